Source: an optimization exercise on an open RTL-to-GDS flow. Production flows keep margins and buffers that such runs may drop. Function was checked by simulation only, so behaviour that the tests miss may differ from the original. The runs stand in the order in which they began. Some may have run side by side, so a run need not build on the results above it, and the first need not be the original design. Not every run is shown, and edits may drop behaviour that the tests do not exercise. Power and IR drop assume default switching activity.

$ cat flow/run.sh
#!/bin/bash
# synth_recipe.tcl (not shown) runs the flow's synth.tcl, then flattens the netlist and writes it again
# the make line also repeats each setting of config.mk as NAME=value (left out here)
make -C /OpenROAD-flow-scripts/flow DESIGN_CONFIG=/design/flow/config.mk WORK_HOME=/design/flow/orfs CLKGATE_MAP_FILE= SYNTH_SCRIPT=/design/flow/synth_recipe.tcl finish
$ cat flow/constraint.sdc
create_clock -name core_clock -period 6.2 [get_ports {CLK}]
set_input_delay 1.2400 -clock core_clock [delete_from_list [all_inputs] [get_ports {CLK}]]
set_output_delay 1.2400 -clock core_clock [all_outputs]
set_load 0.01 [all_outputs]
$ cat flow/config.mk
export PLATFORM = sky130hd
export DESIGN_NAME = JAM
export DESIGN_NICKNAME = JAM
export VERILOG_FILES = /design/flow/design.v
export SDC_FILE = /design/flow/constraint.sdc
export NUM_CORES = 4
export LEC_CHECK = 0
export CAP_MARGIN = 20
export CORE_MARGIN = 2
export CORE_UTILIZATION = 40
export SLEW_MARGIN = 20
$ cat flow/design.v
module JAM (
input CLK,
input RST,
output reg [2:0] W,
output reg [2:0] J,
input [6:0] Cost,
output [3:0] MatchCount,
output [9:0] MinCost,
output Valid );
parameter INIT  = 4'b0000;
parameter COMP  = 4'b0001;
parameter CHAN  = 4'b0010;
parameter FIND  = 4'b0011;
parameter EXCH  = 4'b0100;
parameter REV   = 4'b0101;
parameter GIVE  = 4'b0110;
parameter COUNT = 4'b0111;
parameter VALID = 4'b1000;
reg [3:0] curr_state;
reg [3:0] next_state;
parameter [0:3*128-1] mapTbl = {3'd7, 3'd6, 3'd5, 3'd6, 3'd4, 3'd6, 3'd5, 3'd6, 3'd3, 3'd6, 3'd5, 3'd6, 3'd4, 3'd6, 3'd5, 3'd6,
                            	3'd2, 3'd6, 3'd5, 3'd6, 3'd4, 3'd6, 3'd5, 3'd6, 3'd3, 3'd6, 3'd5, 3'd6, 3'd4, 3'd6, 3'd5, 3'd6,
                            	3'd1, 3'd6, 3'd5, 3'd6, 3'd4, 3'd6, 3'd5, 3'd6, 3'd3, 3'd6, 3'd5, 3'd6, 3'd4, 3'd6, 3'd5, 3'd6,
                	            3'd2, 3'd6, 3'd5, 3'd6, 3'd4, 3'd6, 3'd5, 3'd6, 3'd3, 3'd6, 3'd5, 3'd6, 3'd4, 3'd6, 3'd5, 3'd6,
                		  	    3'd0, 3'd6, 3'd5, 3'd6, 3'd4, 3'd6, 3'd5, 3'd6, 3'd3, 3'd6, 3'd5, 3'd6, 3'd4, 3'd6, 3'd5, 3'd6,
                			    3'd2, 3'd6, 3'd5, 3'd6, 3'd4, 3'd6, 3'd5, 3'd6, 3'd3, 3'd6, 3'd5, 3'd6, 3'd4, 3'd6, 3'd5, 3'd6,
                			    3'd1, 3'd6, 3'd5, 3'd6, 3'd4, 3'd6, 3'd5, 3'd6, 3'd3, 3'd6, 3'd5, 3'd6, 3'd4, 3'd6, 3'd5, 3'd6,
                				3'd2, 3'd6, 3'd5, 3'd6, 3'd4, 3'd6, 3'd5, 3'd6, 3'd3, 3'd6, 3'd5, 3'd6, 3'd4, 3'd6, 3'd5, 3'd6};
reg [0:6] compare;
reg [3:0] permutation [0:7];
reg [3:0] permutation_rot [0:7];
reg [3:0] permutation_ex [0:7];
reg [1:0] FIND_count;
wire [2:0] rot;
wire done;
reg [3:0] matchcount;
reg [9:0] mincost;
always@(posedge CLK) begin
	if(RST) curr_state <= INIT;
	else    curr_state <= next_state; 
end 
always@(*)begin
	case (curr_state)
	INIT  : next_state = COMP;
	COMP  : next_state = CHAN;  
	CHAN  : next_state = FIND;  
	FIND  : if(FIND_count==2) next_state = EXCH;  
	        else next_state = FIND;
	EXCH  : next_state = REV;  
	REV   : next_state = GIVE;  
	GIVE  : next_state = COUNT;
	COUNT : if(done) next_state = VALID;
			else next_state = COMP;
	VALID : next_state =  INIT;
	default : next_state = INIT;
	endcase
end
reg [3:0] count;
reg [9:0] cost;
reg start;
always@(posedge CLK) begin
	if(RST) start <= 0;
	else if(~RST) start <= 1;
	else start <= start;
end 
always@(posedge CLK) begin
	if(RST) begin
		W <= 0;
		J <= 0;
		count <= 1;
	end
	else begin
		W <= count >= 8 ? 0 : count;
		J <= permutation[count >= 8 ? 0 : count];
		if(count == 10) begin
			count <= 2;
			W <= 1;
			J <= permutation[1];
		end
		else begin
			count <= count + 1;
		end
	end
end
always@(posedge CLK) begin
	if(curr_state==INIT) begin
		mincost <= 10'd1023;
		matchcount <= 0;
		cost <= 0;
	end
	else if(start)begin
		cost <= cost + Cost;
		if(count == 10) begin
			if(cost < mincost)begin
				mincost <= cost;
				matchcount <= 1;
			end
			else if(cost == mincost)begin
				matchcount <= matchcount + 1;
			end
			cost <= 0;
		end
	end
end
assign MatchCount = matchcount;
assign MinCost = mincost;
always@(posedge CLK)begin
	if(curr_state == COMP) begin
		compare[6] <= permutation[6] < permutation[7];
		compare[5] <= permutation[5] < permutation[6];
		compare[4] <= permutation[4] < permutation[5];
		compare[3] <= permutation[3] < permutation[4];
		compare[2] <= permutation[2] < permutation[3];
		compare[1] <= permutation[1] < permutation[2];
		compare[0] <= permutation[0] < permutation[1];
	end
end
assign rot = mapTbl[compare*3+:3];
always @(posedge CLK) begin
	if(curr_state == CHAN) begin
  		permutation_rot[0] <= 0<=rot || (0>rot && permutation[0]<permutation[rot]) ? 8 : permutation[0];
  		permutation_rot[1] <= 1<=rot || (1>rot && permutation[1]<permutation[rot]) ? 8 : permutation[1];
  		permutation_rot[2] <= 2<=rot || (2>rot && permutation[2]<permutation[rot]) ? 8 : permutation[2];
  		permutation_rot[3] <= 3<=rot || (3>rot && permutation[3]<permutation[rot]) ? 8 : permutation[3];
  		permutation_rot[4] <= 4<=rot || (4>rot && permutation[4]<permutation[rot]) ? 8 : permutation[4];
  		permutation_rot[5] <= 5<=rot || (5>rot && permutation[5]<permutation[rot]) ? 8 : permutation[5];
  		permutation_rot[6] <= 6<=rot || (6>rot && permutation[6]<permutation[rot]) ? 8 : permutation[6];
  		permutation_rot[7] <= 7<=rot || (7>rot && permutation[7]<permutation[rot]) ? 8 : permutation[7];
  	end
end
reg [2:0] minIdx1;
reg [2:0] minIdx2;
reg [2:0] minIdx3;
reg [2:0] minIdx4;
reg [2:0] minIdx11;
reg [2:0] minIdx22;
reg [2:0] minIdx;
always@(posedge CLK)begin
	if(curr_state==INIT) begin
		FIND_count <= 0;
	end
	if(curr_state==FIND && FIND_count==0)begin
		minIdx4 <= permutation_rot[7] > permutation_rot[6] ? 6 : 7;
		minIdx3 <= permutation_rot[5] > permutation_rot[4] ? 4 : 5;
		minIdx2 <= permutation_rot[3] > permutation_rot[2] ? 2 : 3;
		minIdx1 <= permutation_rot[1] > permutation_rot[0] ? 0 : 1;
		FIND_count <= 1;
	end
	else if(curr_state==FIND && FIND_count==1)begin
		minIdx22 <= permutation_rot[minIdx4] > permutation_rot[minIdx3] ? minIdx3 : minIdx4;
		minIdx11 <= permutation_rot[minIdx2] > permutation_rot[minIdx1] ? minIdx1 : minIdx2;
		FIND_count <= 2;
	end
	else if(curr_state==FIND && FIND_count==2)begin
		minIdx <= permutation_rot[minIdx22] > permutation_rot[minIdx11] ? minIdx11 : minIdx22;
		FIND_count <= 0;
	end
	else begin
		FIND_count <= 0;
	end
end
always@(posedge CLK) begin
	if(curr_state==COMP) begin
		permutation_ex[0] <= permutation[0];
		permutation_ex[1] <= permutation[1];
		permutation_ex[2] <= permutation[2];
		permutation_ex[3] <= permutation[3];
		permutation_ex[4] <= permutation[4];
		permutation_ex[5] <= permutation[5];
		permutation_ex[6] <= permutation[6];
		permutation_ex[7] <= permutation[7];
	end
	else if(curr_state==EXCH) begin
		permutation_ex[rot] <= permutation[minIdx];
		permutation_ex[minIdx] <= permutation[rot];
	end
	else if(curr_state == REV)begin
		if(0>rot)
			permutation_ex[0] <= permutation_ex[7-(0-rot-1)];
		if(1>rot)
			permutation_ex[1] <= permutation_ex[7-(1-rot-1)];
		if(2>rot)
			permutation_ex[2] <= permutation_ex[7-(2-rot-1)];
		if(3>rot)
			permutation_ex[3] <= permutation_ex[7-(3-rot-1)];
		if(4>rot)
			permutation_ex[4] <= permutation_ex[7-(4-rot-1)];
		if(5>rot)
			permutation_ex[5] <= permutation_ex[7-(5-rot-1)];
		if(6>rot)
			permutation_ex[6] <= permutation_ex[7-(6-rot-1)];
		if(7>rot)
			permutation_ex[7] <= permutation_ex[7-(7-rot-1)];
	end
end
always@(posedge CLK)begin
	if(curr_state == INIT) begin
		permutation[0] <= 0;
		permutation[1] <= 1;
		permutation[2] <= 2;
		permutation[3] <= 3;
		permutation[4] <= 4;
		permutation[5] <= 5;
		permutation[6] <= 6;
		permutation[7] <= 7;
	end
	else if(curr_state == GIVE) begin
		permutation[0] <= permutation_ex[0];
		permutation[1] <= permutation_ex[1];
		permutation[2] <= permutation_ex[2];
		permutation[3] <= permutation_ex[3];
		permutation[4] <= permutation_ex[4];
		permutation[5] <= permutation_ex[5];
		permutation[6] <= permutation_ex[6];
		permutation[7] <= permutation_ex[7];
	end
end
assign done = compare==0;
assign Valid = (curr_state == VALID);
endmodule
==> results of run 1 <==
[cells in the mapped netlist (37+ instances only)]
master	count	share of area, %
ha_1	122	11
nand2_1	184	4.9
edfxtp_1	82	18
inv_1	99	2.7
nand3_1	43	1.5
nor2_1	106	2.8
o21ai_0	76	2.7
a21oi_1	136	4.9
dfxtp_1	73	10
mux2i_1	57	4.1
clkbuf_1	61	1.6
nand2b_1	37	1.7
[path summary, 6_finish.rpt]
kind	startpoint	endpoint	slack (ns)	cells after the start
setup / recovery	compare[4]	permutation_rot[5][2]	0.15	25
hold / removal	FIND_count[0]	FIND_count[1]	0.48	1
setup reg to reg	compare[4]	permutation_rot[5][2]	0.15	25
hold reg to reg	FIND_count[0]	FIND_count[1]	0.48	1
[logic make-up (layout without fill, tap and decap cells)]
group | count (synthesis) | in the layout | synth area share, %
and+or+nand+nor | 536 | 536 | 18.6
buffers and inverters | 196 | 277 | 5.71
DFF | 155 | 155 | 28.0
muxes | 88 | 88 | 7.93
AOI/OAI and AO/OA | 531 | 531 | 26.6
xor gates and xnor gates | 24 | 24 | 1.77
adders and majority gates | 125 | 125 | 11.3
[worst max-delay path, stage by stage (launching register included)]
cell and delay [ns]:
edfxtp_1 0.35, buf_4 0.12, inv_1 0.04, ha_1 0.27, inv_1 0.04, ha_1 0.32, buf_12 0.17, xor2_4 0.22
a2111oi_4 0.38, a21o_1 0.29, o22ai_1 0.15, o41ai_1 0.46, o311ai_2 0.22, o211ai_1 0.23, nand3_4 0.15, inv_2 0.09
ha_2 0.21, a22oi_1 0.09, o21ai_0 0.30, a311o_1 0.20, a311oi_2 0.05, or2_4 0.32, ha_1 0.19, or4_1 0.50
o31a_1 0.28, and2_1 0.17
[placed cells by master, fill, tap and decap left out, types with 12 or more instances in the layout]
cell	Yosys	routed
inv_1	99	98
a21o_1	30	29
nand2_1	184	183
nand4_1	17	17
and2_1	16	16
o211ai_1	35	35
nand3_1	43	43
a211oi_1	27	25
nor2_1	106	103
nor4_1	14	12
mux2_2	12	12
o22ai_1	20	18
a22oi_1	16	16
clkbuf_16	0	17
nand2b_1	37	36
clkdlybuf4s50_1	0	29
mux4_2	17	17
a31oi_1	14	13
nor2b_1	20	20
nor3_1	28	25
a21oi_1	136	136
mux2i_1	57	57
buf_4	3	107
dfxtp_1	73	73
o21ai_0	76	71
or3_1	18	18
ha_1	122	115
edfxtp_1	82	82
o21a_1	17	17
[per-stage QoR]
step	worst slack, ns	power [uW]
after CTS	0.00122	2820
after detailed placement	0.0163	1790
after global routing	-0.0895	2940
after floorplan	0.000340	1600
after global placement	0.0598	1780
final	0.149	2820
[sequential cells by signal, summed over array words and instances, names as in the netlist, 2 cells and up]
| name | flops |
|---|---|
| count | 4 |
| mincost | 10 |
| FIND_count | 2 |
| curr_state | 4 |
| permutation_rot | 32 |
| minIdx22 | 2 |
| permutation_ex | 32 |
| minIdx11 | 2 |
| compare | 7 |
| permutation | 32 |
| cost | 10 |
| J | 3 |
| W | 3 |
| matchcount | 4 |
| minIdx | 3 |
[where the power goes]
part,internal [uW],switching [uW],leakage (uW)
Combinational,253,339,0.00513
Sequential,1140,66.1,0.00131
Clock,540,490,0.000281
Total,1930,895,0.00672
[metal layers]
metal  GRT usage [%]  routed length [um]  vias to the layer above
li1                -                   -                     6382
met1            39.0               22400                     6603
met2            43.9               23000                      700
met3            5.25                4590                      150
met4            12.2                2250                        0
met5               0                   0                        -
[layout make-up]
| type | instances | area, um^2 | area share [%] |
|---|---|---|---|
| clock buffer | 19 | 443 | 2.73 |
| clock inverter | 13 | 120 | 0.742 |
| inverter | 103 | 390 | 2.41 |
| multi-input combinational | 1304 | 9570 | 59.1 |
| sequential | 155 | 3920 | 24.2 |
| tap | 455 | 569 | 3.51 |
| timing repair buffer | 142 | 1180 | 7.28 |
[timing repair]
item,4_1_cts,5_1_grt
gates resized for setup,1,46
endpoints found under the setup margin,2,32
setup buffers,0,11
pin swaps,0,14
==> results.py, run 1 <==
metrics = {
    "run_status": {
        "outcome": "timing/DRC/antenna clean",
    },
    "grt": {
        "first_global_vias": 13100,
        "grt_pass1_wl_mm": 79.1,
        "grt_start_max_net_pins": 39,
        "gr-total-overflow": 0,
        "antenna_found_initial": 0,
        "grt_use_total_pct": 28.5,
    },
    "layout": {
        "final_cells": 2191,
        "fin_nets": 1857,
        "fin_util_pct": 46.9,
        "stdcell_area_um2": 16200,
        "fill_cells": 3404,
        "diodes": 0,
        "drive_gt1_share_pct": 14.9,
        "area_growth_pct": 15.6,
    },
    "setup_path": {
        "startpoint_type": "flip-flop",
        "path_max_fanout": 14,
        "worstPathArrival_ns": 6.24,
        "path_class": "reg2reg",
        "end_kind": "flip-flop",
        "required_ns": 6.39,
    },
    "logic_synthesis": {
        "synth_edf_count": 82,
        "synth.yosys.seq_area_share_pct": 28.0,
        "ys_seq_elements": 155,
        "syn-cell-area_um2": 14000,
        "synth_area_per_cell_um2": 8.47,
        "synth_ff_type": "edfxtp_1",
        "postSynthCellCount": 1655,
        "async_flop_share_pct": 0,
        "ys_types": 101,
        "synth_nets": 1789,
        "yosysWarnings": 3,
    },
    "clocking": {
        "path_clk_slew_ns": 0.07,
        "cts_made_buffers": 17,
        "cts.hold.buffers_added": 0,
        "cts_sinks": 155,
        "cts_root_buffer": "clkbuf_16",
        "tritoncts": "yes",
        "cts_max_level": 4,
        "worstSkewPairLatency_ns": 0.45,
        "clockBufferDepth": 2,
    },
    "floorplanning": {
        "io_pins": 30,
        "coreArea_um2": 34500,
        "rows": 68,
        "die_h_um": 191,
        "start_util_pct": 40.6,
        "fp.dieW_um": 191,
        "die_area_um2": 36600,
    },
    "drt": {
        "vias": 13800,
        "wl_per_cell_um": 23.8,
        "drtAntennaViolNets": 0,
        "drcViolationCount": 0,
        "firstDrtPassIters": 6,
        "wl_mm": 52.2,
        "drt_iter0_markers": 1409,
        "via_per_inst": 6.31,
    },
    "min_path": {
        "worstHoldPathType": "reg2reg",
    },
    "timing": {
        "slew_headroom_pct": 27.0,
        "setup_tns_ns": 0,
        "fin_crit_sh_pct": 97.6,
        "fin_skew_ns": 0.0131,
        "slew_viol_final": 0,
        "worst_slew_pin_slew_ns": 1.09,
        "hold_viol_final": 0,
        "fmax_mhz": 165,
        "setup_viol": 0,
        "hold_ws_ns": 0.485,
        "fin_crit_ns": 6.05,
    },
    "placed_design": {
        "placed_area_um2": 15400,
        "place.gp.congestion": 1.00,
        "io_buffers": 29,
        "dp.cells": 2148,
        "place_hpwl_mm": 38.6,
    },
    "flow_run": {
        "drv_cap": 0,
    },
    "pwr": {
        "ir_drop_mv": 0.189,
        "total_leakage_power_uw": 0.00672,
        "p_per_area_nw_per_um2": 174,
    },
}
==> run 2, diff against run 1 <==
==> flow/design.v (replaced) <==
module JAM (
input CLK,
input RST,
output [2:0] W,
output [2:0] J,
input [6:0] Cost,
output [3:0] MatchCount,
output [9:0] MinCost,
output Valid );
reg  [7:0] c;
always @(posedge CLK) begin
	if (RST)            c <= 8'd0;
	else if (~c[7] | ~c[3]) c <= c + 8'd1;  
end
assign W = c[5:3];
assign J = c[2:0];
wire loading = ~c[7] & ~c[6];
reg [6:0] t0_0, t0_1, t0_2, t0_3, t0_4, t0_5, t0_6, t0_7;
reg [6:0] t1_0, t1_1, t1_2, t1_3, t1_4, t1_5, t1_6, t1_7;
reg [6:0] t2_0, t2_1, t2_2, t2_3, t2_4, t2_5, t2_6, t2_7;
reg [6:0] t3_0, t3_1, t3_2, t3_3, t3_4, t3_5, t3_6, t3_7;
reg [6:0] t4_0, t4_1, t4_2, t4_3, t4_4, t4_5, t4_6, t4_7;
reg [6:0] t5_0, t5_1, t5_2, t5_3, t5_4, t5_5, t5_6, t5_7;
reg [6:0] t6_0, t6_1, t6_2, t6_3, t6_4, t6_5, t6_6, t6_7;
reg [6:0] t7_0, t7_1, t7_2, t7_3, t7_4, t7_5, t7_6, t7_7;
always @(posedge CLK) begin
	t0_0 <= t0_1;
	t0_1 <= t0_2;
	t0_2 <= t0_3;
	t0_3 <= t0_4;
	t0_4 <= t0_5;
	t0_5 <= t0_6;
	t0_6 <= t0_7;
	t0_7 <= (loading && c[5:3] == 3'd0) ? Cost : t0_0;
	t1_0 <= t1_1;
	t1_1 <= t1_2;
	t1_2 <= t1_3;
	t1_3 <= t1_4;
	t1_4 <= t1_5;
	t1_5 <= t1_6;
	t1_6 <= t1_7;
	t1_7 <= (loading && c[5:3] == 3'd1) ? Cost : t1_0;
	t2_0 <= t2_1;
	t2_1 <= t2_2;
	t2_2 <= t2_3;
	t2_3 <= t2_4;
	t2_4 <= t2_5;
	t2_5 <= t2_6;
	t2_6 <= t2_7;
	t2_7 <= (loading && c[5:3] == 3'd2) ? Cost : t2_0;
	t3_0 <= t3_1;
	t3_1 <= t3_2;
	t3_2 <= t3_3;
	t3_3 <= t3_4;
	t3_4 <= t3_5;
	t3_5 <= t3_6;
	t3_6 <= t3_7;
	t3_7 <= (loading && c[5:3] == 3'd3) ? Cost : t3_0;
	t4_0 <= t4_1;
	t4_1 <= t4_2;
	t4_2 <= t4_3;
	t4_3 <= t4_4;
	t4_4 <= t4_5;
	t4_5 <= t4_6;
	t4_6 <= t4_7;
	t4_7 <= (loading && c[5:3] == 3'd4) ? Cost : t4_0;
	t5_0 <= t5_1;
	t5_1 <= t5_2;
	t5_2 <= t5_3;
	t5_3 <= t5_4;
	t5_4 <= t5_5;
	t5_5 <= t5_6;
	t5_6 <= t5_7;
	t5_7 <= (loading && c[5:3] == 3'd5) ? Cost : t5_0;
	t6_0 <= t6_1;
	t6_1 <= t6_2;
	t6_2 <= t6_3;
	t6_3 <= t6_4;
	t6_4 <= t6_5;
	t6_5 <= t6_6;
	t6_6 <= t6_7;
	t6_7 <= (loading && c[5:3] == 3'd6) ? Cost : t6_0;
	t7_0 <= t7_1;
	t7_1 <= t7_2;
	t7_2 <= t7_3;
	t7_3 <= t7_4;
	t7_4 <= t7_5;
	t7_5 <= t7_6;
	t7_6 <= t7_7;
	t7_7 <= (loading && c[5:3] == 3'd7) ? Cost : t7_0;
end
wire [3:0] o = c[7] ? {3'b100, c[2]} : {1'b0, c[5:3]};
wire [9:0] oh = 10'd1 << o;
wire q0_0 = oh[0] | oh[1] | oh[2] | oh[3] | oh[4] | oh[5] | oh[6];
wire q0_4 = oh[7] | oh[8] | oh[9];
wire q1_0 = oh[7] | oh[8] | oh[9];
wire q1_1 = oh[0] | oh[1] | oh[2] | oh[3] | oh[4] | oh[5] | oh[6];
wire q2_4 = oh[1] | oh[4];
wire q2_5 = oh[2] | oh[5] | oh[7];
wire q2_6 = oh[3] | oh[6] | oh[9];
wire q2_7 = oh[0] | oh[8];
wire q3_2 = oh[0] | oh[1] | oh[2] | oh[3] | oh[7] | oh[9];
wire q3_3 = oh[4] | oh[5] | oh[6] | oh[8];
wire q4_2 = oh[4] | oh[5] | oh[6] | oh[8];
wire q4_3 = oh[0] | oh[1] | oh[2] | oh[3] | oh[7] | oh[9];
wire q5_1 = oh[7] | oh[8] | oh[9];
wire q5_4 = oh[0] | oh[2] | oh[3] | oh[5] | oh[6];
wire q5_7 = oh[1] | oh[4];
wire q6_5 = oh[3] | oh[6] | oh[9];
wire q6_6 = oh[0] | oh[1] | oh[2] | oh[4] | oh[5] | oh[7] | oh[8];
wire q7_5 = oh[0] | oh[1] | oh[4] | oh[8];
wire q7_7 = oh[2] | oh[3] | oh[5] | oh[6] | oh[7] | oh[9];
wire [6:0] m00 = ({7{q0_0}} & t0_0) | ({7{q0_4}} & t0_4);
wire [6:0] m01 = ({7{q1_0}} & t0_0) | ({7{q1_1}} & t0_1);
wire [6:0] m02 = ({7{q2_4}} & t0_4) | ({7{q2_5}} & t0_5) | ({7{q2_6}} & t0_6) | ({7{q2_7}} & t0_7);
wire [6:0] m03 = ({7{q3_2}} & t0_2) | ({7{q3_3}} & t0_3);
wire [6:0] m10 = ({7{q0_0}} & t1_0) | ({7{q0_4}} & t1_4);
wire [6:0] m11 = ({7{q1_0}} & t1_0) | ({7{q1_1}} & t1_1);
wire [6:0] m12 = ({7{q2_4}} & t1_4) | ({7{q2_5}} & t1_5) | ({7{q2_6}} & t1_6) | ({7{q2_7}} & t1_7);
wire [6:0] m13 = ({7{q3_2}} & t1_2) | ({7{q3_3}} & t1_3);
wire [6:0] m20 = ({7{q0_0}} & t2_0) | ({7{q0_4}} & t2_4);
wire [6:0] m21 = ({7{q1_0}} & t2_0) | ({7{q1_1}} & t2_1);
wire [6:0] m22 = ({7{q2_4}} & t2_4) | ({7{q2_5}} & t2_5) | ({7{q2_6}} & t2_6) | ({7{q2_7}} & t2_7);
wire [6:0] m23 = ({7{q3_2}} & t2_2) | ({7{q3_3}} & t2_3);
wire [6:0] m30 = ({7{q0_0}} & t3_0) | ({7{q0_4}} & t3_4);
wire [6:0] m31 = ({7{q1_0}} & t3_0) | ({7{q1_1}} & t3_1);
wire [6:0] m32 = ({7{q2_4}} & t3_4) | ({7{q2_5}} & t3_5) | ({7{q2_6}} & t3_6) | ({7{q2_7}} & t3_7);
wire [6:0] m33 = ({7{q3_2}} & t3_2) | ({7{q3_3}} & t3_3);
wire [6:0] m40 = ({7{q4_2}} & t4_2) | ({7{q4_3}} & t4_3);
wire [6:0] m41 = ({7{q5_1}} & t4_1) | ({7{q5_4}} & t4_4) | ({7{q5_7}} & t4_7);
wire [6:0] m42 = ({7{q6_5}} & t4_5) | ({7{q6_6}} & t4_6);
wire [6:0] m43 = ({7{q7_5}} & t4_5) | ({7{q7_7}} & t4_7);
wire [6:0] m50 = ({7{q4_2}} & t5_2) | ({7{q4_3}} & t5_3);
wire [6:0] m51 = ({7{q5_1}} & t5_1) | ({7{q5_4}} & t5_4) | ({7{q5_7}} & t5_7);
wire [6:0] m52 = ({7{q6_5}} & t5_5) | ({7{q6_6}} & t5_6);
wire [6:0] m53 = ({7{q7_5}} & t5_5) | ({7{q7_7}} & t5_7);
wire [6:0] m60 = ({7{q4_2}} & t6_2) | ({7{q4_3}} & t6_3);
wire [6:0] m61 = ({7{q5_1}} & t6_1) | ({7{q5_4}} & t6_4) | ({7{q5_7}} & t6_7);
wire [6:0] m62 = ({7{q6_5}} & t6_5) | ({7{q6_6}} & t6_6);
wire [6:0] m63 = ({7{q7_5}} & t6_5) | ({7{q7_7}} & t6_7);
wire [6:0] m70 = ({7{q4_2}} & t7_2) | ({7{q4_3}} & t7_3);
wire [6:0] m71 = ({7{q5_1}} & t7_1) | ({7{q5_4}} & t7_4) | ({7{q5_7}} & t7_7);
wire [6:0] m72 = ({7{q6_5}} & t7_5) | ({7{q6_6}} & t7_6);
wire [6:0] m73 = ({7{q7_5}} & t7_5) | ({7{q7_7}} & t7_7);
function [12:0] mc9;           
	input [12:0] x, y;
	begin
		if (x[12:4] < y[12:4])      mc9 = x;
		else if (y[12:4] < x[12:4]) mc9 = y;
		else                        mc9 = {x[12:4], x[3:0] + y[3:0]};
	end
endfunction
function [8:0] blk2;
	input [6:0] ua, ub, va, vb;
	reg [7:0] p, q;
	begin
		p = ua + vb;
		q = ub + va;
		blk2 = {(p < q) ? p : q, p == q};
	end
endfunction
function [12:0] term;
	input [8:0] x, y;
	reg [1:0] e;
	begin
		e = x[0] + y[0];
		term = {{1'b0, x[8:1]} + {1'b0, y[8:1]}, 1'b0, e == 2'd2, e == 2'd1, e == 2'd0};
	end
endfunction
wire [6:0] a00 = m00, a01 = m01, a02 = m02, a03 = m03;
wire [6:0] a10 = m10, a11 = m11, a12 = m12, a13 = m13;
wire [6:0] a20 = m20, a21 = m21, a22 = m22, a23 = m23;
wire [6:0] a30 = m30, a31 = m31, a32 = m32, a33 = m33;
wire [6:0] b00 = m40, b01 = m41, b02 = m42, b03 = m43;
wire [6:0] b10 = m50, b11 = m51, b12 = m52, b13 = m53;
wire [6:0] b20 = m60, b21 = m61, b22 = m62, b23 = m63;
wire [6:0] b30 = m70, b31 = m71, b32 = m72, b33 = m73;
wire [12:0] ta0 = term(blk2(a00,a01,a10,a11), blk2(a22,a23,a32,a33));
wire [12:0] ta1 = term(blk2(a00,a02,a10,a12), blk2(a21,a23,a31,a33));
wire [12:0] ta2 = term(blk2(a00,a03,a10,a13), blk2(a21,a22,a31,a32));
wire [12:0] ta3 = term(blk2(a01,a02,a11,a12), blk2(a20,a23,a30,a33));
wire [12:0] ta4 = term(blk2(a01,a03,a11,a13), blk2(a20,a22,a30,a32));
wire [12:0] ta5 = term(blk2(a02,a03,a12,a13), blk2(a20,a21,a30,a31));
wire [12:0] tb0 = term(blk2(b00,b01,b10,b11), blk2(b22,b23,b32,b33));
wire [12:0] tb1 = term(blk2(b00,b02,b10,b12), blk2(b21,b23,b31,b33));
wire [12:0] tb2 = term(blk2(b00,b03,b10,b13), blk2(b21,b22,b31,b32));
wire [12:0] tb3 = term(blk2(b01,b02,b11,b12), blk2(b20,b23,b30,b33));
wire [12:0] tb4 = term(blk2(b01,b03,b11,b13), blk2(b20,b22,b30,b32));
wire [12:0] tb5 = term(blk2(b02,b03,b12,b13), blk2(b20,b21,b30,b31));
reg [12:0] pa0, pa1, pa2, pb0, pb1, pb2;
reg v1, v2;
always @(posedge CLK) begin
	pa0 <= mc9(ta0, ta1); pa1 <= mc9(ta2, ta3); pa2 <= mc9(ta4, ta5);
	pb0 <= mc9(tb0, tb1); pb1 <= mc9(tb2, tb3); pb2 <= mc9(tb4, tb5);
	v1  <= c >= 8'd64 && c <= 8'd133;
end
wire [12:0] fa = mc9(mc9(pa0, pa1), pa2);
wire [12:0] fb = mc9(mc9(pb0, pb1), pb2);
wire [3:0]  pc = fa[3:0] * fb[3:0];
reg  [13:0] tr;    
always @(posedge CLK) begin
	tr <= {{1'b0, fa[12:4]} + {1'b0, fb[12:4]}, pc};
	v2 <= v1;
end
reg [9:0] mincost;
reg [3:0] matchcount;
always @(posedge CLK) begin
	if (RST) begin
		mincost    <= 10'd1023;
		matchcount <= 4'd0;
	end else if (v2) begin
		if (tr[13:4] < mincost) begin
			mincost    <= tr[13:4];
			matchcount <= tr[3:0];
		end else if (tr[13:4] == mincost) begin
			matchcount <= matchcount + tr[3:0];
		end
	end
end
assign MinCost    = mincost;
assign MatchCount = matchcount;
assign Valid      = c == 8'd136;
endmodule
==> results.py, run 2 <==
metrics = {
    "run_status": {
        "outcome": "finished with violations",
        "check-failures": "negative setup slack",
    },
    "clocking": {
        "cts_max_level": 2,
        "clockBufferDepth": 3,
        "tritoncts": "yes",
        "worstSkewPairLatency_ns": 0.71,
        "cts.hold.buffers_added": 0,
        "cts_root_buffer": "clkbuf_16",
        "cts_made_buffers": 61,
        "path_clk_slew_ns": 0.07,
        "cts_sinks": 564,
    },
    "layout": {
        "layout_commonest_cell": "buf_4",
        "drive_gt1_share_pct": 39.5,
        "area_growth_pct": 42.9,
        "layout_common_cells": "buf_4, ha_1, dfxtp_1",
        "largest_reg_flops": 14,
        "final_cells": 7474,
        "diodes": 0,
        "top_register": "tr",
        "fin_nets": 6902,
    },
    "logic_synthesis": {
        "synth_area_per_cell_um2": 9.31,
        "yosysTopAreaCell": "dfxtp_1",
        "ys_seq_elements": 564,
        "synth.yosys.seq_area_share_pct": 26.4,
        "syn-cell-area_um2": 42800,
        "synth_most_common_cell": "ha_1",
        "async_flop_share_pct": 0,
        "synth_edf_count": 0,
        "yosysWarnings": 1,
        "synthTopCellsByArea": "dfxtp_1, ha_1, mux2_2, xnor2_1, a21oi_1",
        "ys_types": 71,
        "postSynthCellCount": 4590,
        "synth_top_area_share_pct": 26.4,
        "synth_nets": 5462,
        "ys_top_cells_by_count": "ha_1, dfxtp_1, inv_1, a21oi_1, nand2_1",
        "synth_ff_type": "dfxtp_1",
    },
    "setup_path": {
        "worstPathArrival_ns": 7.62,
        "startpoint_type": "flip-flop",
        "required_ns": 6.74,
        "timing.rr.start": "c[7]",
        "r2r-end": "pb0[10]",
        "ff2ff_path_depth": 35,
        "path_class": "reg2reg",
        "path_max_fanout": 13,
        "slowest_delay_ns": 0.59,
        "crit_top_cell": "o21a_1",
        "end_kind": "flip-flop",
        "ff2ff_setup_slack_ns": -0.88,
        "critPathSlowestCell": "fa_2",
    },
    "grt": {
        "grt_use_met3_pct": 2.52,
        "grt_pass1_wl_mm": 217,
        "gr-total-overflow": 0,
        "grt_start_max_net_pins": 26,
        "grt_busiest_layer": "met2",
        "antenna_found_initial": 0,
        "first_global_vias": 39000,
        "met1_usage_pct": 31.6,
        "grt_use_total_pct": 25.8,
        "grt_use_met2_pct": 44.6,
    },
    "timing": {
        "worst_slew_pin_slew_ns": 1.01,
        "setup_tns_ns": -59.16,
        "slew_viol_final": 0,
        "hold_ws_ns": 0.304,
        "fin_crit_sh_pct": 114,
        "fmax_mhz": 141,
        "rsz0062_at_grt": "yes",
        "fin_crit_ns": 7.08,
        "hold_viol_final": 0,
        "fin_skew_ns": 0.0620,
        "setup_viol": 78,
        "slew_headroom_pct": 32.7,
        "setup_slack_ns": -0.879,
    },
    "drt": {
        "wl_mm": 143,
        "drcViolationCount": 0,
        "firstDrtPassIters": 9,
        "via_per_inst": 5.11,
        "vias": 38200,
        "drt_iter0_markers": 2014,
        "wl_per_cell_um": 19.1,
        "drtAntennaViolNets": 0,
    },
    "min_path": {
        "min_to": "t5_0[0]",
        "min_from": "t5_1[0]",
        "worstHoldPathType": "reg2reg",
        "whs_path_depth": 0,
    },
    "pwr": {
        "power_frac_clock_pct": 23.7,
        "p_per_area_nw_per_um2": 274,
        "switchingPower_uw": 6200,
        "pwr-share-comb_pct": 51.6,
        "p_seq_share_pct": 24.7,
        "swShare_pct": 37.0,
        "power_uw": 16700,
        "power.internal_uw": 10500,
        "ir_drop_mv": 0.385,
        "total_leakage_power_uw": 0.0317,
    },
    "placed_design": {
        "dp.cells": 7148,
        "place.gp.congestion": 0.955,
        "place_ws_ns": -1.21,
        "place_hpwl_mm": 114,
        "io_buffers": 29,
    },
    "floorplanning": {
        "start_util_pct": 40.4,
        "coreArea_um2": 106000,
        "die_h_um": 331,
        "rows": 119,
        "io_pins": 30,
        "fp.dieW_um": 331,
        "die_area_um2": 110000,
    },
    "flow_run": {
        "drv_cap": 0,
    },
}
[run 2: cell count changes in the layout (fill, tap and decap cells not counted), sizes merged, moves of 54 or more]
cell	previous run	this run
ha	122	793
nand2	185	304
inv	110	520
dfxtp	73	564
buf	112	1446
clkbuf	20	74
mux2	14	264
a21oi	137	472
fa	3	70
edfxtp	82	0
xnor2	16	291
a21o	30	172
o21bai	4	194
[run 2: timing repair]
item                       CTS  global route
cloned                       9             0
resized for setup          414           195
setup buffers              147            60
setup endpoints to repair   78            78
pin swaps                  199           228
[run 2: through the flow]
stage / cell area, um^2 / util [%]
floorplan: 43500 / -
global placement: 54400 / 51.5
detailed placement: 54400 / 51.5
CTS: 59600 / 56.4
global route: 61100 / 57.8
finish: 61100 / 57.8
[run 2: routing by layer]
metal / up-vias / share of wire [%]
met2: 756 / 47
met5: - / 0
met1: 18100 / 43
met3: 296 / 4.0
li1: 19000 / -
met4: 0 / 6.1
[run 2: final cells by class]
type                    count  area (um^2)
inverters                 515         1940
well taps                1391         1740
flip-flops and latches    564        11300
clock inverters            42          552
repair buffers           1477        11900
fillers                  9076        44600
clock buffers              74         1660
multi-input cells        3411        32100
[run 2: power groups by stage]
stage / Clock (uW) / Combinational (uW) / Sequential (uW)
2_1_floorplan: 0 / 5090 / 4130
3_3_place_gp: 0 / 7430 / 4210
3_5_place_dp: 0 / 7580 / 4220
4_1_cts: 4010 / 8210 / 4140
5_1_grt: 4160 / 9530 / 4160
6_report: 3960 / 8630 / 4140
[run 2: worst max-delay path by stage]
stage,startpoint,to,slack (ns),cells after the start
6_report,c[7],pb0[10],-0.88,35
3_3_place_gp,c[3],pb0[10],-1.40,35
4_1_cts,c[3],pb1[0],-0.74,35
2_1_floorplan,c[3],pa1[10],-0.56,37
5_1_grt,c[3],pb0[2],-1.15,34
3_5_place_dp,c[3],pa2[2],-1.21,32
[run 2: cell families after synthesis]
family	after synthesis	synth area share (%)
AOI/OAI and AO/OA	1140	17.2
adders and majority gates	869	26.6
and+or+nand+nor	676	7.42
buffers and inverters	617	5.53
DFF	564	26.4
muxes	372	9.52
xor gates and xnor gates	352	7.25
[run 2: critical path, delay by kind of cell, from the launching register on]
kind,cells,cell delay (ns)
buffers and inverters,8,1.07
and+or+nand+nor,1,0.12
DFF,1,0.37
adders and majority gates,6,1.90
xor gates and xnor gates,1,0.18
AOI/OAI and AO/OA,19,3.23
==> run 3, diff against run 2 <==
==> flow/design.v (replaced) <==
module JAM (
input CLK,
input RST,
output [2:0] W,
output [2:0] J,
input [6:0] Cost,
output [3:0] MatchCount,
output [9:0] MinCost,
output Valid );
reg  [7:0] c;
always @(posedge CLK) begin
	if (RST)                 c <= 8'd0;
	else if (c != 8'd138)    c <= c + 8'd1;
end
assign W = c[5:3];
assign J = c[2:0];
assign Valid = c == 8'd138;
wire loading = ~c[7] & ~c[6];
reg [6:0] t0_0, t0_1, t0_2, t0_3, t0_4, t0_5, t0_6, t0_7;
reg [6:0] t1_0, t1_1, t1_2, t1_3, t1_4, t1_5, t1_6, t1_7;
reg [6:0] t2_0, t2_1, t2_2, t2_3, t2_4, t2_5, t2_6, t2_7;
reg [6:0] t3_0, t3_1, t3_2, t3_3, t3_4, t3_5, t3_6, t3_7;
reg [6:0] t4_0, t4_1, t4_2, t4_3, t4_4, t4_5, t4_6, t4_7;
reg [6:0] t5_0, t5_1, t5_2, t5_3, t5_4, t5_5, t5_6, t5_7;
reg [6:0] t6_0, t6_1, t6_2, t6_3, t6_4, t6_5, t6_6, t6_7;
reg [6:0] t7_0, t7_1, t7_2, t7_3, t7_4, t7_5, t7_6, t7_7;
always @(posedge CLK) begin
	t0_0 <= t0_1;
	t0_1 <= t0_2;
	t0_2 <= t0_3;
	t0_3 <= t0_4;
	t0_4 <= t0_5;
	t0_5 <= t0_6;
	t0_6 <= t0_7;
	t0_7 <= (loading && c[5:3] == 3'd0) ? Cost : t0_0;
	t1_0 <= t1_1;
	t1_1 <= t1_2;
	t1_2 <= t1_3;
	t1_3 <= t1_4;
	t1_4 <= t1_5;
	t1_5 <= t1_6;
	t1_6 <= t1_7;
	t1_7 <= (loading && c[5:3] == 3'd1) ? Cost : t1_0;
	t2_0 <= t2_1;
	t2_1 <= t2_2;
	t2_2 <= t2_3;
	t2_3 <= t2_4;
	t2_4 <= t2_5;
	t2_5 <= t2_6;
	t2_6 <= t2_7;
	t2_7 <= (loading && c[5:3] == 3'd2) ? Cost : t2_0;
	t3_0 <= t3_1;
	t3_1 <= t3_2;
	t3_2 <= t3_3;
	t3_3 <= t3_4;
	t3_4 <= t3_5;
	t3_5 <= t3_6;
	t3_6 <= t3_7;
	t3_7 <= (loading && c[5:3] == 3'd3) ? Cost : t3_0;
	t4_0 <= t4_1;
	t4_1 <= t4_2;
	t4_2 <= t4_3;
	t4_3 <= t4_4;
	t4_4 <= t4_5;
	t4_5 <= t4_6;
	t4_6 <= t4_7;
	t4_7 <= (loading && c[5:3] == 3'd4) ? Cost : t4_0;
	t5_0 <= t5_1;
	t5_1 <= t5_2;
	t5_2 <= t5_3;
	t5_3 <= t5_4;
	t5_4 <= t5_5;
	t5_5 <= t5_6;
	t5_6 <= t5_7;
	t5_7 <= (loading && c[5:3] == 3'd5) ? Cost : t5_0;
	t6_0 <= t6_1;
	t6_1 <= t6_2;
	t6_2 <= t6_3;
	t6_3 <= t6_4;
	t6_4 <= t6_5;
	t6_5 <= t6_6;
	t6_6 <= t6_7;
	t6_7 <= (loading && c[5:3] == 3'd6) ? Cost : t6_0;
	t7_0 <= t7_1;
	t7_1 <= t7_2;
	t7_2 <= t7_3;
	t7_3 <= t7_4;
	t7_4 <= t7_5;
	t7_5 <= t7_6;
	t7_6 <= t7_7;
	t7_7 <= (loading && c[5:3] == 3'd7) ? Cost : t7_0;
end
wire [7:0] cn = c + 8'd1;
wire [3:0] on = cn[7] ? {3'b100, cn[2]} : {1'b0, cn[5:3]};
wire [9:0] ohn = 10'd1 << on;
reg  q0_0;
always @(posedge CLK) q0_0 <= ohn[0] | ohn[1] | ohn[2] | ohn[3] | ohn[4] | ohn[5] | ohn[6];
reg  q0_4;
always @(posedge CLK) q0_4 <= ohn[7] | ohn[8] | ohn[9];
reg  q1_0;
always @(posedge CLK) q1_0 <= ohn[7] | ohn[8] | ohn[9];
reg  q1_1;
always @(posedge CLK) q1_1 <= ohn[0] | ohn[1] | ohn[2] | ohn[3] | ohn[4] | ohn[5] | ohn[6];
reg  q2_4;
always @(posedge CLK) q2_4 <= ohn[1] | ohn[4];
reg  q2_5;
always @(posedge CLK) q2_5 <= ohn[2] | ohn[5] | ohn[7];
reg  q2_6;
always @(posedge CLK) q2_6 <= ohn[3] | ohn[6] | ohn[9];
reg  q2_7;
always @(posedge CLK) q2_7 <= ohn[0] | ohn[8];
reg  q3_2;
always @(posedge CLK) q3_2 <= ohn[0] | ohn[1] | ohn[2] | ohn[3] | ohn[7] | ohn[9];
reg  q3_3;
always @(posedge CLK) q3_3 <= ohn[4] | ohn[5] | ohn[6] | ohn[8];
reg  q4_2;
always @(posedge CLK) q4_2 <= ohn[4] | ohn[5] | ohn[6] | ohn[8];
reg  q4_3;
always @(posedge CLK) q4_3 <= ohn[0] | ohn[1] | ohn[2] | ohn[3] | ohn[7] | ohn[9];
reg  q5_1;
always @(posedge CLK) q5_1 <= ohn[7] | ohn[8] | ohn[9];
reg  q5_4;
always @(posedge CLK) q5_4 <= ohn[0] | ohn[2] | ohn[3] | ohn[5] | ohn[6];
reg  q5_7;
always @(posedge CLK) q5_7 <= ohn[1] | ohn[4];
reg  q6_5;
always @(posedge CLK) q6_5 <= ohn[3] | ohn[6] | ohn[9];
reg  q6_6;
always @(posedge CLK) q6_6 <= ohn[0] | ohn[1] | ohn[2] | ohn[4] | ohn[5] | ohn[7] | ohn[8];
reg  q7_5;
always @(posedge CLK) q7_5 <= ohn[0] | ohn[1] | ohn[4] | ohn[8];
reg  q7_7;
always @(posedge CLK) q7_7 <= ohn[2] | ohn[3] | ohn[5] | ohn[6] | ohn[7] | ohn[9];
wire [6:0] m00 = ({7{q0_0}} & t0_0) | ({7{q0_4}} & t0_4);
wire [6:0] m01 = ({7{q1_0}} & t0_0) | ({7{q1_1}} & t0_1);
wire [6:0] m02 = ({7{q2_4}} & t0_4) | ({7{q2_5}} & t0_5) | ({7{q2_6}} & t0_6) | ({7{q2_7}} & t0_7);
wire [6:0] m03 = ({7{q3_2}} & t0_2) | ({7{q3_3}} & t0_3);
wire [6:0] m10 = ({7{q0_0}} & t1_0) | ({7{q0_4}} & t1_4);
wire [6:0] m11 = ({7{q1_0}} & t1_0) | ({7{q1_1}} & t1_1);
wire [6:0] m12 = ({7{q2_4}} & t1_4) | ({7{q2_5}} & t1_5) | ({7{q2_6}} & t1_6) | ({7{q2_7}} & t1_7);
wire [6:0] m13 = ({7{q3_2}} & t1_2) | ({7{q3_3}} & t1_3);
wire [6:0] m20 = ({7{q0_0}} & t2_0) | ({7{q0_4}} & t2_4);
wire [6:0] m21 = ({7{q1_0}} & t2_0) | ({7{q1_1}} & t2_1);
wire [6:0] m22 = ({7{q2_4}} & t2_4) | ({7{q2_5}} & t2_5) | ({7{q2_6}} & t2_6) | ({7{q2_7}} & t2_7);
wire [6:0] m23 = ({7{q3_2}} & t2_2) | ({7{q3_3}} & t2_3);
wire [6:0] m30 = ({7{q0_0}} & t3_0) | ({7{q0_4}} & t3_4);
wire [6:0] m31 = ({7{q1_0}} & t3_0) | ({7{q1_1}} & t3_1);
wire [6:0] m32 = ({7{q2_4}} & t3_4) | ({7{q2_5}} & t3_5) | ({7{q2_6}} & t3_6) | ({7{q2_7}} & t3_7);
wire [6:0] m33 = ({7{q3_2}} & t3_2) | ({7{q3_3}} & t3_3);
wire [6:0] m40 = ({7{q4_2}} & t4_2) | ({7{q4_3}} & t4_3);
wire [6:0] m41 = ({7{q5_1}} & t4_1) | ({7{q5_4}} & t4_4) | ({7{q5_7}} & t4_7);
wire [6:0] m42 = ({7{q6_5}} & t4_5) | ({7{q6_6}} & t4_6);
wire [6:0] m43 = ({7{q7_5}} & t4_5) | ({7{q7_7}} & t4_7);
wire [6:0] m50 = ({7{q4_2}} & t5_2) | ({7{q4_3}} & t5_3);
wire [6:0] m51 = ({7{q5_1}} & t5_1) | ({7{q5_4}} & t5_4) | ({7{q5_7}} & t5_7);
wire [6:0] m52 = ({7{q6_5}} & t5_5) | ({7{q6_6}} & t5_6);
wire [6:0] m53 = ({7{q7_5}} & t5_5) | ({7{q7_7}} & t5_7);
wire [6:0] m60 = ({7{q4_2}} & t6_2) | ({7{q4_3}} & t6_3);
wire [6:0] m61 = ({7{q5_1}} & t6_1) | ({7{q5_4}} & t6_4) | ({7{q5_7}} & t6_7);
wire [6:0] m62 = ({7{q6_5}} & t6_5) | ({7{q6_6}} & t6_6);
wire [6:0] m63 = ({7{q7_5}} & t6_5) | ({7{q7_7}} & t6_7);
wire [6:0] m70 = ({7{q4_2}} & t7_2) | ({7{q4_3}} & t7_3);
wire [6:0] m71 = ({7{q5_1}} & t7_1) | ({7{q5_4}} & t7_4) | ({7{q5_7}} & t7_7);
wire [6:0] m72 = ({7{q6_5}} & t7_5) | ({7{q6_6}} & t7_6);
wire [6:0] m73 = ({7{q7_5}} & t7_5) | ({7{q7_7}} & t7_7);
function [7:0] add7;   
	input [6:0] a, b;
	add7 = a + b;
endfunction
function [9:0] add9;   
	input [8:0] a, b;
	add9 = a + b;
endfunction
function lt10;   
	input [9:0] a, b;
	integer i;
	reg l;
	begin
		l = 1'b0;
		for (i = 0; i < 10; i = i + 1)
			l = (~a[i] & b[i]) | (~(a[i] ^ b[i]) & l);
		lt10 = l;
	end
endfunction
function [12:0] mc9;           
	input [12:0] x, y;
	begin
		if (x[12:4] == y[12:4])                          mc9 = {x[12:4], x[3:0] + y[3:0]};
		else if (lt10({1'b0, x[12:4]}, {1'b0, y[12:4]})) mc9 = x;
		else                                             mc9 = y;
	end
endfunction
function [8:0] blk2;
	input [6:0] ua, ub, va, vb;
	reg [7:0] p, q;
	begin
		p = add7(ua, vb);
		q = add7(ub, va);
		blk2 = {lt10({2'b0, p}, {2'b0, q}) ? p : q, p == q};
	end
endfunction
function [12:0] term;
	input [8:0] x, y;
	reg [1:0] e;
	begin
		e = x[0] + y[0];
		term = {add9({1'b0, x[8:1]}, {1'b0, y[8:1]}), 1'b0, e == 2'd2, e == 2'd1, e == 2'd0};
	end
endfunction
reg  [8:0] xa01;
always @(posedge CLK) xa01 <= blk2(m00, m01, m10, m11);
reg  [8:0] ya01;
always @(posedge CLK) ya01 <= blk2(m20, m21, m30, m31);
reg  [8:0] xa02;
always @(posedge CLK) xa02 <= blk2(m00, m02, m10, m12);
reg  [8:0] ya02;
always @(posedge CLK) ya02 <= blk2(m20, m22, m30, m32);
reg  [8:0] xa03;
always @(posedge CLK) xa03 <= blk2(m00, m03, m10, m13);
reg  [8:0] ya03;
always @(posedge CLK) ya03 <= blk2(m20, m23, m30, m33);
reg  [8:0] xa12;
always @(posedge CLK) xa12 <= blk2(m01, m02, m11, m12);
reg  [8:0] ya12;
always @(posedge CLK) ya12 <= blk2(m21, m22, m31, m32);
reg  [8:0] xa13;
always @(posedge CLK) xa13 <= blk2(m01, m03, m11, m13);
reg  [8:0] ya13;
always @(posedge CLK) ya13 <= blk2(m21, m23, m31, m33);
reg  [8:0] xa23;
always @(posedge CLK) xa23 <= blk2(m02, m03, m12, m13);
reg  [8:0] ya23;
always @(posedge CLK) ya23 <= blk2(m22, m23, m32, m33);
reg  [8:0] xb01;
always @(posedge CLK) xb01 <= blk2(m40, m41, m50, m51);
reg  [8:0] yb01;
always @(posedge CLK) yb01 <= blk2(m60, m61, m70, m71);
reg  [8:0] xb02;
always @(posedge CLK) xb02 <= blk2(m40, m42, m50, m52);
reg  [8:0] yb02;
always @(posedge CLK) yb02 <= blk2(m60, m62, m70, m72);
reg  [8:0] xb03;
always @(posedge CLK) xb03 <= blk2(m40, m43, m50, m53);
reg  [8:0] yb03;
always @(posedge CLK) yb03 <= blk2(m60, m63, m70, m73);
reg  [8:0] xb12;
always @(posedge CLK) xb12 <= blk2(m41, m42, m51, m52);
reg  [8:0] yb12;
always @(posedge CLK) yb12 <= blk2(m61, m62, m71, m72);
reg  [8:0] xb13;
always @(posedge CLK) xb13 <= blk2(m41, m43, m51, m53);
reg  [8:0] yb13;
always @(posedge CLK) yb13 <= blk2(m61, m63, m71, m73);
reg  [8:0] xb23;
always @(posedge CLK) xb23 <= blk2(m42, m43, m52, m53);
reg  [8:0] yb23;
always @(posedge CLK) yb23 <= blk2(m62, m63, m72, m73);
wire [12:0] ta0 = term(xa01, ya23);
wire [12:0] ta1 = term(xa02, ya13);
wire [12:0] ta2 = term(xa03, ya12);
wire [12:0] ta3 = term(xa12, ya03);
wire [12:0] ta4 = term(xa13, ya02);
wire [12:0] ta5 = term(xa23, ya01);
wire [12:0] tb0 = term(xb01, yb23);
wire [12:0] tb1 = term(xb02, yb13);
wire [12:0] tb2 = term(xb03, yb12);
wire [12:0] tb3 = term(xb12, yb03);
wire [12:0] tb4 = term(xb13, yb02);
wire [12:0] tb5 = term(xb23, yb01);
reg  [12:0] pa0;
always @(posedge CLK) pa0 <= mc9(ta0, ta1);
reg  [12:0] pa1;
always @(posedge CLK) pa1 <= mc9(ta2, ta3);
reg  [12:0] pa2;
always @(posedge CLK) pa2 <= mc9(ta4, ta5);
reg  [12:0] fa;
always @(posedge CLK) fa <= mc9(mc9(pa0, pa1), pa2);
reg  [12:0] pb0;
always @(posedge CLK) pb0 <= mc9(tb0, tb1);
reg  [12:0] pb1;
always @(posedge CLK) pb1 <= mc9(tb2, tb3);
reg  [12:0] pb2;
always @(posedge CLK) pb2 <= mc9(tb4, tb5);
reg  [12:0] fb;
always @(posedge CLK) fb <= mc9(mc9(pb0, pb1), pb2);
wire [3:0] pc = fa[3:0] * fb[3:0];
reg  [13:0] tr;
always @(posedge CLK) tr <= {add9(fa[12:4], fb[12:4]), pc};
wire trv = c >= 8'd68 && c <= 8'd137;
reg [9:0] mincost;
reg [3:0] matchcount;
always @(posedge CLK) begin
	if (RST) begin
		mincost    <= 10'd1023;
		matchcount <= 4'd0;
	end else if (trv) begin
		if (lt10(tr[13:4], mincost)) begin
			mincost    <= tr[13:4];
			matchcount <= tr[3:0];
		end else if (tr[13:4] == mincost) begin
			matchcount <= matchcount + tr[3:0];
		end
	end
end
assign MinCost    = mincost;
assign MatchCount = matchcount;
endmodule
==> results.py, run 3 <==
metrics = {
    "drt": {
        "drcViolationCount": 0,
        "vias": 34400,
        "drtAntennaViolNets": 0,
        "wl_per_cell_um": 20.4,
        "via_per_inst": 5.33,
        "drt_iter0_markers": 2543,
        "wl_mm": 132,
        "firstDrtPassIters": 7,
    },
    "layout": {
        "largest_reg_flops": 14,
        "stdcell_area_um2": 53100,
        "area_growth_pct": 11.1,
        "fill_cells": 11100,
        "fin_util_pct": 44.9,
        "layout_common_cells": "ha_1, dfxtp_1, inv_1",
        "fin_nets": 5755,
        "top_register": "tr",
        "layout_commonest_cell": "ha_1",
        "drive_gt1_share_pct": 7.86,
    },
    "logic_synthesis": {
        "synth_ff_type": "dfxtp_1",
        "synth_compound_area_share_pct": 17.6,
        "synth_nets": 5694,
        "async_flop_share_pct": 0,
        "muxShareOfSynthArea_pct": 5.92,
        "yosysTopAreaCell": "dfxtp_1",
        "synth_top_area_share_pct": 34.2,
        "synth-xor-area-share_pct": 6.35,
        "synth_edf_count": 0,
        "yosysWarnings": 1,
        "syn-cell-area_um2": 47800,
        "synth_most_common_cell": "ha_1",
        "postSynthCellCount": 4780,
        "ys_seq_elements": 816,
        "synthAdderAreaFrac_pct": 24.8,
        "synth_top_family_by_area": "adder cells",
        "ys_top_cells_by_count": "ha_1, dfxtp_1, inv_1, a21oi_1, xnor2_1",
        "synthTopCellsByArea": "dfxtp_1, ha_1, a21oi_1, xnor2_1, inv_1",
        "synth.yosys.seq_area_share_pct": 34.2,
        "ys_types": 69,
        "yosys.area_share.simple_pct": 6.56,
        "synth_area_per_cell_um2": 9.99,
    },
    "clocking": {
        "cts_made_buffers": 88,
        "cts_root_buffer": "clkbuf_16",
        "cts.hold.buffers_added": 0,
        "cts_sinks": 816,
        "path_clk_slew_ns": 0.07,
        "clockBufferDepth": 3,
        "ctsResizeCount": 0,
        "cts_max_level": 3,
        "worstSkewPairLatency_ns": 0.69,
        "tritoncts": "yes",
        "cts_setup_buffers": 0,
    },
    "floorplanning": {
        "rows": 126,
        "coreArea_um2": 118000,
        "start_util_pct": 40.4,
        "die_h_um": 350,
        "die_area_um2": 122000,
        "io_pins": 30,
        "fp.dieW_um": 350,
    },
    "timing": {
        "slew_headroom_pct": 19.8,
        "worst_slew_pin_slew_ns": 1.19,
        "hold_ws_ns": 0.319,
        "rsz0062_at_grt": "no",
        "slew_viol_final": 0,
        "setup_tns_ns": 0,
        "hold_viol_final": 0,
        "fmax_mhz": 209,
        "setup_slack_ns": 1.42,
        "setup_viol": 0,
        "fin_skew_ns": 0.0486,
        "fin_crit_ns": 4.78,
        "fin_crit_sh_pct": 77.1,
    },
    "pwr": {
        "p_per_area_nw_per_um2": 314,
        "ir_drop_mv": 0.223,
        "p_seq_share_pct": 36.6,
        "switchingPower_uw": 5420,
        "power.internal_uw": 11200,
        "total_leakage_power_uw": 0.0263,
        "pwr-share-comb_pct": 29.5,
        "swShare_pct": 32.6,
        "power_frac_clock_pct": 33.9,
    },
    "setup_path": {
        "cp_top_family": "compound AO/OA/AOI/OAI gates",
        "crit_top_cell": "a21oi_1",
        "path_max_fanout": 25,
        "path_cells": "buf_4 -> a222oi_1 -> inv_1 -> ha_1 -> a21o_1 -> a21oi_1 -> o21bai_1 -> a21oi_1 -> o21bai_1 -> a21oi_1 -> ha_1 -> a21oi_1 -> nand2_1 -> mux2_2",
        "required_ns": 6.76,
        "critPathSlowestCell": "a222oi_1",
        "worstPathArrival_ns": 5.34,
        "slowest_delay_ns": 0.79,
        "startpoint_type": "flip-flop",
        "path_class": "reg2reg",
        "end_kind": "flip-flop",
        "worst-path-buf-inv": 2,
    },
    "grt": {
        "grt_use_total_pct": 21.5,
        "first_global_vias": 33300,
        "grt_start_max_net_pins": 65,
        "antenna_found_initial": 14,
        "grt_pass1_wl_mm": 200,
        "gr-total-overflow": 0,
    },
    "min_path": {
        "worstHoldPathType": "reg2reg",
    },
    "placed_design": {
        "placed_area_um2": 49900,
        "place_ws_ns": 1.49,
        "io_buffers": 29,
        "place_hpwl_mm": 107,
        "place.gp.congestion": 0.936,
    },
    "flow_run": {
        "drv_cap": 0,
    },
    "run_status": {
        "outcome": "timing/DRC/antenna clean",
    },
}
==> run 3: changes by cell type in the layout (fill, tap and decap cells not counted), sizes merged, moves of 47 or more <==
cell   change
mux2     -158
buf     -1418
a22oi     +57
dfxtp    +252
nand2    -143
xnor2     -71
o21a      -47
a22o     +169
mux2i     +55
xor2      +65
nor2      +59
==> run 3: final cells by class <==
type,instances,area [um^2],share of cell area [%]
well taps,1536,1920,3.62
clock inverters,47,704,1.33
inverters,483,1810,3.42
diodes,5,12.5,0.0236
repair buffers,57,517,0.974
clock buffers,115,2480,4.68
flip-flops and latches,816,16300,30.8
multi-input cells,3395,29300,55.1
==> run 3: cells by family after synthesis <==
group / Yosys count
DFF: 816
buffers and inverters: 569
AOI/OAI and AO/OA: 1241
adders and majority gates: 905
xor gates and xnor gates: 346
muxes: 269
and+or+nand+nor: 634
==> run 3: worst register-to-register path, stage by stage (launching register included) <==
cell	delay [ns]
dfxtp_2	0.51
buf_4	0.31
a222oi_1	0.80
inv_1	0.29
ha_1	0.36
a21o_1	0.18
a21oi_1	0.21
o21bai_1	0.10
a21oi_1	0.25
o21bai_1	0.09
a21oi_1	0.24
ha_1	0.30
a21oi_1	0.42
nand2_1	0.27
mux2_2	0.33
==> run 3: per-stage QoR <==
stage / instances / total power [uW]
final: 6454 / 16700
after global routing: 6449 / 17700
after CTS: 6449 / 16800
after detailed placement: 6287 / 11100
after global placement: 6286 / 11000
after floorplan: 4780 / 9860
==> run 3: path summary, 6_finish.rpt <==
path / start / endpoint / slack (ns) / cells past startpoint
worst max-delay path: q5_7 / yb13[1] / 1.42 / 14
worst min-delay path: t3_3[1] / t3_2[1] / 0.32 / 0
worst max register to register: q5_7 / yb13[1] / 1.42 / 14
worst min register to register: t3_3[1] / t3_2[1] / 0.32 / 0
==> run 3: power groups by stage <==
stage / Combinational [uW] / Clock [uW] / Sequential [uW]
6_report: 4910 / 5640 / 6100
5_1_grt: 5540 / 5980 / 6150
4_1_cts: 4930 / 5760 / 6120
3_5_place_dp: 4880 / 0 / 6230
3_3_place_gp: 4820 / 0 / 6220
2_1_floorplan: 3820 / 0 / 6040
==> run 3: per-layer routing <==
layer | global-route usage (%) | wire [um] | up-vias
met2 | 33.1 | 56200 | 854
met4 | 5.81 | 3130 | 4
met5 | 0 | 24 | -
met1 | 31.3 | 64600 | 16200
met3 | 2.98 | 7940 | 185
li1 | - | - | 17100
==> run 4, diff against run 3 <==
--- a/flow/design.v
+++ b/flow/design.v
@@ -173,14 +173,7 @@
 endfunction
 function lt10;   
 	input [9:0] a, b;
-	integer i;
-	reg l;
-	begin
-		l = 1'b0;
-		for (i = 0; i < 10; i = i + 1)
-			l = (~a[i] & b[i]) | (~(a[i] ^ b[i]) & l);
-		lt10 = l;
-	end
+	lt10 = a < b;
 endfunction
 function [12:0] mc9;           
 	input [12:0] x, y;
==> results.py, run 4 <==
metrics = {
    "min_path": {
        "min_from": "t7_4[0]",
        "whs_path_depth": 0,
        "worstHoldPathType": "reg2reg",
        "min_to": "t7_3[0]",
    },
    "timing": {
        "setup_slack_ns": 1.23,
        "worst_slew_pin_slew_ns": 1.01,
        "hold_ws_ns": 0.311,
        "slew_headroom_pct": 32.3,
        "setup_tns_ns": 0,
        "fin_skew_ns": 0.0772,
        "fin_crit_sh_pct": 80.2,
        "fin_crit_ns": 4.97,
        "slew_viol_final": 0,
        "rsz0062_at_grt": "no",
        "fmax_mhz": 201,
        "hold_viol_final": 0,
        "setup_viol": 0,
    },
    "floorplanning": {
        "rows": 126,
        "fp.dieW_um": 348,
        "coreArea_um2": 118000,
        "start_util_pct": 40.2,
        "die_h_um": 348,
        "io_pins": 30,
        "die_area_um2": 121000,
    },
    "pwr": {
        "total_leakage_power_uw": 0.0260,
        "p_per_area_nw_per_um2": 342,
        "ir_drop_mv": 0.262,
    },
    "setup_path": {
        "ff2ff_path_depth": 17,
        "path_class": "reg2reg",
        "r2r-end": "xb01[5]",
        "crit_start": "q2_4",
        "startpoint_type": "flip-flop",
        "ff2ff_setup_slack_ns": 1.23,
        "end_kind": "flip-flop",
        "required_ns": 6.74,
        "path_max_fanout": 33,
        "worstPathArrival_ns": 5.51,
        "timing.rr.start": "q2_4",
    },
    "layout": {
        "drive_gt1_share_pct": 6.96,
        "fill_cells": 11200,
        "multiInputGateArea_um2": 28600,
        "area_growth_pct": 11.2,
        "layout_common_cells": "dfxtp_1, ha_1, inv_1",
        "seqCellArea_um2": 16300,
        "top_register": "tr",
        "largest_reg_flops": 14,
        "layout_commonest_cell": "dfxtp_1",
        "fin_nets": 5771,
    },
    "clocking": {
        "cts_setup_buffers": 0,
        "worstSkewPairLatency_ns": 0.70,
        "cts_made_buffers": 88,
        "path_clk_slew_ns": 0.06,
        "cts_root_buffer": "clkbuf_16",
        "tritoncts": "yes",
        "cts_max_level": 3,
        "cts.hold.buffers_added": 0,
        "ctsResizeCount": 0,
        "cts_sinks": 816,
        "clockBufferDepth": 3,
    },
    "run_status": {
        "outcome": "timing/DRC/antenna clean",
    },
    "logic_synthesis": {
        "synth.yosys.seq_area_share_pct": 34.6,
        "synth_nets": 5719,
        "synthTopCellsByArea": "dfxtp_1, ha_1, a21oi_1, inv_1, xnor2_1",
        "yosysTopAreaCell": "dfxtp_1",
        "postSynthCellCount": 4839,
        "yosysWarnings": 1,
        "async_flop_share_pct": 0,
        "ys_seq_elements": 816,
        "synth_edf_count": 0,
        "synth_ff_type": "dfxtp_1",
        "synth_area_per_cell_um2": 9.77,
        "ys_top_cells_by_count": "dfxtp_1, ha_1, inv_1, a21oi_1, nor2_1",
        "synth_top_area_share_pct": 34.6,
        "ys_types": 69,
        "synth_most_common_cell": "dfxtp_1",
        "syn-cell-area_um2": 47300,
    },
    "grt": {
        "first_global_vias": 34200,
        "gr-total-overflow": 0,
        "grt_use_total_pct": 22.2,
        "grt_start_max_net_pins": 64,
        "antenna_found_initial": 6,
        "grt_pass1_wl_mm": 205,
    },
    "placed_design": {
        "place_ws_ns": 1.27,
        "place_hpwl_mm": 110,
        "io_buffers": 29,
        "place.gp.congestion": 0.958,
    },
    "drt": {
        "drcViolationCount": 0,
        "drt_iter0_markers": 2431,
        "firstDrtPassIters": 6,
        "drtAntennaViolNets": 0,
        "wl_mm": 135,
        "via_per_inst": 5.33,
        "vias": 34600,
        "wl_per_cell_um": 20.7,
    },
    "flow_run": {
        "drv_cap": 0,
    },
}
==> run 4: cell count changes in the layout (fill, tap and decap cells not counted), moves of 18 or more <==
cell      change
buf_4        +19
o21ai_0      +99
nor2_1       +47
o21bai_1     -97
ha_1         -34
a31o_2       -39
xnor2_1      -27
nor3b_1      -18
a21oi_1      +22
nor3_1       -39
nand4_1      +18
o21a_1       +43
nand2_1      +51
mux2i_1      -28
==> run 4: per-layer routing <==
layer  global-route usage [%]  vias to the layer above  wire length (um)
met3                     2.93                      163              7890
li1                         -                    17200                 -
met1                     30.5                    16400             63200
met2                     36.2                      827             60300
met4                     6.22                        0              3310
met5                        0                        -                 0
==> run 4: cells by family (layout without fill, tap and decap cells) <==
logic type,after synthesis,in the layout,share of synthesized area (%)
mux,257,257,5.77
simple gates,662,662,6.46
xor+xnor,335,335,6.21
buf+inv,600,720,4.87
other cells,0,1,0
compound gates,1298,1298,17.9
flops,816,816,34.6
fa+ha+maj,871,871,24.2
==> run 4: area by class of cell <==
cell class,count,share of cell area [%]
antenna,1,0.00476
inverter,486,3.47
timing repair buffer,76,1.24
multi-input combinational,3423,54.5
tap,1536,3.66
sequential,816,31.1
clock inverter,46,1.40
clock buffer,112,4.63
==> run 4: per-stage QoR <==
step	instances	util (%)	total power [uW]	area (um^2)
detailed placement	6336	42.0	12500	49400
global route	6495	44.7	19200	52500
finish	6496	44.7	18000	52600
global placement	6336	42.0	12400	49400
CTS	6494	44.7	18100	52500
floorplan	4839	-	10900	47300
==> run 4: how the worst max path moves through the flow <==
stage          endpoint  slack (ns)  cells after the start
4_1_cts         yb13[5]        1.18                     16
6_report        xb01[5]        1.23                     17
2_1_floorplan   xb12[3]        2.33                     18
3_3_place_gp    yb12[5]        1.32                     16
5_1_grt         xb01[5]        0.89                     17
3_5_place_dp    yb13[5]        1.27                     16
==> run 4: worst max-delay path, stage by stage, from the launching register on <==
cell	delay, ns
dfxtp_2	0.56
buf_4	0.37
a222oi_1	0.72
inv_1	0.34
ha_1	0.38
a21o_1	0.19
a21oi_1	0.23
o21ai_0	0.12
a21oi_1	0.22
xor2_1	0.24
inv_1	0.07
ha_1	0.31
a21o_1	0.19
a21o_1	0.18
a21oi_1	0.12
o21ai_0	0.09
buf_4	0.18
mux2_2	0.27
==> run 4: power breakdown <==
group          total (uW)  internal, uW  switching (uW)
logic                6070          2590            3490
registers            6280          5860             419
clock network        5610          3320            2290
total               18000         11800            6200
==> run 5, diff against run 4 <==
--- a/flow/design.v
+++ b/flow/design.v
@@ -93,76 +93,76 @@
 wire [7:0] cn = c + 8'd1;
 wire [3:0] on = cn[7] ? {3'b100, cn[2]} : {1'b0, cn[5:3]};
 wire [9:0] ohn = 10'd1 << on;
-reg  q0_0;
-always @(posedge CLK) q0_0 <= ohn[0] | ohn[1] | ohn[2] | ohn[3] | ohn[4] | ohn[5] | ohn[6];
-reg  q0_4;
-always @(posedge CLK) q0_4 <= ohn[7] | ohn[8] | ohn[9];
-reg  q1_0;
-always @(posedge CLK) q1_0 <= ohn[7] | ohn[8] | ohn[9];
-reg  q1_1;
-always @(posedge CLK) q1_1 <= ohn[0] | ohn[1] | ohn[2] | ohn[3] | ohn[4] | ohn[5] | ohn[6];
-reg  q2_4;
-always @(posedge CLK) q2_4 <= ohn[1] | ohn[4];
-reg  q2_5;
-always @(posedge CLK) q2_5 <= ohn[2] | ohn[5] | ohn[7];
-reg  q2_6;
-always @(posedge CLK) q2_6 <= ohn[3] | ohn[6] | ohn[9];
-reg  q2_7;
-always @(posedge CLK) q2_7 <= ohn[0] | ohn[8];
-reg  q3_2;
-always @(posedge CLK) q3_2 <= ohn[0] | ohn[1] | ohn[2] | ohn[3] | ohn[7] | ohn[9];
-reg  q3_3;
-always @(posedge CLK) q3_3 <= ohn[4] | ohn[5] | ohn[6] | ohn[8];
-reg  q4_2;
-always @(posedge CLK) q4_2 <= ohn[4] | ohn[5] | ohn[6] | ohn[8];
-reg  q4_3;
-always @(posedge CLK) q4_3 <= ohn[0] | ohn[1] | ohn[2] | ohn[3] | ohn[7] | ohn[9];
-reg  q5_1;
-always @(posedge CLK) q5_1 <= ohn[7] | ohn[8] | ohn[9];
-reg  q5_4;
-always @(posedge CLK) q5_4 <= ohn[0] | ohn[2] | ohn[3] | ohn[5] | ohn[6];
-reg  q5_7;
-always @(posedge CLK) q5_7 <= ohn[1] | ohn[4];
-reg  q6_5;
-always @(posedge CLK) q6_5 <= ohn[3] | ohn[6] | ohn[9];
-reg  q6_6;
-always @(posedge CLK) q6_6 <= ohn[0] | ohn[1] | ohn[2] | ohn[4] | ohn[5] | ohn[7] | ohn[8];
-reg  q7_5;
-always @(posedge CLK) q7_5 <= ohn[0] | ohn[1] | ohn[4] | ohn[8];
-reg  q7_7;
-always @(posedge CLK) q7_7 <= ohn[2] | ohn[3] | ohn[5] | ohn[6] | ohn[7] | ohn[9];
-wire [6:0] m00 = ({7{q0_0}} & t0_0) | ({7{q0_4}} & t0_4);
-wire [6:0] m01 = ({7{q1_0}} & t0_0) | ({7{q1_1}} & t0_1);
-wire [6:0] m02 = ({7{q2_4}} & t0_4) | ({7{q2_5}} & t0_5) | ({7{q2_6}} & t0_6) | ({7{q2_7}} & t0_7);
-wire [6:0] m03 = ({7{q3_2}} & t0_2) | ({7{q3_3}} & t0_3);
-wire [6:0] m10 = ({7{q0_0}} & t1_0) | ({7{q0_4}} & t1_4);
-wire [6:0] m11 = ({7{q1_0}} & t1_0) | ({7{q1_1}} & t1_1);
-wire [6:0] m12 = ({7{q2_4}} & t1_4) | ({7{q2_5}} & t1_5) | ({7{q2_6}} & t1_6) | ({7{q2_7}} & t1_7);
-wire [6:0] m13 = ({7{q3_2}} & t1_2) | ({7{q3_3}} & t1_3);
-wire [6:0] m20 = ({7{q0_0}} & t2_0) | ({7{q0_4}} & t2_4);
-wire [6:0] m21 = ({7{q1_0}} & t2_0) | ({7{q1_1}} & t2_1);
-wire [6:0] m22 = ({7{q2_4}} & t2_4) | ({7{q2_5}} & t2_5) | ({7{q2_6}} & t2_6) | ({7{q2_7}} & t2_7);
-wire [6:0] m23 = ({7{q3_2}} & t2_2) | ({7{q3_3}} & t2_3);
-wire [6:0] m30 = ({7{q0_0}} & t3_0) | ({7{q0_4}} & t3_4);
-wire [6:0] m31 = ({7{q1_0}} & t3_0) | ({7{q1_1}} & t3_1);
-wire [6:0] m32 = ({7{q2_4}} & t3_4) | ({7{q2_5}} & t3_5) | ({7{q2_6}} & t3_6) | ({7{q2_7}} & t3_7);
-wire [6:0] m33 = ({7{q3_2}} & t3_2) | ({7{q3_3}} & t3_3);
-wire [6:0] m40 = ({7{q4_2}} & t4_2) | ({7{q4_3}} & t4_3);
-wire [6:0] m41 = ({7{q5_1}} & t4_1) | ({7{q5_4}} & t4_4) | ({7{q5_7}} & t4_7);
-wire [6:0] m42 = ({7{q6_5}} & t4_5) | ({7{q6_6}} & t4_6);
-wire [6:0] m43 = ({7{q7_5}} & t4_5) | ({7{q7_7}} & t4_7);
-wire [6:0] m50 = ({7{q4_2}} & t5_2) | ({7{q4_3}} & t5_3);
-wire [6:0] m51 = ({7{q5_1}} & t5_1) | ({7{q5_4}} & t5_4) | ({7{q5_7}} & t5_7);
-wire [6:0] m52 = ({7{q6_5}} & t5_5) | ({7{q6_6}} & t5_6);
-wire [6:0] m53 = ({7{q7_5}} & t5_5) | ({7{q7_7}} & t5_7);
-wire [6:0] m60 = ({7{q4_2}} & t6_2) | ({7{q4_3}} & t6_3);
-wire [6:0] m61 = ({7{q5_1}} & t6_1) | ({7{q5_4}} & t6_4) | ({7{q5_7}} & t6_7);
-wire [6:0] m62 = ({7{q6_5}} & t6_5) | ({7{q6_6}} & t6_6);
-wire [6:0] m63 = ({7{q7_5}} & t6_5) | ({7{q7_7}} & t6_7);
-wire [6:0] m70 = ({7{q4_2}} & t7_2) | ({7{q4_3}} & t7_3);
-wire [6:0] m71 = ({7{q5_1}} & t7_1) | ({7{q5_4}} & t7_4) | ({7{q5_7}} & t7_7);
-wire [6:0] m72 = ({7{q6_5}} & t7_5) | ({7{q6_6}} & t7_6);
-wire [6:0] m73 = ({7{q7_5}} & t7_5) | ({7{q7_7}} & t7_7);
+reg  q0_0_0;
+always @(posedge CLK) q0_0_0 <= ohn[0] | ohn[1] | ohn[2] | ohn[3] | ohn[4] | ohn[5] | ohn[6];
+reg  q0_4_0;
+always @(posedge CLK) q0_4_0 <= ohn[7] | ohn[8] | ohn[9];
+reg  q1_0_0;
+always @(posedge CLK) q1_0_0 <= ohn[7] | ohn[8] | ohn[9];
+reg  q1_1_0;
+always @(posedge CLK) q1_1_0 <= ohn[0] | ohn[1] | ohn[2] | ohn[3] | ohn[4] | ohn[5] | ohn[6];
+reg  q2_4_0;
+always @(posedge CLK) q2_4_0 <= ohn[1] | ohn[4];
+reg  q2_5_0;
+always @(posedge CLK) q2_5_0 <= ohn[2] | ohn[5] | ohn[7];
+reg  q2_6_0;
+always @(posedge CLK) q2_6_0 <= ohn[3] | ohn[6] | ohn[9];
+reg  q2_7_0;
+always @(posedge CLK) q2_7_0 <= ohn[0] | ohn[8];
+reg  q3_2_0;
+always @(posedge CLK) q3_2_0 <= ohn[0] | ohn[1] | ohn[2] | ohn[3] | ohn[7] | ohn[9];
+reg  q3_3_0;
+always @(posedge CLK) q3_3_0 <= ohn[4] | ohn[5] | ohn[6] | ohn[8];
+reg  q4_2_0;
+always @(posedge CLK) q4_2_0 <= ohn[4] | ohn[5] | ohn[6] | ohn[8];
+reg  q4_3_0;
+always @(posedge CLK) q4_3_0 <= ohn[0] | ohn[1] | ohn[2] | ohn[3] | ohn[7] | ohn[9];
+reg  q5_1_0;
+always @(posedge CLK) q5_1_0 <= ohn[7] | ohn[8] | ohn[9];
+reg  q5_4_0;
+always @(posedge CLK) q5_4_0 <= ohn[0] | ohn[2] | ohn[3] | ohn[5] | ohn[6];
+reg  q5_7_0;
+always @(posedge CLK) q5_7_0 <= ohn[1] | ohn[4];
+reg  q6_5_0;
+always @(posedge CLK) q6_5_0 <= ohn[3] | ohn[6] | ohn[9];
+reg  q6_6_0;
+always @(posedge CLK) q6_6_0 <= ohn[0] | ohn[1] | ohn[2] | ohn[4] | ohn[5] | ohn[7] | ohn[8];
+reg  q7_5_0;
+always @(posedge CLK) q7_5_0 <= ohn[0] | ohn[1] | ohn[4] | ohn[8];
+reg  q7_7_0;
+always @(posedge CLK) q7_7_0 <= ohn[2] | ohn[3] | ohn[5] | ohn[6] | ohn[7] | ohn[9];
+wire [6:0] m00 = ({7{q0_0_0}} & t0_0) | ({7{q0_4_0}} & t0_4);
+wire [6:0] m01 = ({7{q1_0_0}} & t0_0) | ({7{q1_1_0}} & t0_1);
+wire [6:0] m02 = ({7{q2_4_0}} & t0_4) | ({7{q2_5_0}} & t0_5) | ({7{q2_6_0}} & t0_6) | ({7{q2_7_0}} & t0_7);
+wire [6:0] m03 = ({7{q3_2_0}} & t0_2) | ({7{q3_3_0}} & t0_3);
+wire [6:0] m10 = ({7{q0_0_0}} & t1_0) | ({7{q0_4_0}} & t1_4);
+wire [6:0] m11 = ({7{q1_0_0}} & t1_0) | ({7{q1_1_0}} & t1_1);
+wire [6:0] m12 = ({7{q2_4_0}} & t1_4) | ({7{q2_5_0}} & t1_5) | ({7{q2_6_0}} & t1_6) | ({7{q2_7_0}} & t1_7);
+wire [6:0] m13 = ({7{q3_2_0}} & t1_2) | ({7{q3_3_0}} & t1_3);
+wire [6:0] m20 = ({7{q0_0_0}} & t2_0) | ({7{q0_4_0}} & t2_4);
+wire [6:0] m21 = ({7{q1_0_0}} & t2_0) | ({7{q1_1_0}} & t2_1);
+wire [6:0] m22 = ({7{q2_4_0}} & t2_4) | ({7{q2_5_0}} & t2_5) | ({7{q2_6_0}} & t2_6) | ({7{q2_7_0}} & t2_7);
+wire [6:0] m23 = ({7{q3_2_0}} & t2_2) | ({7{q3_3_0}} & t2_3);
+wire [6:0] m30 = ({7{q0_0_0}} & t3_0) | ({7{q0_4_0}} & t3_4);
+wire [6:0] m31 = ({7{q1_0_0}} & t3_0) | ({7{q1_1_0}} & t3_1);
+wire [6:0] m32 = ({7{q2_4_0}} & t3_4) | ({7{q2_5_0}} & t3_5) | ({7{q2_6_0}} & t3_6) | ({7{q2_7_0}} & t3_7);
+wire [6:0] m33 = ({7{q3_2_0}} & t3_2) | ({7{q3_3_0}} & t3_3);
+wire [6:0] m40 = ({7{q4_2_0}} & t4_2) | ({7{q4_3_0}} & t4_3);
+wire [6:0] m41 = ({7{q5_1_0}} & t4_1) | ({7{q5_4_0}} & t4_4) | ({7{q5_7_0}} & t4_7);
+wire [6:0] m42 = ({7{q6_5_0}} & t4_5) | ({7{q6_6_0}} & t4_6);
+wire [6:0] m43 = ({7{q7_5_0}} & t4_5) | ({7{q7_7_0}} & t4_7);
+wire [6:0] m50 = ({7{q4_2_0}} & t5_2) | ({7{q4_3_0}} & t5_3);
+wire [6:0] m51 = ({7{q5_1_0}} & t5_1) | ({7{q5_4_0}} & t5_4) | ({7{q5_7_0}} & t5_7);
+wire [6:0] m52 = ({7{q6_5_0}} & t5_5) | ({7{q6_6_0}} & t5_6);
+wire [6:0] m53 = ({7{q7_5_0}} & t5_5) | ({7{q7_7_0}} & t5_7);
+wire [6:0] m60 = ({7{q4_2_0}} & t6_2) | ({7{q4_3_0}} & t6_3);
+wire [6:0] m61 = ({7{q5_1_0}} & t6_1) | ({7{q5_4_0}} & t6_4) | ({7{q5_7_0}} & t6_7);
+wire [6:0] m62 = ({7{q6_5_0}} & t6_5) | ({7{q6_6_0}} & t6_6);
+wire [6:0] m63 = ({7{q7_5_0}} & t6_5) | ({7{q7_7_0}} & t6_7);
+wire [6:0] m70 = ({7{q4_2_0}} & t7_2) | ({7{q4_3_0}} & t7_3);
+wire [6:0] m71 = ({7{q5_1_0}} & t7_1) | ({7{q5_4_0}} & t7_4) | ({7{q5_7_0}} & t7_7);
+wire [6:0] m72 = ({7{q6_5_0}} & t7_5) | ({7{q6_6_0}} & t7_6);
+wire [6:0] m73 = ({7{q7_5_0}} & t7_5) | ({7{q7_7_0}} & t7_7);
 function [7:0] add7;   
 	input [6:0] a, b;
 	add7 = a + b;
@@ -173,7 +173,14 @@
 endfunction
 function lt10;   
 	input [9:0] a, b;
-	lt10 = a < b;
+	integer i;
+	reg l;
+	begin
+		l = 1'b0;
+		for (i = 0; i < 10; i = i + 1)
+			l = (~a[i] & b[i]) | (~(a[i] ^ b[i]) & l);
+		lt10 = l;
+	end
 endfunction
 function [12:0] mc9;           
 	input [12:0] x, y;
--- a/flow/config.mk
+++ b/flow/config.mk
@@ -5,7 +5,9 @@
 export SDC_FILE = /design/flow/constraint.sdc
 export NUM_CORES = 4
 export LEC_CHECK = 0
+export ABC_CLOCK_PERIOD_IN_PS = 4000
 export CAP_MARGIN = 20
 export CORE_MARGIN = 2
 export CORE_UTILIZATION = 40
+export SETUP_SLACK_MARGIN = 2.0
 export SLEW_MARGIN = 20
==> results.py, run 5 <==
metrics = {
    "drt": {
        "wl_mm": 134,
        "firstDrtPassIters": 6,
        "vias": 34600,
        "wl_per_cell_um": 20.7,
        "drcViolationCount": 0,
        "via_per_inst": 5.33,
        "drtAntennaViolNets": 0,
        "drt_iter0_markers": 2505,
    },
    "clocking": {
        "cts_sinks": 816,
        "cts_max_level": 3,
        "worstSkewPairLatency_ns": 0.69,
        "path_clk_slew_ns": 0.07,
        "clockBufferDepth": 3,
        "cts_made_buffers": 88,
        "tritoncts": "yes",
        "cts_root_buffer": "clkbuf_16",
        "cts.hold.buffers_added": 0,
    },
    "setup_path": {
        "worstPathArrival_ns": 4.60,
        "path_class": "reg2reg",
        "end_kind": "flip-flop",
        "ff2ff_setup_slack_ns": 2.11,
        "path_max_fanout": 13,
        "startpoint_type": "flip-flop",
        "timing.rr.start": "q4_2_0",
        "r2r-end": "xb03[3]",
        "required_ns": 6.71,
        "slowest_delay_ns": 0.59,
        "path_cells": "clkbuf_8 -> a22o_1 -> ha_1 -> fa_1 -> a21oi_1 -> nor2_1 -> nor2_1 -> o21bai_1 -> a21oi_1 -> xor2_1 -> inv_1 -> ha_1 -> nand2_1 -> o21ai_2 -> mux2i_1",
        "ff2ff_path_depth": 15,
        "critPathSlowestCell": "mux2i_1",
    },
    "min_path": {
        "min_to": "t3_0[4]",
        "min_from": "t3_1[4]",
        "worstHoldPathType": "reg2reg",
        "whs_path_depth": 0,
    },
    "placed_design": {
        "place_hpwl_mm": 107,
        "place.gp.congestion": 0.936,
        "io_buffers": 29,
        "placed_area_um2": 49900,
    },
    "timing": {
        "fmax_mhz": 244,
        "setup_tns_ns": 0,
        "worst_slew_pin_slew_ns": 1.16,
        "slew_viol_final": 0,
        "rsz0062_at_grt": "yes",
        "slew_headroom_pct": 21.8,
        "setup_viol": 0,
        "fin_crit_ns": 4.09,
        "hold_viol_final": 0,
        "fin_skew_ns": 0.0468,
        "fin_crit_sh_pct": 66.0,
    },
    "layout": {
        "area_growth_pct": 12.5,
        "stdcell_area_um2": 53700,
        "drive_gt1_share_pct": 9.91,
        "fin_nets": 5786,
        "largest_reg_flops": 14,
        "layout_commonest_cell": "ha_1",
        "layout_common_cells": "ha_1, dfxtp_1, inv_1",
        "top_register": "tr",
    },
    "grt": {
        "grt_use_total_pct": 21.6,
        "gr-total-overflow": 0,
        "first_global_vias": 33400,
        "grt_pass1_wl_mm": 201,
        "antenna_found_initial": 14,
        "grt_start_max_net_pins": 65,
    },
    "floorplanning": {
        "rows": 126,
        "coreArea_um2": 118000,
        "io_pins": 30,
        "die_area_um2": 122000,
        "start_util_pct": 40.4,
        "fp.dieW_um": 350,
        "die_h_um": 350,
    },
    "pwr": {
        "ir_drop_mv": 0.225,
        "total_leakage_power_uw": 0.0265,
        "p_per_area_nw_per_um2": 314,
    },
    "logic_synthesis": {
        "synth.yosys.seq_area_share_pct": 34.2,
        "yosysWarnings": 1,
        "synth_top_area_share_pct": 34.2,
        "synth_edf_count": 0,
        "synthTopCellsByArea": "dfxtp_1, ha_1, a21oi_1, xnor2_1, inv_1",
        "ys_seq_elements": 816,
        "postSynthCellCount": 4780,
        "syn-cell-area_um2": 47800,
        "yosysTopAreaCell": "dfxtp_1",
        "async_flop_share_pct": 0,
        "ys_top_cells_by_count": "ha_1, dfxtp_1, inv_1, a21oi_1, xnor2_1",
        "synth_nets": 5694,
        "ys_types": 69,
        "synth_most_common_cell": "ha_1",
        "synth_ff_type": "dfxtp_1",
        "synth_area_per_cell_um2": 9.99,
    },
    "flow_run": {
        "drv_cap": 0,
    },
    "run_status": {
        "outcome": "timing/DRC/antenna clean",
    },
}
## run 5: cell types whose count changed in the layout (fill, tap and decap cells not counted), sizes merged, moves of 17 or more
cell / previous run / this run
o21ai: 223 / 126
a31o: 0 / 39
nor3b: 11 / 29
o21a: 50 / 7
nand4: 65 / 47
a21o: 167 / 150
nor2: 220 / 180
ha: 799 / 833
mux2i: 135 / 163
o21bai: 82 / 179
nor3: 15 / 54
xnor2: 193 / 220
nand2: 211 / 161
## run 5: timing repair
action	4_1_cts	5_1_grt
setup buffers	7	23
gates cloned	0	1
pin swaps	5	11
gates resized for setup	33	74
setup endpoints to repair	123	143
## run 5: critical path: cells and delay by family, from the launching register on
kind / cells / cell delay (ns)
compound gates: 5 / 1.16
fa+ha+maj: 3 / 0.98
mux: 1 / 0.59
flops: 1 / 0.42
buf+inv: 2 / 0.28
simple gates: 3 / 0.28
xor+xnor: 1 / 0.20
## run 5: worst max path at each step
stage / from / cells after the start / slack [ns] / endpoint
final: q4_2_0 / 15 / 2.11 / xb03[3]
after detailed placement: q5_7_0 / 14 / 1.49 / yb13[1]
after CTS: q5_7_0 / 16 / 1.97 / yb13[1]
after global routing: q6_5_0 / 16 / 1.97 / ya23[4]
after floorplan: q5_7_0 / 16 / 2.44 / xb01[1]
after global placement: q5_7_0 / 16 / 1.53 / yb01[1]
## run 5: cell families (layout without fill, tap and decap cells)
logic type	Yosys count	after routing	share of synthesized area (%)
xor+xnor	346	346	6.35
simple gates	634	634	6.56
other cells	0	2	0
flops	816	816	34.2
mux	269	269	5.92
fa+ha+maj	905	905	24.8
buf+inv	569	733	4.54
compound gates	1241	1241	17.6
## run 5: stage by stage
step	total power, uW	cells	setup WS [ns]	utilization [%]	hold WS [ns]
6_report	16900	6482	2.11	45.4	0.322
3_5_place_dp	11100	6287	1.49	42.2	0.337
3_3_place_gp	11000	6286	1.53	42.2	0.332
4_1_cts	16800	6456	1.97	45.0	0.322
5_1_grt	17900	6480	1.97	45.4	0.331
2_1_floorplan	9860	4780	2.44	-	0.330
## run 5: where the power goes
| part | internal, uW | total [uW] | switching [uW] |
|---|---|---|---|
| registers | 5760 | 6100 | 339 |
| clock network | 3340 | 5650 | 2300 |
| logic | 2260 | 5120 | 2860 |
## run 5: cell type report
class | instances | area (um^2)
repair buffers | 88 | 847
inverters | 483 | 1810
fillers | 11100 | 64500
multi-input cells | 3395 | 29600
clock inverters | 47 | 704
flip-flops and latches | 816 | 16400
well taps | 1536 | 1920
diodes | 2 | 5.00
clock buffers | 115 | 2480
## run 5: routing by layer
metal / vias to the layer above / routed length [um] / track usage, %
met3: 188 / 7130 / 3.02
met5: - / 24 / 0
li1: 17200 / - / -
met4: 4 / 3200 / 5.79
met2: 811 / 57400 / 33.3
met1: 16400 / 66200 / 31.4
==> run 6, diff against run 5 <==
--- a/flow/design.v
+++ b/flow/design.v
@@ -10,11 +10,11 @@
 reg  [7:0] c;
 always @(posedge CLK) begin
 	if (RST)                 c <= 8'd0;
-	else if (c != 8'd138)    c <= c + 8'd1;
+	else if (c != 8'd137)    c <= c + 8'd1;
 end
 assign W = c[5:3];
 assign J = c[2:0];
-assign Valid = c == 8'd138;
+assign Valid = c == 8'd137;
 wire loading = ~c[7] & ~c[6];
 reg [6:0] t0_0, t0_1, t0_2, t0_3, t0_4, t0_5, t0_6, t0_7;
 reg [6:0] t1_0, t1_1, t1_2, t1_3, t1_4, t1_5, t1_6, t1_7;
@@ -95,42 +95,80 @@
 wire [9:0] ohn = 10'd1 << on;
 reg  q0_0_0;
 always @(posedge CLK) q0_0_0 <= ohn[0] | ohn[1] | ohn[2] | ohn[3] | ohn[4] | ohn[5] | ohn[6];
+reg  q0_0_1;
+always @(posedge CLK) q0_0_1 <= ohn[0] | ohn[1] | ohn[2] | ohn[3] | ohn[4] | ohn[5] | ohn[6];
 reg  q0_4_0;
 always @(posedge CLK) q0_4_0 <= ohn[7] | ohn[8] | ohn[9];
+reg  q0_4_1;
+always @(posedge CLK) q0_4_1 <= ohn[7] | ohn[8] | ohn[9];
 reg  q1_0_0;
 always @(posedge CLK) q1_0_0 <= ohn[7] | ohn[8] | ohn[9];
+reg  q1_0_1;
+always @(posedge CLK) q1_0_1 <= ohn[7] | ohn[8] | ohn[9];
 reg  q1_1_0;
 always @(posedge CLK) q1_1_0 <= ohn[0] | ohn[1] | ohn[2] | ohn[3] | ohn[4] | ohn[5] | ohn[6];
+reg  q1_1_1;
+always @(posedge CLK) q1_1_1 <= ohn[0] | ohn[1] | ohn[2] | ohn[3] | ohn[4] | ohn[5] | ohn[6];
 reg  q2_4_0;
 always @(posedge CLK) q2_4_0 <= ohn[1] | ohn[4];
+reg  q2_4_1;
+always @(posedge CLK) q2_4_1 <= ohn[1] | ohn[4];
 reg  q2_5_0;
 always @(posedge CLK) q2_5_0 <= ohn[2] | ohn[5] | ohn[7];
+reg  q2_5_1;
+always @(posedge CLK) q2_5_1 <= ohn[2] | ohn[5] | ohn[7];
 reg  q2_6_0;
 always @(posedge CLK) q2_6_0 <= ohn[3] | ohn[6] | ohn[9];
+reg  q2_6_1;
+always @(posedge CLK) q2_6_1 <= ohn[3] | ohn[6] | ohn[9];
 reg  q2_7_0;
 always @(posedge CLK) q2_7_0 <= ohn[0] | ohn[8];
+reg  q2_7_1;
+always @(posedge CLK) q2_7_1 <= ohn[0] | ohn[8];
 reg  q3_2_0;
 always @(posedge CLK) q3_2_0 <= ohn[0] | ohn[1] | ohn[2] | ohn[3] | ohn[7] | ohn[9];
+reg  q3_2_1;
+always @(posedge CLK) q3_2_1 <= ohn[0] | ohn[1] | ohn[2] | ohn[3] | ohn[7] | ohn[9];
 reg  q3_3_0;
 always @(posedge CLK) q3_3_0 <= ohn[4] | ohn[5] | ohn[6] | ohn[8];
+reg  q3_3_1;
+always @(posedge CLK) q3_3_1 <= ohn[4] | ohn[5] | ohn[6] | ohn[8];
 reg  q4_2_0;
 always @(posedge CLK) q4_2_0 <= ohn[4] | ohn[5] | ohn[6] | ohn[8];
+reg  q4_2_1;
+always @(posedge CLK) q4_2_1 <= ohn[4] | ohn[5] | ohn[6] | ohn[8];
 reg  q4_3_0;
 always @(posedge CLK) q4_3_0 <= ohn[0] | ohn[1] | ohn[2] | ohn[3] | ohn[7] | ohn[9];
+reg  q4_3_1;
+always @(posedge CLK) q4_3_1 <= ohn[0] | ohn[1] | ohn[2] | ohn[3] | ohn[7] | ohn[9];
 reg  q5_1_0;
 always @(posedge CLK) q5_1_0 <= ohn[7] | ohn[8] | ohn[9];
+reg  q5_1_1;
+always @(posedge CLK) q5_1_1 <= ohn[7] | ohn[8] | ohn[9];
 reg  q5_4_0;
 always @(posedge CLK) q5_4_0 <= ohn[0] | ohn[2] | ohn[3] | ohn[5] | ohn[6];
+reg  q5_4_1;
+always @(posedge CLK) q5_4_1 <= ohn[0] | ohn[2] | ohn[3] | ohn[5] | ohn[6];
 reg  q5_7_0;
 always @(posedge CLK) q5_7_0 <= ohn[1] | ohn[4];
+reg  q5_7_1;
+always @(posedge CLK) q5_7_1 <= ohn[1] | ohn[4];
 reg  q6_5_0;
 always @(posedge CLK) q6_5_0 <= ohn[3] | ohn[6] | ohn[9];
+reg  q6_5_1;
+always @(posedge CLK) q6_5_1 <= ohn[3] | ohn[6] | ohn[9];
 reg  q6_6_0;
 always @(posedge CLK) q6_6_0 <= ohn[0] | ohn[1] | ohn[2] | ohn[4] | ohn[5] | ohn[7] | ohn[8];
+reg  q6_6_1;
+always @(posedge CLK) q6_6_1 <= ohn[0] | ohn[1] | ohn[2] | ohn[4] | ohn[5] | ohn[7] | ohn[8];
 reg  q7_5_0;
 always @(posedge CLK) q7_5_0 <= ohn[0] | ohn[1] | ohn[4] | ohn[8];
+reg  q7_5_1;
+always @(posedge CLK) q7_5_1 <= ohn[0] | ohn[1] | ohn[4] | ohn[8];
 reg  q7_7_0;
 always @(posedge CLK) q7_7_0 <= ohn[2] | ohn[3] | ohn[5] | ohn[6] | ohn[7] | ohn[9];
+reg  q7_7_1;
+always @(posedge CLK) q7_7_1 <= ohn[2] | ohn[3] | ohn[5] | ohn[6] | ohn[7] | ohn[9];
 wire [6:0] m00 = ({7{q0_0_0}} & t0_0) | ({7{q0_4_0}} & t0_4);
 wire [6:0] m01 = ({7{q1_0_0}} & t0_0) | ({7{q1_1_0}} & t0_1);
 wire [6:0] m02 = ({7{q2_4_0}} & t0_4) | ({7{q2_5_0}} & t0_5) | ({7{q2_6_0}} & t0_6) | ({7{q2_7_0}} & t0_7);
@@ -139,14 +177,14 @@
 wire [6:0] m11 = ({7{q1_0_0}} & t1_0) | ({7{q1_1_0}} & t1_1);
 wire [6:0] m12 = ({7{q2_4_0}} & t1_4) | ({7{q2_5_0}} & t1_5) | ({7{q2_6_0}} & t1_6) | ({7{q2_7_0}} & t1_7);
 wire [6:0] m13 = ({7{q3_2_0}} & t1_2) | ({7{q3_3_0}} & t1_3);
-wire [6:0] m20 = ({7{q0_0_0}} & t2_0) | ({7{q0_4_0}} & t2_4);
-wire [6:0] m21 = ({7{q1_0_0}} & t2_0) | ({7{q1_1_0}} & t2_1);
-wire [6:0] m22 = ({7{q2_4_0}} & t2_4) | ({7{q2_5_0}} & t2_5) | ({7{q2_6_0}} & t2_6) | ({7{q2_7_0}} & t2_7);
-wire [6:0] m23 = ({7{q3_2_0}} & t2_2) | ({7{q3_3_0}} & t2_3);
-wire [6:0] m30 = ({7{q0_0_0}} & t3_0) | ({7{q0_4_0}} & t3_4);
-wire [6:0] m31 = ({7{q1_0_0}} & t3_0) | ({7{q1_1_0}} & t3_1);
-wire [6:0] m32 = ({7{q2_4_0}} & t3_4) | ({7{q2_5_0}} & t3_5) | ({7{q2_6_0}} & t3_6) | ({7{q2_7_0}} & t3_7);
-wire [6:0] m33 = ({7{q3_2_0}} & t3_2) | ({7{q3_3_0}} & t3_3);
+wire [6:0] m20 = ({7{q0_0_1}} & t2_0) | ({7{q0_4_1}} & t2_4);
+wire [6:0] m21 = ({7{q1_0_1}} & t2_0) | ({7{q1_1_1}} & t2_1);
+wire [6:0] m22 = ({7{q2_4_1}} & t2_4) | ({7{q2_5_1}} & t2_5) | ({7{q2_6_1}} & t2_6) | ({7{q2_7_1}} & t2_7);
+wire [6:0] m23 = ({7{q3_2_1}} & t2_2) | ({7{q3_3_1}} & t2_3);
+wire [6:0] m30 = ({7{q0_0_1}} & t3_0) | ({7{q0_4_1}} & t3_4);
+wire [6:0] m31 = ({7{q1_0_1}} & t3_0) | ({7{q1_1_1}} & t3_1);
+wire [6:0] m32 = ({7{q2_4_1}} & t3_4) | ({7{q2_5_1}} & t3_5) | ({7{q2_6_1}} & t3_6) | ({7{q2_7_1}} & t3_7);
+wire [6:0] m33 = ({7{q3_2_1}} & t3_2) | ({7{q3_3_1}} & t3_3);
 wire [6:0] m40 = ({7{q4_2_0}} & t4_2) | ({7{q4_3_0}} & t4_3);
 wire [6:0] m41 = ({7{q5_1_0}} & t4_1) | ({7{q5_4_0}} & t4_4) | ({7{q5_7_0}} & t4_7);
 wire [6:0] m42 = ({7{q6_5_0}} & t4_5) | ({7{q6_6_0}} & t4_6);
@@ -155,14 +193,14 @@
 wire [6:0] m51 = ({7{q5_1_0}} & t5_1) | ({7{q5_4_0}} & t5_4) | ({7{q5_7_0}} & t5_7);
 wire [6:0] m52 = ({7{q6_5_0}} & t5_5) | ({7{q6_6_0}} & t5_6);
 wire [6:0] m53 = ({7{q7_5_0}} & t5_5) | ({7{q7_7_0}} & t5_7);
-wire [6:0] m60 = ({7{q4_2_0}} & t6_2) | ({7{q4_3_0}} & t6_3);
-wire [6:0] m61 = ({7{q5_1_0}} & t6_1) | ({7{q5_4_0}} & t6_4) | ({7{q5_7_0}} & t6_7);
-wire [6:0] m62 = ({7{q6_5_0}} & t6_5) | ({7{q6_6_0}} & t6_6);
-wire [6:0] m63 = ({7{q7_5_0}} & t6_5) | ({7{q7_7_0}} & t6_7);
-wire [6:0] m70 = ({7{q4_2_0}} & t7_2) | ({7{q4_3_0}} & t7_3);
-wire [6:0] m71 = ({7{q5_1_0}} & t7_1) | ({7{q5_4_0}} & t7_4) | ({7{q5_7_0}} & t7_7);
-wire [6:0] m72 = ({7{q6_5_0}} & t7_5) | ({7{q6_6_0}} & t7_6);
-wire [6:0] m73 = ({7{q7_5_0}} & t7_5) | ({7{q7_7_0}} & t7_7);
+wire [6:0] m60 = ({7{q4_2_1}} & t6_2) | ({7{q4_3_1}} & t6_3);
+wire [6:0] m61 = ({7{q5_1_1}} & t6_1) | ({7{q5_4_1}} & t6_4) | ({7{q5_7_1}} & t6_7);
+wire [6:0] m62 = ({7{q6_5_1}} & t6_5) | ({7{q6_6_1}} & t6_6);
+wire [6:0] m63 = ({7{q7_5_1}} & t6_5) | ({7{q7_7_1}} & t6_7);
+wire [6:0] m70 = ({7{q4_2_1}} & t7_2) | ({7{q4_3_1}} & t7_3);
+wire [6:0] m71 = ({7{q5_1_1}} & t7_1) | ({7{q5_4_1}} & t7_4) | ({7{q5_7_1}} & t7_7);
+wire [6:0] m72 = ({7{q6_5_1}} & t7_5) | ({7{q6_6_1}} & t7_6);
+wire [6:0] m73 = ({7{q7_5_1}} & t7_5) | ({7{q7_7_1}} & t7_7);
 function [7:0] add7;   
 	input [6:0] a, b;
 	add7 = a + b;
@@ -284,9 +322,8 @@
 reg  [12:0] fb;
 always @(posedge CLK) fb <= mc9(mc9(pb0, pb1), pb2);
 wire [3:0] pc = fa[3:0] * fb[3:0];
-reg  [13:0] tr;
-always @(posedge CLK) tr <= {add9(fa[12:4], fb[12:4]), pc};
-wire trv = c >= 8'd68 && c <= 8'd137;
+wire [13:0] tr = {add9(fa[12:4], fb[12:4]), pc};
+wire trv = c >= 8'd67 && c <= 8'd136;
 reg [9:0] mincost;
 reg [3:0] matchcount;
 always @(posedge CLK) begin
==> results.py, run 6 <==
metrics = {
    "placed_design": {
        "dp.cells": 6218,
        "io_buffers": 29,
        "place_hpwl_mm": 107,
        "place.gp.congestion": 0.925,
    },
    "logic_synthesis": {
        "ys_types": 74,
        "postSynthCellCount": 4711,
        "yosysWarnings": 1,
        "synth_most_common_cell": "ha_1",
        "synth_ff_type": "dfxtp_1",
        "synthTopCellsByArea": "dfxtp_1, ha_1, a21oi_1, xnor2_1, inv_1",
        "ys_top_cells_by_count": "ha_1, dfxtp_1, inv_1, a21oi_1, xnor2_1",
        "synth_top_area_share_pct": 33.9,
        "async_flop_share_pct": 0,
        "syn-cell-area_um2": 47300,
        "synth_area_per_cell_um2": 10.0,
        "ys_seq_elements": 802,
        "synth.yosys.seq_area_share_pct": 33.9,
        "synth_nets": 5623,
        "yosysTopAreaCell": "dfxtp_1",
        "synth_edf_count": 0,
    },
    "setup_path": {
        "ff2ff_setup_slack_ns": 2.09,
        "path_cells": "buf_4 -> a222oi_1 -> buf_4 -> inv_1 -> ha_1 -> a21o_1 -> a21oi_1 -> o21bai_1 -> a21oi_1 -> xor2_1 -> inv_1 -> ha_1 -> nand2_1 -> o21ai_0 -> nand3_1 -> nand2_2 -> mux2_2",
        "timing.rr.start": "q5_4_1",
        "ff2ff_path_depth": 17,
        "path_class": "reg2reg",
        "required_ns": 6.73,
        "end_kind": "flip-flop",
        "worstPathArrival_ns": 4.64,
        "r2r-end": "yb13[1]",
        "critPathSlowestCell": "mux2_2",
        "path_max_fanout": 27,
        "startpoint_type": "flip-flop",
        "slowest_delay_ns": 0.35,
    },
    "clocking": {
        "cts_made_buffers": 88,
        "tritoncts": "yes",
        "cts_max_level": 3,
        "worstSkewPairLatency_ns": 0.68,
        "clockBufferDepth": 3,
        "cts_root_buffer": "clkbuf_16",
        "path_clk_slew_ns": 0.06,
        "cts.hold.buffers_added": 0,
        "cts_sinks": 802,
    },
    "floorplanning": {
        "die_h_um": 348,
        "fp.dieW_um": 348,
        "start_util_pct": 40.2,
        "io_pins": 30,
        "rows": 126,
        "die_area_um2": 121000,
        "coreArea_um2": 118000,
    },
    "timing": {
        "fin_crit_sh_pct": 66.2,
        "worst_slew_pin_slew_ns": 0.934,
        "hold_viol_final": 0,
        "slew_headroom_pct": 37.6,
        "setup_viol": 0,
        "fmax_mhz": 244,
        "slew_viol_final": 0,
        "fin_skew_ns": 0.0444,
        "setup_tns_ns": 0,
        "fin_crit_ns": 4.11,
        "rsz0062_at_grt": "yes",
    },
    "drt": {
        "wl_mm": 131,
        "wl_per_cell_um": 20.4,
        "drtAntennaViolNets": 0,
        "drcViolationCount": 0,
        "vias": 34100,
        "via_per_inst": 5.31,
        "drt_iter0_markers": 2228,
        "firstDrtPassIters": 7,
    },
    "pwr": {
        "total_leakage_power_uw": 0.0264,
        "p_per_area_nw_per_um2": 310,
        "power_uw": 16500,
        "ir_drop_mv": 0.274,
    },
    "grt": {
        "grt_start_max_net_pins": 67,
        "antenna_found_initial": 8,
        "grt_use_total_pct": 21.4,
        "gr-total-overflow": 0,
        "first_global_vias": 33400,
        "grt_pass1_wl_mm": 198,
    },
    "min_path": {
        "worstHoldPathType": "reg2reg",
        "whs_path_depth": 0,
        "min_from": "t7_2[1]",
        "min_to": "t7_1[1]",
    },
    "layout": {
        "final_cells": 6415,
        "fin_nets": 5717,
        "drive_gt1_share_pct": 9.68,
        "fill_cells": 10900,
        "layout_common_cells": "ha_1, dfxtp_1, inv_1",
        "fin_util_pct": 45.2,
        "layout_commonest_cell": "ha_1",
        "area_growth_pct": 12.3,
    },
    "run_status": {
        "outcome": "timing/DRC/antenna clean",
    },
    "flow_run": {
        "drv_cap": 0,
    },
}
run 6: cell types whose count changed after synthesis, moves of 8 or more:
cell / change
o21ai_0: -22
nor3_1: -17
dfxtp_1: -14
o211ai_1: +14
nor3b_1: -12
nor2_1: -11
a21oi_1: -10
clkbuf_1: +10
mux2i_1: +10
o21bai_1: -10
buf_1: -9
mux2_2: +9
a31o_2: -8
or2_2: -8
run 6: area by class of cell:
class / instances / area, um^2 / area share (%)
Antenna cell: 1 / 2.50 / 0.00470
Clock buffer: 119 / 2510 / 4.72
Clock inverter: 44 / 572 / 1.07
Inverter: 484 / 1820 / 3.42
Multi-Input combinational cell: 3340 / 29400 / 55.4
Sequential cell: 802 / 16100 / 30.3
Tap cell: 1536 / 1920 / 3.61
Timing Repair Buffer: 89 / 831 / 1.56
run 6: what timing repair did:
item	CTS	global route
hold endpoints to repair	0	0
resized for setup	32	69
setup endpoints to repair	177	174
buffers inserted	7	26
pin swaps	4	11
run 6: worst max-delay path by stage:
stage                       from      end  slack, ns  cells past startpoint
after CTS                 q7_5_1  yb13[1]       2.01                     15
final                     q5_4_1  yb13[1]       2.09                     17
after global routing      q5_4_1  yb13[1]       1.83                     17
after floorplan           q5_7_1  yb01[1]       2.45                     16
after global placement    q5_7_1  yb13[1]       1.64                     13
after detailed placement  q5_1_1  xa03[1]       1.52                     14
run 6: report_power, final:
part | total [uW] | switching, uW | internal (uW)
logic | 5150 | 2870 | 2280
clock network | 5440 | 2280 | 3150
registers | 5920 | 306 | 5610
total | 16500 | 5460 | 11000
run 6: critical path: cells and delay by family (launching register included):
kind | cells | cell delay [ns]
adder cells (fa/ha/maj) | 2 | 0.65
flip-flops | 1 | 0.31
multiplexers | 1 | 0.35
AND/OR/NAND/NOR | 3 | 0.52
AO/OA/AOI/OAI | 6 | 1.21
buffers and inverters | 4 | 0.64
XOR/XNOR | 1 | 0.25
run 6: cells by family after synthesis:
kind of cell             synth area share, %
AND/OR/NAND/NOR                         5.94
flip-flops                              33.9
XOR/XNOR                                6.45
buffers and inverters                   4.61
adder cells (fa/ha/maj)                 25.0
AO/OA/AOI/OAI                           17.5
multiplexers                            6.55
run 6: metrics by stage:
stage               hold WS, ns  instance area, um^2  setup slack, ns
floorplan                 0.330                47300             2.45
global placement          0.332                49400             1.64
detailed placement        0.336                49400             1.52
CTS                       0.333                52700             2.01
global route              0.343                53200             1.83
finish                    0.339                53200             2.09
run 6: routing by layer:
metal  global-route usage (%)  routed length (um)
met5                        0                  13
met4                     6.32                3500
met3                     2.52                6610
met2                     33.3               56400
met1                     31.0               64500
==> run 7, diff against run 6 <==
==> flow/design.v (replaced) <==
module JAM (
input CLK,
input RST,
output [2:0] W,
output [2:0] J,
input [6:0] Cost,
output [3:0] MatchCount,
output [9:0] MinCost,
output Valid );
reg  [7:0] c;
always @(posedge CLK) begin
	if (RST)                 c <= 8'd0;
	else if (c != 8'd138)    c <= c + 8'd1;
end
assign W = c[5:3];
assign J = c[2:0];
assign Valid = c == 8'd138;
wire loading = ~c[7] & ~c[6];
reg  [3:0] k;       
reg  [7:0] mu;      
wire [3:0] kn = (k == 4'd9) ? 4'd0 : k + 4'd1;
always @(posedge CLK) begin
	if (RST) begin
		k  <= 4'd0;
		mu <= 8'd0;
	end else begin
		k  <= kn;
		mu <= {8{~loading & ~kn[0] & (kn != 4'd4)}};
	end
end
reg [6:0] t0_0, t0_1, t0_2, t0_3, t0_4, t0_5, t0_6, t0_7;
reg [6:0] t1_0, t1_1, t1_2, t1_3, t1_4, t1_5, t1_6, t1_7;
reg [6:0] t2_0, t2_1, t2_2, t2_3, t2_4, t2_5, t2_6, t2_7;
reg [6:0] t3_0, t3_1, t3_2, t3_3, t3_4, t3_5, t3_6, t3_7;
reg [6:0] t4_0, t4_1, t4_2, t4_3, t4_4, t4_5, t4_6, t4_7;
reg [6:0] t5_0, t5_1, t5_2, t5_3, t5_4, t5_5, t5_6, t5_7;
reg [6:0] t6_0, t6_1, t6_2, t6_3, t6_4, t6_5, t6_6, t6_7;
reg [6:0] t7_0, t7_1, t7_2, t7_3, t7_4, t7_5, t7_6, t7_7;
always @(posedge CLK) begin
	t0_0 <= t0_1;
	t0_1 <= mu[0] ? t0_7 : t0_2;
	t0_2 <= mu[0] ? t0_2 : t0_3;
	t0_3 <= mu[0] ? t0_3 : t0_4;
	t0_4 <= t0_5;
	t0_5 <= t0_6;
	t0_6 <= mu[0] ? t0_4 : t0_7;
	t0_7 <= (loading && c[5:3] == 3'd0) ? Cost : t0_0;
	t1_0 <= t1_1;
	t1_1 <= mu[1] ? t1_7 : t1_2;
	t1_2 <= mu[1] ? t1_2 : t1_3;
	t1_3 <= mu[1] ? t1_3 : t1_4;
	t1_4 <= t1_5;
	t1_5 <= t1_6;
	t1_6 <= mu[1] ? t1_4 : t1_7;
	t1_7 <= (loading && c[5:3] == 3'd1) ? Cost : t1_0;
	t2_0 <= t2_1;
	t2_1 <= mu[2] ? t2_7 : t2_2;
	t2_2 <= mu[2] ? t2_2 : t2_3;
	t2_3 <= mu[2] ? t2_3 : t2_4;
	t2_4 <= t2_5;
	t2_5 <= t2_6;
	t2_6 <= mu[2] ? t2_4 : t2_7;
	t2_7 <= (loading && c[5:3] == 3'd2) ? Cost : t2_0;
	t3_0 <= t3_1;
	t3_1 <= mu[3] ? t3_7 : t3_2;
	t3_2 <= mu[3] ? t3_2 : t3_3;
	t3_3 <= mu[3] ? t3_3 : t3_4;
	t3_4 <= t3_5;
	t3_5 <= t3_6;
	t3_6 <= mu[3] ? t3_4 : t3_7;
	t3_7 <= (loading && c[5:3] == 3'd3) ? Cost : t3_0;
	t4_0 <= t4_1;
	t4_1 <= mu[4] ? t4_7 : t4_2;
	t4_2 <= mu[4] ? t4_2 : t4_3;
	t4_3 <= mu[4] ? t4_3 : t4_4;
	t4_4 <= t4_5;
	t4_5 <= t4_6;
	t4_6 <= mu[4] ? t4_4 : t4_7;
	t4_7 <= (loading && c[5:3] == 3'd4) ? Cost : t4_0;
	t5_0 <= t5_1;
	t5_1 <= mu[5] ? t5_7 : t5_2;
	t5_2 <= mu[5] ? t5_2 : t5_3;
	t5_3 <= mu[5] ? t5_3 : t5_4;
	t5_4 <= t5_5;
	t5_5 <= t5_6;
	t5_6 <= mu[5] ? t5_4 : t5_7;
	t5_7 <= (loading && c[5:3] == 3'd5) ? Cost : t5_0;
	t6_0 <= t6_1;
	t6_1 <= mu[6] ? t6_7 : t6_2;
	t6_2 <= mu[6] ? t6_2 : t6_3;
	t6_3 <= mu[6] ? t6_3 : t6_4;
	t6_4 <= t6_5;
	t6_5 <= t6_6;
	t6_6 <= mu[6] ? t6_4 : t6_7;
	t6_7 <= (loading && c[5:3] == 3'd6) ? Cost : t6_0;
	t7_0 <= t7_1;
	t7_1 <= mu[7] ? t7_7 : t7_2;
	t7_2 <= mu[7] ? t7_2 : t7_3;
	t7_3 <= mu[7] ? t7_3 : t7_4;
	t7_4 <= t7_5;
	t7_5 <= t7_6;
	t7_6 <= mu[7] ? t7_4 : t7_7;
	t7_7 <= (loading && c[5:3] == 3'd7) ? Cost : t7_0;
end
wire [6:0] m00 = t0_0, m01 = t0_1, m02 = t0_2, m03 = t0_4;
wire [6:0] m10 = t1_0, m11 = t1_1, m12 = t1_2, m13 = t1_4;
wire [6:0] m20 = t2_0, m21 = t2_1, m22 = t2_2, m23 = t2_4;
wire [6:0] m30 = t3_0, m31 = t3_1, m32 = t3_2, m33 = t3_4;
wire [6:0] m40 = t4_3, m41 = t4_5, m42 = t4_6, m43 = t4_7;
wire [6:0] m50 = t5_3, m51 = t5_5, m52 = t5_6, m53 = t5_7;
wire [6:0] m60 = t6_3, m61 = t6_5, m62 = t6_6, m63 = t6_7;
wire [6:0] m70 = t7_3, m71 = t7_5, m72 = t7_6, m73 = t7_7;
function [7:0] add7;   
	input [6:0] a, b;
	add7 = a + b;
endfunction
function [9:0] add9;   
	input [8:0] a, b;
	add9 = a + b;
endfunction
function lt10;   
	input [9:0] a, b;
	lt10 = a < b;
endfunction
function [12:0] mc9;           
	input [12:0] x, y;
	begin
		if (x[12:4] == y[12:4])                          mc9 = {x[12:4], x[3:0] + y[3:0]};
		else if (lt10({1'b0, x[12:4]}, {1'b0, y[12:4]})) mc9 = x;
		else                                             mc9 = y;
	end
endfunction
function [8:0] blk2;
	input [6:0] ua, ub, va, vb;
	reg [7:0] p, q;
	begin
		p = add7(ua, vb);
		q = add7(ub, va);
		blk2 = {lt10({2'b0, p}, {2'b0, q}) ? p : q, p == q};
	end
endfunction
function [12:0] term;
	input [8:0] x, y;
	reg [1:0] e;
	begin
		e = x[0] + y[0];
		term = {add9({1'b0, x[8:1]}, {1'b0, y[8:1]}), 1'b0, e == 2'd2, e == 2'd1, e == 2'd0};
	end
endfunction
reg  [8:0] xa01;
always @(posedge CLK) xa01 <= blk2(m00, m01, m10, m11);
reg  [8:0] ya01;
always @(posedge CLK) ya01 <= blk2(m20, m21, m30, m31);
reg  [8:0] xa02;
always @(posedge CLK) xa02 <= blk2(m00, m02, m10, m12);
reg  [8:0] ya02;
always @(posedge CLK) ya02 <= blk2(m20, m22, m30, m32);
reg  [8:0] xa03;
always @(posedge CLK) xa03 <= blk2(m00, m03, m10, m13);
reg  [8:0] ya03;
always @(posedge CLK) ya03 <= blk2(m20, m23, m30, m33);
reg  [8:0] xa12;
always @(posedge CLK) xa12 <= blk2(m01, m02, m11, m12);
reg  [8:0] ya12;
always @(posedge CLK) ya12 <= blk2(m21, m22, m31, m32);
reg  [8:0] xa13;
always @(posedge CLK) xa13 <= blk2(m01, m03, m11, m13);
reg  [8:0] ya13;
always @(posedge CLK) ya13 <= blk2(m21, m23, m31, m33);
reg  [8:0] xa23;
always @(posedge CLK) xa23 <= blk2(m02, m03, m12, m13);
reg  [8:0] ya23;
always @(posedge CLK) ya23 <= blk2(m22, m23, m32, m33);
reg  [8:0] xb01;
always @(posedge CLK) xb01 <= blk2(m40, m41, m50, m51);
reg  [8:0] yb01;
always @(posedge CLK) yb01 <= blk2(m60, m61, m70, m71);
reg  [8:0] xb02;
always @(posedge CLK) xb02 <= blk2(m40, m42, m50, m52);
reg  [8:0] yb02;
always @(posedge CLK) yb02 <= blk2(m60, m62, m70, m72);
reg  [8:0] xb03;
always @(posedge CLK) xb03 <= blk2(m40, m43, m50, m53);
reg  [8:0] yb03;
always @(posedge CLK) yb03 <= blk2(m60, m63, m70, m73);
reg  [8:0] xb12;
always @(posedge CLK) xb12 <= blk2(m41, m42, m51, m52);
reg  [8:0] yb12;
always @(posedge CLK) yb12 <= blk2(m61, m62, m71, m72);
reg  [8:0] xb13;
always @(posedge CLK) xb13 <= blk2(m41, m43, m51, m53);
reg  [8:0] yb13;
always @(posedge CLK) yb13 <= blk2(m61, m63, m71, m73);
reg  [8:0] xb23;
always @(posedge CLK) xb23 <= blk2(m42, m43, m52, m53);
reg  [8:0] yb23;
always @(posedge CLK) yb23 <= blk2(m62, m63, m72, m73);
wire [12:0] ta0 = term(xa01, ya23);
wire [12:0] ta1 = term(xa02, ya13);
wire [12:0] ta2 = term(xa03, ya12);
wire [12:0] ta3 = term(xa12, ya03);
wire [12:0] ta4 = term(xa13, ya02);
wire [12:0] ta5 = term(xa23, ya01);
wire [12:0] tb0 = term(xb01, yb23);
wire [12:0] tb1 = term(xb02, yb13);
wire [12:0] tb2 = term(xb03, yb12);
wire [12:0] tb3 = term(xb12, yb03);
wire [12:0] tb4 = term(xb13, yb02);
wire [12:0] tb5 = term(xb23, yb01);
reg  [12:0] pa0;
always @(posedge CLK) pa0 <= mc9(ta0, ta1);
reg  [12:0] pa1;
always @(posedge CLK) pa1 <= mc9(ta2, ta3);
reg  [12:0] pa2;
always @(posedge CLK) pa2 <= mc9(ta4, ta5);
reg  [12:0] fa;
always @(posedge CLK) fa <= mc9(mc9(pa0, pa1), pa2);
reg  [12:0] pb0;
always @(posedge CLK) pb0 <= mc9(tb0, tb1);
reg  [12:0] pb1;
always @(posedge CLK) pb1 <= mc9(tb2, tb3);
reg  [12:0] pb2;
always @(posedge CLK) pb2 <= mc9(tb4, tb5);
reg  [12:0] fb;
always @(posedge CLK) fb <= mc9(mc9(pb0, pb1), pb2);
wire [3:0] pc = fa[3:0] * fb[3:0];
reg  [13:0] tr;
always @(posedge CLK) tr <= {add9(fa[12:4], fb[12:4]), pc};
wire trv = c >= 8'd68 && c <= 8'd137;
reg [9:0] mincost;
reg [3:0] matchcount;
always @(posedge CLK) begin
	if (RST) begin
		mincost    <= 10'd1023;
		matchcount <= 4'd0;
	end else if (trv) begin
		if (lt10(tr[13:4], mincost)) begin
			mincost    <= tr[13:4];
			matchcount <= tr[3:0];
		end else if (tr[13:4] == mincost) begin
			matchcount <= matchcount + tr[3:0];
		end
	end
end
assign MinCost    = mincost;
assign MatchCount = matchcount;
endmodule
==> flow/config.mk (replaced) <==
export PLATFORM = sky130hd
export DESIGN_NAME = JAM
export DESIGN_NICKNAME = JAM
export VERILOG_FILES = /design/flow/design.v
export SDC_FILE = /design/flow/constraint.sdc
export NUM_CORES = 4
export LEC_CHECK = 0
export ABC_CLOCK_PERIOD_IN_PS = 3500
export CAP_MARGIN = 20
export CORE_MARGIN = 2
export CORE_UTILIZATION = 40
export SETUP_SLACK_MARGIN = 2.6
export SLEW_MARGIN = 20
==> results.py, run 7 <==
metrics = {
    "drt": {
        "drt_iter0_markers": 1694,
        "drtAntennaViolNets": 0,
        "wl_per_cell_um": 20.0,
        "via_per_inst": 5.12,
        "firstDrtPassIters": 6,
        "wl_mm": 126,
        "drcViolationCount": 0,
        "vias": 32200,
    },
    "logic_synthesis": {
        "synth_nets": 5376,
        "postSynthCellCount": 4496,
        "synth-xor-area-share_pct": 6.45,
        "syn-cell-area_um2": 46700,
        "synthAdderAreaFrac_pct": 24.5,
        "synth_area_per_cell_um2": 10.4,
        "ys_seq_elements": 809,
        "synth_top_family_by_area": "adder cells",
        "yosys.area_share.simple_pct": 5.85,
        "ys_top_cells_by_count": "ha_1, dfxtp_1, a21oi_1, inv_1, mux2_2",
        "muxShareOfSynthArea_pct": 8.97,
        "synth_ff_type": "dfxtp_1",
        "synthTopCellsByArea": "dfxtp_1, ha_1, edfxtp_1, mux2_2, a21oi_1",
        "synth_compound_area_share_pct": 13.2,
        "ys_types": 63,
        "synth_edf_count": 112,
        "yosysTopAreaCell": "dfxtp_1",
        "async_flop_share_pct": 0,
        "yosysWarnings": 1,
        "synth_top_area_share_pct": 29.9,
        "synth.yosys.seq_area_share_pct": 37.1,
        "synth_most_common_cell": "ha_1",
    },
    "setup_path": {
        "worstPathArrival_ns": 4.07,
        "end_kind": "flip-flop",
        "timing.rr.start": "pa1[8]",
        "path_max_fanout": 7,
        "path_class": "reg2reg",
        "ff2ff_setup_slack_ns": 2.68,
        "startpoint_type": "flip-flop",
        "required_ns": 6.75,
        "ff2ff_path_depth": 15,
        "r2r-end": "fa[12]",
        "crit_start": "pa1[8]",
    },
    "flow_run": {
        "drv_cap": 0,
    },
    "min_path": {
        "min_from": "t6_1[3]",
        "worstHoldPathType": "reg2reg",
        "min_to": "t6_0[3]",
        "whs_path_depth": 0,
    },
    "pwr": {
        "power_uw": 24700,
        "total_leakage_power_uw": 0.0259,
        "p_per_area_nw_per_um2": 457,
        "ir_drop_mv": 0.284,
    },
    "floorplanning": {
        "io_pins": 30,
        "die_area_um2": 120000,
        "fp.dieW_um": 346,
        "die_h_um": 346,
        "coreArea_um2": 116000,
        "start_util_pct": 40.3,
        "rows": 125,
    },
    "grt": {
        "grt_start_max_net_pins": 71,
        "grt_pass1_wl_mm": 189,
        "grt_use_total_pct": 20.6,
        "antenna_found_initial": 4,
        "first_global_vias": 31900,
        "gr-total-overflow": 0,
    },
    "timing": {
        "fmax_mhz": 284,
        "hold_viol_final": 0,
        "setup_viol": 0,
        "slew_headroom_pct": 27.7,
        "slew_viol_final": 0,
        "worst_slew_pin_slew_ns": 1.09,
        "fin_crit_sh_pct": 56.8,
        "rsz0062_at_grt": "yes",
        "fin_skew_ns": 0.0289,
        "setup_tns_ns": 0,
        "fin_crit_ns": 3.52,
    },
    "placed_design": {
        "place.gp.congestion": 0.889,
        "place_hpwl_mm": 98.7,
        "dp.cells": 6014,
        "io_buffers": 29,
    },
    "layout": {
        "largest_reg_flops": 14,
        "final_cells": 6302,
        "layout_common_cells": "ha_1, dfxtp_1, inv_1",
        "top_register": "tr",
        "fin_nets": 5581,
        "drive_gt1_share_pct": 15.6,
        "layout_commonest_cell": "ha_1",
        "area_growth_pct": 15.8,
    },
    "clocking": {
        "cts_root_buffer": "clkbuf_16",
        "cts_max_level": 3,
        "path_clk_slew_ns": 0.06,
        "worstSkewPairLatency_ns": 0.68,
        "cts_made_buffers": 89,
        "cts_sinks": 809,
        "cts.hold.buffers_added": 0,
        "tritoncts": "yes",
        "clockBufferDepth": 3,
    },
    "run_status": {
        "outcome": "timing/DRC/antenna clean",
    },
}
## run 7: metal layers
metal / wire, um / up-vias / global-route usage (%) / part of all wire, %
met2: 60000 / 509 / 35.3 / 48
met3: 3760 / 211 / 2.32 / 3.0
met5: 0 / - / 0 / 0
li1: - / 16200 / - / -
met4: 4960 / 0 / 7.64 / 3.9
met1: 57100 / 15300 / 26.5 / 45
## run 7: cell type report
type                    instances  area (um^2)
multi-input cells            3209        28500
clock inverters                54          787
clock buffers                 113         2530
inverters                     416         1560
flip-flops and latches        809        17400
well taps                    1524         1910
fillers                     10700        62000
repair buffers                176         1450
diodes                          1         2.50
## run 7: kinds of logic (layout without fill, tap and decap cells)
logic type / after synthesis / after routing
other cells: 0 / 1
fa+ha+maj: 871 / 871
buf+inv: 478 / 759
xor+xnor: 344 / 344
simple gates: 580 / 580
flops: 809 / 809
compound gates: 1025 / 1025
mux: 389 / 389
## run 7: critical path, cell delays in order, from the launching register on
cell and delay (ns):
dfxtp_1 0.32, inv_1 0.04, ha_1 0.33, nand3_4 0.11, a211oi_4 0.28, nor3_4 0.09, buf_4 0.15, buf_4 0.13
nand2_1 0.06, o21ai_0 0.16, ha_2 0.25, or4_4 0.54, a221oi_4 0.24, o2bb2ai_4 0.21, buf_4 0.17, mux2_4 0.31
## run 7: repair_timing
| action | CTS | global route |
|---|---|---|
| hold endpoints to repair | 0 | 0 |
| pin swaps | 27 | 68 |
| endpoints found under the setup margin | 191 | 219 |
| buffers inserted | 39 | 80 |
| cloned | 0 | 1 |
| gates resized for setup | 93 | 170 |
## run 7: power by group
group	internal, uW	switching [uW]	total [uW]
sequential	6310	762	7080
combinational	5490	6210	11700
clock	3590	2340	5930
## run 7: how the worst max path moves through the flow
stage / end / slack, ns / cells after the start
2_1_floorplan: fb[10] / 2.68 / 15
3_3_place_gp: fa[5] / 2.03 / 13
3_5_place_dp: fa[3] / 2.00 / 13
4_1_cts: fa[3] / 2.56 / 15
5_1_grt: xb23[5] / 2.53 / 13
6_report: fa[12] / 2.68 / 15
## run 7: stage by stage
step | util, % | hold WS (ns) | worst slack (ns) | area, um^2
4_1_cts | 45.5 | 0.323 | 2.56 | 52800
5_1_grt | 46.6 | 0.328 | 2.53 | 54100
3_3_place_gp | 42.1 | 0.310 | 2.03 | 48800
3_5_place_dp | 42.1 | 0.312 | 2.00 | 48800
2_1_floorplan | - | 0.310 | 2.68 | 46700
6_report | 46.6 | 0.319 | 2.68 | 54100
==> run 8, diff against run 7 <==
--- a/flow/design.v
+++ b/flow/design.v
@@ -213,19 +213,26 @@
 always @(posedge CLK) pa1 <= mc9(ta2, ta3);
 reg  [12:0] pa2;
 always @(posedge CLK) pa2 <= mc9(ta4, ta5);
+reg  [12:0] ra0;
+always @(posedge CLK) ra0 <= mc9(pa0, pa1);
+reg  [12:0] ra1;
+always @(posedge CLK) ra1 <= pa2;
 reg  [12:0] fa;
-always @(posedge CLK) fa <= mc9(mc9(pa0, pa1), pa2);
+always @(posedge CLK) fa <= mc9(ra0, ra1);
 reg  [12:0] pb0;
 always @(posedge CLK) pb0 <= mc9(tb0, tb1);
 reg  [12:0] pb1;
 always @(posedge CLK) pb1 <= mc9(tb2, tb3);
 reg  [12:0] pb2;
 always @(posedge CLK) pb2 <= mc9(tb4, tb5);
+reg  [12:0] rb0;
+always @(posedge CLK) rb0 <= mc9(pb0, pb1);
+reg  [12:0] rb1;
+always @(posedge CLK) rb1 <= pb2;
 reg  [12:0] fb;
-always @(posedge CLK) fb <= mc9(mc9(pb0, pb1), pb2);
+always @(posedge CLK) fb <= mc9(rb0, rb1);
 wire [3:0] pc = fa[3:0] * fb[3:0];
-reg  [13:0] tr;
-always @(posedge CLK) tr <= {add9(fa[12:4], fb[12:4]), pc};
+wire [13:0] tr = {add9(fa[12:4], fb[12:4]), pc};
 wire trv = c >= 8'd68 && c <= 8'd137;
 reg [9:0] mincost;
 reg [3:0] matchcount;
==> results.py, run 8 <==
metrics = {
    "run_status": {
        "outcome": "timing/DRC/antenna clean",
    },
    "logic_synthesis": {
        "ys_top_cells_by_count": "ha_1, dfxtp_1, inv_1, a21oi_1, nand2_1",
        "synth_area_per_cell_um2": 10.3,
        "muxShareOfSynthArea_pct": 8.83,
        "ys_types": 67,
        "synthAdderAreaFrac_pct": 23.8,
        "synth_top_area_share_pct": 30.6,
        "postSynthCellCount": 4681,
        "synth_most_common_cell": "ha_1",
        "synth_ff_type": "dfxtp_1",
        "synth-xor-area-share_pct": 5.81,
        "syn-cell-area_um2": 48100,
        "synth_compound_area_share_pct": 12.5,
        "ys_seq_elements": 847,
        "yosysTopAreaCell": "dfxtp_1",
        "yosys.area_share.simple_pct": 6.76,
        "yosysWarnings": 1,
        "synth_nets": 5561,
        "synth_edf_count": 112,
        "synthTopCellsByArea": "dfxtp_1, ha_1, edfxtp_1, mux2_2, a21oi_1",
        "synth_top_family_by_area": "adder cells",
        "async_flop_share_pct": 0,
        "synth.yosys.seq_area_share_pct": 37.6,
    },
    "pwr": {
        "p_seq_share_pct": 29.0,
        "total_leakage_power_uw": 0.0257,
        "p_per_area_nw_per_um2": 496,
        "power_frac_clock_pct": 20.2,
        "switchingPower_uw": 10700,
        "pwr-share-comb_pct": 50.9,
        "swShare_pct": 39.7,
        "ir_drop_mv": 0.652,
        "power.internal_uw": 16300,
    },
    "clocking": {
        "worstSkewPairLatency_ns": 0.68,
        "clockBufferDepth": 3,
        "cts.hold.buffers_added": 0,
        "path_clk_slew_ns": 0.06,
        "cts_made_buffers": 91,
        "cts_max_level": 3,
        "tritoncts": "yes",
        "cts_root_buffer": "clkbuf_16",
        "cts_sinks": 847,
    },
    "grt": {
        "first_global_vias": 32600,
        "grt_use_total_pct": 20.4,
        "grt_pass1_wl_mm": 190,
        "gr-total-overflow": 0,
        "antenna_found_initial": 8,
        "grt_start_max_net_pins": 91,
    },
    "timing": {
        "fin_crit_ns": 3.58,
        "fin_skew_ns": 0.0252,
        "fin_crit_sh_pct": 57.8,
        "rsz0062_at_grt": "yes",
        "hold_viol_final": 0,
        "slew_viol_final": 0,
        "worst_slew_pin_slew_ns": 1.16,
        "setup_tns_ns": 0,
        "hold_ws_ns": 0.315,
        "slew_headroom_pct": 22.8,
        "setup_viol": 0,
        "fmax_mhz": 279,
    },
    "setup_path": {
        "timing.rr.start": "t7_3[1]",
        "crit_start": "t7_3[1]",
        "crit_top_cell": "a21oi_1",
        "path_cells": "buf_4 -> fa_1 -> a21o_1 -> a21oi_1 -> o21bai_1 -> a21oi_1 -> xor2_1 -> ha_1 -> a21o_1 -> a21oi_1 -> o21ai_4 -> o21ai_1",
        "end_kind": "flip-flop",
        "worst-path-buf-inv": 1,
        "critPathSlowestCell": "edfxtp_1",
        "path_class": "reg2reg",
        "startpoint_type": "flip-flop",
        "cp_top_family": "compound AO/OA/AOI/OAI gates",
        "worstPathArrival_ns": 4.09,
        "path_max_fanout": 12,
        "required_ns": 6.71,
        "slowest_delay_ns": 0.52,
    },
    "drt": {
        "firstDrtPassIters": 5,
        "drtAntennaViolNets": 0,
        "wl_per_cell_um": 19.5,
        "drcViolationCount": 0,
        "wl_mm": 127,
        "drt_iter0_markers": 1656,
        "vias": 33000,
        "via_per_inst": 5.07,
    },
    "floorplanning": {
        "coreArea_um2": 119000,
        "rows": 127,
        "die_h_um": 351,
        "fp.dieW_um": 351,
        "die_area_um2": 123000,
        "start_util_pct": 40.2,
        "io_pins": 30,
    },
    "placed_design": {
        "place.gp.congestion": 0.943,
        "placed_area_um2": 50200,
        "dp.cells": 6270,
        "io_buffers": 29,
        "place_hpwl_mm": 101,
    },
    "layout": {
        "stdcell_area_um2": 54400,
        "final_cells": 6515,
        "layout_commonest_cell": "ha_1",
        "area_growth_pct": 13.2,
        "drive_gt1_share_pct": 11.7,
        "fin_nets": 5701,
        "layout_common_cells": "ha_1, dfxtp_1, inv_1",
        "fin_util_pct": 45.5,
    },
    "flow_run": {
        "drv_cap": 0,
    },
    "min_path": {
        "worstHoldPathType": "reg2reg",
        "min_from": "t1_5[3]",
    },
}
-- run 8: cell count changes in the layout (fill, tap and decap cells not counted), sizes merged, moves of 23 or more --
cell,previous run,this run
nor2b,36,78
o21ai,168,250
a21oi,469,404
nand2,157,201
o21bai,108,49
inv,424,534
dfxtp,697,735
buf,148,66
nor2,220,197
-- run 8: what timing repair did --
item / CTS / global route
gates cloned: 0 / 8
gates resized for setup: 48 / 121
buffers inserted: 2 / 60
pin swaps: 4 / 46
setup endpoints to repair: 138 / 218
-- run 8: final timing paths --
check / to / slack (ns) / cells after the start
max reg2reg: yb01[1] / 2.62 / 12
min reg2reg: t1_4[3] / 0.32 / 0
min: t1_4[3] / 0.32 / 0
max: yb01[1] / 2.62 / 12
-- run 8: layout make-up --
| type | count | area, um^2 |
|---|---|---|
| inverter | 523 | 1970 |
| antenna | 6 | 15.0 |
| clock inverter | 50 | 469 |
| clock buffer | 119 | 2550 |
| timing repair buffer | 95 | 826 |
| tap | 1612 | 2020 |
| sequential | 847 | 18100 |
| fill | 11300 | 65100 |
| multi-input combinational | 3263 | 28500 |
-- run 8: metal layers --
metal	track usage (%)	share of wire [%]
met4	8.36	4.5
met3	2.30	3.5
met2	34.9	47
met5	0	0
met1	26.1	45
-- run 8: through the flow --
step / worst slack, ns / power (uW)
after floorplan: 2.84 / 17100
after global placement: 2.11 / 20100
after detailed placement: 2.05 / 20200
after CTS: 2.47 / 25900
after global routing: 2.55 / 29000
final: 2.62 / 27000
-- run 8: logic make-up (layout without fill, tap and decap cells) --
group                      Yosys count  count (layout)
xor gates and xnor gates           319             319
muxes                              386             386
and+or+nand+nor                    673             673
AOI/OAI and AO/OA                 1006            1014
other                                0               6
adders and majority gates          871             871
DFF                                847             847
buffers and inverters              579             787
-- run 8: power groups by stage --
stage	Sequential, uW	Combinational (uW)	Clock [uW]
after global routing	7880	15300	5800
after floorplan	7300	9790	0
after CTS	7820	12500	5580
after global placement	7930	12200	0
final	7810	13700	5440
after detailed placement	7930	12300	0
==> run 9, diff against run 8 <==
--- a/flow/design.v
+++ b/flow/design.v
@@ -10,22 +10,22 @@
 reg  [7:0] c;
 always @(posedge CLK) begin
 	if (RST)                 c <= 8'd0;
-	else if (c != 8'd138)    c <= c + 8'd1;
+	else if (c != 8'd135)    c <= c + 8'd1;
 end
 assign W = c[5:3];
 assign J = c[2:0];
-assign Valid = c == 8'd138;
+assign Valid = c == 8'd135;
 wire loading = ~c[7] & ~c[6];
 reg  [3:0] k;       
 reg  [7:0] mu;      
 wire [3:0] kn = (k == 4'd9) ? 4'd0 : k + 4'd1;
 always @(posedge CLK) begin
 	if (RST) begin
-		k  <= 4'd0;
+		k  <= 4'd2;
 		mu <= 8'd0;
 	end else begin
 		k  <= kn;
-		mu <= {8{~loading & ~kn[0] & (kn != 4'd4)}};
+		mu <= {8{(c >= 8'd60) & ~kn[0] & (kn != 4'd4)}};
 	end
 end
 reg [6:0] t0_0, t0_1, t0_2, t0_3, t0_4, t0_5, t0_6, t0_7;
@@ -213,27 +213,20 @@
 always @(posedge CLK) pa1 <= mc9(ta2, ta3);
 reg  [12:0] pa2;
 always @(posedge CLK) pa2 <= mc9(ta4, ta5);
-reg  [12:0] ra0;
-always @(posedge CLK) ra0 <= mc9(pa0, pa1);
-reg  [12:0] ra1;
-always @(posedge CLK) ra1 <= pa2;
 reg  [12:0] fa;
-always @(posedge CLK) fa <= mc9(ra0, ra1);
+always @(posedge CLK) fa <= mc9(mc9(pa0, pa1), pa2);
 reg  [12:0] pb0;
 always @(posedge CLK) pb0 <= mc9(tb0, tb1);
 reg  [12:0] pb1;
 always @(posedge CLK) pb1 <= mc9(tb2, tb3);
 reg  [12:0] pb2;
 always @(posedge CLK) pb2 <= mc9(tb4, tb5);
-reg  [12:0] rb0;
-always @(posedge CLK) rb0 <= mc9(pb0, pb1);
-reg  [12:0] rb1;
-always @(posedge CLK) rb1 <= pb2;
 reg  [12:0] fb;
-always @(posedge CLK) fb <= mc9(rb0, rb1);
+always @(posedge CLK) fb <= mc9(mc9(pb0, pb1), pb2);
 wire [3:0] pc = fa[3:0] * fb[3:0];
-wire [13:0] tr = {add9(fa[12:4], fb[12:4]), pc};
-wire trv = c >= 8'd68 && c <= 8'd137;
+reg  [13:0] tr;
+always @(posedge CLK) tr <= {add9(fa[12:4], fb[12:4]), pc};
+wire trv = c >= 8'd65 && c <= 8'd134;
 reg [9:0] mincost;
 reg [3:0] matchcount;
 always @(posedge CLK) begin
--- a/flow/config.mk
+++ b/flow/config.mk
@@ -9,5 +9,5 @@
 export CAP_MARGIN = 20
 export CORE_MARGIN = 2
 export CORE_UTILIZATION = 40
-export SETUP_SLACK_MARGIN = 2.6
+export SETUP_SLACK_MARGIN = 2.8
 export SLEW_MARGIN = 20
==> results.py, run 9 <==
metrics = {
    "placed_design": {
        "placed_area_um2": 48900,
        "place_hpwl_mm": 99.9,
        "place.gp.congestion": 0.936,
        "io_buffers": 29,
    },
    "clocking": {
        "tritoncts": "yes",
        "worstSkewPairLatency_ns": 0.66,
        "clockBufferDepth": 3,
        "cts.hold.buffers_added": 0,
        "path_clk_slew_ns": 0.06,
        "cts_made_buffers": 87,
        "cts_root_buffer": "clkbuf_16",
        "cts_max_level": 3,
        "cts_sinks": 809,
    },
    "timing": {
        "hold_viol_final": 0,
        "fin_skew_ns": 0.0317,
        "fin_crit_ns": 3.60,
        "fin_crit_sh_pct": 58.1,
        "rsz0062_at_grt": "yes",
        "setup_viol": 0,
        "worst_slew_pin_slew_ns": 1.05,
        "slew_headroom_pct": 30.0,
        "setup_tns_ns": 0,
        "hold_ws_ns": 0.316,
        "fmax_mhz": 277,
        "slew_viol_final": 0,
    },
    "floorplanning": {
        "coreArea_um2": 116000,
        "die_area_um2": 120000,
        "start_util_pct": 40.2,
        "fp.dieW_um": 346,
        "io_pins": 30,
        "rows": 125,
        "die_h_um": 346,
    },
    "setup_path": {
        "required_ns": 6.76,
        "path_cells": "inv_2 -> ha_4 -> nand3b_1 -> a211oi_4 -> nor3_4 -> nor2_4 -> buf_12 -> mux2_4 -> ha_4 -> or4_4 -> a221oi_4 -> o2bb2ai_4 -> buf_6 -> nor3_2 -> or3_4 -> nor2_2",
        "startpoint_type": "flip-flop",
        "end_kind": "flip-flop",
        "slowest_delay_ns": 0.51,
        "worstPathArrival_ns": 4.17,
        "path_max_fanout": 6,
        "path_class": "reg2reg",
        "crit_top_cell": "ha_4",
        "cp_top_family": "simple AND/OR/NAND/NOR gates",
        "critPathSlowestCell": "or4_4",
        "worst-path-buf-inv": 3,
    },
    "layout": {
        "area_growth_pct": 22.1,
        "layout_commonest_cell": "ha_1",
        "top_register": "tr",
        "stdcell_area_um2": 57000,
        "layout_common_cells": "ha_1, dfxtp_1, inv_1",
        "largest_reg_flops": 14,
        "drive_gt1_share_pct": 25.1,
        "fin_nets": 5752,
        "fin_util_pct": 49.1,
    },
    "logic_synthesis": {
        "synth_nets": 5390,
        "synth_ff_type": "dfxtp_1",
        "yosysWarnings": 1,
        "synth_top_area_share_pct": 29.9,
        "async_flop_share_pct": 0,
        "syn-cell-area_um2": 46700,
        "synth.yosys.seq_area_share_pct": 37.1,
        "postSynthCellCount": 4512,
        "ys_types": 67,
        "yosysTopAreaCell": "dfxtp_1",
        "synth_area_per_cell_um2": 10.4,
        "synth_most_common_cell": "ha_1",
        "ys_seq_elements": 809,
        "synthTopCellsByArea": "dfxtp_1, ha_1, edfxtp_1, mux2_2, a21oi_1",
        "synth_edf_count": 112,
        "ys_top_cells_by_count": "ha_1, dfxtp_1, a21oi_1, inv_1, mux2_2",
    },
    "pwr": {
        "ir_drop_mv": 0.477,
        "pwr-share-comb_pct": 57.4,
        "p_seq_share_pct": 24.9,
        "swShare_pct": 39.4,
        "p_per_area_nw_per_um2": 521,
        "power_frac_clock_pct": 17.7,
        "power.internal_uw": 18000,
        "switchingPower_uw": 11700,
        "total_leakage_power_uw": 0.0267,
        "power_uw": 29700,
    },
    "flow_run": {
        "drv_cap": 0,
    },
    "grt": {
        "first_global_vias": 32800,
        "grt_pass1_wl_mm": 195,
        "grt_start_max_net_pins": 58,
        "gr-total-overflow": 0,
        "grt_use_total_pct": 21.1,
        "antenna_found_initial": 3,
    },
    "run_status": {
        "outcome": "timing/DRC/antenna clean",
    },
    "drt": {
        "drcViolationCount": 0,
        "drt_iter0_markers": 1753,
        "wl_mm": 131,
        "wl_per_cell_um": 20.2,
        "vias": 33500,
        "via_per_inst": 5.17,
        "drtAntennaViolNets": 0,
        "firstDrtPassIters": 5,
    },
    "min_path": {
        "worstHoldPathType": "reg2reg",
    },
}
[run 9: cell count changes after synthesis, sizes merged, moves of 38 or more]
cell    previous run  this run
inv              522       417
o21ai            243       190
dfxtp            735       697
nor2b             78        39
a21oi            404       461
o21bai            49       106
[run 9: cell families (layout without fill, tap and decap cells)]
family | count (synthesis) | after routing | synth area share [%]
other cells | 0 | 3 | 0
fa+ha+maj | 869 | 869 | 24.4
simple gates | 594 | 595 | 5.94
flops | 809 | 809 | 37.1
xor+xnor | 342 | 342 | 6.41
compound gates | 1026 | 1026 | 13.2
buf+inv | 482 | 917 | 3.95
mux | 390 | 390 | 8.99
[run 9: worst reg2reg max path, cell delays in order, from the launching register on]
cell,delay (ns)
dfxtp_2,0.34
inv_2,0.05
ha_4,0.27
nand3b_1,0.12
a211oi_4,0.30
nor3_4,0.10
nor2_4,0.15
buf_12,0.13
mux2_4,0.32
ha_4,0.16
or4_4,0.51
a221oi_4,0.26
o2bb2ai_4,0.19
buf_6,0.13
nor3_2,0.03
or3_4,0.37
nor2_2,0.09
[run 9: final timing paths]
path / depth (start not counted) / slack (ns) / endpoint / startpoint
max: 16 / 2.60 / fa[3] / pa1[6]
max reg2reg: 16 / 2.60 / fa[3] / pa1[6]
min: 0 / 0.32 / t0_5[5] / t0_6[5]
min reg2reg: 0 / 0.32 / t0_5[5] / t0_6[5]
[run 9: timing repair]
action / CTS / global route
cloned: 3 / 2
resized for setup: 326 / 459
endpoints found under the setup margin: 289 / 280
buffers inserted: 122 / 152
pin swaps: 105 / 297
[run 9: per-stage QoR]
stage,std cells,worst slack (ns)
floorplan,4512,2.74
global placement,6030,1.97
detailed placement,6030,2.01
CTS,6318,2.68
global route,6472,2.48
finish,6475,2.60
[run 9: power groups by stage]
stage	combinational (uW)	clock [uW]	sequential, uW
global route	18600	5570	7450
detailed placement	11900	0	7450
CTS	14400	5370	7350
global placement	11800	0	7460
floorplan	9260	0	6910
finish	17100	5250	7390
[run 9: metal layers]
metal  track usage, %  vias to the layer above  wire [um]
li1                 -                    16600          -
met1             27.4                    16100      59300
met2             36.6                      549      63000
met3             2.35                      194       4180
met4             6.75                        2       4390
met5                0                        -         13
[run 9: area by class of cell]
type,count,area (um^2)
multi-input cells,3222,30300
clock buffers,115,2450
diodes,3,7.51
flip-flops and latches,809,17500
fillers,10500,59000
well taps,1524,1910
repair buffers,337,2890
clock inverters,48,424
inverters,417,1570
==> run 10, diff against run 9 <==
--- a/flow/design.v
+++ b/flow/design.v
@@ -10,11 +10,11 @@
 reg  [7:0] c;
 always @(posedge CLK) begin
 	if (RST)                 c <= 8'd0;
-	else if (c != 8'd135)    c <= c + 8'd1;
+	else if (c != 8'd136)    c <= c + 8'd1;
 end
 assign W = c[5:3];
 assign J = c[2:0];
-assign Valid = c == 8'd135;
+assign Valid = c == 8'd136;
 wire loading = ~c[7] & ~c[6];
 reg  [3:0] k;       
 reg  [7:0] mu;      
@@ -213,20 +213,28 @@
 always @(posedge CLK) pa1 <= mc9(ta2, ta3);
 reg  [12:0] pa2;
 always @(posedge CLK) pa2 <= mc9(ta4, ta5);
+reg  [12:0] ra0;
+always @(posedge CLK) ra0 <= mc9(pa0, pa1);
+reg  [12:0] ra1;
+always @(posedge CLK) ra1 <= pa2;
 reg  [12:0] fa;
-always @(posedge CLK) fa <= mc9(mc9(pa0, pa1), pa2);
+always @(posedge CLK) fa <= mc9(ra0, ra1);
 reg  [12:0] pb0;
 always @(posedge CLK) pb0 <= mc9(tb0, tb1);
 reg  [12:0] pb1;
 always @(posedge CLK) pb1 <= mc9(tb2, tb3);
 reg  [12:0] pb2;
 always @(posedge CLK) pb2 <= mc9(tb4, tb5);
+reg  [12:0] rb0;
+always @(posedge CLK) rb0 <= mc9(pb0, pb1);
+reg  [12:0] rb1;
+always @(posedge CLK) rb1 <= pb2;
 reg  [12:0] fb;
-always @(posedge CLK) fb <= mc9(mc9(pb0, pb1), pb2);
+always @(posedge CLK) fb <= mc9(rb0, rb1);
 wire [3:0] pc = fa[3:0] * fb[3:0];
 reg  [13:0] tr;
 always @(posedge CLK) tr <= {add9(fa[12:4], fb[12:4]), pc};
-wire trv = c >= 8'd65 && c <= 8'd134;
+wire trv = c >= 8'd66 && c <= 8'd135;
 reg [9:0] mincost;
 reg [3:0] matchcount;
 always @(posedge CLK) begin
==> flow/config.mk (replaced) <==
export PLATFORM = sky130hd
export DESIGN_NAME = JAM
export DESIGN_NICKNAME = JAM
export VERILOG_FILES = /design/flow/design.v
export SDC_FILE = /design/flow/constraint.sdc
export NUM_CORES = 4
export LEC_CHECK = 0
export ABC_CLOCK_PERIOD_IN_PS = 3200
export CAP_MARGIN = 20
export CORE_MARGIN = 2
export CORE_UTILIZATION = 40
export SETUP_SLACK_MARGIN = 3.0
export SLEW_MARGIN = 20
==> results.py, run 10 <==
metrics = {
    "clocking": {
        "cts_sinks": 861,
        "cts_root_buffer": "clkbuf_16",
        "tritoncts": "yes",
        "clockBufferDepth": 3,
        "path_clk_slew_ns": 0.06,
        "cts_made_buffers": 94,
        "worstSkewPairLatency_ns": 0.68,
        "cts_max_level": 3,
    },
    "placed_design": {
        "placed_area_um2": 52100,
        "io_buffers": 29,
        "place.gp.congestion": 0.927,
        "place_hpwl_mm": 107,
        "place_ws_ns": 2.37,
    },
    "min_path": {
        "min_to": "t3_4[3]",
        "whs_path_depth": 0,
        "worstHoldPathType": "reg2reg",
        "min_from": "t3_5[3]",
    },
    "pwr": {
        "p_per_area_nw_per_um2": 498,
        "ir_drop_mv": 1.19,
        "total_leakage_power_uw": 0.0282,
    },
    "setup_path": {
        "critPathSlowestCell": "edfxtp_1",
        "timing.rr.start": "t1_2[0]",
        "crit_start": "t1_2[0]",
        "slowest_delay_ns": 0.44,
        "path_max_fanout": 6,
        "ff2ff_setup_slack_ns": 2.81,
        "worstPathArrival_ns": 3.93,
        "required_ns": 6.74,
        "end_kind": "flip-flop",
        "startpoint_type": "flip-flop",
        "path_class": "reg2reg",
        "path_cells": "buf_6 -> ha_4 -> inv_4 -> fa_2 -> nor2b_2 -> o21ai_2 -> a21boi_2 -> mux2_4 -> nor2_4 -> inv_2 -> ha_4 -> a21o_1 -> a21oi_2 -> o21ai_4 -> buf_12 -> mux2_4",
        "ff2ff_path_depth": 16,
        "r2r-end": "xa02[1]",
    },
    "logic_synthesis": {
        "ys_seq_elements": 861,
        "synth_ff_type": "dfxtp_1",
        "synth_top_area_share_pct": 30.1,
        "synth_nets": 5816,
        "synth_area_per_cell_um2": 10.1,
        "synth_most_common_cell": "ha_1",
        "yosysWarnings": 1,
        "synthTopCellsByArea": "dfxtp_1, ha_1, edfxtp_1, mux2_2, inv_1",
        "yosysTopAreaCell": "dfxtp_1",
        "synth.yosys.seq_area_share_pct": 36.8,
        "async_flop_share_pct": 0,
        "ys_types": 67,
        "ys_top_cells_by_count": "ha_1, dfxtp_1, inv_1, nor2_1, mux2_2",
        "synth_edf_count": 112,
        "postSynthCellCount": 4939,
        "syn-cell-area_um2": 49900,
    },
    "grt": {
        "gr-total-overflow": 0,
        "grt_use_total_pct": 21.5,
        "first_global_vias": 35800,
        "antenna_found_initial": 10,
        "grt_start_max_net_pins": 61,
        "grt_pass1_wl_mm": 211,
    },
    "layout": {
        "area_growth_pct": 22.9,
        "stdcell_area_um2": 61300,
        "fin_nets": 6233,
        "fin_util_pct": 49.6,
        "layout_common_cells": "ha_1, dfxtp_1, inv_1",
        "top_register": "tr",
        "drive_gt1_share_pct": 25.0,
        "largest_reg_flops": 14,
        "fill_cells": 11200,
        "layout_commonest_cell": "ha_1",
    },
    "floorplanning": {
        "start_util_pct": 40.3,
        "die_h_um": 357,
        "fp.dieW_um": 357,
        "die_area_um2": 128000,
        "coreArea_um2": 124000,
        "io_pins": 30,
        "rows": 129,
    },
    "drt": {
        "wl_per_cell_um": 20.1,
        "drcViolationCount": 0,
        "vias": 37100,
        "drt_iter0_markers": 2196,
        "drtAntennaViolNets": 0,
        "wl_mm": 142,
        "via_per_inst": 5.24,
        "firstDrtPassIters": 5,
    },
    "timing": {
        "setup_slack_ns": 2.81,
        "fmax_mhz": 295,
        "setup_viol": 0,
        "setup_tns_ns": 0,
        "fin_skew_ns": 0.0356,
        "slew_viol_final": 0,
        "slew_headroom_pct": 18.4,
        "fin_crit_ns": 3.39,
        "worst_slew_pin_slew_ns": 1.22,
        "rsz0062_at_grt": "yes",
        "fin_crit_sh_pct": 54.7,
        "hold_viol_final": 0,
    },
    "flow_run": {
        "drv_cap": 0,
    },
    "run_status": {
        "outcome": "timing/DRC/antenna clean",
    },
}
run 10: worst max path at each step:
stage | to | depth (start not counted)
final | xa02[1] | 16
after floorplan | pb1[4] | 12
after detailed placement | pb2[4] | 12
after CTS | pa2[12] | 17
after global routing | xa02[5] | 16
after global placement | pa2[12] | 15
run 10: cell families (layout without fill, tap and decap cells):
kind of cell               after synthesis  after routing  synth area share, %
and+or+nand+nor                        977            977                 9.47
AOI/OAI and AO/OA                      921            921                 12.0
adders and majority gates              868            868                 22.9
DFF                                    861            861                 36.8
buffers and inverters                  597           1092                 4.61
muxes                                  425            425                 9.17
xor gates and xnor gates               290            290                 5.09
other                                    0              1                    0
run 10: through the flow:
| step | hold WS (ns) | cells | power, uW |
|---|---|---|---|
| 2_1_floorplan | 0.310 | 4939 | 16900 |
| 3_3_place_gp | 0.310 | 6564 | 19900 |
| 3_5_place_dp | 0.312 | 6564 | 20100 |
| 4_1_cts | 0.316 | 6911 | 28100 |
| 5_1_grt | 0.324 | 7071 | 32600 |
| 6_report | 0.310 | 7072 | 30500 |
run 10: routing by layer:
metal | track usage [%] | share of wire (%) | vias to the layer above
li1 | - | - | 18300
met1 | 27.8 | 44 | 17800
met5 | 0 | 0 | -
met2 | 37.1 | 48 | 794
met4 | 6.63 | 3.4 | 0
met3 | 2.81 | 4.1 | 247
run 10: power breakdown:
group	switching, uW	leakage, uW	internal, uW
Sequential	920	0.00743	6940
Clock	2400	0.00156	3380
Combinational	8560	0.0192	8340
Total	11900	0.0282	18700
run 10: critical path, delay by kind of cell (launching register included):
kind | cells | cell delay [ns]
flip-flops | 1 | 0.44
multiplexers | 2 | 0.62
adder cells (fa/ha/maj) | 3 | 0.76
AO/OA/AOI/OAI | 5 | 0.74
buffers and inverters | 4 | 0.39
AND/OR/NAND/NOR | 2 | 0.29
run 10: timing repair:
action / 4_1_cts / 5_1_grt
hold endpoints to repair: 0 / 0
hold buffers: 0 / 0
endpoints found under the setup margin: 263 / 273
gates resized for setup: 373 / 511
setup buffers: 173 / 160
cloned: 0 / 0
pin swaps: 156 / 293
run 10: cell type report:
class	instances	area, um^2	share of cell area, %
multi-input cells	3481	32200	52.5
well taps	1637	2050	3.34
diodes	1	2.50	0.00408
clock inverters	52	561	0.914
clock buffers	122	2660	4.34
inverters	546	2060	3.36
flip-flops and latches	861	18500	30.3
repair buffers	372	3250	5.30
==> run 11, diff against run 10 <==
--- a/flow/design.v
+++ b/flow/design.v
@@ -10,11 +10,11 @@
 reg  [7:0] c;
 always @(posedge CLK) begin
 	if (RST)                 c <= 8'd0;
-	else if (c != 8'd136)    c <= c + 8'd1;
+	else if (c != 8'd135)    c <= c + 8'd1;
 end
 assign W = c[5:3];
 assign J = c[2:0];
-assign Valid = c == 8'd136;
+assign Valid = c == 8'd135;
 wire loading = ~c[7] & ~c[6];
 reg  [3:0] k;       
 reg  [7:0] mu;      
@@ -213,28 +213,20 @@
 always @(posedge CLK) pa1 <= mc9(ta2, ta3);
 reg  [12:0] pa2;
 always @(posedge CLK) pa2 <= mc9(ta4, ta5);
-reg  [12:0] ra0;
-always @(posedge CLK) ra0 <= mc9(pa0, pa1);
-reg  [12:0] ra1;
-always @(posedge CLK) ra1 <= pa2;
 reg  [12:0] fa;
-always @(posedge CLK) fa <= mc9(ra0, ra1);
+always @(posedge CLK) fa <= mc9(mc9(pa0, pa1), pa2);
 reg  [12:0] pb0;
 always @(posedge CLK) pb0 <= mc9(tb0, tb1);
 reg  [12:0] pb1;
 always @(posedge CLK) pb1 <= mc9(tb2, tb3);
 reg  [12:0] pb2;
 always @(posedge CLK) pb2 <= mc9(tb4, tb5);
-reg  [12:0] rb0;
-always @(posedge CLK) rb0 <= mc9(pb0, pb1);
-reg  [12:0] rb1;
-always @(posedge CLK) rb1 <= pb2;
 reg  [12:0] fb;
-always @(posedge CLK) fb <= mc9(rb0, rb1);
+always @(posedge CLK) fb <= mc9(mc9(pb0, pb1), pb2);
 wire [3:0] pc = fa[3:0] * fb[3:0];
 reg  [13:0] tr;
 always @(posedge CLK) tr <= {add9(fa[12:4], fb[12:4]), pc};
-wire trv = c >= 8'd66 && c <= 8'd135;
+wire trv = c >= 8'd65 && c <= 8'd134;
 reg [9:0] mincost;
 reg [3:0] matchcount;
 always @(posedge CLK) begin
==> flow/config.mk (replaced) <==
export PLATFORM = sky130hd
export DESIGN_NAME = JAM
export DESIGN_NICKNAME = JAM
export VERILOG_FILES = /design/flow/design.v
export SDC_FILE = /design/flow/constraint.sdc
export NUM_CORES = 4
export LEC_CHECK = 0
export ABC_CLOCK_PERIOD_IN_PS = 3500
export CAP_MARGIN = 20
export CORE_MARGIN = 2
export CORE_UTILIZATION = 40
export SETUP_SLACK_MARGIN = 2.6
export SLEW_MARGIN = 20
==> results.py, run 11 <==
metrics = {
    "layout": {
        "layout_commonest_cell": "ha_1",
        "layout_common_cells": "ha_1, dfxtp_1, inv_1",
        "stdcell_area_um2": 54000,
        "largest_reg_flops": 14,
        "area_growth_pct": 15.6,
        "drive_gt1_share_pct": 16.7,
        "fin_nets": 5602,
        "top_register": "tr",
        "diodes": 0,
    },
    "timing": {
        "worst_slew_pin_slew_ns": 1.01,
        "rsz0062_at_grt": "yes",
        "fin_crit_ns": 3.57,
        "fin_skew_ns": 0.0391,
        "slew_viol_final": 0,
        "setup_tns_ns": 0,
        "slew_headroom_pct": 32.8,
        "hold_viol_final": 0,
        "hold_ws_ns": 0.314,
        "fin_crit_sh_pct": 57.5,
        "setup_viol": 0,
        "fmax_mhz": 280,
    },
    "setup_path": {
        "path_class": "reg2reg",
        "startpoint_type": "flip-flop",
        "slowest_delay_ns": 0.48,
        "r2r-end": "xb02[2]",
        "path_cells": "buf_4 -> ha_1 -> fa_2 -> a21o_1 -> a21oi_4 -> o21bai_1 -> a21oi_1 -> xor2_1 -> inv_1 -> ha_1 -> a21o_1 -> a21oi_2 -> o21ai_2 -> buf_4 -> mux2_2",
        "worstPathArrival_ns": 4.10,
        "path_max_fanout": 8,
        "required_ns": 6.74,
        "ff2ff_path_depth": 15,
        "timing.rr.start": "t4_3[0]",
        "critPathSlowestCell": "edfxtp_1",
        "crit_end": "xb02[2]",
        "crit_start": "t4_3[0]",
        "end_kind": "flip-flop",
        "ff2ff_setup_slack_ns": 2.63,
    },
    "placed_design": {
        "placed_area_um2": 48800,
        "place_hpwl_mm": 99.6,
        "io_buffers": 29,
        "place.gp.congestion": 0.926,
    },
    "pwr": {
        "p_per_area_nw_per_um2": 506,
        "power_uw": 27300,
        "ir_drop_mv": 0.360,
        "total_leakage_power_uw": 0.0257,
    },
    "drt": {
        "vias": 32400,
        "drcViolationCount": 0,
        "wl_per_cell_um": 20.0,
        "drtAntennaViolNets": 0,
        "drt_iter0_markers": 1780,
        "wl_mm": 126,
        "firstDrtPassIters": 7,
        "via_per_inst": 5.13,
    },
    "logic_synthesis": {
        "synth_ff_type": "dfxtp_1",
        "yosysWarnings": 1,
        "synth_nets": 5390,
        "syn-cell-area_um2": 46700,
        "ys_top_cells_by_count": "ha_1, dfxtp_1, a21oi_1, inv_1, mux2_2",
        "ys_types": 67,
        "ys_seq_elements": 809,
        "synth_top_area_share_pct": 29.9,
        "yosysTopAreaCell": "dfxtp_1",
        "postSynthCellCount": 4512,
        "synthTopCellsByArea": "dfxtp_1, ha_1, edfxtp_1, mux2_2, a21oi_1",
        "synth_most_common_cell": "ha_1",
        "synth.yosys.seq_area_share_pct": 37.1,
        "synth_edf_count": 112,
        "synth_area_per_cell_um2": 10.4,
        "async_flop_share_pct": 0,
    },
    "clocking": {
        "tritoncts": "yes",
        "clockBufferDepth": 3,
        "cts_root_buffer": "clkbuf_16",
        "cts_made_buffers": 85,
        "cts_sinks": 809,
        "cts_max_level": 3,
        "path_clk_slew_ns": 0.06,
        "worstSkewPairLatency_ns": 0.66,
    },
    "floorplanning": {
        "io_pins": 30,
        "die_area_um2": 120000,
        "coreArea_um2": 116000,
        "rows": 125,
        "fp.dieW_um": 346,
        "start_util_pct": 40.2,
        "die_h_um": 346,
    },
    "grt": {
        "gr-total-overflow": 0,
        "grt_pass1_wl_mm": 191,
        "antenna_found_initial": 4,
        "grt_use_total_pct": 20.7,
        "grt_start_max_net_pins": 62,
        "first_global_vias": 32200,
    },
    "run_status": {
        "outcome": "timing/DRC/antenna clean",
    },
    "flow_run": {
        "drv_cap": 0,
    },
    "min_path": {
        "worstHoldPathType": "reg2reg",
    },
}
==> run 11: cell families (layout without fill, tap and decap cells) <==
family	count (synthesis)	after routing	share of synthesized area, %
multiplexers	390	390	8.99
AO/OA/AOI/OAI	1026	1026	13.2
adder cells (fa/ha/maj)	869	869	24.4
AND/OR/NAND/NOR	594	596	5.94
flip-flops	809	809	37.1
XOR/XNOR	342	342	6.41
buffers and inverters	482	761	3.95
==> run 11: power breakdown <==
group          internal [uW]  leakage [uW]  switching, uW
registers               6460       0.00697            860
clock network           2980       0.00138           2190
logic                   6940        0.0174           7870
total                  16400        0.0257          10900
==> run 11: layout make-up <==
type / instances / area, um^2
timing repair buffer: 188 / 1560
sequential: 809 / 17400
inverter: 417 / 1570
clock inverter: 34 / 313
multi-input combinational: 3223 / 28800
clock buffer: 122 / 2500
tap: 1524 / 1910
fill: 10900 / 62100
==> run 11: worst max-delay path, delay by kind of cell, from the launching register on <==
family | cells | cell delay (ns)
mux | 1 | 0.27
flops | 1 | 0.48
compound gates | 7 | 1.06
buf+inv | 3 | 0.46
xor+xnor | 1 | 0.27
fa+ha+maj | 3 | 0.92
==> run 11: worst min-delay path by stage <==
stage                 start      end  slack (ns)  cells past startpoint
floorplan           t0_5[0]  t0_4[0]        0.31                      0
global placement    t5_1[3]  t5_0[3]        0.31                      0
detailed placement  t3_6[0]  t3_5[0]        0.31                      0
CTS                 t7_1[6]  t7_0[6]        0.32                      0
global route        t7_1[6]  t7_0[6]        0.32                      0
finish              t7_1[6]  t7_0[6]        0.31                      0
==> run 11: timing repair <==
item	CTS	global route
cloned	2	3
buffers inserted	53	75
resized for setup	113	225
hold buffers	0	0
setup endpoints to repair	186	237
pin swaps	29	93
==> run 11: layer usage <==
layer,GRT usage [%],wire length (um),vias up
li1,-,-,16300
met1,26.8,57600,15400
met2,35.5,59500,520
met3,2.66,4420,214
met4,7.02,4680,0
met5,0,0,-
==> run 11: through the flow <==
stage | util, % | cells | worst slack, ns
6_report | 46.5 | 6317 | 2.63
5_1_grt | 46.5 | 6317 | 2.53
4_1_cts | 45.2 | 6239 | 2.55
3_3_place_gp | 42.1 | 6027 | 1.99
3_5_place_dp | 42.1 | 6028 | 1.92
2_1_floorplan | - | 4512 | 2.68
==> run 12, diff against run 11 <==
--- a/flow/design.v
+++ b/flow/design.v
@@ -10,11 +10,11 @@
 reg  [7:0] c;
 always @(posedge CLK) begin
 	if (RST)                 c <= 8'd0;
-	else if (c != 8'd135)    c <= c + 8'd1;
+	else if (c != 8'd134)    c <= c + 8'd1;
 end
 assign W = c[5:3];
 assign J = c[2:0];
-assign Valid = c == 8'd135;
+assign Valid = c == 8'd134;
 wire loading = ~c[7] & ~c[6];
 reg  [3:0] k;       
 reg  [7:0] mu;      
@@ -224,9 +224,8 @@
 reg  [12:0] fb;
 always @(posedge CLK) fb <= mc9(mc9(pb0, pb1), pb2);
 wire [3:0] pc = fa[3:0] * fb[3:0];
-reg  [13:0] tr;
-always @(posedge CLK) tr <= {add9(fa[12:4], fb[12:4]), pc};
-wire trv = c >= 8'd65 && c <= 8'd134;
+wire [13:0] tr = {add9(fa[12:4], fb[12:4]), pc};
+wire trv = c >= 8'd64 && c <= 8'd133;
 reg [9:0] mincost;
 reg [3:0] matchcount;
 always @(posedge CLK) begin
==> results.py, run 12 <==
metrics = {
    "floorplanning": {
        "die_area_um2": 119000,
        "die_h_um": 345,
        "rows": 125,
        "io_pins": 30,
        "start_util_pct": 40.1,
        "fp.dieW_um": 345,
        "coreArea_um2": 116000,
    },
    "timing": {
        "rsz0062_at_grt": "yes",
        "slew_headroom_pct": 27.6,
        "fin_crit_sh_pct": 59.1,
        "setup_viol": 0,
        "fin_skew_ns": 0.0379,
        "slew_viol_final": 0,
        "worst_slew_pin_slew_ns": 1.08,
        "hold_viol_final": 0,
        "setup_slack_ns": 2.53,
        "setup_tns_ns": 0,
        "fmax_mhz": 273,
        "fin_crit_ns": 3.67,
    },
    "logic_synthesis": {
        "yosysWarnings": 1,
        "synth_ff_type": "dfxtp_1",
        "synth_most_common_cell": "ha_1",
        "yosysTopAreaCell": "dfxtp_1",
        "synthTopCellsByArea": "dfxtp_1, ha_1, edfxtp_1, mux2_2, a21oi_1",
        "async_flop_share_pct": 0,
        "synth_top_area_share_pct": 29.4,
        "ys_seq_elements": 795,
        "postSynthCellCount": 4491,
        "synth_area_per_cell_um2": 10.3,
        "synth_nets": 5370,
        "synth.yosys.seq_area_share_pct": 36.7,
        "ys_types": 62,
        "ys_top_cells_by_count": "ha_1, dfxtp_1, a21oi_1, inv_1, mux2_2",
        "synth_edf_count": 112,
        "syn-cell-area_um2": 46500,
    },
    "clocking": {
        "cts_max_level": 3,
        "cts_made_buffers": 85,
        "tritoncts": "yes",
        "cts.hold.buffers_added": 0,
        "cts_sinks": 795,
        "cts_root_buffer": "clkbuf_16",
        "worstSkewPairLatency_ns": 0.68,
        "path_clk_slew_ns": 0.06,
        "clockBufferDepth": 3,
    },
    "pwr": {
        "p_per_area_nw_per_um2": 513,
        "ir_drop_mv": 0.399,
        "total_leakage_power_uw": 0.0259,
        "pwr-share-comb_pct": 55.4,
        "power_uw": 27900,
        "swShare_pct": 39.6,
        "p_seq_share_pct": 25.7,
        "power.internal_uw": 16900,
        "switchingPower_uw": 11100,
        "power_frac_clock_pct": 18.9,
    },
    "setup_path": {
        "critPathSlowestCell": "edfxtp_1",
        "worstPathArrival_ns": 4.25,
        "slowest_delay_ns": 0.48,
        "cp_top_family": "compound AO/OA/AOI/OAI gates",
        "path_max_fanout": 6,
        "path_class": "reg2reg",
        "required_ns": 6.78,
        "worst-path-buf-inv": 2,
        "startpoint_type": "flip-flop",
        "path_cells": "buf_4 -> ha_1 -> fa_1 -> a21o_1 -> a21oi_2 -> o21bai_1 -> a21oi_1 -> xor2_1 -> ha_1 -> a21o_1 -> a21oi_2 -> o21ai_4 -> buf_6 -> mux2i_2",
        "end_kind": "flip-flop",
    },
    "drt": {
        "drcViolationCount": 0,
        "drtAntennaViolNets": 0,
        "via_per_inst": 5.12,
        "drt_iter0_markers": 1600,
        "firstDrtPassIters": 5,
        "wl_per_cell_um": 20.0,
        "vias": 32300,
        "wl_mm": 127,
    },
    "layout": {
        "fin_nets": 5596,
        "layout_common_cells": "ha_1, dfxtp_1, inv_1",
        "drive_gt1_share_pct": 18.9,
        "multiInputGateArea_um2": 29200,
        "seqCellArea_um2": 17100,
        "layout_commonest_cell": "ha_1",
        "fin_util_pct": 47.0,
        "area_growth_pct": 17.1,
        "fill_cells": 10700,
        "final_cells": 6315,
    },
    "placed_design": {
        "place_ws_ns": 1.95,
        "place_hpwl_mm": 99.7,
        "io_buffers": 29,
        "place.gp.congestion": 0.919,
        "dp.cells": 6008,
    },
    "grt": {
        "grt_pass1_wl_mm": 188,
        "grt_start_max_net_pins": 64,
        "grt_use_total_pct": 20.8,
        "gr-total-overflow": 0,
        "antenna_found_initial": 6,
        "first_global_vias": 31700,
    },
    "min_path": {
        "worstHoldPathType": "reg2reg",
    },
    "flow_run": {
        "drv_cap": 0,
    },
    "run_status": {
        "outcome": "timing/DRC/antenna clean",
    },
}
## run 12: changes by cell type after synthesis, sizes merged, moves of 6 or more
cell    change
a21bo       -6
dfxtp      -14
o21a        -8
o211ai      -7
inv         +6
or4         +7
a211oi      -7
a21oi      -10
nor2       -17
o21ai       -6
mux2       +23
nand3       -6
## run 12: final cells by class
| type | count | area share, % |
|---|---|---|
| inverters | 423 | 2.92 |
| clock buffers | 118 | 4.55 |
| flip-flops and latches | 795 | 31.5 |
| multi-input cells | 3212 | 53.6 |
| clock inverters | 41 | 0.839 |
| well taps | 1524 | 3.50 |
| repair buffers | 200 | 3.08 |
| diodes | 2 | 0.00919 |
## run 12: kinds of logic (layout without fill, tap and decap cells)
group                    after synthesis  after routing  synth area share [%]
AND/OR/NAND/NOR                      589            591                  5.91
flip-flops                           795            795                  36.7
adder cells (fa/ha/maj)              870            870                  24.6
XOR/XNOR                             345            345                  6.50
multiplexers                         409            409                  9.56
other                                  0              2                     0
buffers and inverters                488            782                  4.04
AO/OA/AOI/OAI                        995            997                  12.7
## run 12: power by group through the flow
stage	Clock [uW]	Combinational, uW	Sequential (uW)
CTS	5390	13400	7190
floorplan	0	9290	6770
global route	5600	17000	7260
finish	5270	15500	7190
global placement	0	11900	7300
detailed placement	0	12000	7300
## run 12: final timing paths
check           from  endpoint  slack, ns  cells past startpoint
max          t0_2[0]   xa02[7]       2.53                     14
min          t2_5[5]   t2_4[5]       0.31                      0
max reg2reg  t0_2[0]   xa02[7]       2.53                     14
min reg2reg  t2_5[5]   t2_4[5]       0.31                      0
## run 12: metrics by stage
stage / hold WS (ns) / instance area, um^2
finish: 0.312 / 54400
global placement: 0.310 / 48600
CTS: 0.314 / 52300
detailed placement: 0.312 / 48600
global route: 0.317 / 54400
floorplan: 0.310 / 46500
## run 12: metal layers
metal	vias to the layer above	part of all wire (%)	GRT usage, %
met1	15300	46	27.0
met4	2	3.3	6.57
li1	16300	-	-
met5	-	0.010	0
met3	190	3.0	2.47
met2	493	48	36.0
## run 12: repair_timing
action	in CTS	in global routing
endpoints found under the setup margin	222	245
gates resized for setup	152	306
pin swaps	21	128
gates cloned	3	3
buffers inserted	41	99
==> run 13, diff against run 12 <==
--- a/flow/design.v
+++ b/flow/design.v
@@ -10,11 +10,11 @@
 reg  [7:0] c;
 always @(posedge CLK) begin
 	if (RST)                 c <= 8'd0;
-	else if (c != 8'd134)    c <= c + 8'd1;
+	else if (c != 8'd135)    c <= c + 8'd1;
 end
 assign W = c[5:3];
 assign J = c[2:0];
-assign Valid = c == 8'd134;
+assign Valid = c == 8'd135;
 wire loading = ~c[7] & ~c[6];
 reg  [3:0] k;       
 reg  [7:0] mu;      
@@ -224,8 +224,9 @@
 reg  [12:0] fb;
 always @(posedge CLK) fb <= mc9(mc9(pb0, pb1), pb2);
 wire [3:0] pc = fa[3:0] * fb[3:0];
-wire [13:0] tr = {add9(fa[12:4], fb[12:4]), pc};
-wire trv = c >= 8'd64 && c <= 8'd133;
+reg  [13:0] tr;
+always @(posedge CLK) tr <= {add9(fa[12:4], fb[12:4]), pc};
+wire trv = c >= 8'd65 && c <= 8'd134;
 reg [9:0] mincost;
 reg [3:0] matchcount;
 always @(posedge CLK) begin
--- a/flow/config.mk
+++ b/flow/config.mk
@@ -8,6 +8,8 @@
 export ABC_CLOCK_PERIOD_IN_PS = 3500
 export CAP_MARGIN = 20
 export CORE_MARGIN = 2
-export CORE_UTILIZATION = 40
+export CORE_UTILIZATION = 55
+export CTS_BUF_LIST = sky130_fd_sc_hd__clkbuf_4 sky130_fd_sc_hd__clkbuf_8
+export CTS_CLUSTER_SIZE = 30
 export SETUP_SLACK_MARGIN = 2.6
 export SLEW_MARGIN = 20
==> results.py, run 13 <==
metrics = {
    "run_status": {
        "outcome": "timing/DRC/antenna clean",
    },
    "logic_synthesis": {
        "ys_seq_elements": 809,
        "postSynthCellCount": 4512,
        "synth-xor-area-share_pct": 6.41,
        "syn-cell-area_um2": 46700,
        "muxShareOfSynthArea_pct": 8.99,
        "synthTopCellsByArea": "dfxtp_1, ha_1, edfxtp_1, mux2_2, a21oi_1",
        "synth_area_per_cell_um2": 10.4,
        "yosys.area_share.simple_pct": 5.94,
        "ys_types": 67,
        "synth_edf_count": 112,
        "synth_most_common_cell": "ha_1",
        "synth_nets": 5390,
        "synthAdderAreaFrac_pct": 24.4,
        "synth_top_family_by_area": "adder cells",
        "async_flop_share_pct": 0,
        "ys_top_cells_by_count": "ha_1, dfxtp_1, a21oi_1, inv_1, mux2_2",
        "synth_ff_type": "dfxtp_1",
        "yosysWarnings": 1,
        "yosysTopAreaCell": "dfxtp_1",
        "synth.yosys.seq_area_share_pct": 37.1,
        "synth_compound_area_share_pct": 13.2,
        "synth_top_area_share_pct": 29.9,
    },
    "grt": {
        "grt_start_max_net_pins": 58,
        "grt_pass1_wl_mm": 190,
        "gr-total-overflow": 0,
        "antenna_found_initial": 7,
        "first_global_vias": 31900,
        "grt_use_total_pct": 29.1,
    },
    "drt": {
        "vias": 32400,
        "via_per_inst": 5.38,
        "drtAntennaViolNets": 0,
        "wl_mm": 127,
        "wl_per_cell_um": 21.1,
        "drcViolationCount": 0,
        "drt_iter0_markers": 1523,
        "firstDrtPassIters": 6,
    },
    "floorplanning": {
        "rows": 106,
        "die_area_um2": 87300,
        "coreArea_um2": 83800,
        "die_h_um": 295,
        "start_util_pct": 55.7,
        "io_pins": 30,
        "fp.dieW_um": 295,
    },
    "clocking": {
        "worstSkewPairLatency_ns": 0.84,
        "cts.hold.buffers_added": 0,
        "clockBufferDepth": 3,
        "tritoncts": "yes",
        "cts_sinks": 809,
        "cts_root_buffer": "clkbuf_8",
        "cts_max_level": 4,
        "path_clk_slew_ns": 0.07,
        "cts_made_buffers": 140,
    },
    "timing": {
        "fin_crit_ns": 3.54,
        "rsz0062_at_grt": "yes",
        "fin_crit_sh_pct": 57.1,
        "slew_headroom_pct": 22.9,
        "slew_viol_final": 0,
        "hold_viol_final": 0,
        "setup_viol": 0,
        "worst_slew_pin_slew_ns": 1.15,
        "fmax_mhz": 283,
        "fin_skew_ns": 0.0362,
        "setup_tns_ns": 0,
    },
    "pwr": {
        "total_leakage_power_uw": 0.0259,
        "ir_drop_mv": 0.890,
        "p_per_area_nw_per_um2": 506,
    },
    "placed_design": {
        "place_hpwl_mm": 101,
        "place.gp.congestion": 0.935,
        "io_buffers": 29,
    },
    "setup_path": {
        "worstPathArrival_ns": 4.23,
        "startpoint_type": "flip-flop",
        "path_max_fanout": 7,
        "path_class": "reg2reg",
        "required_ns": 6.89,
        "end_kind": "flip-flop",
    },
    "min_path": {
        "worstHoldPathType": "reg2reg",
    },
    "layout": {
        "fill_cells": 7001,
        "largest_reg_flops": 14,
        "fin_util_pct": 64.1,
        "layout_common_cells": "ha_1, dfxtp_1, inv_1",
        "layout_commonest_cell": "ha_1",
        "area_growth_pct": 15.1,
        "drive_gt1_share_pct": 18.0,
        "top_register": "tr",
        "fin_nets": 5647,
    },
    "flow_run": {
        "drv_cap": 0,
    },
}
run 13: power by group:
part           internal [uW]  leakage [uW]  switching [uW]
clock                   3120       0.00167            2320
combinational           6680        0.0173            7740
sequential              6460       0.00697             880
total                  16300        0.0259           10900
run 13: logic make-up (layout without fill, tap and decap cells):
group,count (synthesis),count (layout)
xor gates and xnor gates,342,342
AOI/OAI and AO/OA,1026,1026
buffers and inverters,482,851
DFF,809,809
and+or+nand+nor,594,596
adders and majority gates,869,869
other,0,4
muxes,390,390
run 13: what timing repair did:
action,in CTS,in global routing
endpoints found under the hold margin,0,0
cloned,1,4
setup buffers,48,68
pin swaps,27,95
endpoints found under the setup margin,173,223
resized for setup,103,208
run 13: path summary, 6_finish.rpt:
path	startpoint	end	slack, ns	cells after the start
worst max-delay path	pa1[6]	fa[12]	2.66	13
worst min-delay path	t0_6[4]	t0_5[4]	0.30	0
worst max register to register	pa1[6]	fa[12]	2.66	13
worst min register to register	t0_6[4]	t0_5[4]	0.30	0
run 13: worst max-delay path, cell delays in order (launching register included):
cell       delay, ns
dfxtp_2         0.33
inv_1           0.06
ha_4            0.27
nand3b_1        0.12
a211oi_4        0.32
nor3_4          0.09
nor2_4          0.24
mux2_4          0.35
ha_2            0.18
or4_4           0.52
a221oi_4        0.24
o2bb2ai_4       0.18
buf_4           0.15
mux2_2          0.37
run 13: stage by stage:
stage / worst slack (ns) / power [uW] / instance area [um^2] / cells / hold slack [ns]
floorplan: 2.68 / 16100 / 46700 / 4512 / 0.310
global placement: 2.04 / 19400 / 48400 / 5639 / 0.309
detailed placement: 2.06 / 19400 / 48400 / 5640 / 0.312
CTS: 2.60 / 26000 / 52300 / 5945 / 0.308
global route: 2.52 / 29100 / 53700 / 6018 / 0.314
finish: 2.66 / 27200 / 53800 / 6021 / 0.303
run 13: area by class of cell:
class | instances | area [um^2] | area share, %
antenna | 4 | 10.0 | 0.0186
clock buffer | 206 | 2560 | 4.76
tap | 1134 | 1420 | 2.64
timing repair buffer | 178 | 1500 | 2.79
inverter | 417 | 1570 | 2.92
clock inverter | 50 | 626 | 1.16
sequential | 809 | 17400 | 32.3
multi-input combinational | 3223 | 28700 | 53.4
run 13: routing by layer:
layer | share of wire, % | track usage [%] | routed length, um | vias up
li1 | - | - | - | 16400
met3 | 3.5 | 3.95 | 4490 | 214
met5 | 0.0079 | 0 | 10 | -
met1 | 43 | 35.4 | 54900 | 15100
met2 | 49 | 51.5 | 62100 | 606
met4 | 4.3 | 12.2 | 5500 | 2
==> run 14, diff against run 13 <==
==> flow/config.mk (replaced) <==
export PLATFORM = sky130hd
export DESIGN_NAME = JAM
export DESIGN_NICKNAME = JAM
export VERILOG_FILES = /design/flow/design.v
export SDC_FILE = /design/flow/constraint.sdc
export NUM_CORES = 4
export LEC_CHECK = 0
export ABC_AREA = 1
export CAP_MARGIN = 20
export CORE_MARGIN = 2
export CORE_UTILIZATION = 55
export SETUP_SLACK_MARGIN = 2.6
export SLEW_MARGIN = 20
==> results.py, run 14 <==
metrics = {
    "placed_design": {
        "place_hpwl_mm": 112,
        "place.gp.congestion": 0.993,
        "place_ws_ns": 2.68,
        "io_buffers": 29,
    },
    "run_status": {
        "outcome": "timing/DRC/antenna clean",
    },
    "timing": {
        "rsz0062_at_grt": "yes",
        "fmax_mhz": 285,
        "setup_slack_ns": 2.69,
        "setup_tns_ns": 0,
        "setup_viol": 0,
        "fin_crit_sh_pct": 56.6,
        "slew_headroom_pct": 23.0,
        "hold_viol_final": 0,
        "fin_crit_ns": 3.51,
        "worst_slew_pin_slew_ns": 1.15,
        "slew_viol_final": 0,
        "fin_skew_ns": 0.0285,
    },
    "layout": {
        "layout_common_cells": "nand2_1, ha_1, dfxtp_1",
        "fin_util_pct": 60.7,
        "drive_gt1_share_pct": 5.13,
        "top_register": "tr",
        "fin_nets": 6873,
        "area_growth_pct": 9.11,
        "largest_reg_flops": 14,
        "layout_commonest_cell": "nand2_1",
    },
    "drt": {
        "wl_mm": 139,
        "drt_iter0_markers": 2904,
        "via_per_inst": 5.44,
        "wl_per_cell_um": 19.3,
        "vias": 39400,
        "drtAntennaViolNets": 0,
        "firstDrtPassIters": 6,
        "drcViolationCount": 0,
    },
    "pwr": {
        "ir_drop_mv": 0.410,
        "p_per_area_nw_per_um2": 456,
        "total_leakage_power_uw": 0.0270,
    },
    "setup_path": {
        "cp_top_family": "adder cells",
        "end_kind": "flip-flop",
        "slowest_delay_ns": 0.73,
        "worst-path-buf-inv": 3,
        "worstPathArrival_ns": 3.96,
        "startpoint_type": "flip-flop",
        "path_cells": "ha_1 -> fa_1 -> nand3_1 -> nand2_1 -> a21oi_1 -> o21bai_1 -> xor2_1 -> inv_1 -> ha_1 -> nand4_1 -> inv_1 -> nand2_1 -> nand2_1 -> inv_1 -> o21ai_0",
        "critPathSlowestCell": "o21ai_0",
        "crit_start": "t2_4[0]",
        "path_max_fanout": 13,
        "timing.rr.start": "t2_4[0]",
        "path_class": "reg2reg",
        "required_ns": 6.65,
    },
    "logic_synthesis": {
        "ys_top_cells_by_count": "nand2_1, ha_1, dfxtp_1, inv_1, a21oi_1",
        "synth_nets": 6823,
        "ys_seq_elements": 809,
        "synth_edf_count": 112,
        "synth_area_per_cell_um2": 8.29,
        "synth_most_common_cell": "nand2_1",
        "synth_top_area_share_pct": 28.3,
        "synthTopCellsByArea": "dfxtp_1, ha_1, nand2_1, edfxtp_1, inv_1",
        "syn-cell-area_um2": 49300,
        "postSynthCellCount": 5945,
        "synth.yosys.seq_area_share_pct": 35.1,
        "ys_types": 60,
        "yosysWarnings": 1,
        "async_flop_share_pct": 0,
        "synth_ff_type": "dfxtp_1",
        "yosysTopAreaCell": "dfxtp_1",
    },
    "grt": {
        "grt_start_max_net_pins": 89,
        "antenna_found_initial": 13,
        "grt_use_total_pct": 30.5,
        "first_global_vias": 36600,
        "grt_pass1_wl_mm": 212,
        "gr-total-overflow": 0,
    },
    "clocking": {
        "cts_sinks": 809,
        "cts_made_buffers": 87,
        "worstSkewPairLatency_ns": 0.67,
        "path_clk_slew_ns": 0.06,
        "cts.hold.buffers_added": 0,
        "tritoncts": "yes",
        "clockBufferDepth": 3,
        "cts_root_buffer": "clkbuf_16",
        "cts_max_level": 3,
    },
    "floorplanning": {
        "die_area_um2": 92000,
        "die_h_um": 303,
        "start_util_pct": 55.6,
        "io_pins": 30,
        "rows": 109,
        "fp.dieW_um": 303,
        "coreArea_um2": 88600,
    },
    "min_path": {
        "worstHoldPathType": "reg2reg",
        "min_from": "t7_1[0]",
    },
    "flow_run": {
        "drv_cap": 0,
    },
}
[run 14: changes by cell type in the layout (fill, tap and decap cells not counted), sizes merged, moves of 138 or more]
cell and delta:
a21o -167, mux2 -236, o21ai +223, inv +287, buf -138, nand2 +1398
nand3 +233, mux2i -154
[run 14: stage by stage]
stage / std cells / total power, uW / instance area (um^2) / hold WS (ns)
after detailed placement: 7068 / 19000 / 50700 / 0.312
after CTS: 7231 / 24600 / 53700 / 0.322
after global routing: 7233 / 26600 / 53800 / 0.327
after floorplan: 5945 / 16000 / 49300 / 0.310
after global placement: 7068 / 18900 / 50700 / 0.310
final: 7235 / 24500 / 53800 / 0.322
[run 14: worst reg2reg max path, delay by kind of cell, from the launching register on]
family          cells  cell delay, ns
flops               1            0.42
compound gates      3            0.95
fa+ha+maj           3            0.99
simple gates        5            0.46
xor+xnor            1            0.18
buf+inv             3            0.30
[run 14: final cells by class]
type | count | area, um^2
diodes | 2 | 5.00
clock buffers | 115 | 2470
clock inverters | 47 | 566
fillers | 8076 | 34900
inverters | 707 | 2670
multi-input cells | 4353 | 28900
flip-flops and latches | 809 | 17300
well taps | 1165 | 1460
repair buffers | 37 | 350
[run 14: path summary, 6_finish.rpt]
path	end	slack [ns]	depth (start not counted)
hold reg to reg	t7_0[0]	0.32	0
hold / removal	t7_0[0]	0.32	0
setup reg to reg	ya13[5]	2.69	15
setup / recovery	ya13[5]	2.69	15
[run 14: routing by layer]
layer	vias to the layer above	share of wire [%]	GRT usage, %
met1	18100	48	44.8
met5	-	0.0093	0
met4	2	2.4	7.71
met3	194	6.8	4.41
li1	20100	-	-
met2	1044	42	46.8
[run 14: cell families (layout without fill, tap and decap cells)]
kind of cell | Yosys count | after routing | share of synthesized area [%]
xor+xnor | 260 | 260 | 4.62
other cells | 0 | 2 | 0
compound gates | 1075 | 1075 | 12.2
fa+ha+maj | 869 | 869 | 23.2
flops | 809 | 809 | 35.1
simple gates | 2149 | 2149 | 18.7
buf+inv | 783 | 906 | 6.20
[run 14: repair_timing]
item | CTS | global route
setup endpoints to repair | 1 | 30
pin swaps | 2 | 1
endpoints found under the hold margin | 0 | 0
setup buffers | 1 | 2
resized for setup | 2 | 12
[run 14: where the power goes]
part | internal (uW) | switching (uW) | leakage (uW) | total (uW)
Sequential | 6390 | 867 | 0.00698 | 7250
Combinational | 4160 | 7640 | 0.0185 | 11800
Clock | 3220 | 2250 | 0.00149 | 5470
==> run 15, diff against run 14 <==
--- a/flow/design.v
+++ b/flow/design.v
@@ -10,11 +10,11 @@
 reg  [7:0] c;
 always @(posedge CLK) begin
 	if (RST)                 c <= 8'd0;
-	else if (c != 8'd135)    c <= c + 8'd1;
+	else if (c != 8'd134)    c <= c + 8'd1;
 end
 assign W = c[5:3];
 assign J = c[2:0];
-assign Valid = c == 8'd135;
+assign Valid = c == 8'd134;
 wire loading = ~c[7] & ~c[6];
 reg  [3:0] k;       
 reg  [7:0] mu;      
@@ -118,12 +118,28 @@
 	input [8:0] a, b;
 	add9 = a + b;
 endfunction
+function [1:0] lteq10;
+	input [9:0] a, b;
+	integer i;
+	reg l, e, x;
+	begin
+		l = 1'b0;
+		e = 1'b1;
+		for (i = 0; i < 10; i = i + 1) begin
+			x = ~(a[i] ^ b[i]);
+			l = (~a[i] & b[i]) | (x & l);
+			e = e & x;
+		end
+		lteq10 = {l, e};
+	end
+endfunction
 function lt10;   
 	input [9:0] a, b;
 	lt10 = a < b;
 endfunction
 function [12:0] mc9;           
 	input [12:0] x, y;
+	reg [1:0] c;
 	begin
 		if (x[12:4] == y[12:4])                          mc9 = {x[12:4], x[3:0] + y[3:0]};
 		else if (lt10({1'b0, x[12:4]}, {1'b0, y[12:4]})) mc9 = x;
@@ -133,6 +149,7 @@
 function [8:0] blk2;
 	input [6:0] ua, ub, va, vb;
 	reg [7:0] p, q;
+	reg [1:0] c;
 	begin
 		p = add7(ua, vb);
 		q = add7(ub, va);
@@ -227,21 +244,21 @@
 reg  [13:0] tr;
 always @(posedge CLK) tr <= {add9(fa[12:4], fb[12:4]), pc};
 wire trv = c >= 8'd65 && c <= 8'd134;
-reg [9:0] mincost;
-reg [3:0] matchcount;
+reg  [9:0] mincost;
+reg  [3:0] matchcount;
+wire       tlt = lt10(tr[13:4], mincost);
+wire       teq = tr[13:4] == mincost;
+wire [9:0] nmin = (trv & tlt) ? tr[13:4] : mincost;
+wire [3:0] ncnt = ~trv ? matchcount : tlt ? tr[3:0] : teq ? matchcount + tr[3:0] : matchcount;
 always @(posedge CLK) begin
 	if (RST) begin
 		mincost    <= 10'd1023;
 		matchcount <= 4'd0;
-	end else if (trv) begin
-		if (lt10(tr[13:4], mincost)) begin
-			mincost    <= tr[13:4];
-			matchcount <= tr[3:0];
-		end else if (tr[13:4] == mincost) begin
-			matchcount <= matchcount + tr[3:0];
-		end
-	end
-end
-assign MinCost    = mincost;
-assign MatchCount = matchcount;
+	end else begin
+		mincost    <= nmin;
+		matchcount <= ncnt;
+	end
+end
+assign MinCost    = nmin;
+assign MatchCount = ncnt;
 endmodule
--- a/flow/config.mk
+++ b/flow/config.mk
@@ -5,7 +5,7 @@
 export SDC_FILE = /design/flow/constraint.sdc
 export NUM_CORES = 4
 export LEC_CHECK = 0
-export ABC_AREA = 1
+export ABC_CLOCK_PERIOD_IN_PS = 3500
 export CAP_MARGIN = 20
 export CORE_MARGIN = 2
 export CORE_UTILIZATION = 55
==> results.py, run 15 <==
metrics = {
    "drt": {
        "via_per_inst": 5.46,
        "vias": 32700,
        "firstDrtPassIters": 5,
        "drcViolationCount": 0,
        "wl_per_cell_um": 21.2,
        "drtAntennaViolNets": 0,
        "drt_iter0_markers": 1961,
        "wl_mm": 127,
    },
    "logic_synthesis": {
        "synth_edf_count": 112,
        "synth_top_area_share_pct": 29.8,
        "synthTopCellsByArea": "dfxtp_1, ha_1, edfxtp_1, mux2_2, a21oi_1",
        "synth_nets": 5401,
        "postSynthCellCount": 4523,
        "yosysTopAreaCell": "dfxtp_1",
        "yosysWarnings": 1,
        "synth_area_per_cell_um2": 10.4,
        "synth_ff_type": "dfxtp_1",
        "synth.yosys.seq_area_share_pct": 37.0,
        "ys_top_cells_by_count": "ha_1, dfxtp_1, a21oi_1, inv_1, mux2_2",
        "ys_seq_elements": 809,
        "ys_types": 67,
        "syn-cell-area_um2": 46800,
        "async_flop_share_pct": 0,
        "synth_most_common_cell": "ha_1",
    },
    "setup_path": {
        "crit_top_cell": "buf_6",
        "crit_start": "mincost[4]",
        "worstPathArrival_ns": 2.83,
        "ff2ff_path_depth": 15,
        "worst-path-buf-inv": 4,
        "path_class": "reg2out",
        "slowest_delay_ns": 0.34,
        "r2r-end": "yb03[1]",
        "timing.rr.start": "t6_3[1]",
        "path_max_fanout": 4,
        "critPathSlowestCell": "dfxtp_2",
        "crit_end": "MinCost[4]",
        "required_ns": 4.96,
        "startpoint_type": "flip-flop",
        "crit_cells": 11,
        "cp_top_family": "compound AO/OA/AOI/OAI gates",
        "ff2ff_setup_slack_ns": 2.68,
        "path_cells": "inv_2 -> ha_4 -> and4_4 -> a31oi_4 -> o21ai_4 -> a21o_4 -> nor2_4 -> buf_4 -> buf_6 -> mux2_4 -> buf_6",
        "end_kind": "output port",
    },
    "timing": {
        "fin_crit_sh_pct": 65.6,
        "fin_skew_ns": 0.0342,
        "setup_tns_ns": 0,
        "fin_crit_ns": 4.07,
        "slew_viol_final": 0,
        "worst_slew_pin_slew_ns": 1.05,
        "hold_viol_final": 0,
        "setup_slack_ns": 2.13,
        "slew_headroom_pct": 30.1,
        "setup_viol": 0,
        "fmax_mhz": 246,
        "rsz0062_at_grt": "yes",
        "hold_ws_ns": 0.313,
    },
    "floorplanning": {
        "die_area_um2": 87500,
        "fp.dieW_um": 296,
        "start_util_pct": 55.3,
        "io_pins": 30,
        "die_h_um": 296,
        "coreArea_um2": 84700,
        "rows": 107,
    },
    "layout": {
        "top_register": "tr",
        "fill_cells": 7012,
        "drive_gt1_share_pct": 17.3,
        "area_growth_pct": 15.4,
        "fin_nets": 5641,
        "final_cells": 5983,
        "layout_commonest_cell": "ha_1",
        "layout_common_cells": "ha_1, dfxtp_1, inv_1",
        "largest_reg_flops": 14,
    },
    "grt": {
        "grt_use_total_pct": 28.8,
        "met1_usage_pct": 42.6,
        "gr-total-overflow": 0,
        "grt_busiest_layer": "met1",
        "grt_start_max_net_pins": 67,
        "grt_use_met3_pct": 6.34,
        "grt_pass1_wl_mm": 188,
        "grt_use_met2_pct": 41.5,
        "first_global_vias": 31000,
        "antenna_found_initial": 12,
    },
    "clocking": {
        "cts_root_buffer": "clkbuf_16",
        "cts_sinks": 809,
        "cts_made_buffers": 86,
        "cts.hold.buffers_added": 0,
        "cts_max_level": 3,
        "worstSkewPairLatency_ns": 0.67,
        "clockBufferDepth": 3,
        "path_clk_slew_ns": 0.06,
        "tritoncts": "yes",
    },
    "placed_design": {
        "io_buffers": 29,
        "dp.cells": 5660,
        "place.gp.congestion": 0.912,
        "place_ws_ns": 2.17,
        "place_hpwl_mm": 99.6,
    },
    "run_status": {
        "outcome": "timing/DRC/antenna clean",
    },
    "pwr": {
        "total_leakage_power_uw": 0.0265,
        "p_per_area_nw_per_um2": 456,
        "ir_drop_mv": 0.440,
    },
    "min_path": {
        "worstHoldPathType": "reg2reg",
    },
    "flow_run": {
        "drv_cap": 0,
    },
}
[run 15: cell types whose count changed after synthesis, moves of 123 or more]
cell / delta
mux2_2: +225
nand2_1: -1360
o21ai_0: -171
inv_1: -274
mux2i_1: +149
nand3_1: -227
nor2_1: +123
a21o_1: +169
[run 15: how the worst min path moves through the flow]
stage                     startpoint      end  slack [ns]  cells past startpoint
final                        t4_1[6]  t4_0[6]        0.31                      0
after detailed placement     t0_5[3]  t0_4[3]        0.31                      0
after CTS                    t4_1[6]  t4_0[6]        0.31                      0
after global routing         t1_5[6]  t1_4[6]        0.32                      0
after global placement       t0_5[4]  t0_4[4]        0.31                      0
after floorplan              t0_5[0]  t0_4[0]        0.31                      0
[run 15: cell families (layout without fill, tap and decap cells)]
kind of cell             count (synthesis)  after routing  share of synthesized area [%]
AND/OR/NAND/NOR                        600            602                           5.97
buffers and inverters                  481            793                           3.95
adder cells (fa/ha/maj)                869            869                           24.4
multiplexers                           385            385                           8.94
XOR/XNOR                               342            342                           6.40
other                                    0              2                              0
AO/OA/AOI/OAI                         1037           1037                           13.4
flip-flops                             809            809                           37.0
[run 15: area by class of cell]
class	count	area, um^2	area share (%)
Antenna cell	2	5.00	0.00926
Clock buffer	107	2370	4.39
Clock inverter	55	708	1.31
Inverter	416	1560	2.89
Multi-Input combinational cell	3235	28800	53.3
Sequential cell	809	17400	32.2
Tap cell	1144	1430	2.65
Timing Repair Buffer	215	1800	3.34
[run 15: per-layer routing]
layer  up-vias  share of wire (%)
li1      16400                  -
met1     15300                 49
met2       747                 41
met3       197                6.8
met4         2                3.0
met5         -              0.010
[run 15: where the power goes]
group	total, uW	switching (uW)	internal [uW]
Clock	5510	2310	3200
Sequential	7120	778	6340
Combinational	12000	6390	5630
[run 15: stage by stage]
step,util [%],total power [uW],cell area [um^2]
floorplan,-,14600,46800
global placement,57.2,17200,48500
detailed placement,57.2,17300,48500
CTS,61.9,23500,52400
global route,63.7,26300,54000
finish,63.8,24600,54000
[run 15: repair_timing]
action,CTS,global route
endpoints found under the setup margin,187,241
gates resized for setup,195,193
setup buffers,57,98
cloned,1,3
pin swaps,34,85
==> run 16, diff against run 15 <==
--- a/flow/design.v
+++ b/flow/design.v
@@ -10,11 +10,11 @@
 reg  [7:0] c;
 always @(posedge CLK) begin
 	if (RST)                 c <= 8'd0;
-	else if (c != 8'd134)    c <= c + 8'd1;
+	else if (c != 8'd135)    c <= c + 8'd1;
 end
 assign W = c[5:3];
 assign J = c[2:0];
-assign Valid = c == 8'd134;
+assign Valid = c == 8'd135;
 wire loading = ~c[7] & ~c[6];
 reg  [3:0] k;       
 reg  [7:0] mu;      
@@ -118,28 +118,12 @@
 	input [8:0] a, b;
 	add9 = a + b;
 endfunction
-function [1:0] lteq10;
-	input [9:0] a, b;
-	integer i;
-	reg l, e, x;
-	begin
-		l = 1'b0;
-		e = 1'b1;
-		for (i = 0; i < 10; i = i + 1) begin
-			x = ~(a[i] ^ b[i]);
-			l = (~a[i] & b[i]) | (x & l);
-			e = e & x;
-		end
-		lteq10 = {l, e};
-	end
-endfunction
 function lt10;   
 	input [9:0] a, b;
 	lt10 = a < b;
 endfunction
 function [12:0] mc9;           
 	input [12:0] x, y;
-	reg [1:0] c;
 	begin
 		if (x[12:4] == y[12:4])                          mc9 = {x[12:4], x[3:0] + y[3:0]};
 		else if (lt10({1'b0, x[12:4]}, {1'b0, y[12:4]})) mc9 = x;
@@ -149,7 +133,6 @@
 function [8:0] blk2;
 	input [6:0] ua, ub, va, vb;
 	reg [7:0] p, q;
-	reg [1:0] c;
 	begin
 		p = add7(ua, vb);
 		q = add7(ub, va);
@@ -244,21 +227,21 @@
 reg  [13:0] tr;
 always @(posedge CLK) tr <= {add9(fa[12:4], fb[12:4]), pc};
 wire trv = c >= 8'd65 && c <= 8'd134;
-reg  [9:0] mincost;
-reg  [3:0] matchcount;
-wire       tlt = lt10(tr[13:4], mincost);
-wire       teq = tr[13:4] == mincost;
-wire [9:0] nmin = (trv & tlt) ? tr[13:4] : mincost;
-wire [3:0] ncnt = ~trv ? matchcount : tlt ? tr[3:0] : teq ? matchcount + tr[3:0] : matchcount;
+reg [9:0] mincost;
+reg [3:0] matchcount;
 always @(posedge CLK) begin
 	if (RST) begin
 		mincost    <= 10'd1023;
 		matchcount <= 4'd0;
-	end else begin
-		mincost    <= nmin;
-		matchcount <= ncnt;
-	end
-end
-assign MinCost    = nmin;
-assign MatchCount = ncnt;
+	end else if (trv) begin
+		if (lt10(tr[13:4], mincost)) begin
+			mincost    <= tr[13:4];
+			matchcount <= tr[3:0];
+		end else if (tr[13:4] == mincost) begin
+			matchcount <= matchcount + tr[3:0];
+		end
+	end
+end
+assign MinCost    = mincost;
+assign MatchCount = matchcount;
 endmodule
--- a/flow/config.mk
+++ b/flow/config.mk
@@ -8,6 +8,7 @@
 export ABC_CLOCK_PERIOD_IN_PS = 3500
 export CAP_MARGIN = 20
 export CORE_MARGIN = 2
-export CORE_UTILIZATION = 55
-export SETUP_SLACK_MARGIN = 2.6
+export CORE_UTILIZATION = 60
+export PLACE_DENSITY = 0.72
+export SETUP_SLACK_MARGIN = 2.7
 export SLEW_MARGIN = 20
==> results.py, run 16 <==
metrics = {
    "setup_path": {
        "worstPathArrival_ns": 4.07,
        "startpoint_type": "flip-flop",
        "timing.rr.start": "t6_3[0]",
        "ff2ff_setup_slack_ns": 2.67,
        "r2r-end": "yb01[2]",
        "end_kind": "flip-flop",
        "path_class": "reg2reg",
        "required_ns": 6.75,
        "ff2ff_path_depth": 14,
        "path_max_fanout": 7,
    },
    "layout": {
        "area_growth_pct": 15.5,
        "drive_gt1_share_pct": 18.0,
        "largest_reg_flops": 14,
        "top_register": "tr",
        "fill_cells": 5764,
        "layout_common_cells": "ha_1, dfxtp_1, inv_1",
        "final_cells": 5870,
        "layout_commonest_cell": "ha_1",
        "fin_util_pct": 69.9,
        "fin_nets": 5633,
    },
    "clocking": {
        "cts_made_buffers": 87,
        "tritoncts": "yes",
        "worstSkewPairLatency_ns": 0.66,
        "cts_sinks": 809,
        "cts_max_level": 3,
        "clockBufferDepth": 3,
        "cts.hold.buffers_added": 0,
        "cts_root_buffer": "clkbuf_16",
        "path_clk_slew_ns": 0.07,
    },
    "drt": {
        "wl_mm": 124,
        "via_per_inst": 5.62,
        "wl_per_cell_um": 21.1,
        "drtAntennaViolNets": 0,
        "firstDrtPassIters": 6,
        "drcViolationCount": 0,
        "drt_iter0_markers": 1874,
        "vias": 33000,
    },
    "logic_synthesis": {
        "synth_ff_type": "dfxtp_1",
        "synth_area_per_cell_um2": 10.4,
        "synth_most_common_cell": "ha_1",
        "yosysWarnings": 1,
        "synth_edf_count": 112,
        "synth_top_area_share_pct": 29.9,
        "synth_nets": 5390,
        "ys_seq_elements": 809,
        "synth.yosys.seq_area_share_pct": 37.1,
        "postSynthCellCount": 4512,
        "async_flop_share_pct": 0,
        "syn-cell-area_um2": 46700,
        "yosysTopAreaCell": "dfxtp_1",
        "synthTopCellsByArea": "dfxtp_1, ha_1, edfxtp_1, mux2_2, a21oi_1",
        "ys_top_cells_by_count": "ha_1, dfxtp_1, a21oi_1, inv_1, mux2_2",
        "ys_types": 67,
    },
    "timing": {
        "fin_crit_ns": 3.53,
        "fmax_mhz": 284,
        "worst_slew_pin_slew_ns": 1.10,
        "fin_crit_sh_pct": 56.9,
        "rsz0062_at_grt": "yes",
        "setup_viol": 0,
        "setup_tns_ns": 0,
        "hold_viol_final": 0,
        "fin_skew_ns": 0.0332,
        "slew_viol_final": 0,
        "slew_headroom_pct": 26.4,
    },
    "floorplanning": {
        "die_area_um2": 80100,
        "coreArea_um2": 77200,
        "rows": 102,
        "io_pins": 30,
        "die_h_um": 283,
        "fp.dieW_um": 283,
        "start_util_pct": 60.5,
    },
    "grt": {
        "antenna_found_initial": 1,
        "grt_pass1_wl_mm": 186,
        "first_global_vias": 32600,
        "grt_use_total_pct": 30.0,
        "grt_start_max_net_pins": 48,
        "gr-total-overflow": 0,
    },
    "pwr": {
        "ir_drop_mv": 0.385,
        "p_per_area_nw_per_um2": 519,
        "total_leakage_power_uw": 0.0259,
    },
    "placed_design": {
        "dp.cells": 5545,
        "io_buffers": 29,
        "place.gp.congestion": 1.01,
        "place_hpwl_mm": 96.0,
    },
    "min_path": {
        "worstHoldPathType": "reg2reg",
        "whs_path_depth": 0,
        "min_from": "t1_6[2]",
        "min_to": "t1_5[2]",
    },
    "run_status": {
        "outcome": "timing/DRC/antenna clean",
    },
    "flow_run": {
        "drv_cap": 0,
    },
}
run 16: cell count changes in the layout (fill, tap and decap cells not counted), moves of 14 or more:
cell / delta
a21oi_1: -37
a21oi_2: +27
buf_6: -19
clkdlybuf4s50_1: +14
ha_1: -16
nor2_1: -21
run 16: critical path, cell delays in order, from the launching register on:
cell and delay (ns):
edfxtp_1 0.42, buf_4 0.17, ha_1 0.22, fa_1 0.41, a21o_1 0.19, a21oi_2 0.18
o21bai_1 0.08, a21oi_1 0.19, xor2_1 0.24, inv_1 0.07, ha_1 0.31, nand4_1 0.20
o21ai_4 0.21, buf_4 0.18, mux2_2 0.34
run 16: cell families after synthesis:
logic type               Yosys count  synth area share, %
AO/OA/AOI/OAI                   1026                 13.2
buffers and inverters            482                 3.95
AND/OR/NAND/NOR                  594                 5.94
multiplexers                     390                 8.99
adder cells (fa/ha/maj)          869                 24.4
XOR/XNOR                         342                 6.41
flip-flops                       809                 37.1
run 16: power by group:
group	switching (uW)	total [uW]	internal [uW]
Clock	2250	5500	3250
Combinational	8010	15200	7170
Sequential	855	7320	6460
run 16: worst max-delay path by stage:
stage | to | start | cells after the start | slack (ns)
2_1_floorplan | fa[9] | pa1[11] | 15 | 2.70
5_1_grt | yb01[2] | t6_3[0] | 14 | 2.55
3_5_place_dp | fa[9] | pa1[11] | 13 | 2.04
6_report | yb01[2] | t6_3[0] | 14 | 2.67
3_3_place_gp | fa[7] | pa1[11] | 13 | 2.10
4_1_cts | pa0[9] | xa01[1] | 14 | 2.69
run 16: stage by stage:
step / area (um^2) / worst slack, ns / total power [uW] / hold WS, ns
after floorplan: 46700 / 2.70 / 16100 / 0.310
after global placement: 48200 / 2.10 / 19100 / 0.310
after detailed placement: 48200 / 2.04 / 19300 / 0.312
after CTS: 52300 / 2.69 / 26300 / 0.324
after global routing: 54000 / 2.55 / 29700 / 0.329
final: 54000 / 2.67 / 28000 / 0.322
run 16: cell type report:
| type | instances | area (um^2) | share of cell area, % |
|---|---|---|---|
| inverter | 417 | 1570 | 2.91 |
| antenna | 1 | 2.50 | 0.00464 |
| sequential | 809 | 17400 | 32.2 |
| timing repair buffer | 215 | 1780 | 3.30 |
| multi-input combinational | 3225 | 28900 | 53.5 |
| tap | 1040 | 1300 | 2.41 |
| clock buffer | 112 | 2410 | 4.48 |
| clock inverter | 51 | 642 | 1.19 |
run 16: what timing repair did:
action,CTS,global route
cloned,3,6
pin swaps,47,130
resized for setup,125,252
setup buffers,69,83
setup endpoints to repair,188,244
run 16: routing by layer:
layer / global-route usage (%) / wire length (um)
met5: 0 / 0
met4: 16.0 / 7220
met3: 3.26 / 5420
met2: 51.7 / 59400
met1: 36.7 / 51600
==> run 17, diff against run 16 <==
--- a/flow/design.v
+++ b/flow/design.v
@@ -10,11 +10,11 @@
 reg  [7:0] c;
 always @(posedge CLK) begin
 	if (RST)                 c <= 8'd0;
-	else if (c != 8'd135)    c <= c + 8'd1;
+	else if (c != 8'd134)    c <= c + 8'd1;
 end
 assign W = c[5:3];
 assign J = c[2:0];
-assign Valid = c == 8'd135;
+assign Valid = c == 8'd134;
 wire loading = ~c[7] & ~c[6];
 reg  [3:0] k;       
 reg  [7:0] mu;      
@@ -224,9 +224,8 @@
 reg  [12:0] fb;
 always @(posedge CLK) fb <= mc9(mc9(pb0, pb1), pb2);
 wire [3:0] pc = fa[3:0] * fb[3:0];
-reg  [13:0] tr;
-always @(posedge CLK) tr <= {add9(fa[12:4], fb[12:4]), pc};
-wire trv = c >= 8'd65 && c <= 8'd134;
+wire [13:0] tr = {add9(fa[12:4], fb[12:4]), pc};
+wire trv = c >= 8'd64 && c <= 8'd133;
 reg [9:0] mincost;
 reg [3:0] matchcount;
 always @(posedge CLK) begin
--- a/flow/config.mk
+++ b/flow/config.mk
@@ -8,7 +8,6 @@
 export ABC_CLOCK_PERIOD_IN_PS = 3500
 export CAP_MARGIN = 20
 export CORE_MARGIN = 2
-export CORE_UTILIZATION = 60
-export PLACE_DENSITY = 0.72
-export SETUP_SLACK_MARGIN = 2.7
+export CORE_UTILIZATION = 55
+export SETUP_SLACK_MARGIN = 2.6
 export SLEW_MARGIN = 20
==> results.py, run 17 <==
metrics = {
    "setup_path": {
        "path_max_fanout": 8,
        "slowest_delay_ns": 0.60,
        "critPathSlowestCell": "or4_4",
        "startpoint_type": "flip-flop",
        "required_ns": 6.79,
        "path_class": "reg2reg",
        "path_cells": "inv_1 -> ha_1 -> nand3_1 -> or4_4 -> and2_4 -> mux2_4 -> ha_4 -> nand3_2 -> nor2_2 -> nand4_1 -> buf_4 -> or4_1 -> nand4b_1",
        "worstPathArrival_ns": 4.15,
        "end_kind": "flip-flop",
    },
    "flow_run": {
        "drv_cap": 0,
    },
    "drt": {
        "vias": 32100,
        "drtAntennaViolNets": 0,
        "drt_iter0_markers": 1464,
        "wl_mm": 125,
        "wl_per_cell_um": 21.2,
        "drcViolationCount": 0,
        "via_per_inst": 5.47,
        "firstDrtPassIters": 5,
    },
    "placed_design": {
        "place_hpwl_mm": 98.7,
        "dp.cells": 5617,
        "placed_area_um2": 48100,
        "place_ws_ns": 1.84,
        "place.gp.congestion": 0.913,
        "io_buffers": 29,
    },
    "layout": {
        "layout_commonest_cell": "ha_1",
        "multiInputGateArea_um2": 28900,
        "diodes": 0,
        "area_growth_pct": 14.2,
        "fill_cells": 6957,
        "drive_gt1_share_pct": 16.2,
        "final_cells": 5866,
        "stdcell_area_um2": 53000,
        "layout_common_cells": "ha_1, dfxtp_1, inv_1",
        "fin_nets": 5543,
        "seqCellArea_um2": 17100,
        "fin_util_pct": 63.4,
    },
    "logic_synthesis": {
        "synth_ff_type": "dfxtp_1",
        "synth_edf_count": 112,
        "ys_seq_elements": 795,
        "yosysTopAreaCell": "dfxtp_1",
        "ys_types": 62,
        "ys_top_cells_by_count": "ha_1, dfxtp_1, a21oi_1, inv_1, mux2_2",
        "synth_area_per_cell_um2": 10.3,
        "synth.yosys.seq_area_share_pct": 36.7,
        "synth_most_common_cell": "ha_1",
        "synthTopCellsByArea": "dfxtp_1, ha_1, edfxtp_1, mux2_2, a21oi_1",
        "synth_nets": 5370,
        "yosysWarnings": 1,
        "synth_top_area_share_pct": 29.4,
        "syn-cell-area_um2": 46500,
        "postSynthCellCount": 4491,
        "async_flop_share_pct": 0,
    },
    "clocking": {
        "cts_made_buffers": 83,
        "cts_max_level": 3,
        "clockBufferDepth": 3,
        "tritoncts": "yes",
        "cts_sinks": 795,
        "path_clk_slew_ns": 0.06,
        "cts_root_buffer": "clkbuf_16",
        "worstSkewPairLatency_ns": 0.64,
    },
    "pwr": {
        "ir_drop_mv": 0.588,
        "power_frac_clock_pct": 18.6,
        "p_seq_share_pct": 26.1,
        "swShare_pct": 40.0,
        "switchingPower_uw": 10900,
        "pwr-share-comb_pct": 55.2,
        "total_leakage_power_uw": 0.0255,
        "p_per_area_nw_per_um2": 515,
        "power.internal_uw": 16400,
    },
    "timing": {
        "setup_tns_ns": 0,
        "fin_crit_ns": 3.56,
        "slew_viol_final": 0,
        "slew_headroom_pct": 25.3,
        "setup_slack_ns": 2.64,
        "hold_viol_final": 0,
        "fmax_mhz": 281,
        "worst_slew_pin_slew_ns": 1.11,
        "fin_crit_sh_pct": 57.5,
        "setup_viol": 0,
        "fin_skew_ns": 0.0291,
        "rsz0062_at_grt": "yes",
    },
    "grt": {
        "grt_use_total_pct": 28.7,
        "antenna_found_initial": 2,
        "grt_pass1_wl_mm": 187,
        "first_global_vias": 31900,
        "grt_start_max_net_pins": 61,
        "gr-total-overflow": 0,
    },
    "floorplanning": {
        "io_pins": 30,
        "die_h_um": 295,
        "rows": 106,
        "coreArea_um2": 83700,
        "fp.dieW_um": 295,
        "start_util_pct": 55.5,
        "die_area_um2": 86800,
    },
    "min_path": {
        "worstHoldPathType": "reg2reg",
    },
    "run_status": {
        "outcome": "timing/DRC/antenna clean",
    },
}
## run 17: cell types whose count changed after synthesis, moves of 7 or more
cell      before  now
o21ai_0      182  173
buf_2         12    5
dfxtp_1      697  683
nor2_1       204  191
or4_1          2    9
o21a_1        35   27
nor3_1        17   24
mux2_4         0    7
mux2_2       236  252
o211ai_1      16    9
a21oi_1      461  450
## run 17: metrics by stage
| stage | hold WS, ns | power (uW) |
|---|---|---|
| floorplan | 0.310 | 16100 |
| global placement | 0.310 | 19600 |
| detailed placement | 0.312 | 19600 |
| CTS | 0.311 | 25800 |
| global route | 0.322 | 29200 |
| finish | 0.310 | 27300 |
## run 17: cell type report
class,count,area share [%]
clock buffers,117,4.52
clock inverters,36,0.738
inverters,423,3.00
multi-input cells,3213,54.5
flip-flops and latches,795,32.3
well taps,1134,2.67
repair buffers,148,2.33
## run 17: power groups by stage
stage / combinational, uW / sequential [uW] / clock [uW]
6_report: 15100 / 7140 / 5100
5_1_grt: 16600 / 7220 / 5400
3_5_place_dp: 12300 / 7240 / 0
3_3_place_gp: 12300 / 7240 / 0
4_1_cts: 13400 / 7140 / 5200
2_1_floorplan: 9290 / 6770 / 0
## run 17: repair_timing
action | in CTS | in global routing
gates cloned | 4 | 1
pin swaps | 12 | 76
resized for setup | 133 | 231
setup buffers | 20 | 71
endpoints found under the setup margin | 216 | 230
hold buffers | 0 | 0
## run 17: cell families (layout without fill, tap and decap cells)
| group | Yosys count | in the layout | share of synthesized area (%) |
|---|---|---|---|
| AOI/OAI and AO/OA | 995 | 996 | 12.7 |
| adders and majority gates | 870 | 870 | 24.6 |
| DFF | 795 | 795 | 36.7 |
| and+or+nand+nor | 589 | 593 | 5.91 |
| buffers and inverters | 488 | 724 | 4.04 |
| muxes | 409 | 409 | 9.56 |
| xor gates and xnor gates | 345 | 345 | 6.50 |
## run 17: critical path: cells and delay by family, from the launching register on
| kind | cells | cell delay (ns) |
|---|---|---|
| AND/OR/NAND/NOR | 8 | 1.97 |
| adder cells (fa/ha/maj) | 2 | 0.59 |
| multiplexers | 1 | 0.34 |
| flip-flops | 1 | 0.34 |
| buffers and inverters | 2 | 0.27 |
## run 17: routing by layer
metal / vias up / global-route usage (%) / part of all wire (%)
met5: - / 0 / 0.010
met4: 2 / 12.5 / 4.7
met3: 197 / 3.21 / 3.2
met2: 542 / 50.3 / 49
met1: 15200 / 35.5 / 43
li1: 16200 / - / -
## run 17: worst paths after layout
kind                            startpoint       to  slack [ns]  cells past startpoint
worst max register to register     pb1[11]    fb[3]        2.64                     13
worst min register to register     t3_6[5]  t3_5[5]        0.31                      0
worst max-delay path               pb1[11]    fb[3]        2.64                     13
worst min-delay path               t3_6[5]  t3_5[5]        0.31                      0
==> run 18, diff against run 17 <==
--- a/flow/config.mk
+++ b/flow/config.mk
@@ -9,5 +9,7 @@
 export CAP_MARGIN = 20
 export CORE_MARGIN = 2
 export CORE_UTILIZATION = 55
+export CTS_BUF_LIST = sky130_fd_sc_hd__clkbuf_4 sky130_fd_sc_hd__clkbuf_8
+export CTS_CLUSTER_SIZE = 30
 export SETUP_SLACK_MARGIN = 2.6
 export SLEW_MARGIN = 20
==> results.py, run 18 <==
metrics = {
    "setup_path": {
        "ff2ff_setup_slack_ns": 2.62,
        "startpoint_type": "flip-flop",
        "path_class": "reg2reg",
        "timing.rr.start": "pb0[6]",
        "r2r-end": "fb[7]",
        "end_kind": "flip-flop",
        "ff2ff_path_depth": 14,
        "path_max_fanout": 8,
        "worstPathArrival_ns": 4.26,
        "required_ns": 6.87,
    },
    "clocking": {
        "tritoncts": "yes",
        "path_clk_slew_ns": 0.06,
        "worstSkewPairLatency_ns": 0.82,
        "cts_max_level": 4,
        "clockBufferDepth": 3,
        "cts_made_buffers": 133,
        "cts_root_buffer": "clkbuf_8",
        "cts_sinks": 795,
    },
    "logic_synthesis": {
        "yosysTopAreaCell": "dfxtp_1",
        "syn-cell-area_um2": 46500,
        "synth_most_common_cell": "ha_1",
        "synth_nets": 5370,
        "synth_area_per_cell_um2": 10.3,
        "synth.yosys.seq_area_share_pct": 36.7,
        "yosysWarnings": 1,
        "synth_edf_count": 112,
        "async_flop_share_pct": 0,
        "synth_ff_type": "dfxtp_1",
        "synthTopCellsByArea": "dfxtp_1, ha_1, edfxtp_1, mux2_2, a21oi_1",
        "synth_top_area_share_pct": 29.4,
        "ys_top_cells_by_count": "ha_1, dfxtp_1, a21oi_1, inv_1, mux2_2",
        "ys_types": 62,
        "postSynthCellCount": 4491,
        "ys_seq_elements": 795,
    },
    "grt": {
        "first_global_vias": 32300,
        "grt_start_max_net_pins": 61,
        "gr-total-overflow": 0,
        "antenna_found_initial": 3,
        "grt_pass1_wl_mm": 188,
        "grt_use_total_pct": 28.9,
    },
    "floorplanning": {
        "fp.dieW_um": 295,
        "start_util_pct": 55.5,
        "rows": 106,
        "die_area_um2": 86800,
        "die_h_um": 295,
        "coreArea_um2": 83700,
        "io_pins": 30,
    },
    "min_path": {
        "min_to": "t2_4[1]",
        "worstHoldPathType": "reg2reg",
        "whs_path_depth": 0,
        "min_from": "t2_5[1]",
    },
    "drt": {
        "firstDrtPassIters": 5,
        "drcViolationCount": 0,
        "wl_mm": 126,
        "vias": 32400,
        "drt_iter0_markers": 1483,
        "via_per_inst": 5.43,
        "drtAntennaViolNets": 0,
        "wl_per_cell_um": 21.1,
    },
    "timing": {
        "setup_slack_ns": 2.62,
        "fin_crit_ns": 3.58,
        "worst_slew_pin_slew_ns": 1.11,
        "setup_tns_ns": 0,
        "slew_viol_final": 0,
        "hold_viol_final": 0,
        "fin_crit_sh_pct": 57.8,
        "fmax_mhz": 279,
        "fin_skew_ns": 0.0366,
        "slew_headroom_pct": 25.8,
        "rsz0062_at_grt": "yes",
        "hold_ws_ns": 0.321,
        "setup_viol": 0,
    },
    "placed_design": {
        "place_ws_ns": 1.84,
        "io_buffers": 29,
        "place.gp.congestion": 0.913,
        "place_hpwl_mm": 98.7,
    },
    "layout": {
        "fin_nets": 5595,
        "fin_util_pct": 63.6,
        "drive_gt1_share_pct": 18.4,
        "layout_commonest_cell": "ha_1",
        "area_growth_pct": 14.5,
        "layout_common_cells": "ha_1, dfxtp_1, inv_1",
    },
    "run_status": {
        "outcome": "timing/DRC/antenna clean",
    },
    "flow_run": {
        "drv_cap": 0,
    },
    "pwr": {
        "p_per_area_nw_per_um2": 508,
        "ir_drop_mv": 0.602,
        "total_leakage_power_uw": 0.0257,
    },
}
run 18: area by class of cell:
type | instances | area [um^2]
Antenna cell | 2 | 5.00
Clock buffer | 198 | 2470
Clock inverter | 46 | 398
Fill cell | 6989 | 30500
Inverter | 423 | 1590
Multi-Input combinational cell | 3214 | 29000
Sequential cell | 795 | 17100
Tap cell | 1134 | 1420
Timing Repair Buffer | 149 | 1240
run 18: logic make-up (layout without fill, tap and decap cells):
kind of cell               count (synthesis)  after routing  share of synthesized area, %
xor gates and xnor gates                 345            345                          6.50
AOI/OAI and AO/OA                        995            997                          12.7
buffers and inverters                    488            816                          4.04
muxes                                    409            409                          9.56
adders and majority gates                870            870                          24.6
DFF                                      795            795                          36.7
other                                      0              2                             0
and+or+nand+nor                          589            593                          5.91
run 18: how the worst max path moves through the flow:
stage                        from         end  cells after the start
after floorplan            pa1[5]      fa[10]                     13
after global placement      fb[4]  mincost[7]                     15
after detailed placement    fb[4]  mincost[7]                     15
after CTS                 t3_4[1]     ya13[1]                     14
after global routing      t7_3[1]     yb01[2]                     14
final                      pb0[6]       fb[7]                     14
run 18: per-layer routing:
layer / routed length [um] / global-route usage [%] / vias to the layer above / share of wire (%)
met2: 61400 / 50.3 / 490 / 49
met3: 3920 / 3.97 / 198 / 3.1
met1: 54800 / 35.5 / 15400 / 44
met4: 5440 / 13.1 / 0 / 4.3
li1: - / - / 16300 / -
met5: 0 / 0 / - / 0
run 18: critical path, cell delays in order (launching register included):
cell and delay (ns):
dfxtp_1 0.39, ha_4 0.22, o21ai_1 0.12, a21oi_1 0.07, o41a_1 0.41, or2_4 0.25
and2_4 0.21, mux2_4 0.34, ha_4 0.28, nand3_2 0.09, o21bai_1 0.18, a21oi_2 0.25
o21ai_2 0.12, buf_12 0.16, mux2_4 0.35
run 18: repair_timing:
item	4_1_cts	5_1_grt
gates resized for setup	148	226
pin swaps	13	88
hold buffers	0	0
cloned	5	1
endpoints found under the setup margin	215	225
setup buffers	21	71
run 18: report_power, final:
| group | leakage (uW) | switching (uW) | internal [uW] |
|---|---|---|---|
| registers | 0.00686 | 810 | 6330 |
| clock network | 0.00153 | 2210 | 2760 |
| logic | 0.0173 | 7950 | 6970 |
| total | 0.0257 | 11000 | 16100 |
run 18: stage by stage:
| step | area, um^2 | total power (uW) | instances |
|---|---|---|---|
| after global placement | 48100 | 19600 | 5617 |
| after floorplan | 46500 | 16100 | 4491 |
| final | 53200 | 27000 | 5961 |
| after detailed placement | 48100 | 19600 | 5617 |
| after CTS | 51600 | 25700 | 5887 |
| after global routing | 53200 | 29000 | 5960 |
==> run 19, diff against run 18 <==
==> flow/config.mk (replaced) <==
export PLATFORM = sky130hd
export DESIGN_NAME = JAM
export DESIGN_NICKNAME = JAM
export VERILOG_FILES = /design/flow/design.v
export SDC_FILE = /design/flow/constraint.sdc
export NUM_CORES = 4
export LEC_CHECK = 0
export ABC_CLOCK_PERIOD_IN_PS = 3500
export CAP_MARGIN = 20
export CORE_MARGIN = 2
export CORE_UTILIZATION = 60
export PLACE_DENSITY = 0.7
export SETUP_SLACK_MARGIN = 2.65
export SLEW_MARGIN = 20
==> results.py, run 19 <==
metrics = {
    "grt": {
        "antenna_found_initial": 5,
        "gr-total-overflow": 0,
        "grt_pass1_wl_mm": 182,
        "grt_start_max_net_pins": 71,
        "grt_use_total_pct": 30.2,
        "first_global_vias": 32000,
    },
    "floorplanning": {
        "coreArea_um2": 77100,
        "rows": 102,
        "die_h_um": 282,
        "io_pins": 30,
        "fp.dieW_um": 282,
        "die_area_um2": 79700,
        "start_util_pct": 60.3,
    },
    "timing": {
        "slew_viol_final": 0,
        "slew_headroom_pct": 26.1,
        "hold_viol_final": 0,
        "fin_crit_ns": 3.57,
        "rsz0062_at_grt": "yes",
        "worst_slew_pin_slew_ns": 1.11,
        "setup_tns_ns": 0,
        "fin_crit_sh_pct": 57.5,
        "setup_viol": 0,
        "fin_skew_ns": 0.0290,
        "fmax_mhz": 280,
        "hold_ws_ns": 0.319,
    },
    "drt": {
        "wl_per_cell_um": 21.2,
        "firstDrtPassIters": 6,
        "via_per_inst": 5.65,
        "drtAntennaViolNets": 0,
        "vias": 32700,
        "drcViolationCount": 0,
        "wl_mm": 123,
        "drt_iter0_markers": 1930,
    },
    "layout": {
        "drive_gt1_share_pct": 17.8,
        "fin_nets": 5565,
        "layout_common_cells": "ha_1, dfxtp_1, inv_1",
        "final_cells": 5798,
        "area_growth_pct": 15.1,
        "diodes": 0,
        "layout_commonest_cell": "ha_1",
    },
    "logic_synthesis": {
        "synth_most_common_cell": "ha_1",
        "yosysWarnings": 1,
        "synth_ff_type": "dfxtp_1",
        "async_flop_share_pct": 0,
        "postSynthCellCount": 4491,
        "synth_edf_count": 112,
        "synth_area_per_cell_um2": 10.3,
        "synth.yosys.seq_area_share_pct": 36.7,
        "yosysTopAreaCell": "dfxtp_1",
        "synth_top_area_share_pct": 29.4,
        "synth_nets": 5370,
        "ys_top_cells_by_count": "ha_1, dfxtp_1, a21oi_1, inv_1, mux2_2",
        "ys_types": 62,
        "synthTopCellsByArea": "dfxtp_1, ha_1, edfxtp_1, mux2_2, a21oi_1",
        "syn-cell-area_um2": 46500,
        "ys_seq_elements": 795,
    },
    "setup_path": {
        "worstPathArrival_ns": 4.08,
        "startpoint_type": "flip-flop",
        "path_class": "reg2reg",
        "required_ns": 6.72,
        "path_max_fanout": 8,
        "end_kind": "flip-flop",
    },
    "clocking": {
        "cts_max_level": 3,
        "tritoncts": "yes",
        "cts_made_buffers": 84,
        "cts_sinks": 795,
        "cts_root_buffer": "clkbuf_16",
        "clockBufferDepth": 3,
        "path_clk_slew_ns": 0.06,
        "worstSkewPairLatency_ns": 0.66,
    },
    "pwr": {
        "pwr-share-comb_pct": 55.0,
        "swShare_pct": 40.0,
        "ir_drop_mv": 0.332,
        "power_frac_clock_pct": 19.0,
        "total_leakage_power_uw": 0.0258,
        "p_seq_share_pct": 25.9,
        "p_per_area_nw_per_um2": 525,
        "power.internal_uw": 16800,
        "switchingPower_uw": 11200,
    },
    "flow_run": {
        "drv_cap": 0,
    },
    "placed_design": {
        "io_buffers": 29,
        "place.gp.congestion": 0.938,
        "dp.cells": 5522,
        "place_hpwl_mm": 95.1,
    },
    "run_status": {
        "outcome": "timing/DRC/antenna clean",
    },
    "min_path": {
        "worstHoldPathType": "reg2reg",
    },
}
## run 19: metal layers
metal / GRT usage, % / wire (um) / share of wire (%)
met1: 36.7 / 51500 / 42
met2: 52.1 / 58900 / 48
met3: 3.61 / 5000 / 4.1
met4: 16.4 / 7720 / 6.3
met5: 0 / 14 / 0.011
## run 19: through the flow
stage	utilization, %	setup WS (ns)	instance area (um^2)	power (uW)
after floorplan	-	2.65	46500	16100
after global placement	62.3	2.16	48000	19100
after detailed placement	62.3	2.07	48000	19300
after CTS	67.1	2.65	51700	25900
after global routing	69.4	2.52	53500	29800
final	69.4	2.63	53500	28100
## run 19: cell families (layout without fill, tap and decap cells)
family,after synthesis,after routing,synth area share [%]
flops,795,795,36.7
simple gates,589,593,5.91
buf+inv,488,750,4.04
xor+xnor,345,345,6.50
compound gates,995,996,12.7
mux,409,409,9.56
fa+ha+maj,870,870,24.6
## run 19: final cells by class
class | instances | area (um^2)
clock buffers | 104 | 2240
clock inverters | 54 | 743
inverters | 423 | 1590
well taps | 1040 | 1300
repair buffers | 169 | 1400
fillers | 5941 | 23600
multi-input cells | 3213 | 29100
flip-flops and latches | 795 | 17100
## run 19: final timing paths
kind / start / to / slack [ns] / cells past startpoint
hold / removal: t1_5[6] / t1_4[6] / 0.32 / 0
setup reg to reg: pb1[6] / fb[8] / 2.63 / 15
hold reg to reg: t1_5[6] / t1_4[6] / 0.32 / 0
setup / recovery: pb1[6] / fb[8] / 2.63 / 15
## run 19: power groups by stage
stage	Sequential (uW)	Clock, uW	Combinational, uW
after CTS	7240	5400	13200
after global placement	7340	0	11800
final	7290	5340	15500
after floorplan	6770	0	9300
after detailed placement	7350	0	11900
after global routing	7330	5630	16800
## run 19: what timing repair did
| action | CTS | global route |
|---|---|---|
| hold buffers | 0 | 0 |
| pin swaps | 28 | 110 |
| endpoints found under the setup margin | 197 | 238 |
| gates cloned | 3 | 4 |
| buffers inserted | 45 | 66 |
| resized for setup | 128 | 286 |
## run 19: critical path, cell delays in order (launching register included)
cell     delay, ns
dfxtp_2       0.34
inv_2         0.04
ha_4          0.21
o21ai_2       0.11
a21oi_1       0.05
o41a_1        0.45
or2_4         0.25
and2_4        0.21
buf_4         0.15
mux2_4        0.33
ha_4          0.29
nand4_1       0.17
a21oi_4       0.27
o21ai_4       0.10
buf_12        0.15
mux2_4        0.33

[re-timing with driven ports]
The results above use ideal ports. As a check the final layouts listed here were re-extracted and re-timed, cells and wires unchanged.
Step 1 (the two cells are an assumption about what drives the block):
set clk [get_ports {CLK}]
set_driving_cell -lib_cell sky130_fd_sc_hd__clkbuf_16 $clk
set_driving_cell -lib_cell sky130_fd_sc_hd__buf_2 [delete_from_list [all_inputs] $clk]
Step 2 adds t to the input delays and takes it off the output delays; t is the mean of the earliest and latest rising clock arrival at the registers after step 1. Input paths then give back, and output paths get back, about the clock's delay inside the block.
Three values: ideal ports, drivers, drivers and shift; two values: the first two.
run	t, ns	setup slack, ns	hold WS [ns]	worst register clock-pin slew, ns	cell pins on the clock port's net
run 1	0.489	0.149 / 0.149 / 0.149	0.485 / 0.485 / 0.485	0.08 / 0.08	1
run 2	0.756	-0.879 / -0.879 / -0.879	0.304 / 0.304 / 0.304	0.08 / 0.08	1
run 3	0.738	1.421 / 1.421 / 1.421	0.319 / 0.319 / 0.319	0.07 / 0.07	1
run 4	0.740	1.227 / 1.227 / 1.227	0.311 / 0.311 / 0.311	0.07 / 0.07	1
run 5	0.740	2.108 / 2.108 / 2.108	0.322 / 0.322 / 0.322	0.07 / 0.07	1
run 6	0.734	2.095 / 2.095 / 2.095	0.339 / 0.339 / 0.339	0.07 / 0.07	1
run 7	0.734	2.678 / 2.678 / 2.678	0.319 / 0.319 / 0.319	0.07 / 0.07	1
run 8	0.742	2.616 / 2.616 / 2.616	0.315 / 0.315 / 0.315	0.07 / 0.07	1
run 9	0.716	2.595 / 2.595 / 2.595	0.316 / 0.316 / 0.316	0.07 / 0.07	1
run 10	0.732	2.809 / 2.809 / 2.809	0.310 / 0.310 / 0.310	0.07 / 0.07	1
run 11	0.716	2.634 / 2.634 / 2.634	0.314 / 0.314 / 0.314	0.07 / 0.07	1
run 12	0.731	2.534 / 2.534 / 2.534	0.312 / 0.312 / 0.312	0.07 / 0.07	1
run 13	0.887	2.661 / 2.661 / 2.661	0.303 / 0.303 / 0.303	0.07 / 0.07	1
run 14	0.726	2.693 / 2.639 / 2.693	0.322 / 0.322 / 0.322	0.07 / 0.07	1
run 15	0.720	2.131 / 2.067 / 2.685	0.313 / 0.313 / 0.313	0.07 / 0.07	1
run 16	0.708	2.674 / 2.674 / 2.674	0.322 / 0.322 / 0.322	0.07 / 0.07	1
run 17	0.700	2.635 / 2.635 / 2.635	0.310 / 0.310 / 0.310	0.07 / 0.07	1
run 18	0.869	2.617 / 2.617 / 2.617	0.321 / 0.321 / 0.321	0.07 / 0.07	1
run 19	0.717	2.635 / 2.635 / 2.635	0.319 / 0.319 / 0.319	0.07 / 0.07	1
